Background: an optimization exercise with open tools, aiming at small area. Do not read the settings as production practice. At most, simulation tests tie the RTL to the original design; equivalence was not proved. The runs stand in the order in which they began. Some may have run side by side, so a run need not build on the results above it, and the first need not be the original design. Some runs may be left out. An edit can pass the tests and still lose a function that they never use. The RTL of runs 1, 9 to 11, 18, 20, 22 and 23 was laid out without a check of its function. In runs 15 to 29 the design's own scripts or RTL, not TritonCTS, make the clock network. The clock port is modelled as an ideal driver, which makes a skipped or thinned clock tree look cheaper than it is; a real chip needs a root buffer or a tree.

===== design.v =====
module datapath(clk, rst, start_addr, end_addr, data_reg_ld_wire_in, i_sel, i_ld, i_clr, j_ld, j_clr, data_reg_ld, data_reg_clr, sel_def_max_min, min_ld, min_clr, max_ld, max_clr, max_diff_ld, max_diff_clr, i_lte_j, data_lt_min, data_lt_max, max_diff, start_addr_out);
input clk, rst;
input [7:0] start_addr, end_addr, data_reg_ld_wire_in;
input i_sel, i_ld, i_clr, j_ld, j_clr, data_reg_ld, data_reg_clr, sel_def_max_min, min_ld, min_clr, max_ld, max_clr, max_diff_ld, max_diff_clr;
output i_lte_j, data_lt_min, data_lt_max; 
output [7:0] max_diff;
output [7:0] start_addr_out;
wire [7:0] i_ld_wire_in, i_add_wire, i_wire_out;
wire [7:0] j_wire_out;
wire [7:0] data_reg_wire_out;
wire [7:0] min_mux_wire_out, max_mux_wire_out;
wire [7:0] min_wire_out, max_wire_out;
wire [7:0] sub_wire_out;
	Mux I_MUX(start_addr, i_add_wire, i_sel, i_ld_wire_in);
	Register I_REG(clk, rst, i_clr, i_ld, i_ld_wire_in, i_wire_out);
	Register START_REG(clk, rst, 0, 1, start_addr, start_addr_out);
	Register J_REG(clk, rst, j_clr, j_ld, end_addr, j_wire_out);
	Adder I_ADDER(i_wire_out, 8'b00000001, i_add_wire);
	Compare_LTE IJ_COMP(i_wire_out, j_wire_out, i_lte_j);
	Register DATA_REG(clk, rst, data_reg_clr, data_reg_ld, data_reg_ld_wire_in, data_reg_wire_out);
	Mux MIN_MUX(8'b11111111, data_reg_wire_out, sel_def_max_min, min_mux_wire_out);
	Mux MAX_MUX(8'b00000000, data_reg_wire_out, sel_def_max_min, max_mux_wire_out);
	Register MIN_REG(clk, rst, min_clr, min_ld, min_mux_wire_out, min_wire_out);
	Register MAX_REG(clk, rst, max_clr, max_ld, max_mux_wire_out, max_wire_out);
	Compare_LTE MIN_COMP(data_reg_wire_out, min_wire_out, data_lt_min);
	Compare_LTE MAX_COMP(max_wire_out, data_reg_wire_out, data_lt_max);
	Subtractor MAXMIN_SUB(max_wire_out, min_wire_out, sub_wire_out);
	Register MAX_DIFF_REG(clk, rst, max_diff_clr, max_diff_ld, sub_wire_out, max_diff); 
endmodule
module Mux(Input0, Input1, Sel, Data_out);
	parameter input_size = 8;
	input [input_size-1:0] Input0;
	input [input_size-1:0] Input1;
	input Sel;
	output reg [7:0] Data_out;
	always @ (Sel, Input0, Input1) begin
		if( Sel == 0) begin
			Data_out <= Input0;
		end
		else  begin
			Data_out <= Input1;
		end
	end
endmodule
module Register(clk, rst, clr, ld, I, Q);
	parameter reg_width = 8;
	input clk, rst, clr, ld;
	input [reg_width-1:0] I;
	output reg [reg_width-1:0] Q;
	always @ (posedge clk) begin
		if( rst == 1 ) begin
			Q <= 0;		
		end
		else begin
			if( clr == 1 ) begin
				Q <= 0;
			end
			else if( ld == 1 ) begin
				Q <= I;
			end
		end
	end   
endmodule
module Adder(A, B, Result);
	parameter adder_size = 8;
	input [adder_size-1:0] A;
	input [adder_size-1:0] B;
	output reg [adder_size-1:0] Result;
	always @ (A, B) begin
		Result <= A + B;
	end
endmodule
module Subtractor(A, B, Result);
	parameter sub_size = 8;
	input [sub_size-1:0] A;
	input [sub_size-1:0] B;
	output reg [sub_size-1:0] Result;
	always @ (A, B) begin	
		Result <= A - B;
	end
endmodule
module Compare_LTE(A, B, LTE);
	parameter adder_size = 8;
	input [adder_size - 1:0] A;
	input [adder_size-1:0] B;
	output reg LTE;
	always @ (A, B) begin
		if(A <= B) begin
			LTE <= 1;
		end
		else begin
			LTE <=0;
		end
	end
endmodule
module controller(clk, rst, start, i_lte_j, data_lt_min, data_lt_max, max_diff, start_addr_out, i_sel, i_ld, i_clr, j_ld, j_clr, data_reg_ld, data_reg_clr, sel_def_max_min, min_ld, min_clr, max_ld, max_clr, max_diff_ld, max_diff_clr, busy, data_reg_ld_wire_in, scl, sda, sda_oe_out, sda_in);
input clk, rst, start, i_lte_j, data_lt_min, data_lt_max;
input [7:0] max_diff;
input [7:0] start_addr_out;
output reg i_sel, i_ld, i_clr, j_ld, j_clr, data_reg_ld, data_reg_clr, sel_def_max_min, min_ld, min_clr, max_ld, max_clr, max_diff_ld, max_diff_clr, busy;
output reg [7:0] data_reg_ld_wire_in;
output scl, sda, sda_oe_out;
input sda_in;
parameter S_init = 0, 
	  S_wait_for_reg_load = 1, 
	  S_setup_signal_generate = 2, 
  	  S_start_signal_generate = 3, 
	  S_data_signal_generate0 = 4, 
	  S_data_signal_generate1 = 5,
	  S_send_write_bit0 = 6,
	  S_send_write_bit1 = 7,
	  S_release_sda_device_addr = 8,
	  S_wait_for_ack_device_addr0 = 9,
	  S_wait_for_ack_device_addr1 = 10,
	  S_dummy_device_addr = 11,
	  S_send_word_addr0 = 12,
	  S_send_word_addr1 = 13,
	  S_release_sda_word_addr = 14,
	  S_wait_for_ack_word_addr0 = 15,
	  S_wait_for_ack_word_addr1 = 16,
	  S_dummy_word_addr = 17,
	  S_start_signal_generate_read0 = 18,
	  S_start_signal_generate_read1 = 19,
	  S_device_addr_generate0 = 20,
	  S_device_addr_generate1 = 21,
	  S_send_read_bit0 = 22,
	  S_send_read_bit1 = 23,
	  S_release_sda_device_addr2 = 24,
	  S_wait_for_ack_device_addr2_0 = 25,
	  S_wait_for_ack_device_addr2_1 = 26,
	  S_dummy_device_addr1 = 27,
	  S_send_ack_mem = 28,
	  S_send_ack_mem1 = 29,
	  S_send_ack_mem2 = 30,
	  S_receive_data_from_mem = 31,
	  S_get_compare_ij_result = 32,
  	  S_wait_for_ltmin_ltmax_signal = 33,
	  S_get_ltmin_ltmax_signal = 34,
	  S_wait_for_min_max_update = 35,
	  S_incr_addr = 36,
	  S_ld_max_diff = 37,
	  S_wait_for_max_diff_update = 38,
	  S_send_stop_signal = 39,
	  S_send_stop_signal1 = 40,
	  S_send_stop_signal2 = 41,
	  S_send_stop_signal3 = 42,
	  S_send_stop_signal4 = 43,
	  S_send_stop_signal5 = 44,
	  S_update_reg_write = 45,
	  S_send_data_mem = 46,
	  S_stop = 47;
reg [5:0] State;
parameter [6:0]DEVICE_ID = 7'b1010001;
parameter WRITE_BIT = 1'b0;
parameter READ_BIT = 1'b1;
reg reg_load_ctr, reg_ctr_wait_for_ltmin_ltmax, reg_ctr_wait_for_min_max_update, reg_ctr_wait_for_max_diff_update;
reg [1:0] start_ctr_reg, data_ctr_reg0, data_ctr_reg1, data_rw_reg0, data_rw_reg1, release_ctr_device_reg, release_ctr_word_reg, deviceaddr_ack_ctr_reg, send_word_ctr_reg0, send_word_ctr_reg1, wordaddr_ack_ctr_reg, start_ctr_read_reg, data_ctr_reg2, data_ctr_reg3, data_rw_reg2, data_rw_reg3, release_ctr_device_reg2, deviceaddr_ack_ctr_reg2, dummy_ctr_device_addr_reg, dummy_ctr_word_addr_reg, dummy_ctr_device_addr1_reg;
reg [2:0] index1, index2;
reg [3:0] index_word_addr;
reg [4:0] read_data_ctr_reg;
reg sda_oe, scl_oe, sda_data; 
reg [2:0] read_value_ctr_reg;
reg [7:0] read_ctr_cont_reg, write_addr_reg;
reg flag_write_reg, flag_data_write_reg;
reg [2:0] setup_ctr_reg;
reg [7:0] tmp_addr_reg;
reg [7:0] MAX_DIFF;
reg FIRSTTIME;
assign sda = sda_data;
assign sda_oe_out = sda_oe;
assign scl = scl_oe ? 1'b1 : 1'b0;
	always @(posedge clk)
	begin
		if(rst == 1)
		begin
			State <= S_init;
			busy <= 1'b0;
			i_sel <= 1'b0; i_ld <= 1'b0;
			i_clr <= 1'b1; j_ld <= 1'b0; j_clr <= 1'b1;
			sel_def_max_min <= 1'b0; min_ld <= 1'b0; 
			min_clr <= 1'b1; max_clr <= 1'b1;
			max_diff_ld <= 1'b0; max_diff_clr <= 1'b1;
			data_reg_ld <= 1'b0; data_reg_clr <= 1'b1;
			reg_load_ctr <= 1;
			reg_ctr_wait_for_ltmin_ltmax <= 1;
			reg_ctr_wait_for_min_max_update <= 1;
			reg_ctr_wait_for_max_diff_update <= 1;
			scl_oe <= 1'b1;
			sda_oe <= 1'b1;
			sda_data <= 1'b1;
			setup_ctr_reg <= 3;
			start_ctr_reg <= 1;
			data_ctr_reg0 <= 1;
			data_ctr_reg1 <= 1;
			data_ctr_reg2 <= 1;
			data_ctr_reg3 <= 1;
			data_rw_reg0 <= 1;
			data_rw_reg1 <= 1;
			data_rw_reg2 <= 1;
			data_rw_reg3 <= 1;
			release_ctr_device_reg <= 1;
			release_ctr_device_reg2 <= 1;
			release_ctr_word_reg <= 1;
			deviceaddr_ack_ctr_reg <= 1;
			deviceaddr_ack_ctr_reg2 <= 1;
			wordaddr_ack_ctr_reg <= 1;
			send_word_ctr_reg0 <= 1;
			send_word_ctr_reg1 <= 1;
			start_ctr_read_reg <= 1;
			read_data_ctr_reg <= 17;
			dummy_ctr_device_addr_reg <= 1;
			dummy_ctr_word_addr_reg <= 1;
			dummy_ctr_device_addr1_reg <= 1;
			index1 <= 7;
			index2 <= 7;
			index_word_addr <= 8;
			read_value_ctr_reg <= 7;
			flag_write_reg <= 0;
			flag_data_write_reg <= 0;
			write_addr_reg <= 255;			
			FIRSTTIME <= 1'b1;
		end
		else
		begin
			case(State)
				S_init:
				begin
					busy <= 1'b0;
					i_ld <= 1'b1;
					i_clr <= 1'b0;
					j_ld <= 1'b1;
					j_clr <= 1'b0;
					i_sel <= 1'b0;
					sel_def_max_min <= 1'b0;
					min_clr <= 1'b0; max_clr <= 1'b0;
					min_ld <= 1'b1; max_ld <= 1'b1;
					scl_oe <= 1'b1;
					sda_oe <= 1'b1;
					sda_data <= 1'b1;
					if(start == 1'b1)
					begin
						State <= S_wait_for_reg_load;
						busy <= 1'b1;
					end
					else
					begin
						State <= S_init;
					end
				end
				S_wait_for_reg_load:
				begin
					if(reg_load_ctr != 0)
					begin
						tmp_addr_reg <= start_addr_out;
						reg_load_ctr <= reg_load_ctr - 1;
						State <= S_wait_for_reg_load;
						i_ld <= 1'b0; i_clr <= 1'b0;
						min_ld <= 1'b0; min_clr <= 1'b0;
						max_ld <= 1'b0; max_clr <= 1'b0;
					end
					else
					begin
						if(FIRSTTIME == 1'b1)
						begin
							State <= S_setup_signal_generate;
						end
						else
						begin
							State <= S_send_ack_mem;
						end	
					end
				end
				S_setup_signal_generate:
				begin
					if(setup_ctr_reg != 0)
					begin
						scl_oe <= 1'b1;
						sda_oe <= 1'b1;
						sda_data <= 1'b1;
						State <= S_setup_signal_generate;
						setup_ctr_reg <= setup_ctr_reg - 1;		
					end
					else
					begin
						State <= S_start_signal_generate;
					end
				end	
				S_start_signal_generate:
				begin
					if(start_ctr_reg != 0)
					begin
						scl_oe <= 1'b1;
						sda_oe <= 1'b1;
						sda_data <= 1'b0;
						State <= S_start_signal_generate;
						start_ctr_reg <= start_ctr_reg - 1;		
					end
					else
					begin
						State <= S_data_signal_generate0;
					end
				end
				S_data_signal_generate0:
				begin
					if(data_ctr_reg0 != 0)
					begin
						scl_oe <= 1'b0;
						sda_oe <= 1'b1;
						sda_data <= DEVICE_ID[index1-1];
						State <= S_data_signal_generate0;
						data_ctr_reg0 <= data_ctr_reg0 - 1;
					end
					else
					begin
						State <= S_data_signal_generate1;
					end
				end
				S_data_signal_generate1:
				begin
					if(data_ctr_reg1 != 0)
					begin
						scl_oe <= 1'b1;
						sda_oe <= 1'b1;
						sda_data <= DEVICE_ID[index1-1];
						data_ctr_reg1 <= data_ctr_reg1 - 1;
						index1 <= index1 - 1;	
					end
					else
					begin
						if(index1 == 0)
						begin
							State <= S_send_write_bit0;
						end
						else
						begin
							State <= S_data_signal_generate0;
							data_ctr_reg0 <= 1;
							data_ctr_reg1 <= 1;
						end
					end
				end
				S_send_write_bit0:
				begin
					if(data_rw_reg0 != 0)
					begin
						scl_oe <= 1'b0;
						sda_oe <= 1'b1;
						sda_data <= WRITE_BIT;
						data_rw_reg0 <= data_rw_reg0 - 1;
					end
					else
					begin
						State <= S_send_write_bit1;
					end
				end
				S_send_write_bit1:
				begin
					if(data_rw_reg1 != 0)
					begin
						scl_oe <= 1'b1;
						sda_oe <= 1'b1;
						sda_data <= WRITE_BIT;
						data_rw_reg1 <= data_rw_reg1 - 1;
					end
					else
					begin
						State <= S_release_sda_device_addr;
					end
				end
				S_release_sda_device_addr:
				begin
					if(release_ctr_device_reg != 0)
					begin
						scl_oe <= 1'b0;
						sda_oe <= 1'b0;
						release_ctr_device_reg <= release_ctr_device_reg - 1;
					end
					else
					begin
						State <= S_wait_for_ack_device_addr0;
					end	
				end
				S_wait_for_ack_device_addr0:
				begin
					State <= S_wait_for_ack_device_addr1;
				end
				S_wait_for_ack_device_addr1:
				begin
					scl_oe <= 1'b1;
					if(deviceaddr_ack_ctr_reg != 0)
					begin
						deviceaddr_ack_ctr_reg <= deviceaddr_ack_ctr_reg - 1;
					end
					else
					begin
						State <= S_dummy_device_addr;
					end
				end
				S_dummy_device_addr:
				begin
					if(dummy_ctr_device_addr_reg != 0)
					begin
						scl_oe <= 1'b0;
						State <= S_dummy_device_addr;
						dummy_ctr_device_addr_reg <= dummy_ctr_device_addr_reg - 1;
					end
					else
					begin
						State <= S_send_word_addr0;
					end
				end
				S_send_word_addr0:
				begin
					if(send_word_ctr_reg0 != 0)
					begin
						scl_oe <= 1'b0;
						sda_oe <= 1'b1;
						if( (flag_write_reg == 0) && (flag_data_write_reg == 0) )
						begin
							sda_data <= tmp_addr_reg[index_word_addr-1];
						end
						else if( (flag_write_reg == 1) && (flag_data_write_reg == 0) )
						begin
							sda_data <= write_addr_reg[index_word_addr-1];
						end
						else if( (flag_write_reg == 1) && (flag_data_write_reg == 1) )
						begin
							sda_data <= MAX_DIFF[index_word_addr-1];
						end
						State <= S_send_word_addr0;
						send_word_ctr_reg0 <= send_word_ctr_reg0 - 1;
					end
					else
					begin
						State <= S_send_word_addr1;
					end
				end	
				S_send_word_addr1:
				begin
					if(send_word_ctr_reg1 != 0)
					begin
						scl_oe <= 1'b1;
						sda_oe <= 1'b1;
						if( (flag_write_reg == 0) && (flag_data_write_reg == 0) )
						begin
							sda_data <= tmp_addr_reg[index_word_addr-1];
						end
						else if( (flag_write_reg == 1) && (flag_data_write_reg == 0) )
						begin
							sda_data <= write_addr_reg[index_word_addr-1];
						end
						else if( (flag_write_reg == 1) && (flag_data_write_reg == 1) )
						begin
							sda_data <= MAX_DIFF[index_word_addr-1];
						end
						State <= S_send_word_addr1;
						send_word_ctr_reg1 <= send_word_ctr_reg1 - 1;
						index_word_addr <= index_word_addr - 1;	
					end
					else
					begin
						if(index_word_addr == 0)
						begin
							State <= S_release_sda_word_addr;
						end
						else
						begin
							State <= S_send_word_addr0;
							send_word_ctr_reg0 <= 1;
							send_word_ctr_reg1 <= 1;
						end
					end
				end
				S_release_sda_word_addr:
				begin
					if(release_ctr_word_reg != 0)
					begin
						scl_oe <= 1'b0;
						sda_oe <= 1'b0;
						release_ctr_word_reg <= release_ctr_word_reg - 1;
					end
					else
					begin
						State <= S_wait_for_ack_word_addr0;
					end	
				end
				S_wait_for_ack_word_addr0:
				begin
					State <= S_wait_for_ack_word_addr1; 
				end
				S_wait_for_ack_word_addr1:
				begin
					scl_oe <= 1'b1;
					if(wordaddr_ack_ctr_reg != 0)
					begin
						wordaddr_ack_ctr_reg <= wordaddr_ack_ctr_reg - 1;
					end
					else
					begin
						State <= S_dummy_word_addr;
					end
				end
				S_dummy_word_addr:
				begin
					if(dummy_ctr_word_addr_reg != 0)
					begin
						scl_oe <= 1'b0;
						State <= S_dummy_word_addr;
						dummy_ctr_word_addr_reg <= dummy_ctr_word_addr_reg - 1;
					end
					else
					begin
						if( (flag_write_reg == 0) && (flag_data_write_reg == 0) )
						begin
							State <= S_start_signal_generate_read0;
						end
						else if( (flag_write_reg == 1) && (flag_data_write_reg == 0) )
						begin
							State <= S_send_data_mem;	
						end
						else if((flag_write_reg == 1) && (flag_data_write_reg == 1))
						begin
							State <= S_send_stop_signal;
						end
					end
				end	
				S_start_signal_generate_read0:
				begin
					scl_oe <= 1'b1;
					sda_oe <= 1'b1;
					sda_data <= 1'b1;
					State <= S_start_signal_generate_read1;
				end				
				S_start_signal_generate_read1:
				begin
					if(start_ctr_read_reg != 0)
					begin
						scl_oe <= 1'b1;
						sda_oe <= 1'b1;
						sda_data <= 1'b0;
						State <= S_start_signal_generate_read1;
						start_ctr_read_reg <= start_ctr_read_reg - 1;		
					end
					else
					begin
						State <= S_device_addr_generate0;
					end
				end
				S_device_addr_generate0:
				begin
					if(data_ctr_reg2 != 0)
					begin
						scl_oe <= 1'b0;
						sda_oe <= 1'b1;
						sda_data <= DEVICE_ID[index2-1];
						State <= S_device_addr_generate0;
						data_ctr_reg2 <= data_ctr_reg2 - 1;
					end
					else
					begin
						State <= S_device_addr_generate1;
					end
				end
				S_device_addr_generate1:
				begin
					if(data_ctr_reg3 != 0)
					begin
						scl_oe <= 1'b1;
						sda_oe <= 1'b1;
						sda_data <= DEVICE_ID[index2-1];
						data_ctr_reg3 <= data_ctr_reg3 - 1;
						index2 <= index2 - 1;	
					end
					else
					begin
						if(index2 == 0)
						begin
							State <= S_send_read_bit0;
						end
						else
						begin
							State <= S_device_addr_generate0;
							data_ctr_reg2 <= 1;
							data_ctr_reg3 <= 1;
						end
					end
				end
				S_send_read_bit0:
				begin
					if(data_rw_reg2 != 0)
					begin
						scl_oe <= 1'b0;
						sda_oe <= 1'b1;
						sda_data <= READ_BIT;
						data_rw_reg2 <= data_rw_reg2 - 1;
					end
					else
					begin
						State <= S_send_read_bit1;
					end
				end
				S_send_read_bit1:
				begin
					if(data_rw_reg3 != 0)
					begin
						scl_oe <= 1'b1;
						sda_oe <= 1'b1;
						sda_data <= READ_BIT;
						data_rw_reg3 <= data_rw_reg3 - 1;
					end
					else
					begin
						State <= S_release_sda_device_addr2;
					end
				end
				S_release_sda_device_addr2:
				begin
					if(release_ctr_device_reg2 != 0)
					begin
						scl_oe <= 1'b0;
						sda_oe <= 1'b0;
						release_ctr_device_reg2 <= release_ctr_device_reg2 - 1;
					end
					else
					begin
						State <= S_wait_for_ack_device_addr2_0;
					end	
				end
				S_wait_for_ack_device_addr2_0:
				begin
					State <= S_wait_for_ack_device_addr2_1;
				end
				S_wait_for_ack_device_addr2_1:
				begin
					scl_oe <= 1'b1;
					if(deviceaddr_ack_ctr_reg2 != 0)
					begin
						deviceaddr_ack_ctr_reg2 <= deviceaddr_ack_ctr_reg2 - 1;
					end
					else
					begin
						State <= S_dummy_device_addr1;
					end
				end	
				S_dummy_device_addr1:
				begin
					if(dummy_ctr_device_addr1_reg != 0)
					begin
						scl_oe <= 1'b1;
						State <= S_dummy_device_addr1;
						dummy_ctr_device_addr1_reg <= dummy_ctr_device_addr1_reg - 1;
					end
					else
					begin
						scl_oe <= 1'b0;
						State <= S_receive_data_from_mem;
					end
				end
				S_send_ack_mem:
				begin
					scl_oe <= 1'b1;
					sda_oe <= 1'b1;
					sda_data <= 1'b0;
					State <= S_send_ack_mem1;
				end	
				S_send_ack_mem1:
				begin
					scl_oe <= 1'b0;
					sda_oe <= 1'b1;
					read_data_ctr_reg <= 17;
					read_value_ctr_reg <= 7;
					read_ctr_cont_reg <= read_ctr_cont_reg - 1;
					State <= S_send_ack_mem2;
				end
				S_send_ack_mem2:
				begin
					sda_oe <= 1'b0;
					State <= S_receive_data_from_mem;
				end
				S_receive_data_from_mem:
				begin
					if(read_data_ctr_reg != 0)
					begin	
						read_data_ctr_reg <= read_data_ctr_reg - 1;
						if((read_data_ctr_reg != 17) && (read_data_ctr_reg%2 == 1))
						begin
							data_reg_ld_wire_in[read_value_ctr_reg] <= sda_in;
							read_value_ctr_reg <= read_value_ctr_reg - 1;
						end
					end
					else
					begin
						State <= S_get_compare_ij_result;
					end
				end			
				S_get_compare_ij_result:
				begin
					if(i_lte_j == 1'b1)
					begin
						data_reg_ld <= 1'b1; data_reg_clr <= 1'b0;
						State <= S_wait_for_ltmin_ltmax_signal;
					end
					else if(i_lte_j == 1'b0)
					begin
						scl_oe <= 1'b1;
						sda_oe <= 1'b1;
						sda_data <= 1'b1;
						State <= S_ld_max_diff;
						i_ld <= 1'b0; i_clr <= 1'b0;	
					end
				end
				S_wait_for_ltmin_ltmax_signal:
				begin
					if(reg_ctr_wait_for_ltmin_ltmax != 0)
					begin
						reg_ctr_wait_for_ltmin_ltmax = reg_ctr_wait_for_ltmin_ltmax - 1;	
						State <= S_wait_for_ltmin_ltmax_signal;
					end	
					else
					begin
						State <= S_get_ltmin_ltmax_signal;
					end
				end
				S_get_ltmin_ltmax_signal:
				begin
					data_reg_ld <= 1'b0; data_reg_clr <= 1'b0;
					if(data_lt_min == 1'b1)
					begin
						sel_def_max_min <= 1'b1;
						min_ld <= 1'b1; min_clr <= 1'b0;
					end
					else if(data_lt_min == 1'b0)
					begin
						sel_def_max_min <= 1'b1;
						min_ld <= 1'b0; min_clr <= 1'b0;
					end
					if(data_lt_max == 1'b1)
					begin
						sel_def_max_min <= 1'b1;
						max_ld <= 1'b1; max_clr <= 1'b0;
					end
					else if(data_lt_max == 1'b0)
					begin
						sel_def_max_min <= 1'b1;
						max_ld <= 1'b0; max_clr <= 1'b0;
					end
					State <= S_wait_for_min_max_update;
				end
				S_wait_for_min_max_update:
				begin
					if(reg_ctr_wait_for_min_max_update != 0)
					begin
						reg_ctr_wait_for_min_max_update = reg_ctr_wait_for_min_max_update - 1;
						State <= S_wait_for_min_max_update;
					end
					else
					begin
						min_ld <= 1'b0; max_ld <= 1'b0;
						State <= S_incr_addr;
					end
				end
				S_incr_addr:
				begin
					i_ld <= 1'b1; i_clr <= 1'b0;
					i_sel <= 1'b1;	
					State <= S_wait_for_reg_load;
					FIRSTTIME <= 1'b0;
					reg_load_ctr <= 1;
					reg_ctr_wait_for_ltmin_ltmax <= 1;
					reg_ctr_wait_for_min_max_update <= 1;
				end
				S_ld_max_diff:
				begin
					max_diff_ld <= 1'b1; max_diff_clr <= 1'b0;
					State <= S_wait_for_max_diff_update;
				end
				S_wait_for_max_diff_update:
				begin
					if(reg_ctr_wait_for_max_diff_update != 0)
					begin
						reg_ctr_wait_for_max_diff_update <= reg_ctr_wait_for_max_diff_update - 1;
						State <= S_wait_for_max_diff_update;
					end
					else
					begin
						State <= S_send_stop_signal;
					end
				end
				S_send_stop_signal:
				begin
					scl_oe <= 1'b1;
					sda_oe <= 1'b1;
					sda_data <= 1'b0;
					State <= S_send_stop_signal1;
				end
				S_send_stop_signal1:
				begin
					sda_oe <= 1'b1;
					sda_data <= 1'b1;
					State <= S_send_stop_signal2;
				end
				S_send_stop_signal2:
				begin
					scl_oe <= 1'b0;
					State <= S_send_stop_signal3;
				end
				S_send_stop_signal3:
				begin
					scl_oe <= 1'b1;
					State <= S_send_stop_signal4;
				end
				S_send_stop_signal4:
				begin
					scl_oe <= 1'b1;
					sda_oe <= 1'b1;
					sda_data <= 1'b0;
					State <= S_send_stop_signal5;	
				end
				S_send_stop_signal5:
				begin
					scl_oe <= 1'b1;
					sda_oe <= 1'b1;
					sda_data <= 1'b1;
					if(flag_data_write_reg == 0)
					begin
						State <= S_update_reg_write;
					end
					else if(flag_data_write_reg == 1) 
					begin
						busy <= 0;
						State <= S_stop;
					end
				end
				S_update_reg_write:
				begin
					start_ctr_reg <= 1;
					data_ctr_reg0 <= 1;
					data_ctr_reg1 <= 1;
					index1 <= 7;
					data_rw_reg0 <= 1;
					data_rw_reg1 <= 1;
					release_ctr_device_reg <= 1;
					deviceaddr_ack_ctr_reg <= 1;
					dummy_ctr_device_addr_reg <= 1;
					send_word_ctr_reg0 <= 1;
					send_word_ctr_reg1 <= 1;
					release_ctr_word_reg <= 1;
					wordaddr_ack_ctr_reg <= 1;
					dummy_ctr_word_addr_reg <= 1;
					index_word_addr <= 8;
					flag_write_reg <= 1;
					MAX_DIFF <= max_diff;
					State <= S_start_signal_generate;
				end
				S_send_data_mem:
				begin
					send_word_ctr_reg0 <= 1;
					send_word_ctr_reg1 <= 1;
					release_ctr_word_reg <= 1;
					wordaddr_ack_ctr_reg <= 1;
					dummy_ctr_word_addr_reg <= 1;
					index_word_addr <= 8;
					flag_data_write_reg <= 1;
					State <= S_send_word_addr0;
				end
				S_stop:
				begin
				end
			endcase	
		end
	end  
endmodule
module fsmd(clk, rst, start, start_addr, end_addr, busy, max_diff, scl, sda, sda_oe, sda_in);
	input clk, rst, start;
	input [7:0] start_addr, end_addr;
	output busy;
	output [7:0] max_diff;
	wire i_sel, i_ld, i_clr, i_lte_j, j_ld, j_clr, data_reg_ld, data_reg_clr, sel_def_max_min, min_ld, min_clr, max_ld, max_clr, data_lt_min, data_lt_max, max_diff_ld, max_diff_clr;
	wire [7:0] max_diff, data_reg_ld_wire_in, start_addr_out;
	output scl, sda, sda_oe;
	input sda_in;
	controller C1 (clk, rst, start, i_lte_j, data_lt_min, data_lt_max, max_diff, start_addr_out, i_sel, i_ld, i_clr, j_ld, j_clr, data_reg_ld, data_reg_clr, sel_def_max_min, min_ld, min_clr, max_ld, max_clr, max_diff_ld, max_diff_clr, busy, data_reg_ld_wire_in, scl, sda, sda_oe, sda_in);
	datapath D1 (clk, rst, start_addr, end_addr, data_reg_ld_wire_in, i_sel, i_ld, i_clr, j_ld, j_clr, data_reg_ld, data_reg_clr, sel_def_max_min, min_ld, min_clr, max_ld, max_clr, max_diff_ld, max_diff_clr, i_lte_j, data_lt_min, data_lt_max,  max_diff, start_addr_out);
endmodule
module Top_Circuit(clk, rst, start, start_addr, end_addr, max_diff, busy, scl, sda_out, sda_oe, sda_in);
input clk, rst, start;
input [7:0] start_addr, end_addr;
output reg [7:0] max_diff;
output reg busy;
output scl, sda_out, sda_oe;
input sda_in;
wire [7:0] wire_max_diff;
wire wire_busy;
	fsmd F1(clk, rst, start, start_addr, end_addr, wire_busy, wire_max_diff, scl, sda_out, sda_oe, sda_in);
	always @(posedge clk)
	begin
		max_diff <= wire_max_diff;
		busy <= wire_busy;
	end
endmodule

===== run.sh =====
#!/bin/bash
# synth_recipe.tcl (not shown) runs the flow's synth.tcl, then flattens the netlist and writes it again
# the make line also repeats each setting of config.mk as NAME=value (left out here)
make -C /OpenROAD-flow-scripts/flow DESIGN_CONFIG=/design/flow/config.mk WORK_HOME=/design/flow/orfs CLKGATE_MAP_FILE= SYNTH_SCRIPT=/design/flow/synth_recipe.tcl finish

===== config.mk =====
export PLATFORM = sky130hd
export DESIGN_NAME = Top_Circuit
export DESIGN_NICKNAME = Top_Circuit
export VERILOG_FILES = /design/flow/design.v
export SDC_FILE = /design/flow/constraint.sdc
export NUM_CORES = 4
export LEC_CHECK = 0
export CAP_MARGIN = 20
export CORE_MARGIN = 2
export CORE_UTILIZATION = 40
export PLACE_DENSITY = 0.6
export SLEW_MARGIN = 20

===== constraint.sdc =====
create_clock -name core_clock -period 5.0 [get_ports {clk}]
set_input_delay 1.0000 -clock core_clock [delete_from_list [all_inputs] [get_ports {clk}]]
set_output_delay 1.0000 -clock core_clock [all_outputs]
set_load 0.01 [all_outputs]

==> out/results.txt, run 1 <==
ys async rst share: 0%
CP max FO: 21
DP HPWL: 19.8 mm
Critical Path Max Stage Delay: 0.81 ns
hold_sp: F1.D1.MAX_DIFF_REG.Q[7]$_SDFFE_PP0P_
Worst path slowest cell: dfxtp_1
final setup fails: 0
post-synth cell types: 83
max_slew headroom: 25.8%
flops & latches, synth: 182
share of layout cells above drive strength 1: 6.93%
largest net degree at the start of global routing: 48
post-synth top area share: 31.6%
antenna violations before repair: 0
wire length per cell: 17.6 um
Setup Crit Path Kind: reg2reg
area leader, netlist: dfxtp_1
H-tree levels: 4
PortBufs: 31
Worst EP arrival: 3.73 ns
fmax: 295 MHz
Routed WL: 26.7 mm
Slew @ Worst Pin: 1.10 ns
RePlAce Congestion: 0.970
Final Cycle Share: 67.8%
worst slack at placement: 1.70 ns
TritonCTS Buffers: 17
Max Cap Violations: 0
status: complete, no violations
DRC viols: 0
gr usage total: 21.1%
CTS root buffer: clkbuf_16
site row count: 57
FF-to-FF Start: F1.C1.State[1]$_SDFFE_PP0P_
via/cell ratio: 5.57
CTS tree: yes
grt ovf: 0
final worst slack: 1.61 ns
Slew Limit Fails: 0
clock-pin slew on the worst setup and hold paths: 0.08 ns
Mapped Cells: 1187
FILL cells: 2403
Fin. Hold Viols: 0
average size of a mapped cell: 8.37 um^2
critical-path cell list: buf_4, or2b_1, nor4_1, or4b_1, a2111o_1, a2111oi_0, a221oi_1
Fin Clk Skew: 0.0144 ns
CP startpoint: F1.C1.State[1]$_SDFFE_PP0P_
synthesized cell area: 0.00994 mm^2
CP required: 5.33 ns
Post-CTS Resized: 0
die width: 162 um
yosys warns: 9
Hold Slack: 0.374 ns
ANT cells: 0
clk buf depth: 2
Final nets: 1269
worst min-delay path class: reg2reg
post-layout minimum cycle time: 3.39 ns
die area: 0.0261 mm^2
initial drt markers: 713
Boundary Pins: 32
Syn Nets: 1272
setup bufs post-CTS: 0
Post-synth EDFFs: 25
Die H: 162 um
setup TNS: 0 ns
crit end category: register
Vias: 8478
crit start category: register
Worst-Skew Late Latency: 0.44 ns
unrepaired setup endpoints after global routing: no
global-route wire length before repair: 43.9 mm
hold-fix buffers at CTS: 0
ANT nets after route: 0
CORE AREA: 0.0243 mm^2
ys flop type: dfxtp_1
ranking of synthesized cells by area: dfxtp_1 (32%), ha_1 (8.1%), edfxtp_1 (7.6%)
Area after DPL: 0.0105 mm^2
clock sinks: 182
Initial Utilization: 40.9%
Pre-antenna DRT Iters: 5
register area share after synthesis: 39.2%
cell area after layout: 0.0110 mm^2
vias in the first global route: 7976
Area growth syn-to-layout: 11.2%
-- final timing paths --
kind / end / cells after the start / slack [ns]
worst max-delay path: F1.C1.State[1]$_SDFFE_PP0P_ / 7 / 1.61
worst min-delay path: max_diff[7]$_DFF_P_ / 0 / 0.37
worst max register to register: F1.C1.State[1]$_SDFFE_PP0P_ / 7 / 1.61
worst min register to register: max_diff[7]$_DFF_P_ / 0 / 0.37
-- Yosys cell counts, types with 15 or more instances --
library cell,n
dfxtp_1,157
nor2_1,121
nand2_1,115
inv_1,89
a21oi_1,68
o21ai_0,65
ha_1,64
clkbuf_1,45
nor3_1,33
nand3_1,30
mux2i_1,27
nor2b_1,27
edfxtp_1,25
o22ai_1,22
xnor2_1,22
a211oi_1,21
nand2b_1,15
-- cell type report --
cell class,count,area [um^2],share of cell area [%]
multi-input cells,844,5390,48.8
clock inverters,15,154,1.39
inverters,91,342,3.09
flip-flops and latches,182,3890,35.2
clock buffers,17,425,3.85
repair buffers,48,433,3.92
well taps,324,405,3.67
-- cell usage in the layout (no fill, tap or decap), types with 25 or more instances in the layout --
cell,n
o21ai_0,65
edfxtp_1,25
ha_1,64
inv_1,89
clkdlybuf4s50_1,30
nor2b_1,27
dfxtp_1,157
nor3_1,33
nor2_1,121
mux2i_1,27
a21oi_1,68
nand2_1,115
nand3_1,30
-- metrics by stage --
| stage | cells | util, % |
|---|---|---|
| floorplan | 1187 | - |
| global placement | 1489 | 43.0 |
| detailed placement | 1489 | 43.0 |
| CTS | 1521 | 45.4 |
| global route | 1521 | 45.4 |
| finish | 1521 | 45.4 |
-- layer usage --
layer	global-route usage, %	vias to the layer above	wire length [um]
met2	32.0	302	11700
li1	-	4202	-
met4	6.37	0	550
met5	0	-	0
met3	3.18	43	1700
met1	30.9	3931	12800
-- cell families after synthesis --
family          count (synthesis)  synth area share (%)
fa+ha+maj                      65                  8.26
compound gates                281                  18.4
mux                            33                  3.51
simple gates                  436                  21.6
flops                         182                  39.2
buf+inv                       161                  6.52
xor+xnor                       29                  2.56
-- worst max-delay path, delay by kind of cell (launching register included) --
family	cells	cell delay (ns)
AND/OR/NAND/NOR	3	1.27
AO/OA/AOI/OAI	3	0.83
flip-flops	1	0.81
buffers and inverters	1	0.35
Power of run 1 is not shown: the default activity estimate is doubtful for this run.
==> run 2, diff against run 1 <==
==> design.v (replaced) <==
module Top_Circuit(clk, rst, start, start_addr, end_addr, max_diff, busy, scl, sda_out, sda_oe, sda_in);
input clk, rst, start;
input [7:0] start_addr, end_addr;
output [7:0] max_diff;
output reg busy;
output reg scl, sda_out, sda_oe;
input sda_in;
localparam IDLE = 3'd0, PRE = 3'd1, FRM = 3'd2, RX = 3'd3, FIN = 3'd4, STOP = 3'd5, DONE = 3'd6;
reg [2:0] ph;
reg [5:0] c;
reg [1:0] fr;
reg wp;
reg [7:0] sr, ia, mn, mx;
reg f2;
wire [7:0] diff = mx - mn;
assign max_diff = f2 ? diff : 8'd0;
wire lte = ia <= end_addr;
reg [7:0] byte_v;
always @* begin
	case (fr)
		2'd0: byte_v = 8'hA2;
		2'd1: byte_v = wp ? 8'hFF : {sr[7], 7'b0};
		2'd2: byte_v = 8'hA3;
		default: byte_v = diff;
	endcase
end
wire [2:0] bidx = ~c[4:2];
wire bitv = (fr == 2'd1 && !wp) ? sr[7] : byte_v[bidx];
reg busy_c, f1;
always @* begin
	scl = 1'b1; sda_oe = 1'b1; sda_out = 1'b1;
	busy_c = 1'b1; f1 = 1'b0;
	case (ph)
		IDLE: busy_c = 1'b0;
		PRE: sda_out = (c < 6'd7);
		FRM: begin
			f1 = wp;
			if (c < 6'd32) begin
				scl = c[1]; sda_out = bitv;
			end else begin
				sda_oe = 1'b0;
				scl = (c == 6'd35) || (c == 6'd36) || (fr == 2'd2 && c == 6'd37);
			end
		end
		RX: begin
			if (c == 6'd28) begin scl = 1'b1; sda_out = 1'b0; end
			else if (c == 6'd29) begin scl = 1'b0; sda_out = 1'b0; end
			else begin scl = 1'b0; sda_oe = 1'b0; end
		end
		FIN: begin
			f1 = (c >= 6'd21);
			case (c)
				6'd18: begin scl = 1'b0; sda_oe = 1'b0; end
				6'd23, 6'd27, 6'd30, 6'd31: sda_out = 1'b0;
				6'd25: scl = 1'b0;
				default: ;
			endcase
		end
		STOP: begin
			f1 = 1'b1;
			case (c)
				6'd0, 6'd4: sda_out = 1'b0;
				6'd2: scl = 1'b0;
				6'd5: busy_c = 1'b0;
				default: ;
			endcase
		end
		default: begin busy_c = 1'b0; f1 = 1'b1; end
	endcase
end
wire rx_shift = (ph == RX) && !c[0] && (c >= 6'd2) && (c <= 6'd16);
wire tx_shift = (ph == FRM) && (fr == 2'd1) && (c[1:0] == 2'b11);
always @(posedge clk) begin
	busy <= busy_c;
	f2 <= f1;
	if (ph == IDLE) sr <= start_addr;
	else if (rx_shift || tx_shift) sr <= {sr[6:0], sda_in};
	if (ph == PRE && c == 6'd0 && fr == 2'd0) ia <= start_addr;
	if (ph == IDLE) begin
		mn <= 8'hFF; mx <= 8'h00;
	end else if (ph == RX && c == 6'd17 && lte) begin
		ia <= ia + 8'd1;
		if (sr <= mn) mn <= sr;
		if (mx <= sr) mx <= sr;
	end
	if (rst) begin
		ph <= IDLE;
	end else begin
		c <= c + 6'd1;
		case (ph)
			IDLE: begin
				c <= 6'd0; fr <= 2'd0; wp <= 1'b0;
				if (start) ph <= PRE;
			end
			PRE: if (c == 6'd8) begin ph <= FRM; c <= 6'd0; end
			FRM: begin
				if (fr == 2'd2 && c == 6'd37) begin ph <= RX; c <= 6'd0; end
				else if (fr == 2'd1 && !wp && c == 6'd38) begin ph <= PRE; c <= 6'd6; fr <= 2'd2; end
				else if (fr == 2'd1 && wp && c == 6'd39) begin c <= 6'd0; fr <= 2'd3; end
				else if (fr == 2'd0 && c == 6'd38) begin c <= 6'd0; fr <= 2'd1; end
				else if (fr == 2'd3 && c == 6'd38) begin ph <= STOP; c <= 6'd0; end
			end
			RX: begin
				if (c == 6'd17 && !lte) ph <= FIN;
				if (c == 6'd29) c <= 6'd0;
			end
			FIN: if (c == 6'd31) begin ph <= FRM; c <= 6'd0; fr <= 2'd0; wp <= 1'b1; end
			STOP: if (c == 6'd5) ph <= DONE;
			default: ;
		endcase
	end
end
endmodule
==> out/results.txt, run 2 <==
clk buf depth: 2
setup bufs post-CTS: 0
Area growth syn-to-layout: 13.0%
Final Cycle Share: 81.2%
H-tree levels: 2
post-synthesis xor/xnor area fraction: 2.28%
CP max FO: 4
area leader, netlist: dfxtp_1
delay-heaviest family, CP: compound AO/OA/AOI/OAI gates
Post-Layout Cell Count: 616
site row count: 35
register area share after synthesis: 28.5%
mux cell area share after synthesis: 5.39%
Critical Path Max Stage Delay: 0.50 ns
crit end category: primary output
post-synth top area share: 15.1%
Post-CTS Resized: 0
R2R depth: 7
main combinational cell family by area after synthesis: simple AND/OR/NAND/NOR gates
Slew Limit Fails: 0
Boundary Pins: 32
Post-synth EDFFs: 17
Critical Path Stages: 10
unrepaired setup endpoints after global routing: no
dpl cells: 608
most common cell after layout, fill and taps aside: nand2_1
CORE AREA: 0.00928 mm^2
DRC viols: 0
worst min-delay path class: reg2reg
Pre-antenna DRT Iters: 5
die width: 102 um
Synth Area in Adders: 12.9%
CP Buf/Inv Count: 2
fmax: 246 MHz
grt ovf: 0
Fin. Hold Viols: 0
initial drt markers: 377
TritonCTS Buffers: 5
setup TNS: 0 ns
Worst-Skew Late Latency: 0.31 ns
crit start category: register
gr usage total: 19.4%
clock sinks: 46
Fin Clk Skew: 0.00474 ns
share of layout cells above drive strength 1: 4.93%
status: complete, no violations
DP HPWL: 7.43 mm
ANT cells: 0
Max Cap Violations: 0
ANT nets after route: 0
via/cell ratio: 5.63
CTS tree: yes
Mapped Cells: 468
Post-synth top cells: nand2_1 (66), ha_1 (38), inv_1 (37)
Worst EP arrival: 3.06 ns
Initial Utilization: 41.3%
final setup fails: 0
commonest cells after routing, fill and taps aside: nand2_1 (66), ha_1 (38), inv_1 (37)
ys flop type: dfxtp_1
critical-path cell list: ha_1, inv_1, fa_1, a21o_1, a21oi_1, xnor2_1, a211o_1, a2111oi_0, o31ai_1, clkdlybuf4s50_1
largest net degree at the start of global routing: 24
Routed WL: 9.80 mm
CTS root buffer: clkbuf_8
die area: 0.0104 mm^2
RePlAce Congestion: 0.897
max_slew headroom: 29.0%
global-route wire length before repair: 16.2 mm
simple-gate share of the synthesized area: 23.8%
clock-pin slew on the worst setup and hold paths: 0.09 ns
final core occ: 46.7%
Vias: 3470
antenna violations before repair: 0
Worst path slowest cell: clkdlybuf4s50_1
FILL cells: 921
Die H: 102 um
vias in the first global route: 3285
Slew @ Worst Pin: 1.06 ns
Cells on Worst Hold Path: 2
post-layout minimum cycle time: 4.06 ns
ranking of synthesized cells by area: dfxtp_1 (15%), edfxtp_1 (13%), ha_1 (12%)
ys async rst share: 0%
hold-fix buffers at CTS: 0
PortBufs: 31
Compound-Gate Fraction of Synth Area: 20.8%
top-count cell post-synth: nand2_1
synthesized cell area: 0.00383 mm^2
flops & latches, synth: 46
wire length per cell: 15.9 um
Syn Nets: 527
yosys warns: 1
average size of a mapped cell: 8.19 um^2
Setup Crit Path Kind: reg2out
Final nets: 545
post-synth cell types: 66
CP required: 4.00 ns
-- run 2: cell types whose count changed in the layout (fill, tap and decap cells not counted), moves of 26 or more --
cell     delta
inv_1      -52
dfxtp_1   -128
nand2_1    -49
nor2_1     -94
nor3_1     -28
ha_1       -26
o21ai_0    -48
a21oi_1    -41
-- run 2: stage by stage --
stage | worst slack (ns) | hold WS [ns] | cell area (um^2)
2_1_floorplan | 1.92 | 0.435 | 3830
3_3_place_gp | 1.20 | 0.446 | 4230
3_5_place_dp | 1.09 | 0.457 | 4230
4_1_cts | 0.933 | 0.475 | 4330
5_1_grt | 0.640 | 0.504 | 4330
6_report | 0.941 | 0.467 | 4330
-- run 2: worst paths after layout --
| check | endpoint | startpoint | slack [ns] |
|---|---|---|---|
| setup / recovery | sda_out | mn[0]$_SDFFE_PP1P_ | 0.94 |
| hold / removal | mx[0]$_SDFFE_PP0P_ | mx[0]$_SDFFE_PP0P_ | 0.47 |
| setup reg to reg | ia[6]$_DFF_P_ | ph[0]$_SDFFE_PP0P_ | 1.98 |
| hold reg to reg | mx[0]$_SDFFE_PP0P_ | mx[0]$_SDFFE_PP0P_ | 0.47 |
-- run 2: cell type report --
type / instances / area, um^2 / area share [%]
Multi-Input combinational cell: 362 / 2500 / 57.8
Sequential cell: 46 / 1090 / 25.2
Timing Repair Buffer: 33 / 325 / 7.51
Tap cell: 129 / 161 / 3.73
Inverter: 38 / 143 / 3.29
Clock buffer: 6 / 93.8 / 2.17
Clock inverter: 2 / 13.8 / 0.318
-- run 2: cells by family after synthesis --
family,count (synthesis)
muxes,20
buffers and inverters,60
xor gates and xnor gates,10
adders and majority gates,39
and+or+nand+nor,180
DFF,46
AOI/OAI and AO/OA,113
-- run 2: metal layers --
metal / up-vias / global-route usage (%) / routed length (um)
met5: - / 0 / 0
met4: 0 / 4.92 / 131
met3: 12 / 2.39 / 517
met2: 115 / 30.3 / 4270
met1: 1609 / 28.5 / 4880
li1: 1734 / - / -
-- run 2: tightest hold or removal path, cell delays in order, from the launching register on --
cell and delay [ns]:
dfxtp_1 0.32, nand2_1 0.05, mux2i_1 0.05
Power of run 2 is not shown: the default activity estimate is doubtful for this run.
==> run 3, diff against run 2 <==
==> design.v (replaced) <==
module Top_Circuit(clk, rst, start, start_addr, end_addr, max_diff, busy, scl, sda_out, sda_oe, sda_in);
input clk, rst, start;
input [7:0] start_addr, end_addr;
output [7:0] max_diff;
output reg busy;
output reg scl, sda_out, sda_oe;
input sda_in;
localparam IDLE = 3'd0, PRE = 3'd1, FRM = 3'd2, RX = 3'd3, FIN = 3'd4, STOP = 3'd5;
reg [2:0] ph;
reg [5:0] c;
reg [1:0] fr;
reg wp;
reg [7:0] sr, ia, mn, mx;
reg f2;
reg [7:0] diff, ia_inc;
reg [5:0] c_inc;
reg lte, sr_le_mn, mx_le_sr, cy;
integer k;
always @* begin
	cy = 1'b1;
	for (k = 0; k < 8; k = k + 1) begin
		diff[k] = mx[k] ^ ~mn[k] ^ cy;
		cy = (mx[k] & ~mn[k]) | (cy & (mx[k] ^ ~mn[k]));
	end
	cy = 1'b1;
	for (k = 0; k < 8; k = k + 1) begin
		ia_inc[k] = ia[k] ^ cy;
		cy = cy & ia[k];
	end
	cy = 1'b1;
	for (k = 0; k < 6; k = k + 1) begin
		c_inc[k] = c[k] ^ cy;
		cy = cy & c[k];
	end
	lte = 1'b1; sr_le_mn = 1'b1; mx_le_sr = 1'b1;
	for (k = 0; k < 8; k = k + 1) begin
		lte = (~ia[k] & end_addr[k]) | (~ia[k] & lte) | (end_addr[k] & lte);
		sr_le_mn = (~sr[k] & mn[k]) | (~sr[k] & sr_le_mn) | (mn[k] & sr_le_mn);
		mx_le_sr = (~mx[k] & sr[k]) | (~mx[k] & mx_le_sr) | (sr[k] & mx_le_sr);
	end
end
assign max_diff = f2 ? diff : 8'd0;
wire [2:0] kb = c[4:2];
reg bitv;
always @* begin
	case (fr)
		2'd1: bitv = wp | sr[7];
		2'd3: bitv = diff[~kb];
		default: bitv = (kb == 3'd0) || (kb == 3'd2) || (kb == 3'd6) || (kb == 3'd7 && fr[1]);
	endcase
end
reg busy_c;
always @* begin
	scl = 1'b1; sda_oe = 1'b1; sda_out = 1'b1;
	busy_c = 1'b1;
	case (ph)
		IDLE: busy_c = 1'b0;
		PRE: sda_out = (c < 6'd7);
		FRM: begin
			if (!c[5]) begin
				scl = c[1]; sda_out = bitv;
			end else begin
				sda_oe = 1'b0;
				scl = (c == 6'd35) || (c == 6'd36) || (fr == 2'd2 && c == 6'd37);
			end
		end
		RX: begin
			if (c == 6'd28) begin scl = 1'b1; sda_out = 1'b0; end
			else if (c == 6'd29) begin scl = 1'b0; sda_out = 1'b0; end
			else begin scl = 1'b0; sda_oe = 1'b0; end
		end
		FIN: if (c == 6'd18) begin scl = 1'b0; sda_oe = 1'b0; end
		STOP: begin
			case (c)
				6'd0, 6'd4: sda_out = 1'b0;
				6'd2: scl = 1'b0;
				6'd5: busy_c = (fr != 2'd3);
				default: ;
			endcase
		end
		default: ;
	endcase
end
wire rx_shift = (ph == RX) && !c[0] && (c >= 6'd2) && (c <= 6'd16);
wire tx_shift = (ph == FRM) && (fr == 2'd1) && (c[1:0] == 2'b11);
always @(posedge clk) begin
	busy <= busy_c;
	f2 <= wp;
	if (ph == IDLE) sr <= start_addr;
	else if (rx_shift || tx_shift) sr <= {sr[6:0], sda_in};
	if (ph == PRE && c == 6'd0) ia <= start_addr;
	if (ph == IDLE) begin
		mn <= 8'hFF; mx <= 8'h00;
	end else if (ph == RX && c == 6'd17 && lte) begin
		ia <= ia_inc;
		if (sr_le_mn) mn <= sr;
		if (mx_le_sr) mx <= sr;
	end
	if (rst) begin
		ph <= IDLE; wp <= 1'b0;
	end else begin
		c <= c_inc;
		case (ph)
			IDLE: begin
				c <= 6'd0; fr <= 2'd0; wp <= 1'b0;
				if (start) ph <= PRE;
			end
			PRE: if (c == 6'd8) begin ph <= FRM; c <= 6'd0; end
			FRM: if (c == 6'd38) begin
				case (fr)
					2'd0: begin c <= 6'd0; fr <= 2'd1; end
					2'd1: if (wp) begin c <= 6'd63; fr <= 2'd3; end
					      else begin ph <= PRE; c <= 6'd6; fr <= 2'd2; end
					2'd2: begin ph <= RX; c <= 6'd1; end
					default: begin ph <= STOP; c <= 6'd0; end
				endcase
			end
			RX: begin
				if (c == 6'd17 && !lte) ph <= FIN;
				if (c == 6'd29) c <= 6'd0;
			end
			FIN: begin
				if (c == 6'd20) wp <= 1'b1;
				if (c == 6'd22) begin ph <= STOP; c <= 6'd0; end
			end
			STOP: if (c == 6'd5) begin
				if (fr == 2'd3) c <= 6'd5;
				else begin ph <= PRE; c <= 6'd6; fr <= 2'd0; end
			end
			default: ;
		endcase
	end
end
endmodule
==> out/results.txt, run 3 <==
ranking of synthesized cells by area: dfxtp_1 (18%), edfxtp_1 (14%), ha_1 (7.7%)
status: failed layout checks
worst slack at placement: -0.537 ns
wire length per cell: 16.3 um
R2R Setup Slk: 2.42 ns
Hold Slack: 0.475 ns
unrepaired setup endpoints after global routing: yes
Worst EP arrival: 4.33 ns
ANT nets after route: 0
synthesized cell area: 0.00343 mm^2
final worst slack: -0.328 ns
FILL cells: 819
die width: 96.6 um
grt ovf: 0
vias in the first global route: 2858
RePlAce Congestion: 0.909
CTS root buffer: clkbuf_8
via/cell ratio: 5.61
Area after DPL: 0.00387 mm^2
clk buf depth: 2
Post-synth top cells: nand2_1 (50), inv_1 (35), dfxtp_1 (30)
Worst-Skew Late Latency: 0.31 ns
crit end category: primary output
R2R depth: 6
Setup Crit Path Kind: reg2out
main combinational cell family by area after synthesis: simple AND/OR/NAND/NOR gates
clock-pin slew on the worst setup and hold paths: 0.10 ns
setup bufs post-CTS: 0
ys async rst share: 0%
PortBufs: 31
Pre-antenna DRT Iters: 4
Initial Utilization: 41.5%
Die H: 96.6 um
Routed WL: 8.56 mm
DRC viols: 0
Area growth syn-to-layout: 16.0%
fmax: 188 MHz
FF-to-FF Start: ph[1]$_SDFFE_PP0P_
H-tree levels: 2
Synth Area in Adders: 12.1%
CORE AREA: 0.00826 mm^2
DP HPWL: 6.63 mm
Slew @ Worst Pin: 0.701 ns
post-synth cell types: 68
Boundary Pins: 32
post-layout minimum cycle time: 5.33 ns
Post-synth EDFFs: 16
area leader, netlist: dfxtp_1
worst min-delay path class: reg2reg
most common cell after layout, fill and taps aside: nand2_1
commonest cells after routing, fill and taps aside: nand2_1 (50), inv_1 (34), nor2_1 (29), clkdlybuf4s50_1 (29), dfxtp_1 (28)
yosys warns: 1
antenna violations before repair: 0
max_slew headroom: 53.2%
Fin. Hold Viols: 0
ANT cells: 0
cell area after layout: 0.00398 mm^2
dpl cells: 518
final setup fails: 1
share of layout cells above drive strength 1: 11.6%
Final nets: 467
TritonCTS Buffers: 5
Compound-Gate Fraction of Synth Area: 17.5%
FF-to-FF End: mn[1]$_SDFFE_PP1P_
Syn Nets: 435
CP startpoint: mx[0]$_SDFFE_PP0P_
ys flop type: dfxtp_1
simple-gate share of the synthesized area: 24.4%
site row count: 33
Final Cycle Share: 107%
Setup crit end: sda_out
SO Viols: setup timing
Max Cap Violations: 0
top-count cell post-synth: nand2_1
gr usage total: 19.5%
global-route wire length before repair: 14.0 mm
mux cell area share after synthesis: 7.77%
clock sinks: 46
CTS tree: yes
Mapped Cells: 388
register area share after synthesis: 31.5%
post-synthesis xor/xnor area fraction: 1.02%
largest net degree at the start of global routing: 21
Post-Layout Cell Count: 526
Fin Clk Skew: 0.0128 ns
die area: 0.00933 mm^2
CP max FO: 2
flops & latches, synth: 46
Vias: 2953
Slew Limit Fails: 0
CP required: 4.00 ns
average size of a mapped cell: 8.84 um^2
crit start category: register
post-synth top area share: 17.5%
initial drt markers: 151
Cells on Worst Hold Path: 2
run 3: critical path: stages (launching register included):
cell      delay (ns)
dfxtp_2         0.34
inv_1           0.05
ha_1            0.13
inv_1           0.05
fa_2            0.33
fa_2            0.34
fa_2            0.35
fa_2            0.35
inv_2           0.06
fa_1            0.15
inv_1           0.05
fa_2            0.34
xnor2_2         0.14
xnor2_1         0.15
mux4_2          0.45
o211ai_1        0.19
a32oi_1         0.12
a221o_1         0.28
buf_2           0.14
run 3: timing repair:
| item | 4_1_cts | 5_1_grt |
|---|---|---|
| setup endpoints to repair | 2 | 2 |
| pin swaps | 2 | 1 |
| hold buffers | 0 | 0 |
| gates resized for setup | 11 | 3 |
run 3: logic make-up (layout without fill, tap and decap cells):
logic type      Yosys count  after routing
simple gates            158            158
compound gates           78             78
xor+xnor                  4              4
buf+inv                  49             82
fa+ha+maj                30             30
flops                    46             46
mux                      23             23
run 3: layout make-up:
class	count	area (um^2)	area share, %
clock inverter	3	18.8	0.472
tap	105	131	3.30
timing repair buffer	39	368	9.25
clock buffer	5	68.8	1.73
multi-input combinational	293	2180	54.7
inverter	35	131	3.30
sequential	46	1080	27.2
run 3: metrics by stage:
stage	utilization (%)	TNS, ns
6_report	48.2	-0.328
5_1_grt	48.2	-0.474
4_1_cts	48.0	-0.331
3_5_place_dp	46.9	-0.537
3_3_place_gp	46.9	-0.465
2_1_floorplan	-	0
run 3: worst min-delay path by stage:
stage	startpoint	to	slack [ns]
after CTS	mx[5]$_SDFFE_PP0P_	mx[5]$_SDFFE_PP0P_	0.47
after floorplan	wp$_SDFFE_PP0P_	f2$_DFF_P_	0.40
after global routing	wp$_SDFFE_PP0P_	f2$_DFF_P_	0.48
final	mx[5]$_SDFFE_PP0P_	mx[5]$_SDFFE_PP0P_	0.48
after global placement	mx[5]$_SDFFE_PP0P_	mx[5]$_SDFFE_PP0P_	0.45
after detailed placement	mx[5]$_SDFFE_PP0P_	mx[5]$_SDFFE_PP0P_	0.46
run 3: per-layer routing:
layer,vias up,wire length (um),GRT usage (%)
met3,8,504,2.72
met5,-,0,0
met4,0,99,4.69
li1,1439,-,-
met2,102,4080,33.6
met1,1404,3880,25.9
Power of run 3 is not shown: the default activity estimate is doubtful for this run.
==> run 4, diff against run 3 <==
--- a/design.v
+++ b/design.v
@@ -11,10 +11,11 @@
 reg [1:0] fr;
 reg wp;
 reg [7:0] sr, ia, mn, mx;
-reg f2;
+reg dbit;
 reg [7:0] diff, ia_inc;
 reg [5:0] c_inc;
-reg lte, sr_le_mn, mx_le_sr, cy;
+reg lte, sr_le_y, cy;
+wire [7:0] y = c[1] ? mx : mn;
 integer k;
 always @* begin
 	cy = 1'b1;
@@ -32,20 +33,19 @@
 		c_inc[k] = c[k] ^ cy;
 		cy = cy & c[k];
 	end
-	lte = 1'b1; sr_le_mn = 1'b1; mx_le_sr = 1'b1;
+	lte = 1'b1; sr_le_y = ~c[1];
 	for (k = 0; k < 8; k = k + 1) begin
 		lte = (~ia[k] & end_addr[k]) | (~ia[k] & lte) | (end_addr[k] & lte);
-		sr_le_mn = (~sr[k] & mn[k]) | (~sr[k] & sr_le_mn) | (mn[k] & sr_le_mn);
-		mx_le_sr = (~mx[k] & sr[k]) | (~mx[k] & mx_le_sr) | (sr[k] & mx_le_sr);
+		sr_le_y = (~sr[k] & y[k]) | (~sr[k] & sr_le_y) | (y[k] & sr_le_y);
 	end
 end
-assign max_diff = f2 ? diff : 8'd0;
+assign max_diff = wp ? diff : 8'd0;
 wire [2:0] kb = c[4:2];
 reg bitv;
 always @* begin
 	case (fr)
 		2'd1: bitv = wp | sr[7];
-		2'd3: bitv = diff[~kb];
+		2'd3: bitv = dbit;
 		default: bitv = (kb == 3'd0) || (kb == 3'd2) || (kb == 3'd6) || (kb == 3'd7 && fr[1]);
 	endcase
 end
@@ -85,7 +85,9 @@
 wire tx_shift = (ph == FRM) && (fr == 2'd1) && (c[1:0] == 2'b11);
 always @(posedge clk) begin
 	busy <= busy_c;
-	f2 <= wp;
+	dbit <= diff[~c_inc[4:2]];
+	if (ph == IDLE) wp <= 1'b0;
+	else if (ph == FIN && c == 6'd21) wp <= 1'b1;
 	if (ph == IDLE) sr <= start_addr;
 	else if (rx_shift || tx_shift) sr <= {sr[6:0], sda_in};
 	if (ph == PRE && c == 6'd0) ia <= start_addr;
@@ -93,16 +95,15 @@
 		mn <= 8'hFF; mx <= 8'h00;
 	end else if (ph == RX && c == 6'd17 && lte) begin
 		ia <= ia_inc;
-		if (sr_le_mn) mn <= sr;
-		if (mx_le_sr) mx <= sr;
-	end
+		if (sr_le_y) mn <= sr;
+	end else if (ph == RX && c == 6'd18 && !sr_le_y) mx <= sr;
 	if (rst) begin
-		ph <= IDLE; wp <= 1'b0;
+		ph <= IDLE;
 	end else begin
 		c <= c_inc;
 		case (ph)
 			IDLE: begin
-				c <= 6'd0; fr <= 2'd0; wp <= 1'b0;
+				c <= 6'd0; fr <= 2'd0;
 				if (start) ph <= PRE;
 			end
 			PRE: if (c == 6'd8) begin ph <= FRM; c <= 6'd0; end
@@ -120,7 +121,6 @@
 				if (c == 6'd29) c <= 6'd0;
 			end
 			FIN: begin
-				if (c == 6'd20) wp <= 1'b1;
 				if (c == 6'd22) begin ph <= STOP; c <= 6'd0; end
 			end
 			STOP: if (c == 6'd5) begin
==> out/results.txt, run 4 <==
Mapped Cells: 387
post-synth top area share: 18.0%
ys async rst share: 0%
Setup Crit Path Kind: reg2out
status: complete, no violations
post-synth cell types: 61
ANT cells: 0
CTS tree: yes
max_slew headroom: 33.6%
FF-to-FF Start: mx[0]$_SDFFE_PP0P_
clk buf depth: 2
vias in the first global route: 2805
Area growth syn-to-layout: 13.6%
final setup fails: 0
Post-synth EDFFs: 16
clock-pin slew on the worst setup and hold paths: 0.09 ns
Boundary Pins: 32
CP required: 4.00 ns
H-tree levels: 2
Final nets: 456
Setup crit end: max_diff[7]
ys flop type: dfxtp_1
synthesized cell area: 0.00334 mm^2
Post-CTS Resized: 0
CP startpoint: mx[0]$_SDFFE_PP0P_
post-layout minimum cycle time: 4.71 ns
Post-synth top cells: a21oi_1 (33), dfxtp_1 (30), nand2_1 (29)
worst min-delay path class: reg2reg
crit end category: primary output
wire length per cell: 16.7 um
hold-fix buffers at CTS: 0
fmax: 212 MHz
antenna violations before repair: 0
Routed WL: 8.58 mm
Worst-Skew Late Latency: 0.31 ns
ranking of synthesized cells by area: dfxtp_1 (18%), edfxtp_1 (14%), ha_1 (7.9%)
largest net degree at the start of global routing: 28
CORE AREA: 0.00818 mm^2
Die H: 95.4 um
register area share after synthesis: 32.4%
Max Cap Violations: 0
Slew @ Worst Pin: 0.986 ns
ANT nets after route: 0
Vias: 2959
unrepaired setup endpoints after global routing: no
Fin. Hold Viols: 0
share of layout cells above drive strength 1: 6.83%
Slew Limit Fails: 0
via/cell ratio: 5.75
FILL cells: 810
top-count cell post-synth: a21oi_1
commonest cells after routing, fill and taps aside: a21oi_1 (33), clkdlybuf4s50_1 (31), dfxtp_1 (30)
gr usage total: 20.0%
average size of a mapped cell: 8.63 um^2
area leader, netlist: dfxtp_1
setup bufs post-CTS: 0
site row count: 33
crit start category: register
RePlAce Congestion: 0.903
flops & latches, synth: 46
R2R Setup Slk: 1.47 ns
DP HPWL: 6.39 mm
setup TNS: 0 ns
Syn Nets: 434
Initial Utilization: 40.9%
CP max FO: 2
Area after DPL: 0.00371 mm^2
grt ovf: 0
Final Cycle Share: 94.2%
DRC viols: 0
most common cell after layout, fill and taps aside: a21oi_1
cell area after layout: 0.00379 mm^2
yosys warns: 1
R2R depth: 14
Pre-antenna DRT Iters: 5
clock sinks: 46
die area: 0.00910 mm^2
CTS root buffer: clkbuf_8
FF-to-FF End: dbit$_DFF_P_
Worst EP arrival: 3.71 ns
global-route wire length before repair: 14.2 mm
Fin Clk Skew: 0.0102 ns
PortBufs: 31
initial drt markers: 112
TritonCTS Buffers: 5
die width: 95.4 um
## run 4: worst max-delay path, cell delays in order (launching register included)
cell             delay (ns)
dfxtp_1                0.32
inv_1                  0.07
ha_1                   0.16
fa_1                   0.16
inv_1                  0.05
fa_1                   0.37
fa_1                   0.39
fa_1                   0.39
fa_1                   0.37
inv_1                  0.07
fa_1                   0.17
xor2_1                 0.17
xnor2_1                0.09
nor2_1                 0.09
clkdlybuf4s50_1        0.54
## run 4: logic make-up after synthesis
family	after synthesis	share of synthesized area, %
xor gates and xnor gates	4	1.05
DFF	46	32.4
adders and majority gates	30	12.4
AOI/OAI and AO/OA	117	22.1
muxes	23	7.57
and+or+nand+nor	121	18.4
buffers and inverters	46	6.07
## run 4: cell type report
type / count / area [um^2] / share of cell area (%)
Tap cell: 105 / 131 / 3.46
Inverter: 28 / 105 / 2.77
Clock buffer: 6 / 72.6 / 1.91
Multi-Input combinational cell: 295 / 2060 / 54.4
Timing Repair Buffer: 33 / 325 / 8.58
Sequential cell: 46 / 1080 / 28.5
Clock inverter: 2 / 13.8 / 0.363
## run 4: how the worst min path moves through the flow
stage | from | endpoint | slack, ns | cells after the start
after floorplan | mx[0]$_SDFFE_PP0P_ | mx[0]$_SDFFE_PP0P_ | 0.45 | 2
after global placement | mx[0]$_SDFFE_PP0P_ | mx[0]$_SDFFE_PP0P_ | 0.47 | 2
after detailed placement | mx[0]$_SDFFE_PP0P_ | mx[0]$_SDFFE_PP0P_ | 0.47 | 2
after CTS | mx[0]$_SDFFE_PP0P_ | mx[0]$_SDFFE_PP0P_ | 0.48 | 2
after global routing | mx[0]$_SDFFE_PP0P_ | mx[0]$_SDFFE_PP0P_ | 0.49 | 2
final | mx[0]$_SDFFE_PP0P_ | mx[0]$_SDFFE_PP0P_ | 0.49 | 2
## run 4: stage by stage
step	hold WS (ns)	utilization (%)	cells	setup WS (ns)
final	0.491	46.4	515	0.288
after global routing	0.493	46.4	515	0.120
after CTS	0.482	46.4	515	0.275
after detailed placement	0.469	45.3	507	0.615
after global placement	0.467	45.3	507	0.619
after floorplan	0.450	-	387	1.18
## run 4: routing by layer
layer	share of wire, %	vias to the layer above	GRT usage (%)
met3	4.3	13	3.08
met2	49	83	34.4
met1	45	1409	26.0
met5	0	-	0
li1	-	1454	-
met4	1.8	0	5.95
Power of run 4 is not shown: the default activity estimate is doubtful for this run.
==> run 5, diff against run 4 <==
==> flow/run.sh (new file) <==
#!/bin/bash
# Standard ORFS layout, with the port buffers made from the smallest buffer cell.
set -euo pipefail
export BUFFER_PORTS_ARGS="-buffer_cell sky130_fd_sc_hd__buf_1"
bash standard.sh > standard_flow.log 2>&1
==> standard.sh (new file) <==
#!/bin/bash
# synth_recipe.tcl (not shown) runs the flow's synth.tcl, then flattens the netlist and writes it again
# the make line also repeats each setting of config.mk as NAME=value (left out here)
make -C /OpenROAD-flow-scripts/flow DESIGN_CONFIG=/design/flow/config.mk WORK_HOME=/design/flow/orfs CLKGATE_MAP_FILE= SYNTH_SCRIPT=/design/flow/synth_recipe.tcl "${@:-finish}"
removed: run.sh
==> out/results.txt, run 5 <==
FILL cells: 847
vias in the first global route: 2891
Routed WL: 8.53 mm
Post-synth EDFFs: 16
antenna violations before repair: 0
multi-input logic area: 0.00207 mm^2
die width: 95.4 um
top-count cell post-synth: a21oi_1
Area growth syn-to-layout: 7.94%
Die H: 95.4 um
DP HPWL: 6.32 mm
flops & latches, synth: 46
max_slew headroom: 33.5%
Pre-antenna DRT Iters: 5
post-synth cell types: 61
post-synth top area share: 18.0%
via/cell ratio: 5.84
worst min-delay path class: reg2reg
gr usage total: 20.1%
die area: 0.00910 mm^2
crit end category: primary output
final setup fails: 0
commonest cells after routing, fill and taps aside: a21oi_1 (33), buf_1 (31), dfxtp_1 (30)
Max Cap Violations: 0
area leader, netlist: dfxtp_1
Slew Limit Fails: 0
TritonCTS Buffers: 5
Setup Crit Path Kind: reg2out
Syn Nets: 434
CP max FO: 2
ys flop type: dfxtp_1
ranking of synthesized cells by area: dfxtp_1 (18%), edfxtp_1 (14%), ha_1 (7.9%)
Mapped Cells: 387
setup bufs post-CTS: 0
clock-pin slew on the worst setup and hold paths: 0.09 ns
synthesized cell area: 0.00334 mm^2
Initial Utilization: 40.9%
Worst EP arrival: 3.43 ns
Final Cycle Share: 88.7%
Slew @ Worst Pin: 0.986 ns
Worst-Skew Late Latency: 0.30 ns
Final nets: 456
setup TNS: 0 ns
PortBufs: 31
Vias: 3009
unrepaired setup endpoints after global routing: no
clock sinks: 46
ys async rst share: 0%
average size of a mapped cell: 8.63 um^2
fmax: 226 MHz
ANT cells: 0
largest net degree at the start of global routing: 28
share of layout cells above drive strength 1: 6.83%
Post-synth top cells: a21oi_1 (33), dfxtp_1 (30), nand2_1 (29)
CORE AREA: 0.00818 mm^2
H-tree levels: 2
initial drt markers: 149
wire length per cell: 16.6 um
sequential cell area: 0.00108 mm^2
Fin Clk Skew: 0.00787 ns
DRC viols: 0
CP required: 4.00 ns
grt ovf: 0
site row count: 33
yosys warns: 1
status: complete, no violations
RePlAce Congestion: 0.927
ANT nets after route: 0
crit start category: register
post-layout minimum cycle time: 4.43 ns
Boundary Pins: 32
global-route wire length before repair: 14.3 mm
most common cell after layout, fill and taps aside: a21oi_1
clk buf depth: 2
CTS root buffer: clkbuf_8
register area share after synthesis: 32.4%
CTS tree: yes
Fin. Hold Viols: 0
Post-CTS Resized: 0
hold-fix buffers at CTS: 0
[run 5: critical path, stage by stage, from the launching register on]
cell and delay [ns]:
dfxtp_1 0.32, inv_1 0.07, ha_1 0.17, fa_1 0.17, inv_1 0.05, fa_1 0.39
fa_1 0.40, fa_1 0.42, fa_1 0.37, inv_1 0.08, fa_1 0.18, xor2_1 0.17
xnor2_1 0.09, nor2_1 0.10, buf_1 0.15
[run 5: area by class of cell]
type / count / share of cell area, %
inverter: 28 / 2.91
tap: 105 / 3.64
multi-input combinational: 295 / 57.4
timing repair buffer: 33 / 3.64
clock inverter: 2 / 0.382
sequential: 46 / 30.0
clock buffer: 6 / 2.01
[run 5: logic make-up (layout without fill, tap and decap cells)]
kind of cell | after synthesis | in the layout | share of synthesized area [%]
buf+inv | 46 | 69 | 6.07
mux | 23 | 23 | 7.57
compound gates | 117 | 117 | 22.1
simple gates | 121 | 121 | 18.4
flops | 46 | 46 | 32.4
xor+xnor | 4 | 4 | 1.05
fa+ha+maj | 30 | 30 | 12.4
[run 5: final timing paths]
check	from	endpoint	slack [ns]	cells past startpoint
setup / recovery	mx[0]$_SDFFE_PP0P_	max_diff[7]	0.57	14
hold / removal	mx[0]$_SDFFE_PP0P_	mx[0]$_SDFFE_PP0P_	0.49	2
setup reg to reg	mx[0]$_SDFFE_PP0P_	dbit$_DFF_P_	1.40	14
hold reg to reg	mx[0]$_SDFFE_PP0P_	mx[0]$_SDFFE_PP0P_	0.49	2
[run 5: stage by stage]
| step | setup slack, ns | cell area (um^2) | util, % | std cells | hold WS, ns |
|---|---|---|---|---|---|
| floorplan | 1.18 | 3340 | - | 387 | 0.450 |
| CTS | 0.575 | 3610 | 44.1 | 515 | 0.486 |
| global route | 0.375 | 3610 | 44.1 | 515 | 0.522 |
| global placement | 0.985 | 3520 | 43.1 | 507 | 0.463 |
| detailed placement | 0.935 | 3520 | 43.1 | 507 | 0.470 |
| finish | 0.567 | 3610 | 44.1 | 515 | 0.489 |
[run 5: per-layer routing]
| layer | vias to the layer above | share of wire (%) | GRT usage (%) | routed length (um) |
|---|---|---|---|---|
| met1 | 1413 | 43 | 25.5 | 3650 |
| met3 | 17 | 5.9 | 3.16 | 503 |
| li1 | 1453 | - | - | - |
| met4 | 0 | 1.9 | 6.90 | 162 |
| met2 | 126 | 49 | 34.8 | 4210 |
| met5 | - | 0 | 0 | 0 |
Power of run 5 is not shown: the default activity estimate is doubtful for this run.
==> run 6, diff against run 5 <==
==> flow/run.sh (replaced) <==
#!/bin/bash
# The standard ORFS layout (standard.sh) with changes that only affect which cells are
# chosen: synthesis maps logic with an area-oriented abc script and leaves adders as plain
# gates for abc (no half/full adder cells), and port buffers use the smallest buffer cell.
set -euo pipefail
here=$PWD
export BUFFER_PORTS_ARGS="-buffer_cell sky130_fd_sc_hd__buf_1"
export ADDER_MAP_FILE=
export AREA_ABC_SCRIPT=$here/flow/area.abc
export FLOW_SYNTH_TCL=$here/synth_recipe.tcl
sed "s|SYNTH_SCRIPT=[^ ]*|SYNTH_SCRIPT=$here/flow/synth_area.tcl|" standard.sh > standard_area_synth.sh
bash standard_area_synth.sh synth > synth_flow.log 2>&1
bash standard.sh > standard_flow.log 2>&1
==> flow/area.abc (new file) <==
strash; ifraig; scorr; dc2; strash; dch -f; map -a; strash; dch -f; map -a; strash; dch -f; map -a; topo
==> flow/synth_area.tcl (new file) <==
# The standard synthesis (synth_recipe.tcl, sourced unchanged below) with one change:
# abc maps the logic with an area-oriented script (flow/area.abc) instead of ORFS's
# abc_speed/abc_area script. Registers are untouched by abc, so their names and cells stay
# those of the standard synthesis.
proc abc {args} {
  set i [lsearch -exact $args -script]
  if { $i >= 0 } { lset args [expr { $i + 1 }] $::env(AREA_ABC_SCRIPT) }
  yosys abc {*}$args
}
source $::env(FLOW_SYNTH_TCL)
--- a/config.mk
+++ b/config.mk
@@ -8,5 +8,8 @@
 export CAP_MARGIN = 20
 export CORE_MARGIN = 2
 export CORE_UTILIZATION = 40
+export CTS_BUF_LIST = sky130_fd_sc_hd__clkbuf_16
+export CTS_CLUSTER_DIAMETER = 200
+export CTS_CLUSTER_SIZE = 50
 export PLACE_DENSITY = 0.6
 export SLEW_MARGIN = 20
==> out/results.txt, run 6 <==
status: complete, no violations
Setup Crit Path Kind: reg2out
post-layout minimum cycle time: 3.54 ns
max_slew headroom: 36.9%
register area share after synthesis: 37.5%
grt ovf: 0
gr usage total: 21.2%
FILL cells: 723
H-tree levels: 2
Area growth syn-to-layout: 14.0%
clock sinks: 46
Boundary Pins: 32
DRC viols: 0
PortBufs: 31
Initial Utilization: 41.9%
synthesized cell area: 0.00288 mm^2
Post-synth EDFFs: 16
Final nets: 485
CTS tree: yes
Pre-antenna DRT Iters: 5
Die H: 88.9 um
setup bufs post-CTS: 0
Worst-Skew Late Latency: 0.29 ns
largest net degree at the start of global routing: 29
Worst EP arrival: 2.54 ns
ANT nets after route: 0
worst min-delay path class: reg2reg
post-synth top area share: 20.9%
Post-synth top cells: clkinv_1 (79), nor2_1 (77), o21ai_0 (51)
hold-fix buffers at CTS: 0
TritonCTS Buffers: 5
crit end category: primary output
vias in the first global route: 2662
cell area after layout: 0.00328 mm^2
crit start category: register
final setup fails: 0
clk buf depth: 2
CORE AREA: 0.00687 mm^2
antenna violations before repair: 0
Mapped Cells: 424
via/cell ratio: 5.26
ys async rst share: 0%
die width: 88.9 um
Fin. Hold Viols: 0
Slew @ Worst Pin: 0.941 ns
flops & latches, synth: 46
Routed WL: 7.75 mm
Final Cycle Share: 70.9%
post-synth cell types: 30
Vias: 2957
yosys warns: 1
Area after DPL: 0.00314 mm^2
unrepaired setup endpoints after global routing: no
CP required: 4.00 ns
average size of a mapped cell: 6.79 um^2
Slew Limit Fails: 0
top-count cell post-synth: clkinv_1
setup TNS: 0 ns
area leader, netlist: dfxtp_1
Post-CTS Resized: 0
fmax: 282 MHz
RePlAce Congestion: 1.03
global-route wire length before repair: 12.9 mm
ranking of synthesized cells by area: dfxtp_1 (21%), edfxtp_1 (17%), clkinv_1 (10%)
share of layout cells above drive strength 1: 2.58%
DP HPWL: 6.01 mm
wire length per cell: 13.8 um
Fin Clk Skew: 0.00492 ns
CP max FO: 3
CTS root buffer: clkbuf_16
site row count: 30
most common cell after layout, fill and taps aside: clkinv_1
initial drt markers: 341
commonest cells after routing, fill and taps aside: clkinv_1 (79), nor2_1 (77), o21ai_0 (51)
ANT cells: 0
die area: 0.00790 mm^2
clock-pin slew on the worst setup and hold paths: 0.06 ns
Max Cap Violations: 0
ys flop type: dfxtp_1
Syn Nets: 444
[run 6: final cells by class]
class	instances	area [um^2]	area share (%)
Clock buffer	5	125	3.81
Clock inverter	3	13.8	0.419
Inverter	79	297	9.03
Multi-Input combinational cell	299	1510	45.9
Sequential cell	46	1080	32.9
Tap cell	96	120	3.66
Timing Repair Buffer	34	139	4.23
[run 6: worst max-delay path, stage by stage (launching register included)]
cell	delay, ns
dfxtp_1	0.37
clkinv_1	0.09
maj3_1	0.38
a21oi_1	0.20
nand2_1	0.07
o21ai_0	0.13
clkinv_1	0.11
nor2_1	0.11
a21oi_1	0.07
a21oi_1	0.21
a21oi_1	0.11
xnor2_1	0.15
nor2_1	0.10
buf_1	0.16
[run 6: cell families after synthesis]
| kind of cell | synth area share [%] |
|---|---|
| compound gates | 26.5 |
| xor+xnor | 4.26 |
| fa+ha+maj | 0.695 |
| buf+inv | 10.3 |
| flops | 37.5 |
| mux | 0.348 |
| simple gates | 20.3 |
[run 6: path summary, 6_finish.rpt]
| kind | startpoint | endpoint | slack (ns) | depth (start not counted) |
|---|---|---|---|---|
| worst max-delay path | mx[1]$_SDFFE_PP0P_ | max_diff[7] | 1.46 | 13 |
| worst min-delay path | mn[2]$_SDFFE_PP1P_ | mn[2]$_SDFFE_PP1P_ | 0.51 | 2 |
| worst max register to register | c[1]$_DFFE_PN_ | mn[7]$_SDFFE_PP1P_ | 1.81 | 13 |
| worst min register to register | mn[2]$_SDFFE_PP1P_ | mn[2]$_SDFFE_PP1P_ | 0.51 | 2 |
[run 6: metrics by stage]
stage,hold slack [ns],cells,setup slack [ns],util (%)
after global routing,0.538,562,1.09,47.8
final,0.510,562,1.46,47.8
after floorplan,0.466,424,1.61,-
after global placement,0.484,554,1.56,45.8
after detailed placement,0.492,554,1.44,45.8
after CTS,0.509,562,1.43,47.8
[run 6: layer usage]
metal / share of wire, % / global-route usage [%] / routed length [um]
met1: 50 / 31.3 / 3900
met3: 6.2 / 4.20 / 481
met5: 0 / 0 / 0
met4: 1.3 / 6.89 / 97
met2: 42 / 30.9 / 3260
Power of run 6 is not shown: the default activity estimate is doubtful for this run.
==> run 7, diff against run 6 <==
--- a/config.mk
+++ b/config.mk
@@ -8,8 +8,8 @@
 export CAP_MARGIN = 20
 export CORE_MARGIN = 2
 export CORE_UTILIZATION = 40
-export CTS_BUF_LIST = sky130_fd_sc_hd__clkbuf_16
-export CTS_CLUSTER_DIAMETER = 200
-export CTS_CLUSTER_SIZE = 50
+export CTS_BUF_LIST = sky130_fd_sc_hd__clkbuf_8
+export CTS_CLUSTER_DIAMETER = 100
+export CTS_CLUSTER_SIZE = 30
 export PLACE_DENSITY = 0.6
 export SLEW_MARGIN = 20
==> out/results.txt, run 7 <==
antenna violations before repair: 0
flops & latches, synth: 46
FF-to-FF Start: c[1]$_DFFE_PN_
TritonCTS Buffers: 5
ys flop type: dfxtp_1
CP startpoint: mx[1]$_SDFFE_PP0P_
sequential cell area: 0.00108 mm^2
RePlAce Congestion: 1.03
critical-path cell list: clkinv_1, maj3_1, a21oi_1, nand2_1, o21ai_0, clkinv_1, nor2_1, a21oi_1, a21oi_1, a21oi_1, xnor2_1, nor2_1, buf_1
share of layout cells above drive strength 1: 2.58%
largest net degree at the start of global routing: 29
Critical Path Most Common Cell: a21oi_1
CTS tree: yes
worst min-delay path class: reg2reg
global-route wire length before repair: 12.9 mm
status: complete, no violations
unrepaired setup endpoints after global routing: no
die area: 0.00790 mm^2
ANT cells: 0
Critical Path Max Stage Delay: 0.38 ns
final setup fails: 0
H-tree levels: 2
CP required: 4.00 ns
Post-synth top cells: clkinv_1 (79), nor2_1 (77), o21ai_0 (51)
final worst slack: 1.43 ns
clock-pin slew on the worst setup and hold paths: 0.09 ns
wire length per cell: 13.8 um
crit start category: register
Worst EP arrival: 2.57 ns
Slew @ Worst Pin: 0.950 ns
CP max FO: 3
yosys warns: 1
Post-Layout Cell Count: 562
post-layout minimum cycle time: 3.57 ns
CP Buf/Inv Count: 3
site row count: 30
hold_sp: mn[2]$_SDFFE_PP1P_
initial drt markers: 359
via/cell ratio: 5.32
Worst path slowest cell: dfxtp_1
Vias: 2988
Final Cycle Share: 71.4%
CORE AREA: 0.00687 mm^2
die width: 88.9 um
delay-heaviest family, CP: compound AO/OA/AOI/OAI gates
clk buf depth: 2
FILL cells: 731
max_slew headroom: 36.3%
average size of a mapped cell: 6.79 um^2
gr usage total: 21.1%
Mapped Cells: 424
worst slack at placement: 1.44 ns
Setup Crit Path Kind: reg2out
dpl cells: 554
Pre-antenna DRT Iters: 5
Initial Utilization: 41.9%
Worst-Skew Late Latency: 0.30 ns
ranking of synthesized cells by area: dfxtp_1 (21%), edfxtp_1 (17%), clkinv_1 (10%)
area leader, netlist: dfxtp_1
Routed WL: 7.74 mm
Fin. Hold Viols: 0
ys async rst share: 0%
setup TNS: 0 ns
Final nets: 485
register area share after synthesis: 37.5%
PortBufs: 31
Die H: 88.9 um
Syn Nets: 444
grt ovf: 0
crit end category: primary output
Boundary Pins: 32
commonest cells after routing, fill and taps aside: clkinv_1 (79), nor2_1 (77), o21ai_0 (51)
multi-input logic area: 0.00151 mm^2
CTS root buffer: clkbuf_8
Area growth syn-to-layout: 12.0%
clock sinks: 46
Fin Clk Skew: 0.00960 ns
top-count cell post-synth: clkinv_1
post-synth cell types: 30
Slew Limit Fails: 0
vias in the first global route: 2651
DP HPWL: 6.01 mm
Post-CTS Resized: 0
synthesized cell area: 0.00288 mm^2
DRC viols: 0
Max Cap Violations: 0
hold-fix buffers at CTS: 0
fmax: 280 MHz
setup bufs post-CTS: 0
post-synth top area share: 20.9%
most common cell after layout, fill and taps aside: clkinv_1
Post-synth EDFFs: 16
ANT nets after route: 0
## run 7: changes by cell type in the layout (fill, tap and decap cells not counted)
cell / previous run / this run
clkbuf_8: 0 / 5
clkbuf_16: 5 / 0
## run 7: area by class of cell
class                   instances  area share (%)
inverters                      79            9.19
clock inverters                 3           0.427
repair buffers                 34            4.30
clock buffers                   5            2.13
multi-input cells             299            46.7
well taps                      96            3.72
flip-flops and latches         46            33.5
## run 7: metal layers
layer  GRT usage [%]  part of all wire [%]
met4            6.47                   1.7
met5               0                     0
met2            30.9                    42
met1            31.3                    50
met3            3.92                   6.2
## run 7: cell families (layout without fill, tap and decap cells)
family                   after synthesis  count (layout)  synth area share [%]
AND/OR/NAND/NOR                      147             147                  20.3
XOR/XNOR                              14              14                  4.26
buffers and inverters                 79             121                  10.3
flip-flops                            46              46                  37.5
adder cells (fa/ha/maj)                2               2                 0.695
multiplexers                           1               1                 0.348
AO/OA/AOI/OAI                        135             135                  26.5
## run 7: worst paths after layout
kind | end | slack (ns) | cells after the start
max | max_diff[7] | 1.43 | 13
min reg2reg | mn[2]$_SDFFE_PP1P_ | 0.51 | 2
min | mn[2]$_SDFFE_PP1P_ | 0.51 | 2
max reg2reg | mn[7]$_SDFFE_PP1P_ | 1.79 | 13
## run 7: metrics by stage
step                cell area (um^2)  hold slack [ns]  utilization [%]
finish                          3230            0.511             47.0
global route                    3230            0.543             47.0
CTS                             3230            0.513             47.0
detailed placement              3140            0.492             45.8
global placement                3140            0.484             45.8
floorplan                       2880            0.466                -
## run 7: worst reg2reg max path, stage by stage (launching register included)
cell      delay, ns
edfxtp_1       0.83
o21ai_0        0.24
nand2_1        0.09
o21ai_0        0.07
o22ai_1        0.16
o21ai_0        0.12
a221oi_1       0.27
o221ai_1       0.14
nand2_1        0.12
clkinv_1       0.07
nor2_1         0.39
clkinv_1       0.32
a21oi_1        0.19
o21ai_0        0.09
Power of run 7 is not shown: the default activity estimate is doubtful for this run.
==> run 8, diff against run 7 <==
--- a/config.mk
+++ b/config.mk
@@ -8,8 +8,5 @@
 export CAP_MARGIN = 20
 export CORE_MARGIN = 2
 export CORE_UTILIZATION = 40
-export CTS_BUF_LIST = sky130_fd_sc_hd__clkbuf_8
-export CTS_CLUSTER_DIAMETER = 100
-export CTS_CLUSTER_SIZE = 30
 export PLACE_DENSITY = 0.6
 export SLEW_MARGIN = 20
==> out/results.txt, run 8 <==
status: complete, no violations
clock sinks: 46
Worst EP arrival: 2.57 ns
crit start category: register
fmax: 280 MHz
CTS tree: yes
most common cell after layout, fill and taps aside: clkinv_1
final worst slack: 1.43 ns
RePlAce Congestion: 1.03
Slew @ Worst Pin: 0.956 ns
Worst Hold Endpoint: mn[4]$_SDFFE_PP1P_
largest net degree at the start of global routing: 29
clk buf depth: 2
CP required: 4.00 ns
Fin. Hold Viols: 0
final setup fails: 0
Worst path slowest cell: dfxtp_1
antenna violations before repair: 0
Critical Path Max Stage Delay: 0.38 ns
share of layout cells above drive strength 1: 2.58%
ys flop type: dfxtp_1
global-route wire length before repair: 12.9 mm
R2R Setup Slk: 1.82 ns
CORE AREA: 0.00687 mm^2
ys async rst share: 0%
setup bufs post-CTS: 0
gr busiest metal: met1
Setup Crit Path Kind: reg2out
register area share after synthesis: 37.5%
post-synth top area share: 20.9%
Critical Path Most Common Cell: a21oi_1
ANT cells: 0
max_slew headroom: 35.9%
Boundary Pins: 32
area leader, netlist: dfxtp_1
TritonCTS Buffers: 5
worst min-delay path class: reg2reg
vias in the first global route: 2651
Worst-Skew Late Latency: 0.30 ns
met2 usage: 30.9%
Final nets: 485
post-synth cell types: 30
via/cell ratio: 5.30
Pre-antenna DRT Iters: 5
met3 Track Usage GR: 3.92%
FILL cells: 731
average size of a mapped cell: 6.79 um^2
ANT nets after route: 0
top-count cell post-synth: clkinv_1
cell area after layout: 0.00323 mm^2
Post-CTS Resized: 0
FF-to-FF End: mn[7]$_SDFFE_PP1P_
commonest cells after routing, fill and taps aside: clkinv_1 (79), nor2_1 (77), o21ai_0 (51)
worst slack at placement: 1.44 ns
gr usage total: 21.1%
unrepaired setup endpoints after global routing: no
initial drt markers: 369
Final Cycle Share: 71.3%
met1 Usage GRT: 31.3%
DRC viols: 0
CTS root buffer: clkbuf_8
Post-synth EDFFs: 16
Cells on Worst Hold Path: 2
Vias: 2978
H-tree levels: 2
setup TNS: 0 ns
synthesized cell area: 0.00288 mm^2
grt ovf: 0
PortBufs: 31
R2R depth: 13
Fin Clk Skew: 0.00786 ns
Slew Limit Fails: 0
DP HPWL: 6.01 mm
wire length per cell: 13.7 um
Max Cap Violations: 0
Die H: 88.9 um
critical-path cell list: clkinv_1, maj3_1, a21oi_1, nand2_1, o21ai_0, clkinv_1, nor2_1, a21oi_1, a21oi_1, a21oi_1, xnor2_1, nor2_1, buf_1
clock-pin slew on the worst setup and hold paths: 0.09 ns
die area: 0.00790 mm^2
FF-to-FF Start: c[1]$_DFFE_PN_
hold-fix buffers at CTS: 0
hold_sp: sr[4]$_DFFE_PP_
site row count: 30
ranking of synthesized cells by area: dfxtp_1 (21%), edfxtp_1 (17%), clkinv_1 (10%)
flops & latches, synth: 46
Post-synth top cells: clkinv_1 (79), nor2_1 (77), o21ai_0 (51)
post-layout minimum cycle time: 3.57 ns
Area after DPL: 0.00314 mm^2
yosys warns: 1
Hold Slack: 0.511 ns
Routed WL: 7.71 mm
Area growth syn-to-layout: 12.0%
Mapped Cells: 424
crit end category: primary output
die width: 88.9 um
CP max FO: 3
Syn Nets: 444
Initial Utilization: 41.9%
[run 8: cell counts after synthesis]
Identical to the previous run, type by type.
[run 8: final cells by class]
cell class | count | area (um^2) | area share [%]
Multi-Input combinational cell | 299 | 1510 | 46.7
Sequential cell | 46 | 1080 | 33.5
Inverter | 79 | 297 | 9.19
Timing Repair Buffer | 34 | 139 | 4.30
Tap cell | 96 | 120 | 3.72
Clock buffer | 7 | 76.3 | 2.37
Clock inverter | 1 | 6.26 | 0.194
[run 8: kinds of logic (layout without fill, tap and decap cells)]
kind of cell	Yosys count	count (layout)	synth area share [%]
AO/OA/AOI/OAI	135	135	26.5
XOR/XNOR	14	14	4.26
adder cells (fa/ha/maj)	2	2	0.695
buffers and inverters	79	121	10.3
flip-flops	46	46	37.5
multiplexers	1	1	0.348
AND/OR/NAND/NOR	147	147	20.3
[run 8: how the worst max path moves through the flow]
stage                            start            endpoint  slack [ns]  cells past startpoint
floorplan                  end_addr[1]  mn[1]$_SDFFE_PP1P_        1.61                     16
global placement           end_addr[1]  mn[6]$_SDFFE_PP1P_        1.56                     18
detailed placement         end_addr[1]  mn[7]$_SDFFE_PP1P_        1.44                     18
CTS                 mx[0]$_SDFFE_PP0P_         max_diff[7]        1.40                     13
global route        mx[1]$_SDFFE_PP0P_         max_diff[7]        1.07                     13
finish              mx[1]$_SDFFE_PP0P_         max_diff[7]        1.43                     13
[run 8: metrics by stage]
| step | util, % | std cells |
|---|---|---|
| 3_5_place_dp | 45.8 | 554 |
| 2_1_floorplan | - | 424 |
| 6_report | 47.0 | 562 |
| 5_1_grt | 47.0 | 562 |
| 3_3_place_gp | 45.8 | 554 |
| 4_1_cts | 47.0 | 562 |
[run 8: routing by layer]
metal,routed length [um],vias up,part of all wire [%]
met5,0,-,0
met4,114,0,1.5
met3,506,17,6.6
met2,3220,107,42
met1,3870,1315,50
li1,-,1539,-
[run 8: critical path: cells and delay by family (launching register included)]
family,cells,cell delay (ns)
simple gates,3,0.27
buf+inv,3,0.36
compound gates,5,0.72
flops,1,0.38
xor+xnor,1,0.15
fa+ha+maj,1,0.38
Power of run 8 is not shown: the default activity estimate is doubtful for this run.
==> run 9, diff against run 8 <==
--- a/design.v
+++ b/design.v
@@ -11,7 +11,6 @@
 reg [1:0] fr;
 reg wp;
 reg [7:0] sr, ia, mn, mx;
-reg dbit;
 reg [7:0] diff, ia_inc;
 reg [5:0] c_inc;
 reg lte, sr_le_y, cy;
@@ -45,7 +44,7 @@
 always @* begin
 	case (fr)
 		2'd1: bitv = wp | sr[7];
-		2'd3: bitv = dbit;
+		2'd3: bitv = sr[7];
 		default: bitv = (kb == 3'd0) || (kb == 3'd2) || (kb == 3'd6) || (kb == 3'd7 && fr[1]);
 	endcase
 end
@@ -82,13 +81,13 @@
 	endcase
 end
 wire rx_shift = (ph == RX) && !c[0] && (c >= 6'd2) && (c <= 6'd16);
-wire tx_shift = (ph == FRM) && (fr == 2'd1) && (c[1:0] == 2'b11);
+wire tx_shift = (ph == FRM) && fr[0] && !c[5] && (c[1:0] == 2'b11);
 always @(posedge clk) begin
 	busy <= busy_c;
-	dbit <= diff[~c_inc[4:2]];
 	if (ph == IDLE) wp <= 1'b0;
 	else if (ph == FIN && c == 6'd21) wp <= 1'b1;
 	if (ph == IDLE) sr <= start_addr;
+	else if (ph == FRM && fr == 2'd1 && wp) sr <= diff;
 	else if (rx_shift || tx_shift) sr <= {sr[6:0], sda_in};
 	if (ph == PRE && c == 6'd0) ia <= start_addr;
 	if (ph == IDLE) begin
==> out/results.txt, run 9 <==
R2R Setup Slk: 1.94 ns
synthesized cell area: 0.00282 mm^2
Worst-Skew Late Latency: 0.30 ns
R2R depth: 11
Max Cap Violations: 0
Final Cycle Share: 76.6%
worst min-delay path class: reg2reg
grt ovf: 0
Post-CTS Resized: 0
clock-pin slew on the worst setup and hold paths: 0.09 ns
initial drt markers: 276
PortBufs: 31
via/cell ratio: 5.47
final setup fails: 0
fmax: 261 MHz
cell area after layout: 0.00320 mm^2
share of layout cells above drive strength 1: 3.31%
die area: 0.00773 mm^2
commonest cells after routing, fill and taps aside: clkinv_1 (75), nand2_1 (58), o21ai_0 (57)
ranking of synthesized cells by area: dfxtp_1 (21%), edfxtp_1 (17%), o21ai_0 (10%)
Post-synth EDFFs: 16
CP startpoint: mx[1]$_SDFFE_PP0P_
Post-synth top cells: clkinv_1 (75), nand2_1 (58), o21ai_0 (57)
max_slew headroom: 38.1%
vias in the first global route: 2669
Slew Limit Fails: 0
area leader, netlist: dfxtp_1
unrepaired setup endpoints after global routing: no
TritonCTS Buffers: 5
setup TNS: 0 ns
clock sinks: 45
register area share after synthesis: 37.7%
clk buf depth: 2
DP HPWL: 6.41 mm
crit end category: primary output
die width: 87.9 um
FF-to-FF Start: ph[0]$_SDFFE_PP0P_
post-synth top area share: 20.6%
gr usage total: 22.4%
DRC viols: 0
RePlAce Congestion: 0.952
Initial Utilization: 41.5%
hold-fix buffers at CTS: 0
site row count: 30
Die H: 87.9 um
Syn Nets: 430
Area growth syn-to-layout: 13.7%
post-synth cell types: 32
CTS tree: yes
CP required: 4.00 ns
ys flop type: dfxtp_1
Area after DPL: 0.00309 mm^2
average size of a mapped cell: 6.87 um^2
ys async rst share: 0%
yosys warns: 1
wire length per cell: 14.8 um
top-count cell post-synth: clkinv_1
ANT nets after route: 0
Hold Slack: 0.483 ns
CP max FO: 3
final core occ: 47.1%
Vias: 3002
FILL cells: 718
H-tree levels: 2
crit start category: register
Fin. Hold Viols: 0
Fin Clk Skew: 0.0132 ns
most common cell after layout, fill and taps aside: clkinv_1
CORE AREA: 0.00679 mm^2
Boundary Pins: 32
Worst EP arrival: 2.83 ns
Setup crit end: max_diff[6]
ANT cells: 0
setup bufs post-CTS: 0
Routed WL: 8.15 mm
Final nets: 472
Mapped Cells: 410
post-layout minimum cycle time: 3.83 ns
global-route wire length before repair: 13.3 mm
flops & latches, synth: 45
CTS root buffer: clkbuf_8
Slew @ Worst Pin: 0.926 ns
antenna violations before repair: 0
Setup Crit Path Kind: reg2out
status: complete, no violations
largest net degree at the start of global routing: 21
FF-to-FF End: ph[2]$_SDFFE_PP0P_
Pre-antenna DRT Iters: 5
==> run 9: stage by stage <==
| step | std cells | setup slack (ns) |
|---|---|---|
| 2_1_floorplan | 410 | 1.76 |
| 3_3_place_gp | 541 | 1.59 |
| 3_5_place_dp | 541 | 1.50 |
| 4_1_cts | 549 | 1.15 |
| 5_1_grt | 549 | 0.824 |
| 6_report | 549 | 1.17 |
==> run 9: layer usage <==
layer / global-route usage (%) / share of wire [%]
met1: 34.0 / 49
met2: 32.9 / 44
met3: 3.86 / 5.9
met4: 5.31 / 1.4
met5: 0 / 0
==> run 9: worst min-delay path by stage <==
stage               slack [ns]                from  cells after the start                  to
detailed placement        0.47  mx[0]$_SDFFE_PP0P_                      2  mx[0]$_SDFFE_PP0P_
finish                    0.48  mx[0]$_SDFFE_PP0P_                      2  mx[0]$_SDFFE_PP0P_
CTS                       0.48  mx[0]$_SDFFE_PP0P_                      2  mx[0]$_SDFFE_PP0P_
global placement          0.46  mx[7]$_SDFFE_PP0P_                      2  mx[7]$_SDFFE_PP0P_
floorplan                 0.45  mx[0]$_SDFFE_PP0P_                      2  mx[0]$_SDFFE_PP0P_
global route              0.52  mx[7]$_SDFFE_PP0P_                      2  mx[7]$_SDFFE_PP0P_
==> run 9: critical path: stages, from the launching register on <==
cell and delay [ns]:
dfxtp_1 0.35, clkinv_1 0.10, or2_2 0.29, nand2_1 0.09, o21ai_0 0.10, clkinv_1 0.06, nor2_1 0.04, a21oi_1 0.19
nor2_1 0.07, a21oi_1 0.21, nor2_1 0.06, a21oi_1 0.19, nor2_1 0.06, a21oi_1 0.20, xor2_1 0.18, clkinv_1 0.09
nor2_1 0.08, buf_1 0.16
==> run 9: final cells by class <==
cell class / count / area, um^2 / area share [%]
multi-input cells: 290 / 1480 / 46.3
inverters: 75 / 282 / 8.79
clock inverters: 2 / 38.8 / 1.21
well taps: 96 / 120 / 3.75
flip-flops and latches: 45 / 1060 / 33.1
clock buffers: 6 / 72.6 / 2.27
repair buffers: 35 / 146 / 4.57
==> run 9: cells by family after synthesis <==
family	synth area share [%]
multiplexers	0.355
AO/OA/AOI/OAI	29.2
flip-flops	37.7
AND/OR/NAND/NOR	19.9
adder cells (fa/ha/maj)	0.355
XOR/XNOR	2.49
buffers and inverters	9.99
Power of run 9 is not shown: the default activity estimate is doubtful for this run.
==> run 10, diff against run 9 <==
==> flow/area.abc (replaced) <==
strash; &get -n; &st; &synch2; &dch -f; &put; amap; topo
==> out/results.txt, run 10 <==
post-synth cell types: 35
vias in the first global route: 2588
initial drt markers: 381
die area: 0.00742 mm^2
share of layout cells above drive strength 1: 2.28%
post-layout minimum cycle time: 4.07 ns
Die H: 86.1 um
Fin Clk Skew: 0.0144 ns
Mapped Cells: 353
PortBufs: 31
Pre-antenna DRT Iters: 5
Syn Nets: 373
setup TNS: 0 ns
synthesized cell area: 0.00270 mm^2
Setup Crit Path Kind: reg2out
ys flop type: dfxtp_1
Boundary Pins: 32
flops & latches, synth: 45
global-route wire length before repair: 13.2 mm
Slew Limit Fails: 0
antenna violations before repair: 0
ANT nets after route: 0
Post-CTS Resized: 0
crit end category: primary output
post-synth top area share: 21.5%
Area growth syn-to-layout: 11.7%
TritonCTS Buffers: 5
clock-pin slew on the worst setup and hold paths: 0.10 ns
Worst Hold Endpoint: ia[7]$_DFF_P_
ys async rst share: 0%
gr usage total: 22.5%
ranking of synthesized cells by area: dfxtp_1 (22%), edfxtp_1 (18%), clkinv_1 (7.9%)
fmax: 246 MHz
most common cell after layout, fill and taps aside: clkinv_1
area leader, netlist: dfxtp_1
Post-synth EDFFs: 16
Max Cap Violations: 0
hold-fix buffers at CTS: 0
average size of a mapped cell: 7.65 um^2
FF-to-FF End: mx[2]$_SDFFE_PP0P_
top-count cell post-synth: clkinv_1
dpl cells: 463
CTS root buffer: clkbuf_8
Cells on Worst Hold Path: 1
CP required: 4.00 ns
CP max FO: 4
DRC viols: 0
ANT cells: 0
FF-to-FF Start: c[1]$_DFFE_PN_
max_slew headroom: 44.4%
multi-input logic area: 0.00142 mm^2
unrepaired setup endpoints after global routing: no
DP HPWL: 6.14 mm
Initial Utilization: 42.0%
Vias: 2853
via/cell ratio: 6.06
CORE AREA: 0.00642 mm^2
status: complete, no violations
worst min-delay path class: reg2reg
Fin. Hold Viols: 0
grt ovf: 0
crit start category: register
hold_sp: ia[7]$_DFF_P_
Final nets: 413
die width: 86.1 um
RePlAce Congestion: 0.964
sequential cell area: 0.00106 mm^2
Post-synth top cells: clkinv_1 (57), nor2_1 (56), nand2_1 (35)
Routed WL: 7.99 mm
yosys warns: 1
largest net degree at the start of global routing: 21
register area share after synthesis: 39.3%
Post-Layout Cell Count: 471
wire length per cell: 17.0 um
FILL cells: 648
setup bufs post-CTS: 0
R2R depth: 13
final core occ: 46.9%
R2R Setup Slk: 1.37 ns
Worst-Skew Late Latency: 0.31 ns
clk buf depth: 2
CTS tree: yes
Slew @ Worst Pin: 0.831 ns
site row count: 29
commonest cells after routing, fill and taps aside: clkinv_1 (57), nor2_1 (56), nand2_1 (35)
Final Cycle Share: 81.3%
Worst EP arrival: 3.07 ns
final setup fails: 0
H-tree levels: 2
clock sinks: 45
-- run 10: changes by cell type in the layout (fill, tap and decap cells not counted), sizes merged, moves of 6 or more --
cell	change
o221a	+10
nand3	-6
a21oi	-22
clkinv	-18
a22oi	-7
a211oi	+6
nand2	-23
o221ai	+11
o21ai	-30
-- run 10: how the worst max path moves through the flow --
stage                  startpoint            endpoint  slack, ns  cells after the start
3_3_place_gp          end_addr[1]       ia[7]$_DFF_P_       1.29                     14
4_1_cts        mn[0]$_SDFFE_PP1P_         max_diff[7]       0.93                     18
5_1_grt        mn[0]$_SDFFE_PP1P_         max_diff[7]       0.57                     18
6_report       mn[0]$_SDFFE_PP1P_         max_diff[7]       0.93                     18
3_5_place_dp          end_addr[1]       ia[7]$_DFF_P_       1.15                     14
2_1_floorplan      c[1]$_DFFE_PN_  mx[0]$_SDFFE_PP0P_       1.62                     12
-- run 10: critical path: stages, from the launching register on --
cell and delay (ns):
dfxtp_1 0.32, clkinv_1 0.10, nor2_1 0.25, nand2_1 0.09
o21ai_0 0.13, nand2_1 0.08, o21ai_0 0.13, nand2_1 0.09
o21ai_0 0.14, nand2_1 0.08, o21ai_0 0.13, o21ai_0 0.22
nor2_1 0.17, clkinv_1 0.07, a22oi_1 0.19, nor2_1 0.07
a21oi_1 0.28, nor2_1 0.07, buf_1 0.13
-- run 10: final cells by class --
type,count,share of cell area (%)
multi-input cells,251,47.2
flip-flops and latches,45,35.2
inverters,57,7.10
repair buffers,33,4.36
well taps,77,3.20
clock buffers,6,2.41
clock inverters,2,0.498
-- run 10: stage by stage --
step	hold WS (ns)	setup slack, ns	cell area, um^2
finish	0.500	0.933	3010
global route	0.527	0.572	3010
detailed placement	0.481	1.15	2930
CTS	0.496	0.932	3010
global placement	0.474	1.29	2930
floorplan	0.449	1.62	2700
-- run 10: cell families (layout without fill, tap and decap cells) --
logic type      count (synthesis)  in the layout  share of synthesized area [%]
compound gates                119            119                           31.2
buf+inv                        57             98                           7.93
flops                          45             45                           39.3
simple gates                  132            132                           21.6
-- run 10: metal layers --
layer	part of all wire (%)	track usage, %	vias up
li1	-	-	1403
met1	49	34.0	1307
met2	42	33.1	134
met3	7.2	2.98	9
met4	1.2	6.93	0
met5	0	0	-
Power of run 10 is not shown: the default activity estimate is doubtful for this run.
==> run 11, diff against run 10 <==
--- a/config.mk
+++ b/config.mk
@@ -8,5 +8,7 @@
 export CAP_MARGIN = 20
 export CORE_MARGIN = 2
 export CORE_UTILIZATION = 40
+export CTS_BUF_LIST = sky130_fd_sc_hd__clkbuf_4 sky130_fd_sc_hd__clkbuf_8
+export CTS_CLUSTER_SIZE = 12
 export PLACE_DENSITY = 0.6
 export SLEW_MARGIN = 20
==> out/results.txt, run 11 <==
synthesized cell area: 0.00270 mm^2
DP HPWL: 6.14 mm
R2R depth: 13
FF-to-FF Start: c[1]$_DFFE_PN_
largest net degree at the start of global routing: 21
Final Cycle Share: 81.3%
die area: 0.00742 mm^2
RePlAce Congestion: 0.964
Worst EP arrival: 3.07 ns
initial drt markers: 388
Worst Hold Endpoint: ia[7]$_DFF_P_
hold-fix buffers at CTS: 0
wire length per cell: 17.0 um
Max Cap Violations: 0
most common cell after layout, fill and taps aside: clkinv_1
Slew Limit Fails: 0
register area share after synthesis: 39.3%
commonest cells after routing, fill and taps aside: clkinv_1 (57), nor2_1 (56), nand2_1 (35)
Pre-antenna DRT Iters: 5
Boundary Pins: 32
status: complete, no violations
post-layout minimum cycle time: 4.07 ns
Fin. Hold Viols: 0
PortBufs: 31
final setup fails: 0
Setup Crit Path Kind: reg2out
DRC viols: 0
crit start category: register
clk buf depth: 2
ys async rst share: 0%
clock sinks: 45
fmax: 246 MHz
CORE AREA: 0.00642 mm^2
Critical Path Most Common Cell: o21ai_0
Post-synth EDFFs: 16
yosys warns: 1
global-route wire length before repair: 13.1 mm
die width: 86.1 um
Initial Utilization: 42.0%
Worst path slowest cell: dfxtp_1
area leader, netlist: dfxtp_1
Slew @ Worst Pin: 0.816 ns
setup TNS: 0 ns
top-count cell post-synth: clkinv_1
share of layout cells above drive strength 1: 2.54%
Syn Nets: 373
CP required: 4.00 ns
unrepaired setup endpoints after global routing: no
post-synth cell types: 35
worst min-delay path class: reg2reg
critical-path cell list: clkinv_1, nor2_1, nand2_1, o21ai_0, nand2_1, o21ai_0, nand2_1, o21ai_0, nand2_1, o21ai_0, o21ai_0, nor2_1, clkinv_1, a22oi_1, nor2_1, a21oi_1, nor2_1, buf_1
CTS tree: yes
grt ovf: 0
gr usage total: 22.5%
Final nets: 413
Mapped Cells: 353
Routed WL: 8.03 mm
average size of a mapped cell: 7.65 um^2
Fin Clk Skew: 0.0160 ns
Vias: 2864
ANT cells: 0
TritonCTS Buffers: 5
max_slew headroom: 45.4%
vias in the first global route: 2588
Post-CTS Resized: 0
Post-synth top cells: clkinv_1 (57), nor2_1 (56), nand2_1 (35)
setup bufs post-CTS: 0
Critical Path Max Stage Delay: 0.32 ns
CTS root buffer: clkbuf_8
post-synth top area share: 21.5%
ys flop type: dfxtp_1
Worst-Skew Late Latency: 0.31 ns
CP max FO: 4
Cells on Worst Hold Path: 1
ANT nets after route: 0
FF-to-FF End: mx[2]$_SDFFE_PP0P_
antenna violations before repair: 0
via/cell ratio: 6.08
R2R Setup Slk: 1.35 ns
hold_sp: ia[7]$_DFF_P_
crit end category: primary output
flops & latches, synth: 45
FILL cells: 646
ranking of synthesized cells by area: dfxtp_1 (22%), edfxtp_1 (18%), clkinv_1 (7.9%)
clock-pin slew on the worst setup and hold paths: 0.10 ns
Area growth syn-to-layout: 11.8%
site row count: 29
H-tree levels: 2
Die H: 86.1 um
-- run 11: worst max path at each step --
stage | startpoint | to | slack (ns) | cells past startpoint
floorplan | c[1]$_DFFE_PN_ | mx[0]$_SDFFE_PP0P_ | 1.62 | 12
global placement | end_addr[1] | ia[7]$_DFF_P_ | 1.29 | 14
detailed placement | end_addr[1] | ia[7]$_DFF_P_ | 1.15 | 14
CTS | mn[0]$_SDFFE_PP1P_ | max_diff[7] | 0.93 | 18
global route | mn[0]$_SDFFE_PP1P_ | max_diff[7] | 0.57 | 18
finish | mn[0]$_SDFFE_PP1P_ | max_diff[7] | 0.93 | 18
-- run 11: critical path, delay by kind of cell (launching register included) --
family / cells / cell delay (ns)
compound gates: 7 / 1.20
simple gates: 8 / 0.91
flops: 1 / 0.32
buf+inv: 3 / 0.31
-- run 11: area by class of cell --
cell class                      count  area [um^2]  area share, %
Clock buffer                        6         76.3           2.53
Clock inverter                      2         15.0          0.498
Inverter                           57          214           7.09
Sequential cell                    45         1060           35.2
Tap cell                           77         96.3           3.19
Multi-Input combinational cell    251         1420           47.2
Timing Repair Buffer               33          131           4.35
-- run 11: kinds of logic after synthesis --
kind of cell / share of synthesized area, %
simple gates: 21.6
compound gates: 31.2
flops: 39.3
buf+inv: 7.93
-- run 11: through the flow --
stage | util (%) | hold slack, ns | setup WS, ns | cell area [um^2] | std cells
CTS | 47.0 | 0.496 | 0.933 | 3020 | 471
global route | 47.0 | 0.527 | 0.570 | 3020 | 471
finish | 47.0 | 0.492 | 0.935 | 3020 | 471
global placement | 45.6 | 0.474 | 1.29 | 2930 | 463
floorplan | - | 0.449 | 1.62 | 2700 | 353
detailed placement | 45.6 | 0.481 | 1.15 | 2930 | 463
-- run 11: layer usage --
| metal | GRT usage [%] | share of wire [%] | up-vias |
|---|---|---|---|
| met5 | 0 | 0 | - |
| met4 | 6.93 | 1.3 | 0 |
| met3 | 2.98 | 7.6 | 11 |
| met2 | 33.1 | 42 | 146 |
| met1 | 34.0 | 49 | 1303 |
| li1 | - | - | 1404 |
Power of run 11 is not shown: the default activity estimate is doubtful for this run.
==> run 12, diff against run 11 <==
==> design.v (replaced) <==
module Top_Circuit(clk, rst, start, start_addr, end_addr, max_diff, busy, scl, sda_out, sda_oe, sda_in);
input clk, rst, start;
input [7:0] start_addr, end_addr;
output [7:0] max_diff;
output reg busy;
output reg scl, sda_out, sda_oe;
input sda_in;
localparam IDLE = 3'd0,   
           F0 = 3'd1,     
           F1 = 3'd2,     
           F23 = 3'd3,    
           RX = 3'd4,     
           STOP = 3'd5,   
           STOPF = 3'd6;  
reg [2:0] sg;
reg [5:0] c;
reg wp;                   
reg [7:0] sr, ia, mn, mx;
reg [7:0] diff, ia_inc;
reg [5:0] c_inc;
reg lte, sr_le_y, cy;
wire [7:0] y = c[1] ? mx : mn;
integer k;
always @* begin
	cy = 1'b1;
	for (k = 0; k < 8; k = k + 1) begin
		diff[k] = mx[k] ^ ~mn[k] ^ cy;
		cy = (mx[k] & ~mn[k]) | (cy & (mx[k] ^ ~mn[k]));
	end
	cy = 1'b1;
	for (k = 0; k < 8; k = k + 1) begin
		ia_inc[k] = ia[k] ^ cy;
		cy = cy & ia[k];
	end
	cy = 1'b1;
	for (k = 0; k < 6; k = k + 1) begin
		c_inc[k] = c[k] ^ cy;
		cy = cy & c[k];
	end
	lte = 1'b1; sr_le_y = ~c[1];
	for (k = 0; k < 8; k = k + 1) begin
		lte = (~ia[k] & end_addr[k]) | (~ia[k] & lte) | (end_addr[k] & lte);
		sr_le_y = (~sr[k] & y[k]) | (~sr[k] & sr_le_y) | (y[k] & sr_le_y);
	end
end
assign max_diff = wp ? diff : 8'd0;
wire [2:0] kb = c[4:2];
wire devbit = (kb == 3'd0) || (kb == 3'd2) || (kb == 3'd6) || (kb == 3'd7 && sg == F23);
reg busy_c;
always @* begin
	scl = 1'b1; sda_oe = 1'b1; sda_out = 1'b1;
	busy_c = 1'b1;
	case (sg)
		IDLE: busy_c = 1'b0;
		F0, F1, F23: begin
			if (!c[5]) begin
				scl = c[1];
				sda_out = (sg == F1) ? (wp | sr[7]) : (sg == F23 && wp) ? sr[7] : devbit;
			end else if (c[4]) begin
				sda_out = (c < 6'd62);
			end else begin
				sda_oe = 1'b0;
				scl = (c == 6'd35) || (c == 6'd36) || (sg == F23 && !wp && c == 6'd37);
			end
		end
		RX: begin
			if (c[5]) begin
				if (c == 6'd50) begin scl = 1'b0; sda_oe = 1'b0; end
			end else if (c == 6'd28) begin scl = 1'b1; sda_out = 1'b0; end
			else if (c == 6'd29) begin scl = 1'b0; sda_out = 1'b0; end
			else begin scl = 1'b0; sda_oe = 1'b0; end
		end
		default: begin
			case (c)
				6'd0, 6'd4: sda_out = 1'b0;
				6'd2: scl = 1'b0;
				6'd5: busy_c = (sg != STOPF);
				default: ;
			endcase
		end
	endcase
end
wire rx_shift = (sg == RX) && !c[5] && !c[0] && (c >= 6'd2) && (c <= 6'd16);
wire tx_shift = ((sg == F1 && !wp) || (sg == F23 && wp)) && !c[5] && (c[1:0] == 2'b11);
always @(posedge clk) begin
	busy <= busy_c;
	if (sg == IDLE) wp <= 1'b0;
	else if (sg == RX && c == 6'd53) wp <= 1'b1;
	if (sg == IDLE) sr <= start_addr;
	else if (sg == F1 && wp) sr <= diff;
	else if (rx_shift || tx_shift) sr <= {sr[6:0], sda_in};
	if (sg == F0 && c == 6'd55) ia <= start_addr;
	if (sg == IDLE) begin
		mn <= 8'hFF; mx <= 8'h00;
	end else if (sg == RX && c == 6'd17 && lte) begin
		ia <= ia_inc;
		if (sr_le_y) mn <= sr;
	end else if (sg == RX && c == 6'd18 && !sr_le_y) mx <= sr;
	if (rst) begin
		sg <= IDLE;
	end else begin
		c <= c_inc;
		case (sg)
			IDLE: begin
				c <= 6'd55;
				if (start) sg <= F0;
			end
			F0: if (c == 6'd38) begin sg <= F1; c <= 6'd0; end
			F1: if (!wp && c == 6'd38) begin sg <= F23; c <= 6'd61; end
			    else if (wp && c == 6'd39) begin sg <= F23; c <= 6'd0; end
			F23: if (c == 6'd38) begin
				if (wp) begin sg <= STOPF; c <= 6'd0; end
				else begin sg <= RX; c <= 6'd1; end
			end
			RX: begin
				if (c == 6'd17 && !lte) c <= 6'd50;
				if (c == 6'd29) c <= 6'd0;
				if (c == 6'd54) begin sg <= STOP; c <= 6'd0; end
			end
			STOP: if (c == 6'd5) begin sg <= F0; c <= 6'd61; end
			STOPF: if (c == 6'd5) c <= 6'd5;
			default: ;
		endcase
	end
end
endmodule
==> flow/area.abc (replaced) <==
strash; ifraig; scorr; dc2; dc2; dch -f; amap; strash; &get -n; &st; &synch2; &put; dch -f; amap; strash; dch -f; amap; topo
--- a/config.mk
+++ b/config.mk
@@ -8,7 +8,5 @@
 export CAP_MARGIN = 20
 export CORE_MARGIN = 2
 export CORE_UTILIZATION = 40
-export CTS_BUF_LIST = sky130_fd_sc_hd__clkbuf_4 sky130_fd_sc_hd__clkbuf_8
-export CTS_CLUSTER_SIZE = 12
 export PLACE_DENSITY = 0.6
 export SLEW_MARGIN = 20
==> out/results.txt, run 12 <==
antenna violations before repair: 0
Slew @ Worst Pin: 0.821 ns
Post-synth EDFFs: 14
status: complete, no violations
yosys warns: 1
vias in the first global route: 2668
Synth Area in Adders: 0%
ys flop type: dfxtp_1
Final Cycle Share: 79.3%
setup bufs post-CTS: 0
Setup Crit Path Kind: reg2reg
Boundary Pins: 32
PortBufs: 31
R2R Setup Slk: 1.04 ns
global-route wire length before repair: 13.3 mm
Vias: 2886
final setup fails: 0
FF-to-FF Start: c[1]$_DFFE_PN_
mux cell area share after synthesis: 0%
ANT nets after route: 0
CP max FO: 16
FF-to-FF End: mn[5]$_SDFFE_PP1P_
Fin Clk Skew: 0.00631 ns
grt ovf: 0
CP required: 5.22 ns
Mapped Cells: 373
Slew Limit Fails: 0
Syn Nets: 393
FILL cells: 693
Post-CTS Resized: 0
hold_sp: mx[0]$_SDFFE_PP0P_
site row count: 29
gr usage total: 22.9%
CP startpoint: c[1]$_DFFE_PN_
post-synth cell types: 34
worst min-delay path class: reg2reg
Area growth syn-to-layout: 12.1%
clock sinks: 43
fmax: 252 MHz
Die H: 85.4 um
Final nets: 433
Max Cap Violations: 0
post-synth top area share: 21.9%
simple-gate share of the synthesized area: 22.6%
most common cell after layout, fill and taps aside: nor2_1
RePlAce Congestion: 0.915
wire length per cell: 16.5 um
Fin. Hold Viols: 0
initial drt markers: 174
post-layout minimum cycle time: 3.96 ns
crit start category: register
average size of a mapped cell: 7.10 um^2
via/cell ratio: 5.88
hold-fix buffers at CTS: 0
CORE AREA: 0.00639 mm^2
TritonCTS Buffers: 5
die area: 0.00729 mm^2
CTS root buffer: clkbuf_8
Worst EP arrival: 4.18 ns
unrepaired setup endpoints after global routing: no
clk buf depth: 2
area leader, netlist: dfxtp_1
Hold Slack: 0.512 ns
Worst-Skew Late Latency: 0.31 ns
Post-synth top cells: nor2_1 (78), clkinv_1 (60), a21oi_1 (34)
H-tree levels: 2
post-synthesis xor/xnor area fraction: 0%
share of layout cells above drive strength 1: 2.42%
Pre-antenna DRT Iters: 5
Initial Utilization: 41.5%
commonest cells after routing, fill and taps aside: nor2_1 (78), clkinv_1 (60), a21oi_1 (34)
top-count cell post-synth: nor2_1
ys async rst share: 0%
register area share after synthesis: 37.8%
Setup crit end: mn[5]$_SDFFE_PP1P_
synthesized cell area: 0.00265 mm^2
die width: 85.4 um
R2R depth: 17
Compound-Gate Fraction of Synth Area: 31.1%
DP HPWL: 6.16 mm
max_slew headroom: 45.1%
Cells on Worst Hold Path: 2
clock-pin slew on the worst setup and hold paths: 0.09 ns
CTS tree: yes
largest net degree at the start of global routing: 18
ranking of synthesized cells by area: dfxtp_1 (22%), edfxtp_1 (16%), nor2_1 (11%)
main combinational cell family by area after synthesis: compound AO/OA/AOI/OAI gates
setup TNS: 0 ns
crit end category: register
flops & latches, synth: 43
DRC viols: 0
ANT cells: 0
Routed WL: 8.11 mm
## run 12: cell types whose count changed after synthesis, moves of 5 or more
cell	before	now
nor2_1	56	78
o221ai_1	14	7
a21oi_1	17	34
a221oi_1	4	10
o221a_1	10	0
nand2_1	35	27
o22ai_1	13	18
nand3_1	2	7
## run 12: cells by family (layout without fill, tap and decap cells)
logic type	Yosys count	count (layout)
DFF	43	43
buffers and inverters	60	101
and+or+nand+nor	143	143
AOI/OAI and AO/OA	127	127
## run 12: stage by stage
step	worst slack, ns	instance area, um^2	utilization, %	std cells
after floorplan	1.47	2650	-	373
after global placement	1.26	2880	45.0	483
after detailed placement	1.18	2880	45.0	483
after CTS	1.14	2970	46.5	491
after global routing	0.657	2970	46.5	491
final	1.04	2970	46.5	491
## run 12: layout make-up
cell class	count	area, um^2	area share [%]
multi-input combinational	270	1420	47.9
timing repair buffer	33	131	4.42
sequential	43	1000	33.7
clock buffer	5	68.8	2.32
clock inverter	3	25.0	0.842
tap	77	96.3	3.24
inverter	60	225	7.58
## run 12: per-layer routing
metal / part of all wire, % / GRT usage (%) / vias to the layer above
li1: - / - / 1440
met1: 46 / 31.9 / 1340
met2: 46 / 35.8 / 90
met3: 5.4 / 3.70 / 16
met4: 2.5 / 8.23 / 0
met5: 0 / 0 / -
## run 12: critical path, cell delays in order, from the launching register on
cell and delay [ns]:
edfxtp_1 0.69, clkinv_1 0.44, o22ai_1 0.31, nand2_1 0.09
o211ai_1 0.08, o21ai_0 0.10, o21ai_0 0.17, a222oi_1 0.08
nor2_1 0.09, a21oi_1 0.04, a211oi_1 0.22, nor2_1 0.07
o21a_1 0.10, a21oi_1 0.18, clkinv_1 0.14, nor4_1 0.61
clkinv_1 0.25, o221ai_1 0.22
## run 12: how the worst min path moves through the flow
stage,end,slack [ns]
final,mx[0]$_SDFFE_PP0P_,0.51
after global routing,mx[0]$_SDFFE_PP0P_,0.55
after CTS,mx[0]$_SDFFE_PP0P_,0.51
after detailed placement,mx[0]$_SDFFE_PP0P_,0.50
after global placement,mx[0]$_SDFFE_PP0P_,0.49
after floorplan,mx[0]$_SDFFE_PP0P_,0.46
Power of run 12 is not shown: the default activity estimate is doubtful for this run.
==> run 13, diff against run 12 <==
--- a/config.mk
+++ b/config.mk
@@ -7,6 +7,6 @@
 export LEC_CHECK = 0
 export CAP_MARGIN = 20
 export CORE_MARGIN = 2
-export CORE_UTILIZATION = 40
-export PLACE_DENSITY = 0.6
+export CORE_UTILIZATION = 65
+export PLACE_DENSITY = 0.8
 export SLEW_MARGIN = 20
==> out/results.txt, run 13 <==
global-route wire length before repair: 11.9 mm
worst min-delay path class: reg2reg
post-synthesis xor/xnor area fraction: 0%
Setup Crit Path Kind: reg2reg
Boundary Pins: 32
Post-synth EDFFs: 14
R2R depth: 17
largest net degree at the start of global routing: 18
most common cell after layout, fill and taps aside: nor2_1
die width: 67.8 um
final worst slack: 1.06 ns
die area: 0.00460 mm^2
wire length per cell: 16.9 um
area leader, netlist: dfxtp_1
ys flop type: dfxtp_1
Fin. Hold Viols: 0
average size of a mapped cell: 7.10 um^2
commonest cells after routing, fill and taps aside: nor2_1 (78), clkinv_1 (60), a21oi_1 (34)
CP max FO: 16
Worst-Skew Late Latency: 0.32 ns
ANT cells: 0
share of layout cells above drive strength 1: 2.42%
post-synth top area share: 21.9%
Hold Slack: 0.517 ns
initial drt markers: 673
main combinational cell family by area after synthesis: compound AO/OA/AOI/OAI gates
Initial Utilization: 66.7%
Syn Nets: 393
crit end category: register
PortBufs: 31
CP required: 5.22 ns
Final Cycle Share: 78.8%
ANT nets after route: 0
top-count cell post-synth: nor2_1
grt ovf: 0
Routed WL: 7.82 mm
clk buf depth: 2
crit start category: register
Post-CTS Resized: 0
register area share after synthesis: 37.8%
Compound-Gate Fraction of Synth Area: 31.1%
CORE AREA: 0.00397 mm^2
ranking of synthesized cells by area: dfxtp_1 (22%), edfxtp_1 (16%), nor2_1 (11%)
flops & latches, synth: 43
setup bufs post-CTS: 0
fmax: 254 MHz
synthesized cell area: 0.00265 mm^2
CTS tree: yes
hold-fix buffers at CTS: 0
Worst EP arrival: 4.16 ns
Slew Limit Fails: 0
ys async rst share: 0%
simple-gate share of the synthesized area: 22.6%
Final nets: 433
clock-pin slew on the worst setup and hold paths: 0.09 ns
gr usage total: 34.8%
Max Cap Violations: 0
Mapped Cells: 373
unrepaired setup endpoints after global routing: no
Area growth syn-to-layout: 11.6%
vias in the first global route: 2511
DP HPWL: 5.68 mm
Vias: 3059
TritonCTS Buffers: 5
H-tree levels: 2
DRC viols: 0
worst slack at placement: 1.24 ns
setup TNS: 0 ns
site row count: 23
post-layout minimum cycle time: 3.94 ns
post-synth cell types: 34
final setup fails: 0
yosys warns: 1
max_slew headroom: 46.3%
status: complete, no violations
Pre-antenna DRT Iters: 6
Fin Clk Skew: 0.0104 ns
via/cell ratio: 6.59
CTS root buffer: clkbuf_8
clock sinks: 43
Synth Area in Adders: 0%
RePlAce Congestion: 0.993
mux cell area share after synthesis: 0%
Cells on Worst Hold Path: 2
Die H: 67.8 um
Post-synth top cells: nor2_1 (78), clkinv_1 (60), a21oi_1 (34)
Slew @ Worst Pin: 0.800 ns
antenna violations before repair: 0
[run 13: changes by cell type in the layout (fill, tap and decap cells not counted), sizes merged]
cell and delta:
bufinv +1, clkinvlp -1
[run 13: path summary, 6_finish.rpt]
path | start | endpoint | slack (ns)
min | ia[3]$_DFF_P_ | ia[3]$_DFF_P_ | 0.52
max | c[1]$_DFFE_PN_ | mn[4]$_SDFFE_PP1P_ | 1.06
max reg2reg | c[1]$_DFFE_PN_ | mn[4]$_SDFFE_PP1P_ | 1.06
min reg2reg | ia[3]$_DFF_P_ | ia[3]$_DFF_P_ | 0.52
[run 13: per-layer routing]
| metal | global-route usage [%] | wire (um) | vias to the layer above |
|---|---|---|---|
| li1 | - | - | 1436 |
| met1 | 48.1 | 3340 | 1381 |
| met2 | 50.6 | 3340 | 200 |
| met3 | 11.2 | 847 | 42 |
| met4 | 13.5 | 296 | 0 |
| met5 | 0 | 0 | - |
[run 13: area by class of cell]
class,instances,area (um^2)
inverter,60,225
tap,50,62.6
timing repair buffer,33,131
multi-input combinational,270,1420
clock inverter,3,43.8
clock buffer,5,68.8
fill,329,1020
sequential,43,1000
[run 13: critical path, cell delays in order, from the launching register on]
cell,delay [ns]
edfxtp_1,0.67
clkinv_1,0.42
o22ai_1,0.30
nand2_1,0.08
o211ai_1,0.08
o21ai_0,0.10
o21ai_0,0.20
a222oi_1,0.10
nor2_1,0.10
a21oi_1,0.04
a211oi_1,0.21
nor2_1,0.07
o21a_1,0.10
a21oi_1,0.17
clkinv_1,0.13
nor4_1,0.60
clkinv_1,0.26
o221ai_1,0.22
[run 13: per-stage QoR]
| step | instances | util (%) | area [um^2] |
|---|---|---|---|
| final | 464 | 74.4 | 2960 |
| after global routing | 464 | 74.4 | 2960 |
| after CTS | 464 | 74.4 | 2960 |
| after detailed placement | 456 | 71.6 | 2840 |
| after global placement | 456 | 71.6 | 2840 |
| after floorplan | 373 | - | 2650 |
[run 13: logic make-up (layout without fill, tap and decap cells)]
group                  after synthesis  after routing
AOI/OAI and AO/OA                  127            127
buffers and inverters               60            101
DFF                                 43             43
and+or+nand+nor                    143            143
Power of run 13 is not shown: the default activity estimate is doubtful for this run.
==> run 14, diff against run 13 <==
==> flow/area.abc (replaced) <==
strash; dc2; dc2; dch -f; amap; strash; dc2; dch -f; amap; strash; dc2; dch -f; amap; topo
--- a/config.mk
+++ b/config.mk
@@ -7,6 +7,6 @@
 export LEC_CHECK = 0
 export CAP_MARGIN = 20
 export CORE_MARGIN = 2
-export CORE_UTILIZATION = 65
-export PLACE_DENSITY = 0.8
+export CORE_UTILIZATION = 40
+export PLACE_DENSITY = 0.6
 export SLEW_MARGIN = 20
==> out/results.txt, run 14 <==
ANT nets after route: 0
worst slack at placement: 1.61 ns
H-tree levels: 2
Post-CTS Resized: 0
yosys warns: 1
Fin Clk Skew: 0.00552 ns
average size of a mapped cell: 7.57 um^2
mux cell area share after synthesis: 0%
R2R depth: 13
register area share after synthesis: 38.7%
Post-synth EDFFs: 14
commonest cells after routing, fill and taps aside: nor2_1 (55), clkinv_1 (54), nand2_1 (35)
ys async rst share: 0%
Syn Nets: 362
hold-fix buffers at CTS: 0
FF-to-FF End: mn[7]$_SDFFE_PP1P_
Worst EP arrival: 2.76 ns
RePlAce Congestion: 0.953
post-synth cell types: 33
site row count: 29
vias in the first global route: 2570
die width: 84.4 um
PortBufs: 31
antenna violations before repair: 0
CP max FO: 3
Synth Area in Adders: 0%
worst min-delay path class: reg2reg
setup TNS: 0 ns
ANT cells: 0
FF-to-FF Start: c[1]$_DFFE_PN_
hold_sp: ia[0]$_DFF_P_
final setup fails: 0
via/cell ratio: 6.00
Post-synth top cells: nor2_1 (55), clkinv_1 (54), nand2_1 (35)
Worst-Skew Late Latency: 0.30 ns
synthesized cell area: 0.00259 mm^2
Worst path slowest cell: dfxtp_1
Mapped Cells: 342
most common cell after layout, fill and taps aside: nor2_1
post-synthesis xor/xnor area fraction: 0%
simple-gate share of the synthesized area: 17.4%
Initial Utilization: 41.0%
Setup Crit Path Kind: reg2out
clk buf depth: 2
Max Cap Violations: 0
ys flop type: dfxtp_1
status: complete, no violations
share of layout cells above drive strength 1: 3.12%
gr usage total: 21.3%
initial drt markers: 257
critical-path cell list: clkinv_1, a22oi_1, nand2_1, o21ai_0, nand2_1, o21ai_0, nand2_1, o21ai_0, nand2_1, o21ai_0, nand2_1, o21ai_0, nand2_1, o21ai_0, nor2_1, a21oi_1, nor2_1, buf_1
final worst slack: 1.24 ns
top-count cell post-synth: nor2_1
Area growth syn-to-layout: 13.2%
post-synth top area share: 22.4%
R2R Setup Slk: 1.65 ns
TritonCTS Buffers: 5
post-layout minimum cycle time: 3.76 ns
Boundary Pins: 32
flops & latches, synth: 43
area leader, netlist: dfxtp_1
cell area after layout: 0.00293 mm^2
crit end category: primary output
Worst Hold Endpoint: ia[0]$_DFF_P_
Area after DPL: 0.00283 mm^2
Slew @ Worst Pin: 1.05 ns
final core occ: 46.4%
setup bufs post-CTS: 0
Slew Limit Fails: 0
CP required: 4.00 ns
main combinational cell family by area after synthesis: compound AO/OA/AOI/OAI gates
Final Cycle Share: 75.1%
CP Buf/Inv Count: 2
CTS tree: yes
max_slew headroom: 29.2%
CORE AREA: 0.00631 mm^2
Compound-Gate Fraction of Synth Area: 36.1%
wire length per cell: 15.7 um
unrepaired setup endpoints after global routing: no
largest net degree at the start of global routing: 17
clock-pin slew on the worst setup and hold paths: 0.09 ns
Vias: 2771
Routed WL: 7.23 mm
Fin. Hold Viols: 0
Die H: 84.4 um
grt ovf: 0
Final nets: 404
clock sinks: 43
DP HPWL: 5.54 mm
crit start category: register
delay-heaviest family, CP: compound AO/OA/AOI/OAI gates
Pre-antenna DRT Iters: 6
FILL cells: 676
fmax: 266 MHz
Critical Path Max Stage Delay: 0.38 ns
CTS root buffer: clkbuf_8
die area: 0.00713 mm^2
DRC viols: 0
Cells on Worst Hold Path: 1
ranking of synthesized cells by area: dfxtp_1 (22%), edfxtp_1 (16%), nor2_1 (8.0%)
global-route wire length before repair: 12.4 mm
==> run 14: cell type report <==
type                            instances  area (um^2)  share of cell area [%]
Multi-Input combinational cell        245         1380                    47.3
Sequential cell                        43         1000                    34.2
Inverter                               54          203                    6.92
Timing Repair Buffer                   35          146                    5.00
Tap cell                               77         96.3                    3.29
Clock buffer                            6         82.6                    2.82
Clock inverter                          2         15.0                   0.513
==> run 14: stage by stage <==
| stage | hold slack (ns) | cells |
|---|---|---|
| finish | 0.497 | 462 |
| global route | 0.522 | 462 |
| CTS | 0.503 | 462 |
| detailed placement | 0.482 | 454 |
| global placement | 0.465 | 454 |
| floorplan | 0.443 | 342 |
==> run 14: worst max-delay path by stage <==
stage | start | endpoint | slack (ns) | cells after the start
final | mx[1]$_SDFFE_PP0P_ | max_diff[7] | 1.24 | 18
after global routing | mx[1]$_SDFFE_PP0P_ | max_diff[7] | 0.76 | 18
after CTS | mx[1]$_SDFFE_PP0P_ | max_diff[7] | 1.25 | 18
after detailed placement | mn[1]$_SDFFE_PP1P_ | max_diff[7] | 1.61 | 18
after global placement | mx[1]$_SDFFE_PP0P_ | max_diff[7] | 1.63 | 18
after floorplan | c[1]$_DFFE_PN_ | mx[7]$_SDFFE_PP0P_ | 1.68 | 12
==> run 14: kinds of logic (layout without fill, tap and decap cells) <==
| group | count (synthesis) | count (layout) |
|---|---|---|
| compound gates | 136 | 136 |
| buf+inv | 54 | 97 |
| flops | 43 | 43 |
| simple gates | 109 | 109 |
==> run 14: worst register-to-register path, stage by stage, from the launching register on <==
cell and delay [ns]:
edfxtp_1 0.64, clkinv_1 0.43, o22ai_1 0.28, nand2_1 0.09, o221ai_1 0.08, o221ai_1 0.14
a222oi_1 0.26, o21ai_0 0.14, o211ai_1 0.09, o21ai_0 0.14, nand2_1 0.34, clkinv_1 0.33
o22ai_1 0.22, nand2_1 0.07
==> run 14: layer usage <==
layer / share of wire, % / track usage (%) / vias up
met5: 0 / 0 / -
met4: 1.5 / 6.64 / 0
met3: 6.9 / 4.62 / 11
met2: 43 / 32.3 / 117
met1: 49 / 30.4 / 1264
li1: - / - / 1379
Power of run 14 is not shown: the default activity estimate is doubtful for this run.
==> run 15, diff against run 14 <==
==> flow/run.sh (replaced) <==
#!/bin/bash
# The standard ORFS layout (standard.sh) with changes that only affect which cells are
# chosen and how the clock is distributed:
#  - synthesis maps logic with an area-oriented abc script (flow/area.abc) and leaves adders
#    as plain gates for abc (no half/full adder cells); registers are untouched;
#  - port buffers use the smallest buffer cell;
#  - the clock port drives three leaf clock buffers, one per register cluster
#    (flow/manual_cts.tcl), instead of a root buffer and four leaves.
set -euo pipefail
here=$PWD
export BUFFER_PORTS_ARGS="-buffer_cell sky130_fd_sc_hd__buf_1"
export ADDER_MAP_FILE=
export AREA_ABC_SCRIPT=$here/flow/area.abc
export FLOW_SYNTH_TCL=$here/synth_recipe.tcl
export PRE_CTS_TCL=$here/flow/manual_cts.tcl
export MANUAL_CLK_K=3
export MANUAL_CLKBUF=sky130_fd_sc_hd__clkbuf_8
sed "s|SYNTH_SCRIPT=[^ ]*|SYNTH_SCRIPT=$here/flow/synth_area.tcl|" standard.sh > standard_area_synth.sh
bash standard_area_synth.sh synth > synth_flow.log 2>&1
bash standard.sh > standard_flow.log 2>&1
==> flow/manual_clk.tcl (new file) <==
set block [ord::get_db_block]
set clknet [[$block findBTerm clk] getNet]
set master [[ord::get_db] findMaster $::env(MANUAL_CLKBUF)]
set K $::env(MANUAL_CLK_K)
set its {}
foreach it [$clknet getITerms] {
  set bb [[$it getInst] getBBox]
  lappend its [list $it [expr {([$bb xMin] + [$bb xMax]) / 2.0}] [expr {([$bb yMin] + [$bb yMax]) / 2.0}]]
}
set its [lsort -real -index 1 $its]
set n [llength $its]
# initial centers: spread along x
set cs {}
for {set k 0} {$k < $K} {incr k} {
  set e [lindex $its [expr {int(($k + 0.5) * $n / $K)}]]
  lappend cs [list [lindex $e 1] [lindex $e 2]]
}
for {set iter 0} {$iter < 50} {incr iter} {
  set asg {}
  foreach e $its {
    set best 0; set bd 1e30
    for {set k 0} {$k < $K} {incr k} {
      set c [lindex $cs $k]
      set d [expr {abs([lindex $e 1] - [lindex $c 0]) + abs([lindex $e 2] - [lindex $c 1])}]
      if {$d < $bd} { set bd $d; set best $k }
    }
    lappend asg $best
  }
  set ncs {}
  for {set k 0} {$k < $K} {incr k} {
    set sx 0; set sy 0; set m 0
    foreach e $its a $asg { if {$a == $k} { set sx [expr {$sx + [lindex $e 1]}]; set sy [expr {$sy + [lindex $e 2]}]; incr m } }
    if {$m > 0} { lappend ncs [list [expr {$sx / $m}] [expr {$sy / $m}]] } else { lappend ncs [lindex $cs $k] }
  }
  set cs $ncs
}
for {set k 0} {$k < $K} {incr k} {
  set inst [odb::dbInst_create $block $master clkbuf_leaf_$k]
  set net [odb::dbNet_create $block clknet_leaf_$k]
  $net setSigType CLOCK
  [$inst findITerm A] connect $clknet
  [$inst findITerm X] connect $net
  set m 0
  foreach e $its a $asg { if {$a == $k} { set it [lindex $e 0]; $it disconnect; $it connect $net; incr m } }
  set c [lindex $cs $k]
  $inst setLocation [expr {int([lindex $c 0])}] [expr {int([lindex $c 1])}]
  $inst setPlacementStatus PLACED
  puts "clock leaf $k: $::env(MANUAL_CLKBUF) drives $m sinks"
}
==> flow/manual_cts.tcl (new file) <==
# PRE_CTS_TCL hook: the design has only a few dozen registers, so instead of TritonCTS's
# H-tree (a root buffer and four leaf buffers) the clock port drives a few leaf buffers
# directly, one per cluster of registers. The rest of ORFS's cts step (legalisation, timing
# repair) runs as usual.
source [file join [file dirname [info script]] manual_clk.tcl]
set_propagated_clock [all_clocks]
proc clock_tree_synthesis { args } {
  puts "clock tree: built by flow/manual_clk.tcl, TritonCTS not run"
}
==> out/results.txt, run 15 <==
flops & latches, synth: 43
ANT cells: 0
Post-synth top cells: nor2_1 (55), clkinv_1 (54), nand2_1 (35)
top-count cell post-synth: nor2_1
via/cell ratio: 5.98
Post-CTS Resized: 0
initial drt markers: 221
Routed WL: 7.22 mm
antenna violations before repair: 0
Area growth syn-to-layout: 11.0%
RePlAce Congestion: 0.953
setup TNS: 0 ns
Syn Nets: 362
synthesized cell area: 0.00259 mm^2
post-synth top area share: 22.4%
Fin. Hold Viols: 0
Setup Crit Path Kind: reg2out
wire length per cell: 15.8 um
Worst-Skew Late Latency: 0.16 ns
hold-fix buffers at CTS: 0
worst min-delay path class: reg2reg
main combinational cell family by area after synthesis: compound AO/OA/AOI/OAI gates
area leader, netlist: dfxtp_1
crit end category: primary output
post-layout minimum cycle time: 3.60 ns
setup bufs post-CTS: 0
gr usage total: 20.3%
DP HPWL: 5.54 mm
die width: 84.4 um
DRC viols: 0
critical-path cell list: clkinv_1, a22oi_1, nand2_1, o21ai_0, nand2_1, o21ai_0, nand2_1, o21ai_0, nand2_1, o21ai_0, nand2_1, o21ai_0, nand2_1, o21ai_0, nor2_1, a21oi_1, nor2_1, buf_1
most common cell after layout, fill and taps aside: nor2_1
Boundary Pins: 32
ys async rst share: 0%
Area after DPL: 0.00283 mm^2
CORE AREA: 0.00631 mm^2
register area share after synthesis: 38.7%
die area: 0.00713 mm^2
vias in the first global route: 2527
clock-pin slew on the worst setup and hold paths: 0.10 ns
unrepaired setup endpoints after global routing: no
ranking of synthesized cells by area: dfxtp_1 (22%), edfxtp_1 (16%), nor2_1 (8.0%)
Fin Clk Skew: 0.00723 ns
Pre-antenna DRT Iters: 5
global-route wire length before repair: 12.3 mm
CP required: 4.00 ns
largest net degree at the start of global routing: 17
Initial Utilization: 41.0%
Die H: 84.4 um
max_slew headroom: 25.9%
Synth Area in Adders: 0%
mux cell area share after synthesis: 0%
post-synthesis xor/xnor area fraction: 0%
grt ovf: 0
cell area after layout: 0.00287 mm^2
share of layout cells above drive strength 1: 1.84%
Final Cycle Share: 72.1%
average size of a mapped cell: 7.57 um^2
ANT nets after route: 0
Compound-Gate Fraction of Synth Area: 36.1%
Worst EP arrival: 2.60 ns
Slew @ Worst Pin: 1.10 ns
yosys warns: 1
status: complete, no violations
Hold Slack: 0.499 ns
Mapped Cells: 342
Critical Path Max Stage Delay: 0.38 ns
Final nets: 402
Slew Limit Fails: 0
site row count: 29
FILL cells: 680
crit start category: register
commonest cells after routing, fill and taps aside: nor2_1 (55), clkinv_1 (54), nand2_1 (35)
Worst path slowest cell: dfxtp_1
fmax: 277 MHz
CP max FO: 3
ys flop type: dfxtp_1
post-synth cell types: 33
final core occ: 45.5%
Vias: 2732
Max Cap Violations: 0
final setup fails: 0
simple-gate share of the synthesized area: 17.4%
PortBufs: 31
Post-synth EDFFs: 14
-- run 15: cell counts after synthesis --
No cell type changed its count.
-- run 15: area by class of cell --
type	count	area [um^2]	area share, %
inverter	54	203	7.06
buffer	3	41.3	1.44
multi-input combinational	245	1380	48.2
sequential	43	1000	34.9
timing repair buffer	35	146	5.10
tap	77	96.3	3.36
-- run 15: critical path, delay by kind of cell (launching register included) --
family          cells  cell delay, ns
flops               1            0.38
compound gates      8            1.13
buf+inv             2            0.25
simple gates        8            0.68
-- run 15: kinds of logic after synthesis --
family	count (synthesis)
compound gates	136
buf+inv	54
flops	43
simple gates	109
-- run 15: final timing paths --
| kind | startpoint | end | slack, ns | cells past startpoint |
|---|---|---|---|---|
| setup reg to reg | c[1]$_DFFE_PN_ | mn[7]$_SDFFE_PP1P_ | 1.66 | 13 |
| hold / removal | ia[0]$_DFF_P_ | ia[0]$_DFF_P_ | 0.50 | 1 |
| hold reg to reg | ia[0]$_DFF_P_ | ia[0]$_DFF_P_ | 0.50 | 1 |
| setup / recovery | mx[1]$_SDFFE_PP0P_ | max_diff[7] | 1.40 | 18 |
-- run 15: routing by layer --
| layer | track usage, % | routed length, um | up-vias |
|---|---|---|---|
| li1 | - | - | 1367 |
| met1 | 30.3 | 3510 | 1254 |
| met2 | 32.5 | 3120 | 104 |
| met3 | 2.75 | 520 | 7 |
| met4 | 2.02 | 64 | 0 |
| met5 | 0 | 0 | - |
-- run 15: stage by stage --
| stage | setup slack, ns | std cells |
|---|---|---|
| final | 1.40 | 457 |
| after global routing | 0.910 | 457 |
| after CTS | 1.40 | 457 |
| after detailed placement | 1.61 | 454 |
| after global placement | 1.63 | 454 |
| after floorplan | 1.68 | 342 |
Power of run 15 is not shown: the default activity estimate is doubtful for this run.
==> run 16, diff against run 15 <==
--- a/config.mk
+++ b/config.mk
@@ -8,5 +8,6 @@
 export CAP_MARGIN = 20
 export CORE_MARGIN = 2
 export CORE_UTILIZATION = 40
+export GPL_TIMING_DRIVEN = 0
 export PLACE_DENSITY = 0.6
 export SLEW_MARGIN = 20
==> out/results.txt, run 16 <==
R2R Setup Slk: 1.38 ns
final worst slack: 1.38 ns
Worst path slowest cell: nor4_2
Compound-Gate Fraction of Synth Area: 36.1%
CORE AREA: 0.00631 mm^2
via/cell ratio: 5.76
mux cell area share after synthesis: 0%
post-synthesis xor/xnor area fraction: 0%
post-synth top area share: 22.4%
PortBufs: 31
Final nets: 400
top-count cell post-synth: nor2_1
DRC viols: 0
cell area after layout: 0.00287 mm^2
R2R depth: 10
Pre-antenna DRT Iters: 4
clock-pin slew on the worst setup and hold paths: 0.09 ns
main combinational cell family by area after synthesis: compound AO/OA/AOI/OAI gates
Die H: 84.4 um
Syn Nets: 362
ranking of synthesized cells by area: dfxtp_1 (22%), edfxtp_1 (16%), nor2_1 (8.0%)
CP max FO: 14
Hold Slack: 0.483 ns
average size of a mapped cell: 7.57 um^2
Slew Limit Fails: 0
hold-fix buffers at CTS: 0
Routed WL: 6.91 mm
Fin Clk Skew: 0.0480 ns
unrepaired setup endpoints after global routing: no
commonest cells after routing, fill and taps aside: clkinv_1 (54), nor2_1 (54), nand2_1 (35)
worst slack at placement: 1.41 ns
vias in the first global route: 2357
register area share after synthesis: 38.7%
Post-synth EDFFs: 14
ys flop type: dfxtp_1
die area: 0.00713 mm^2
grt ovf: 0
RePlAce Congestion: 0.905
global-route wire length before repair: 11.7 mm
CP startpoint: c[1]$_DFFE_PN_
Post-CTS Resized: 0
Cells on Worst Hold Path: 1
ys async rst share: 0%
max_slew headroom: 44.2%
FF-to-FF End: ia[1]$_DFF_P_
synthesized cell area: 0.00259 mm^2
final setup fails: 0
crit end category: register
Synth Area in Adders: 0%
crit start category: register
CP required: 5.05 ns
Boundary Pins: 32
Setup Crit Path Kind: reg2reg
post-synth cell types: 33
gr usage total: 19.4%
setup TNS: 0 ns
ANT nets after route: 0
yosys warns: 1
Initial Utilization: 41.0%
setup bufs post-CTS: 0
critical-path cell list: clkinv_1, nor2_1, clkinv_1, nor2_1, nand2_1, nor4_2, clkinv_1, nor2_1, a21oi_1, o22a_1
Vias: 2619
share of layout cells above drive strength 1: 2.12%
ANT cells: 0
worst min-delay path class: reg2reg
Worst-Skew Late Latency: 0.18 ns
flops & latches, synth: 43
Worst EP arrival: 3.68 ns
fmax: 276 MHz
Mapped Cells: 342
hold_sp: ia[0]$_DFF_P_
Area growth syn-to-layout: 10.8%
post-layout minimum cycle time: 3.62 ns
antenna violations before repair: 0
area leader, netlist: dfxtp_1
Post-synth top cells: nor2_1 (55), clkinv_1 (54), nand2_1 (35)
Critical Path Max Stage Delay: 0.71 ns
status: complete, no violations
site row count: 29
Area after DPL: 0.00282 mm^2
Worst Hold Endpoint: ia[0]$_DFF_P_
FF-to-FF Start: c[1]$_DFFE_PN_
Max Cap Violations: 0
Final Cycle Share: 72.5%
largest net degree at the start of global routing: 21
DP HPWL: 5.43 mm
Fin. Hold Viols: 0
die width: 84.4 um
delay-heaviest family, CP: simple AND/OR/NAND/NOR gates
CP Buf/Inv Count: 3
simple-gate share of the synthesized area: 17.4%
initial drt markers: 176
wire length per cell: 15.2 um
Slew @ Worst Pin: 0.831 ns
[run 16: cell counts after synthesis]
No cell type changed its count.
[run 16: worst reg2reg max path: stages (launching register included)]
cell and delay, ns:
edfxtp_1 0.65, clkinv_1 0.46, nor2_1 0.26, clkinv_1 0.17
nor2_1 0.25, nand2_1 0.13, nor4_2 0.71, clkinv_1 0.48
nor2_1 0.21, a21oi_1 0.06, o22a_1 0.19
[run 16: worst max path at each step]
stage                              end  slack (ns)  cells past startpoint
floorplan           mx[7]$_SDFFE_PP0P_        1.68                     12
global placement    mx[0]$_SDFFE_PP0P_        0.39                     12
detailed placement       ia[1]$_DFF_P_        1.41                     10
CTS                        max_diff[7]        1.37                     18
global route               max_diff[7]        0.88                     18
finish                   ia[1]$_DFF_P_        1.38                     10
[run 16: metrics by stage]
step	util [%]	std cells
2_1_floorplan	-	342
3_3_place_gp	44.4	450
3_5_place_dp	44.7	452
4_1_cts	45.4	455
5_1_grt	45.4	455
6_report	45.4	455
[run 16: cell type report]
class	count	area [um^2]
Buffer	3	41.3
Fill cell	689	3450
Inverter	54	203
Multi-Input combinational cell	245	1400
Sequential cell	43	1000
Tap cell	77	96.3
Timing Repair Buffer	33	126
[run 16: cells by family after synthesis]
family	after synthesis
AO/OA/AOI/OAI	136
flip-flops	43
buffers and inverters	54
AND/OR/NAND/NOR	109
[run 16: per-layer routing]
metal / vias up / part of all wire [%] / track usage [%]
met5: - / 0 / 0
met4: 0 / 0.80 / 1.30
met3: 5 / 4.9 / 1.18
met2: 63 / 44 / 30.7
met1: 1188 / 50 / 30.4
li1: 1363 / - / -
Power of run 16 is not shown: the default activity estimate is doubtful for this run.
==> run 17, diff against run 16 <==
--- a/config.mk
+++ b/config.mk
@@ -5,9 +5,9 @@
 export SDC_FILE = /design/flow/constraint.sdc
 export NUM_CORES = 4
 export LEC_CHECK = 0
-export CAP_MARGIN = 20
+export CAP_MARGIN = 0
 export CORE_MARGIN = 2
 export CORE_UTILIZATION = 40
 export GPL_TIMING_DRIVEN = 0
 export PLACE_DENSITY = 0.6
-export SLEW_MARGIN = 20
+export SLEW_MARGIN = 0
==> out/results.txt, run 17 <==
status: complete, no violations
synthesized cell area: 0.00259 mm^2
most common cell after layout, fill and taps aside: nor2_1
Die H: 84.4 um
CP max FO: 14
CP Buf/Inv Count: 3
Fin. Hold Viols: 0
Worst-Skew Late Latency: 0.15 ns
fmax: 247 MHz
RePlAce Congestion: 0.905
CP required: 5.00 ns
Fin Clk Skew: 0.00152 ns
post-layout minimum cycle time: 4.05 ns
average size of a mapped cell: 7.57 um^2
via/cell ratio: 5.85
area leader, netlist: dfxtp_1
wire length per cell: 15.2 um
PortBufs: 31
ys async rst share: 0%
site row count: 29
worst min-delay path class: reg2reg
Syn Nets: 362
gr usage total: 19.8%
grt ovf: 0
post-synth top area share: 22.4%
yosys warns: 1
Slew @ Worst Pin: 1.26 ns
ranking of synthesized cells by area: dfxtp_1 (22%), edfxtp_1 (16%), nor2_1 (8.0%)
register area share after synthesis: 38.7%
global-route wire length before repair: 12.0 mm
Critical Path Max Stage Delay: 1.02 ns
setup bufs post-CTS: 0
flops & latches, synth: 43
Post-synth EDFFs: 14
setup TNS: 0 ns
delay-heaviest family, CP: simple AND/OR/NAND/NOR gates
crit start category: register
Post-CTS Resized: 0
Routed WL: 6.89 mm
Initial Utilization: 41.0%
Critical Path Most Common Cell: clkinv_1
ANT nets after route: 0
DP HPWL: 5.38 mm
crit end category: register
Worst EP arrival: 4.05 ns
DRC viols: 0
Post-synth top cells: nor2_1 (55), clkinv_1 (54), nand2_1 (35)
unrepaired setup endpoints after global routing: no
Area growth syn-to-layout: 10.1%
Worst path slowest cell: nor4_1
CORE AREA: 0.00631 mm^2
largest net degree at the start of global routing: 17
critical-path cell list: clkinv_1, nor2_1, clkinv_1, nor2_1, nand2_1, nor4_1, clkinv_1, a22oi_1, o22ai_1
final setup fails: 0
ANT cells: 0
final core occ: 45.1%
die area: 0.00713 mm^2
die width: 84.4 um
antenna violations before repair: 0
share of layout cells above drive strength 1: 1.06%
commonest cells after routing, fill and taps aside: nor2_1 (55), clkinv_1 (54), nand2_1 (35)
Setup Crit Path Kind: reg2reg
Vias: 2652
Final nets: 398
Slew Limit Fails: 0
initial drt markers: 202
FILL cells: 664
ys flop type: dfxtp_1
clock-pin slew on the worst setup and hold paths: 0.09 ns
post-synth cell types: 33
hold-fix buffers at CTS: 0
Pre-antenna DRT Iters: 5
Mapped Cells: 342
Final Cycle Share: 81.0%
max_slew headroom: 15.1%
Boundary Pins: 32
vias in the first global route: 2431
Max Cap Violations: 0
top-count cell post-synth: nor2_1
-- run 17: kinds of logic (layout without fill, tap and decap cells) --
kind of cell | count (synthesis) | after routing | share of synthesized area [%]
flip-flops | 43 | 43 | 38.7
AO/OA/AOI/OAI | 136 | 136 | 36.1
AND/OR/NAND/NOR | 109 | 109 | 17.4
buffers and inverters | 54 | 88 | 7.83
-- run 17: metal layers --
layer | GRT usage, % | share of wire, % | vias up
met4 | 1.73 | 0.97 | 0
met1 | 30.6 | 49 | 1212
li1 | - | - | 1364
met5 | 0 | 0 | -
met3 | 0.885 | 4.8 | 4
met2 | 32.0 | 45 | 72
-- run 17: through the flow --
stage	hold WS, ns	cells	setup WS, ns	area (um^2)
3_3_place_gp	0.455	450	0.390	2800
6_report	0.491	453	0.949	2850
2_1_floorplan	0.443	342	1.68	2590
5_1_grt	0.543	453	0.570	2850
3_5_place_dp	0.463	450	0.945	2810
4_1_cts	0.487	453	0.912	2850
-- run 17: path summary, 6_finish.rpt --
path	start	end	slack, ns	cells after the start
worst max-delay path	c[1]$_DFFE_PN_	ia[2]$_DFF_P_	0.95	9
worst min-delay path	ia[0]$_DFF_P_	ia[0]$_DFF_P_	0.49	1
worst max register to register	c[1]$_DFFE_PN_	ia[2]$_DFF_P_	0.95	9
worst min register to register	ia[0]$_DFF_P_	ia[0]$_DFF_P_	0.49	1
-- run 17: cell type report --
cell class / count / area (um^2) / share of cell area (%)
flip-flops and latches: 43 / 1000 / 35.1
multi-input cells: 245 / 1390 / 48.8
inverters: 54 / 203 / 7.12
plain buffers: 3 / 41.3 / 1.45
well taps: 77 / 96.3 / 3.38
repair buffers: 31 / 116 / 4.09
Power of run 17 is not shown: the default activity estimate is doubtful for this run.
==> run 18, diff against run 17 <==
--- a/design.v
+++ b/design.v
@@ -12,10 +12,20 @@
            RX = 3'd4,     
            STOP = 3'd5,   
            STOPF = 3'd6;  
-reg [2:0] sg;
-reg [5:0] c;
-reg wp;                   
-reg [7:0] sr, ia, mn, mx;
+reg [2:0] sg_n;
+wire [2:0] sg = ~sg_n;
+reg [5:0] c_n;
+wire [5:0] c = ~c_n;
+reg wp_n;
+wire wp = ~wp_n;                   
+reg [7:0] sr_n;
+wire [7:0] sr = ~sr_n;
+reg [7:0] mx_n;
+wire [7:0] mx = ~mx_n;
+reg [7:0] mn_n;
+wire [7:0] mn = ~mn_n;
+reg [7:0] ia_n;
+wire [7:0] ia = ~ia_n;
 reg [7:0] diff, ia_inc;
 reg [5:0] c_inc;
 reg lte, sr_le_y, cy;
@@ -84,41 +94,41 @@
 wire tx_shift = ((sg == F1 && !wp) || (sg == F23 && wp)) && !c[5] && (c[1:0] == 2'b11);
 always @(posedge clk) begin
 	busy <= busy_c;
-	if (sg == IDLE) wp <= 1'b0;
-	else if (sg == RX && c == 6'd53) wp <= 1'b1;
-	if (sg == IDLE) sr <= start_addr;
-	else if (sg == F1 && wp) sr <= diff;
-	else if (rx_shift || tx_shift) sr <= {sr[6:0], sda_in};
-	if (sg == F0 && c == 6'd55) ia <= start_addr;
+	if (sg == IDLE) wp_n <= ~(1'b0);
+	else if (sg == RX && c == 6'd53) wp_n <= ~(1'b1);
+	if (sg == IDLE) sr_n <= ~(start_addr);
+	else if (sg == F1 && wp) sr_n <= ~(diff);
+	else if (rx_shift || tx_shift) sr_n <= ~({sr[6:0], sda_in});
+	if (sg == F0 && c == 6'd55) ia_n <= ~(start_addr);
 	if (sg == IDLE) begin
-		mn <= 8'hFF; mx <= 8'h00;
+		mn_n <= ~(8'hFF); mx_n <= ~(8'h00);
 	end else if (sg == RX && c == 6'd17 && lte) begin
-		ia <= ia_inc;
-		if (sr_le_y) mn <= sr;
-	end else if (sg == RX && c == 6'd18 && !sr_le_y) mx <= sr;
+		ia_n <= ~(ia_inc);
+		if (sr_le_y) mn_n <= ~(sr);
+	end else if (sg == RX && c == 6'd18 && !sr_le_y) mx_n <= ~(sr);
 	if (rst) begin
-		sg <= IDLE;
+		sg_n <= ~(IDLE);
 	end else begin
-		c <= c_inc;
+		c_n <= ~(c_inc);
 		case (sg)
 			IDLE: begin
-				c <= 6'd55;
-				if (start) sg <= F0;
+				c_n <= ~(6'd55);
+				if (start) sg_n <= ~(F0);
 			end
-			F0: if (c == 6'd38) begin sg <= F1; c <= 6'd0; end
-			F1: if (!wp && c == 6'd38) begin sg <= F23; c <= 6'd61; end
-			    else if (wp && c == 6'd39) begin sg <= F23; c <= 6'd0; end
+			F0: if (c == 6'd38) begin sg_n <= ~(F1); c_n <= ~(6'd0); end
+			F1: if (!wp && c == 6'd38) begin sg_n <= ~(F23); c_n <= ~(6'd61); end
+			    else if (wp && c == 6'd39) begin sg_n <= ~(F23); c_n <= ~(6'd0); end
 			F23: if (c == 6'd38) begin
-				if (wp) begin sg <= STOPF; c <= 6'd0; end
-				else begin sg <= RX; c <= 6'd1; end
+				if (wp) begin sg_n <= ~(STOPF); c_n <= ~(6'd0); end
+				else begin sg_n <= ~(RX); c_n <= ~(6'd1); end
 			end
 			RX: begin
-				if (c == 6'd17 && !lte) c <= 6'd50;
-				if (c == 6'd29) c <= 6'd0;
-				if (c == 6'd54) begin sg <= STOP; c <= 6'd0; end
+				if (c == 6'd17 && !lte) c_n <= ~(6'd50);
+				if (c == 6'd29) c_n <= ~(6'd0);
+				if (c == 6'd54) begin sg_n <= ~(STOP); c_n <= ~(6'd0); end
 			end
-			STOP: if (c == 6'd5) begin sg <= F0; c <= 6'd61; end
-			STOPF: if (c == 6'd5) c <= 6'd5;
+			STOP: if (c == 6'd5) begin sg_n <= ~(F0); c_n <= ~(6'd61); end
+			STOPF: if (c == 6'd5) c_n <= ~(6'd5);
 			default: ;
 		endcase
 	end
--- a/flow/run.sh
+++ b/flow/run.sh
@@ -4,7 +4,7 @@
 #  - synthesis maps logic with an area-oriented abc script (flow/area.abc) and leaves adders
 #    as plain gates for abc (no half/full adder cells); registers are untouched;
 #  - port buffers use the smallest buffer cell;
-#  - the clock port drives three leaf clock buffers, one per register cluster
+#  - the clock port drives four leaf clock buffers, one per register cluster
 #    (flow/manual_cts.tcl), instead of a root buffer and four leaves.
 set -euo pipefail
 here=$PWD
@@ -13,7 +13,7 @@
 export AREA_ABC_SCRIPT=$here/flow/area.abc
 export FLOW_SYNTH_TCL=$here/synth_recipe.tcl
 export PRE_CTS_TCL=$here/flow/manual_cts.tcl
-export MANUAL_CLK_K=3
+export MANUAL_CLK_K=4
 export MANUAL_CLKBUF=sky130_fd_sc_hd__clkbuf_8
 sed "s|SYNTH_SCRIPT=[^ ]*|SYNTH_SCRIPT=$here/flow/synth_area.tcl|" standard.sh > standard_area_synth.sh
 bash standard_area_synth.sh synth > synth_flow.log 2>&1
==> flow/area.abc (replaced) <==
strash; ifraig; scorr; dc2; dc2; dch -f; amap; strash; &get -n; &st; &synch2; &put; dch -f; amap; strash; dch -f; amap; topo
==> out/results.txt, run 18 <==
Boundary Pins: 32
post-synth top area share: 22.1%
DRC viols: 0
Slew Limit Fails: 0
flops & latches, synth: 43
vias in the first global route: 2529
Pre-antenna DRT Iters: 5
status: complete, no violations
initial drt markers: 327
die width: 85.0 um
DR top layer: met4
wire length per cell: 15.7 um
Worst EP arrival: 4.39 ns
Setup Crit Path Kind: reg2reg
ranking of synthesized cells by area: dfxtp_1 (22%), edfxtp_1 (16%), nor2_1 (10%)
Fin. Hold Viols: 0
Post-synth top cells: nor2_1 (70), clkinv_1 (55), dfxtp_1 (29)
Post-CTS Resized: 0
Fin Clk Skew: 0.0398 ns
Slew @ Worst Pin: 1.28 ns
most common cell after layout, fill and taps aside: nor2_1
share of layout cells above drive strength 1: 1.30%
ANT cells: 0
Die H: 85.0 um
via/cell ratio: 6.03
site row count: 29
Detail Route met3 WL: 570 um
antenna violations before repair: 0
grt ovf: 0
Max Cap Violations: 0
Final Cycle Share: 86.8%
Area growth syn-to-layout: 10.4%
Initial Utilization: 41.3%
global-route wire length before repair: 12.2 mm
crit start category: register
commonest cells after routing, fill and taps aside: nor2_1 (70), clkinv_1 (55), buf_1 (31)
met2 WL post-DR: 3.17 mm
Final nets: 407
hold-fix buffers at CTS: 0
clock-pin slew on the worst setup and hold paths: 0.09 ns
R2R Setup Slk: 0.66 ns
DP HPWL: 5.41 mm
ANT nets after route: 0
worst min-delay path class: reg2reg
area leader, netlist: dfxtp_1
Syn Nets: 370
setup TNS: 0 ns
Post-synth EDFFs: 14
unrepaired setup endpoints after global routing: no
Worst-Skew Late Latency: 0.15 ns
ys flop type: dfxtp_1
ys async rst share: 0%
register area share after synthesis: 38.1%
post-synth cell types: 35
CORE AREA: 0.00635 mm^2
average size of a mapped cell: 7.50 um^2
top-count cell post-synth: nor2_1
largest net degree at the start of global routing: 19
fmax: 230 MHz
CP required: 5.05 ns
CP max FO: 11
yosys warns: 1
gr usage total: 19.9%
die area: 0.00722 mm^2
Met1 Routed Length: 3.44 mm
synthesized cell area: 0.00262 mm^2
max_slew headroom: 13.6%
final setup fails: 0
Routed WL: 7.23 mm
RePlAce Congestion: 0.944
crit end category: register
setup bufs post-CTS: 0
Vias: 2787
Mapped Cells: 350
PortBufs: 31
post-layout minimum cycle time: 4.34 ns
run 18: changes by cell type in the layout (fill, tap and decap cells not counted), moves of 7 or more:
cell	delta
nor2_1	+15
a22oi_1	-13
o21ai_0	-12
a21oi_1	+11
nand2_1	-10
nor3_1	+7
o22ai_1	-7
run 18: stage by stage:
step	hold slack [ns]	area [um^2]	worst slack [ns]	instances	utilization, %
finish	0.509	2900	0.660	462	45.6
CTS	0.514	2900	0.774	462	45.6
global route	0.550	2900	0.271	462	45.6
floorplan	0.462	2620	1.59	350	-
detailed placement	0.502	2840	0.805	458	44.8
global placement	0.486	2840	0.353	458	44.7
run 18: cell families after synthesis:
| kind of cell | Yosys count | share of synthesized area [%] |
|---|---|---|
| flops | 43 | 38.1 |
| simple gates | 129 | 21.1 |
| compound gates | 123 | 32.9 |
| buf+inv | 55 | 7.87 |
run 18: worst max-delay path, stage by stage, from the launching register on:
cell and delay (ns):
dfxtp_1 0.41, clkinv_1 0.26, nor2_1 0.64, nand2_1 0.45
a21o_1 0.31, nor4_1 0.98, clkinv_1 0.48, nand2_1 0.31
o21a_1 0.18, nor2_1 0.04, a311oi_1 0.18
run 18: cell type report:
| type | instances | area [um^2] |
|---|---|---|
| Fill cell | 654 | 3450 |
| Multi-Input combinational cell | 252 | 1420 |
| Sequential cell | 43 | 1000 |
| Inverter | 55 | 206 |
| Timing Repair Buffer | 31 | 116 |
| Tap cell | 77 | 96.3 |
| Buffer | 4 | 55.1 |
run 18: routing by layer:
metal / vias up / track usage (%)
met5: - / 0
met1: 1275 / 30.9
met2: 110 / 30.5
li1: 1397 / -
met3: 5 / 1.75
met4: 0 / 3.46
run 18: final timing paths:
path	to	from	cells past startpoint
worst min-delay path	mn_n[7]$_SDFFE_PP0P_	mn_n[7]$_SDFFE_PP0P_	2
worst max-delay path	ia_n[7]$_DFF_P_	sg_n[0]$_SDFFE_PP1P_	10
worst max register to register	ia_n[7]$_DFF_P_	sg_n[0]$_SDFFE_PP1P_	10
worst min register to register	mn_n[7]$_SDFFE_PP0P_	mn_n[7]$_SDFFE_PP0P_	2
Power of run 18 is not shown: the default activity estimate is doubtful for this run.
==> run 19, diff against run 18 <==
==> design.v: back to that of run 12 <==
==> flow/area.abc (replaced) <==
strash; dc2; dc2; dch -f; amap; strash; dc2; dch -f; amap; strash; dc2; dch -f; amap; topo
==> out/results.txt, run 19 <==
fmax: 249 MHz
Critical Path Max Stage Delay: 1.02 ns
global-route wire length before repair: 12.1 mm
Slew @ Worst Pin: 1.26 ns
Post-synth top cells: nor2_1 (55), clkinv_1 (54), nand2_1 (35)
cell area after layout: 0.00286 mm^2
RePlAce Congestion: 0.905
CP max FO: 14
Boundary Pins: 32
DRC viols: 0
Worst EP arrival: 4.00 ns
unrepaired setup endpoints after global routing: no
clock-pin slew on the worst setup and hold paths: 0.09 ns
via/cell ratio: 5.96
average size of a mapped cell: 7.57 um^2
status: complete, no violations
Critical Path Most Common Cell: clkinv_1
register area share after synthesis: 38.7%
worst min-delay path class: reg2reg
Pre-antenna DRT Iters: 5
Initial Utilization: 41.0%
critical-path cell list: clkinv_1, nor2_1, clkinv_1, nor2_1, nand2_1, nor4_1, clkinv_1, a22oi_1, o22ai_1
Max Cap Violations: 0
die area: 0.00713 mm^2
flops & latches, synth: 43
ys flop type: dfxtp_1
setup bufs post-CTS: 0
synthesized cell area: 0.00259 mm^2
largest net degree at the start of global routing: 17
ANT nets after route: 0
DP HPWL: 5.38 mm
final core occ: 45.3%
PortBufs: 31
CORE AREA: 0.00631 mm^2
commonest cells after routing, fill and taps aside: nor2_1 (55), clkinv_1 (54), nand2_1 (35)
post-synth cell types: 33
share of layout cells above drive strength 1: 1.33%
Die H: 84.4 um
final setup fails: 0
Post-Layout Cell Count: 454
Slew Limit Fails: 0
crit end category: register
Vias: 2705
vias in the first global route: 2434
ANT cells: 0
post-synth top area share: 22.4%
Post-synth EDFFs: 14
area leader, netlist: dfxtp_1
Area growth syn-to-layout: 10.6%
CP required: 4.98 ns
most common cell after layout, fill and taps aside: nor2_1
CP Buf/Inv Count: 3
Post-CTS Resized: 0
Syn Nets: 362
Worst path slowest cell: nor4_1
Area after DPL: 0.00281 mm^2
Routed WL: 7.00 mm
Worst-Skew Late Latency: 0.15 ns
Fin Clk Skew: 0.0320 ns
wire length per cell: 15.4 um
site row count: 29
antenna violations before repair: 0
gr usage total: 20.1%
dpl cells: 450
Final Cycle Share: 80.4%
Mapped Cells: 342
Final nets: 399
initial drt markers: 206
top-count cell post-synth: nor2_1
Setup Crit Path Kind: reg2reg
grt ovf: 0
setup TNS: 0 ns
delay-heaviest family, CP: simple AND/OR/NAND/NOR gates
yosys warns: 1
Fin. Hold Viols: 0
die width: 84.4 um
post-layout minimum cycle time: 4.02 ns
hold-fix buffers at CTS: 0
ys async rst share: 0%
ranking of synthesized cells by area: dfxtp_1 (22%), edfxtp_1 (16%), nor2_1 (8.0%)
max_slew headroom: 15.1%
crit start category: register
-- run 19: changes by cell type in the layout (fill, tap and decap cells not counted), moves of 4 or more --
cell      previous run  this run
nor2_1              70        55
a22oi_1              5        18
o21ai_0             22        34
a21oi_1             21        10
nand2_1             25        35
nor3_1              11         4
o22ai_1             15        22
a211oi_1             6         1
o221ai_1            15        10
a222oi_1             5         1
-- run 19: worst paths after layout --
path / start / cells after the start / endpoint / slack (ns)
max: c[1]$_DFFE_PN_ / 9 / ia[4]$_DFF_P_ / 0.98
min: ia[0]$_DFF_P_ / 1 / ia[0]$_DFF_P_ / 0.49
max reg2reg: c[1]$_DFFE_PN_ / 9 / ia[4]$_DFF_P_ / 0.98
min reg2reg: ia[0]$_DFF_P_ / 1 / ia[0]$_DFF_P_ / 0.49
-- run 19: metrics by stage --
step	setup slack (ns)	hold WS, ns
6_report	0.978	0.489
5_1_grt	0.619	0.543
4_1_cts	0.947	0.486
3_5_place_dp	0.945	0.463
3_3_place_gp	0.390	0.455
2_1_floorplan	1.68	0.443
-- run 19: kinds of logic after synthesis --
kind of cell / after synthesis / share of synthesized area, %
AOI/OAI and AO/OA: 136 / 36.1
buffers and inverters: 54 / 7.83
DFF: 43 / 38.7
and+or+nand+nor: 109 / 17.4
-- run 19: metal layers --
metal | vias up | share of wire (%) | track usage (%)
met2 | 102 | 45 | 31.7
met3 | 10 | 6.0 | 1.47
met1 | 1229 | 48 | 31.2
met5 | - | 0 | 0
li1 | 1364 | - | -
met4 | 0 | 1.1 | 2.02
-- run 19: cell type report --
class	instances	area (um^2)
fill	663	3450
multi-input combinational	245	1390
sequential	43	1000
inverter	54	203
timing repair buffer	31	116
tap	77	96.3
buffer	4	55.1
-- run 19: worst register-to-register path, stage by stage (launching register included) --
cell and delay [ns]:
edfxtp_1 0.65, clkinv_1 0.46, nor2_1 0.28, clkinv_1 0.16, nor2_1 0.23, nand2_1 0.11
nor4_1 1.02, clkinv_1 0.57, a22oi_1 0.31, o22ai_1 0.09
Power of run 19 is not shown: the default activity estimate is doubtful for this run.
==> run 20, diff against run 19 <==
--- a/design.v
+++ b/design.v
@@ -2,16 +2,17 @@
 input clk, rst, start;
 input [7:0] start_addr, end_addr;
 output [7:0] max_diff;
-output reg busy;
+output busy;
 output reg scl, sda_out, sda_oe;
 input sda_in;
 localparam IDLE = 3'd0,   
+           IDLEB = 3'd4,  
            F0 = 3'd1,     
            F1 = 3'd2,     
            F23 = 3'd3,    
-           RX = 3'd4,     
-           STOP = 3'd5,   
-           STOPF = 3'd6;  
+           RX = 3'd5,     
+           STOP = 3'd6,   
+           STOPF = 3'd7;  
 reg [2:0] sg;
 reg [5:0] c;
 reg wp;                   
@@ -47,11 +48,13 @@
 wire [2:0] kb = c[4:2];
 wire devbit = (kb == 3'd0) || (kb == 3'd2) || (kb == 3'd6) || (kb == 3'd7 && sg == F23);
 reg busy_c;
+wire idle = (sg[1:0] == 2'b00);
+assign busy = (sg == IDLEB) || !(idle || (sg == F0 && c == 6'd55) || (sg == STOPF && c == 6'd6));
 always @* begin
 	scl = 1'b1; sda_oe = 1'b1; sda_out = 1'b1;
 	busy_c = 1'b1;
 	case (sg)
-		IDLE: busy_c = 1'b0;
+		IDLE, IDLEB: busy_c = 1'b0;
 		F0, F1, F23: begin
 			if (!c[5]) begin
 				scl = c[1];
@@ -74,7 +77,7 @@
 			case (c)
 				6'd0, 6'd4: sda_out = 1'b0;
 				6'd2: scl = 1'b0;
-				6'd5: busy_c = (sg != STOPF);
+				6'd5, 6'd6: busy_c = (sg != STOPF);
 				default: ;
 			endcase
 		end
@@ -83,27 +86,26 @@
 wire rx_shift = (sg == RX) && !c[5] && !c[0] && (c >= 6'd2) && (c <= 6'd16);
 wire tx_shift = ((sg == F1 && !wp) || (sg == F23 && wp)) && !c[5] && (c[1:0] == 2'b11);
 always @(posedge clk) begin
-	busy <= busy_c;
-	if (sg == IDLE) wp <= 1'b0;
+	if (idle) wp <= 1'b0;
 	else if (sg == RX && c == 6'd53) wp <= 1'b1;
-	if (sg == IDLE) sr <= start_addr;
+	if (idle) sr <= start_addr;
 	else if (sg == F1 && wp) sr <= diff;
 	else if (rx_shift || tx_shift) sr <= {sr[6:0], sda_in};
 	if (sg == F0 && c == 6'd55) ia <= start_addr;
-	if (sg == IDLE) begin
+	if (idle) begin
 		mn <= 8'hFF; mx <= 8'h00;
 	end else if (sg == RX && c == 6'd17 && lte) begin
 		ia <= ia_inc;
 		if (sr_le_y) mn <= sr;
 	end else if (sg == RX && c == 6'd18 && !sr_le_y) mx <= sr;
 	if (rst) begin
-		sg <= IDLE;
+		sg <= busy_c ? IDLEB : IDLE;
 	end else begin
 		c <= c_inc;
 		case (sg)
-			IDLE: begin
+			IDLE, IDLEB: begin
 				c <= 6'd55;
-				if (start) sg <= F0;
+				sg <= start ? F0 : IDLE;
 			end
 			F0: if (c == 6'd38) begin sg <= F1; c <= 6'd0; end
 			F1: if (!wp && c == 6'd38) begin sg <= F23; c <= 6'd61; end
@@ -118,7 +120,7 @@
 				if (c == 6'd54) begin sg <= STOP; c <= 6'd0; end
 			end
 			STOP: if (c == 6'd5) begin sg <= F0; c <= 6'd61; end
-			STOPF: if (c == 6'd5) c <= 6'd5;
+			STOPF: if (c == 6'd6) c <= 6'd6;
 			default: ;
 		endcase
 	end
--- a/flow/run.sh
+++ b/flow/run.sh
@@ -4,7 +4,7 @@
 #  - synthesis maps logic with an area-oriented abc script (flow/area.abc) and leaves adders
 #    as plain gates for abc (no half/full adder cells); registers are untouched;
 #  - port buffers use the smallest buffer cell;
-#  - the clock port drives four leaf clock buffers, one per register cluster
+#  - the clock port drives three (four if needed for slew) leaf clock buffers, one per register cluster
 #    (flow/manual_cts.tcl), instead of a root buffer and four leaves.
 set -euo pipefail
 here=$PWD
@@ -13,7 +13,8 @@
 export AREA_ABC_SCRIPT=$here/flow/area.abc
 export FLOW_SYNTH_TCL=$here/synth_recipe.tcl
 export PRE_CTS_TCL=$here/flow/manual_cts.tcl
-export MANUAL_CLK_K=4
+export MANUAL_CLK_K=3
+export MANUAL_CLK_MAX_SLEW=0.105
 export MANUAL_CLKBUF=sky130_fd_sc_hd__clkbuf_8
 sed "s|SYNTH_SCRIPT=[^ ]*|SYNTH_SCRIPT=$here/flow/synth_area.tcl|" standard.sh > standard_area_synth.sh
 bash standard_area_synth.sh synth > synth_flow.log 2>&1
==> flow/area.abc (replaced) <==
strash; ifraig; scorr; dc2; dc2; dch -f; amap; strash; dc2; dch -f; amap; strash; dch -f; amap; topo
==> flow/manual_clk.tcl (replaced) <==
proc manual_clk_build { K } {
  set block [ord::get_db_block]
  set clknet [[$block findBTerm clk] getNet]
  set master [[ord::get_db] findMaster $::env(MANUAL_CLKBUF)]
  set its {}
  foreach it [$clknet getITerms] {
    set bb [[$it getInst] getBBox]
    lappend its [list $it [expr {([$bb xMin] + [$bb xMax]) / 2.0}] [expr {([$bb yMin] + [$bb yMax]) / 2.0}]]
  }
  set its [lsort -real -index 1 $its]
  set n [llength $its]
  set cs {}
  for {set k 0} {$k < $K} {incr k} {
    set e [lindex $its [expr {int(($k + 0.5) * $n / $K)}]]
    lappend cs [list [lindex $e 1] [lindex $e 2]]
  }
  for {set iter 0} {$iter < 50} {incr iter} {
    set asg {}
    foreach e $its {
      set best 0; set bd 1e30
      for {set k 0} {$k < $K} {incr k} {
        set c [lindex $cs $k]
        set d [expr {abs([lindex $e 1] - [lindex $c 0]) + abs([lindex $e 2] - [lindex $c 1])}]
        if {$d < $bd} { set bd $d; set best $k }
      }
      lappend asg $best
    }
    set ncs {}
    for {set k 0} {$k < $K} {incr k} {
      set sx 0; set sy 0; set m 0
      foreach e $its a $asg {
        if {$a == $k} { set sx [expr {$sx + [lindex $e 1]}]; set sy [expr {$sy + [lindex $e 2]}]; incr m }
      }
      if {$m > 0} { lappend ncs [list [expr {$sx / $m}] [expr {$sy / $m}]] } else { lappend ncs [lindex $cs $k] }
    }
    set cs $ncs
  }
  set made {}
  for {set k 0} {$k < $K} {incr k} {
    set inst [odb::dbInst_create $block $master clkbuf_leaf_$k]
    set net [odb::dbNet_create $block clknet_leaf_$k]
    $net setSigType CLOCK
    [$inst findITerm A] connect $clknet
    [$inst findITerm X] connect $net
    set m 0
    foreach e $its a $asg {
      if {$a == $k} { set it [lindex $e 0]; $it disconnect; $it connect $net; incr m }
    }
    set c [lindex $cs $k]
    $inst setLocation [expr {int([lindex $c 0])}] [expr {int([lindex $c 1])}]
    $inst setPlacementStatus PLACED
    lappend made [list $inst $net $m]
  }
  return $made
}

proc manual_clk_undo { made } {
  set block [ord::get_db_block]
  set clknet [[$block findBTerm clk] getNet]
  foreach e $made {
    lassign $e inst net m
    foreach it [$net getITerms] { if {[$it getInst] ne $inst} { $it disconnect; $it connect $clknet } }
    odb::dbInst_destroy $inst
    odb::dbNet_destroy $net
  }
}

proc manual_clk_worst_slew { } {
  estimate_parasitics -placement
  set worst 0
  foreach pin [get_pins -hierarchical */CLK] {
    set s [get_property $pin slew_max]
    if {$s > $worst} { set worst $s }
  }
  return $worst
}

set K $::env(MANUAL_CLK_K)
while 1 {
  set made [manual_clk_build $K]
  set_propagated_clock [all_clocks]
  set w [manual_clk_worst_slew]
  puts "manual clock tree: $K leaf buffers ($::env(MANUAL_CLKBUF)), sinks [lmap e $made {lindex $e 2}], estimated worst clock-pin slew $w ns"
  if {$w <= $::env(MANUAL_CLK_MAX_SLEW) || $K >= 4} { break }
  manual_clk_undo $made
  incr K
}
==> out/results.txt, run 20 <==
Slew @ Worst Pin: 1.25 ns
hold-fix buffers at CTS: 0
wire length per cell: 16.2 um
initial drt markers: 203
CORE AREA: 0.00639 mm^2
post-synth top area share: 19.2%
mux cell area share after synthesis: 0%
Post-CTS Resized: 0
post-layout minimum cycle time: 4.18 ns
Post-synth top cells: nor2_1 (77), clkinv_1 (63), o21ai_0 (39)
setup TNS: 0 ns
gr usage total: 21.3%
die width: 85.6 um
worst min-delay path class: reg2reg
max_slew headroom: 15.8%
Initial Utilization: 41.7%
Post-Layout Cell Count: 484
Critical Path Max Stage Delay: 0.68 ns
via/cell ratio: 5.98
die area: 0.00732 mm^2
CP max FO: 10
post-synthesis xor/xnor area fraction: 0%
Fin Clk Skew: 0.0262 ns
largest net degree at the start of global routing: 21
register area share after synthesis: 38.0%
final setup fails: 0
global-route wire length before repair: 13.0 mm
Pre-antenna DRT Iters: 5
Worst-Skew Late Latency: 0.15 ns
fmax: 239 MHz
antenna violations before repair: 0
ranking of synthesized cells by area: edfxtp_1 (19%), dfxtp_1 (19%), nor2_1 (11%)
Die H: 85.6 um
clock-pin slew on the worst setup and hold paths: 0.09 ns
setup bufs post-CTS: 0
dpl cells: 479
critical-path cell list: buf_1, or2_0, a222oi_1, o21ai_0, a31oi_1, nor3_1, a21oi_1, nor2_1, clkinv_1, nor2_1, clkinv_1, o221ai_1
Worst path slowest cell: nor2_1
Post-synth EDFFs: 17
Final Cycle Share: 83.6%
post-synth cell types: 30
area leader, netlist: edfxtp_1
commonest cells after routing, fill and taps aside: nor2_1 (77), clkinv_1 (63), o21ai_0 (39)
most common cell after layout, fill and taps aside: nor2_1
yosys warns: 1
grt ovf: 0
Routed WL: 7.86 mm
Max Cap Violations: 0
Vias: 2892
share of layout cells above drive strength 1: 1.23%
simple-gate share of the synthesized area: 20.1%
Setup Crit Path Kind: in2reg
Area growth syn-to-layout: 10.3%
unrepaired setup endpoints after global routing: no
top-count cell post-synth: nor2_1
CP Buf/Inv Count: 3
main combinational cell family by area after synthesis: compound AO/OA/AOI/OAI gates
RePlAce Congestion: 0.943
ANT cells: 0
DP HPWL: 5.88 mm
Slew Limit Fails: 0
site row count: 29
synthesized cell area: 0.00266 mm^2
PortBufs: 31
Worst EP arrival: 4.23 ns
Fin. Hold Viols: 0
crit end category: register
average size of a mapped cell: 7.17 um^2
Syn Nets: 391
delay-heaviest family, CP: simple AND/OR/NAND/NOR gates
ANT nets after route: 0
flops & latches, synth: 42
vias in the first global route: 2695
Boundary Pins: 32
Compound-Gate Fraction of Synth Area: 33.0%
status: complete, no violations
CP required: 5.05 ns
Synth Area in Adders: 0%
Final nets: 429
ys async rst share: 0%
crit start category: input port
Mapped Cells: 371
ys flop type: dfxtp_1
DRC viols: 0
run 20: routing by layer:
metal | vias to the layer above | wire length, um | track usage, %
met1 | 1318 | 3580 | 29.7
met3 | 20 | 486 | 1.92
li1 | 1437 | - | -
met2 | 117 | 3600 | 35.9
met5 | - | 0 | 0
met4 | 0 | 189 | 5.19
run 20: cell type report:
| type | count | area (um^2) |
|---|---|---|
| fill | 691 | 3450 |
| multi-input combinational | 266 | 1410 |
| sequential | 42 | 1010 |
| inverter | 63 | 236 |
| timing repair buffer | 32 | 124 |
| tap | 77 | 96.3 |
| buffer | 4 | 55.1 |
run 20: final timing paths:
| check | slack, ns | end | from | cells past startpoint |
|---|---|---|---|---|
| max | 0.82 | mn[2]$_SDFFE_PP1P_ | end_addr[1] | 12 |
| min | 0.49 | mx[3]$_SDFFE_PP0P_ | mx[3]$_SDFFE_PP0P_ | 2 |
| max reg2reg | 1.06 | mn[2]$_SDFFE_PP1P_ | sg[0]$_SDFFCE_PP0P_ | 10 |
| min reg2reg | 0.49 | mx[3]$_SDFFE_PP0P_ | mx[3]$_SDFFE_PP0P_ | 2 |
run 20: metrics by stage:
stage / utilization (%) / hold WS, ns / setup slack, ns / area [um^2]
after floorplan: - / 0.452 / 1.81 / 2660
after global placement: 45.0 / 0.475 / 0.668 / 2870
after detailed placement: 45.0 / 0.480 / 0.675 / 2870
after CTS: 45.8 / 0.495 / 0.554 / 2930
after global routing: 46.0 / 0.514 / 0.379 / 2940
final: 46.0 / 0.489 / 0.822 / 2940
run 20: logic make-up after synthesis:
family / Yosys count
flops: 42
compound gates: 136
buf+inv: 63
simple gates: 130
run 20: worst register-to-register path, stage by stage, from the launching register on:
cell and delay [ns]:
edfxtp_1 0.50, clkinv_1 0.18, nor2_1 0.21, clkinv_1 0.12, nor2_1 0.38, nand2_1 0.10, nor2_1 0.50, clkinv_1 0.47
nor2_1 0.69, clkinv_1 0.43, o221ai_1 0.25
Power of run 20 is not shown: the default activity estimate is doubtful for this run.
==> run 21, diff against run 20 <==
==> design.v: back to that of run 12 <==
==> flow/area.abc (replaced) <==
strash; dc2; dc2; dch -f; amap; strash; dc2; dch -f; amap; strash; dc2; dch -f; amap; topo
==> out/results.txt, run 21 <==
initial drt markers: 202
largest net degree at the start of global routing: 17
commonest cells after routing, fill and taps aside: nor2_1 (55), clkinv_1 (54), nand2_1 (35)
Cells on Worst Hold Path: 1
Final nets: 398
most common cell after layout, fill and taps aside: nor2_1
die width: 84.4 um
FF-to-FF Start: c[1]$_DFFE_PN_
dpl cells: 450
Initial Utilization: 41.0%
critical-path cell list: clkinv_1, nor2_1, clkinv_1, nor2_1, nand2_1, nor4_1, clkinv_1, a22oi_1, o22ai_1
Vias: 2652
Mapped Cells: 342
cell area after layout: 0.00285 mm^2
Setup Crit Path Kind: reg2reg
grt ovf: 0
vias in the first global route: 2431
site row count: 29
Worst EP arrival: 4.05 ns
Routed WL: 6.89 mm
Worst-Skew Late Latency: 0.15 ns
DP HPWL: 5.38 mm
Final Cycle Share: 81.0%
Area growth syn-to-layout: 10.1%
setup bufs post-CTS: 0
Boundary Pins: 32
max_slew headroom: 15.1%
DRC viols: 0
FF-to-FF End: ia[2]$_DFF_P_
average size of a mapped cell: 7.57 um^2
Worst Hold Endpoint: ia[0]$_DFF_P_
hold_sp: ia[0]$_DFF_P_
fmax: 247 MHz
CP Buf/Inv Count: 3
met1 Usage GRT: 30.6%
met2 usage: 32.0%
Pre-antenna DRT Iters: 5
crit start category: register
ys async rst share: 0%
Post-Layout Cell Count: 453
wire length per cell: 15.2 um
crit end category: register
clock-pin slew on the worst setup and hold paths: 0.09 ns
Fin Clk Skew: 0.00152 ns
unrepaired setup endpoints after global routing: no
hold-fix buffers at CTS: 0
Slew @ Worst Pin: 1.26 ns
Post-CTS Resized: 0
via/cell ratio: 5.85
final core occ: 45.1%
Post-synth EDFFs: 14
CORE AREA: 0.00631 mm^2
setup TNS: 0 ns
antenna violations before repair: 0
CP required: 5.00 ns
register area share after synthesis: 38.7%
ys flop type: dfxtp_1
Area after DPL: 0.00281 mm^2
global-route wire length before repair: 12.0 mm
yosys warns: 1
worst min-delay path class: reg2reg
gr busiest metal: met2
Post-synth top cells: nor2_1 (55), clkinv_1 (54), nand2_1 (35)
ANT nets after route: 0
post-synth top area share: 22.4%
post-layout minimum cycle time: 4.05 ns
area leader, netlist: dfxtp_1
ANT cells: 0
Fin. Hold Viols: 0
Die H: 84.4 um
R2R depth: 9
synthesized cell area: 0.00259 mm^2
Critical Path Most Common Cell: clkinv_1
delay-heaviest family, CP: simple AND/OR/NAND/NOR gates
gr usage total: 19.8%
Worst path slowest cell: nor4_1
top-count cell post-synth: nor2_1
Max Cap Violations: 0
Slew Limit Fails: 0
post-synth cell types: 33
RePlAce Congestion: 0.905
PortBufs: 31
Syn Nets: 362
flops & latches, synth: 43
status: complete, no violations
ranking of synthesized cells by area: dfxtp_1 (22%), edfxtp_1 (16%), nor2_1 (8.0%)
share of layout cells above drive strength 1: 1.06%
Critical Path Max Stage Delay: 1.02 ns
met3 Track Usage GR: 0.885%
final setup fails: 0
R2R Setup Slk: 0.95 ns
CP max FO: 14
die area: 0.00713 mm^2
run 21: worst max path at each step:
stage / from / end / cells after the start
global placement: c[1]$_DFFE_PN_ / mx[0]$_SDFFE_PP0P_ / 12
floorplan: c[1]$_DFFE_PN_ / mx[7]$_SDFFE_PP0P_ / 12
global route: c[1]$_DFFE_PN_ / mx[5]$_SDFFE_PP0P_ / 12
finish: c[1]$_DFFE_PN_ / ia[2]$_DFF_P_ / 9
CTS: c[1]$_DFFE_PN_ / ia[2]$_DFF_P_ / 9
detailed placement: c[1]$_DFFE_PN_ / ia[2]$_DFF_P_ / 9
run 21: layout make-up:
type | instances | area, um^2
Fill cell | 664 | 3470
Multi-Input combinational cell | 245 | 1390
Sequential cell | 43 | 1000
Inverter | 54 | 203
Timing Repair Buffer | 31 | 116
Tap cell | 77 | 96.3
Buffer | 3 | 41.3
run 21: routing by layer:
layer	up-vias	part of all wire, %
met5	-	0
met4	0	0.97
met2	72	45
li1	1364	-
met3	4	4.8
met1	1212	49
run 21: cells by family (layout without fill, tap and decap cells):
logic type | after synthesis | count (layout) | share of synthesized area [%]
compound gates | 136 | 136 | 36.1
simple gates | 109 | 109 | 17.4
buf+inv | 54 | 88 | 7.83
flops | 43 | 43 | 38.7
run 21: worst reg2reg max path: cells and delay by family, from the launching register on:
family,cells,cell delay [ns]
flops,1,0.66
buf+inv,3,1.17
compound gates,2,0.41
simple gates,4,1.65
run 21: per-stage QoR:
| step | setup WS, ns | hold WS, ns |
|---|---|---|
| after floorplan | 1.68 | 0.443 |
| after detailed placement | 0.945 | 0.463 |
| final | 0.949 | 0.491 |
| after global routing | 0.570 | 0.543 |
| after CTS | 0.912 | 0.487 |
| after global placement | 0.390 | 0.455 |
Power of run 21 is not shown: the default activity estimate is doubtful for this run.
==> run 22, diff against run 21 <==
--- a/design.v
+++ b/design.v
@@ -80,8 +80,8 @@
 		end
 	endcase
 end
-wire rx_shift = (sg == RX) && !c[5] && !c[0] && (c >= 6'd2) && (c <= 6'd16);
-wire tx_shift = ((sg == F1 && !wp) || (sg == F23 && wp)) && !c[5] && (c[1:0] == 2'b11);
+wire rx_shift = (sg == RX) && !c[0];
+wire tx_shift = (sg == F1 || sg == F23) && (c[1:0] == 2'b11);
 always @(posedge clk) begin
 	busy <= busy_c;
 	if (sg == IDLE) wp <= 1'b0;
==> flow/area.abc (replaced) <==
strash; ifraig; scorr; dc2; dc2; dch -f; amap; strash; &get -n; &st; &synch2; &put; dch -f; amap; strash; dch -f; amap; topo
==> out/results.txt, run 22 <==
yosys warns: 1
ANT cells: 0
post-synth top area share: 22.3%
Setup Crit Path Kind: reg2reg
Max Cap Violations: 0
CP required: 4.74 ns
post-layout minimum cycle time: 4.46 ns
fmax: 224 MHz
flops & latches, synth: 43
Pre-antenna DRT Iters: 5
global-route wire length before repair: 13.1 mm
site row count: 29
die width: 84.7 um
crit end category: register
setup TNS: 0 ns
commonest cells after routing, fill and taps aside: nor2_1 (86), clkinv_1 (58), a21oi_1 (34)
Final Cycle Share: 89.2%
status: complete, no violations
hold_sp: ia[7]$_DFF_P_
ys flop type: dfxtp_1
Area growth syn-to-layout: 10.5%
largest net degree at the start of global routing: 19
ranking of synthesized cells by area: dfxtp_1 (22%), edfxtp_1 (16%), nor2_1 (12%)
clock-pin slew on the worst setup and hold paths: 0.07 ns
grt ovf: 0
max_slew headroom: 15.9%
Fin. Hold Viols: 0
setup bufs post-CTS: 0
die area: 0.00718 mm^2
ANT nets after route: 0
via/cell ratio: 5.82
Initial Utilization: 41.3%
crit start category: register
R2R Setup Slk: 0.54 ns
share of layout cells above drive strength 1: 1.24%
Setup crit end: sr[4]$_DFFE_PP_
CP max FO: 18
wire length per cell: 16.1 um
synthesized cell area: 0.00261 mm^2
Fin Clk Skew: 0.0268 ns
Final nets: 424
most common cell after layout, fill and taps aside: nor2_1
initial drt markers: 174
Die H: 84.7 um
R2R depth: 7
Routed WL: 7.69 mm
antenna violations before repair: 0
gr usage total: 21.7%
Boundary Pins: 32
Vias: 2786
average size of a mapped cell: 7.10 um^2
area leader, netlist: dfxtp_1
DRC viols: 0
Mapped Cells: 367
FF-to-FF Start: sg[0]$_SDFFE_PP0P_
DP HPWL: 5.95 mm
Slew Limit Fails: 0
register area share after synthesis: 38.4%
Syn Nets: 387
top-count cell post-synth: nor2_1
RePlAce Congestion: 0.925
PortBufs: 31
Post-synth top cells: nor2_1 (86), clkinv_1 (58), a21oi_1 (34)
CP startpoint: sg[0]$_SDFFE_PP0P_
hold-fix buffers at CTS: 0
Post-synth EDFFs: 14
Worst EP arrival: 4.20 ns
Slew @ Worst Pin: 1.26 ns
vias in the first global route: 2700
unrepaired setup endpoints after global routing: no
FF-to-FF End: sr[4]$_DFFE_PP_
FILL cells: 682
post-synth cell types: 31
ys async rst share: 0%
Worst-Skew Late Latency: 0.15 ns
CORE AREA: 0.00631 mm^2
worst min-delay path class: reg2reg
Post-CTS Resized: 0
final setup fails: 0
==> run 22: kinds of logic (layout without fill, tap and decap cells) <==
kind of cell           after synthesis  in the layout  synth area share [%]
and+or+nand+nor                    148            148                  23.7
AOI/OAI and AO/OA                  118            118                  29.6
DFF                                 43             43                  38.4
buffers and inverters               58             93                  8.35
==> run 22: critical path: stages, from the launching register on <==
cell and delay (ns):
dfxtp_1 0.40, nor2_1 0.44, clkinv_1 0.29, nor2_1 1.00
clkinv_1 0.91, nand2_1 0.51, a21oi_1 0.07, o21ai_0 0.44
==> run 22: area by class of cell <==
class / count / area, um^2 / share of cell area (%)
Inverter: 58 / 218 / 7.56
Buffer: 4 / 55.1 / 1.91
Sequential cell: 43 / 1000 / 34.8
Tap cell: 77 / 96.3 / 3.34
Multi-Input combinational cell: 266 / 1390 / 48.4
Timing Repair Buffer: 31 / 116 / 4.04
==> run 22: through the flow <==
step                area, um^2  instances  setup slack [ns]  hold slack [ns]  util [%]
finish                    2880        479             0.541            0.481      45.6
global route              2880        479             0.192            0.511      45.6
floorplan                 2610        367              2.04            0.445         -
detailed placement        2820        475             0.602            0.466      44.6
CTS                       2870        479             0.530            0.480      45.5
global placement          2820        475             0.609            0.466      44.6
==> run 22: worst min-delay path by stage <==
stage               endpoint  slack, ns  depth (start not counted)
2_1_floorplan  ia[7]$_DFF_P_       0.44                          1
3_3_place_gp   ia[4]$_DFF_P_       0.47                          2
3_5_place_dp   ia[7]$_DFF_P_       0.47                          1
4_1_cts        ia[7]$_DFF_P_       0.48                          1
5_1_grt        ia[4]$_DFF_P_       0.51                          2
6_report       ia[7]$_DFF_P_       0.48                          1
==> run 22: metal layers <==
metal / vias to the layer above / wire [um] / track usage [%]
li1: 1408 / - / -
met1: 1285 / 3820 / 32.8
met2: 86 / 3340 / 34.3
met3: 7 / 451 / 1.97
met4: 0 / 79 / 3.61
met5: - / 0 / 0
Power of run 22 is not shown: the default activity estimate is doubtful for this run.
==> run 23, diff against run 22 <==
--- a/design.v
+++ b/design.v
@@ -6,12 +6,12 @@
 output reg scl, sda_out, sda_oe;
 input sda_in;
 localparam IDLE = 3'd0,   
-           F0 = 3'd1,     
-           F1 = 3'd2,     
-           F23 = 3'd3,    
-           RX = 3'd4,     
-           STOP = 3'd5,   
-           STOPF = 3'd6;  
+           F0 = 3'd5,     
+           F1 = 3'd6,     
+           F23 = 3'd7,    
+           RX = 3'd1,     
+           STOP = 3'd2,   
+           STOPF = 3'd3;  
 reg [2:0] sg;
 reg [5:0] c;
 reg wp;                   
@@ -60,23 +60,19 @@
 				sda_out = (c < 6'd62);
 			end else begin
 				sda_oe = 1'b0;
-				scl = (c == 6'd35) || (c == 6'd36) || (sg == F23 && !wp && c == 6'd37);
+				scl = (c[2:0] == 3'd3) || (c[2:0] == 3'd4) || (sg == F23 && !wp && c[2:0] == 3'd5);
 			end
 		end
 		RX: begin
 			if (c[5]) begin
-				if (c == 6'd50) begin scl = 1'b0; sda_oe = 1'b0; end
-			end else if (c == 6'd28) begin scl = 1'b1; sda_out = 1'b0; end
-			else if (c == 6'd29) begin scl = 1'b0; sda_out = 1'b0; end
+				if (!c[2] && !c[0]) begin scl = 1'b0; sda_oe = 1'b0; end
+			end else if (c[4:2] == 3'b111) begin scl = !c[0]; sda_out = 1'b0; end
 			else begin scl = 1'b0; sda_oe = 1'b0; end
 		end
 		default: begin
-			case (c)
-				6'd0, 6'd4: sda_out = 1'b0;
-				6'd2: scl = 1'b0;
-				6'd5: busy_c = (sg != STOPF);
-				default: ;
-			endcase
+			if (c[1:0] == 2'b00) sda_out = 1'b0;
+			if (c[1:0] == 2'b10) scl = 1'b0;
+			if (c[2] && c[0]) busy_c = (sg != STOPF);
 		end
 	endcase
 end
@@ -85,11 +81,11 @@
 always @(posedge clk) begin
 	busy <= busy_c;
 	if (sg == IDLE) wp <= 1'b0;
-	else if (sg == RX && c == 6'd53) wp <= 1'b1;
+	else if (sg == RX && c[5] && c[2] && c[0]) wp <= 1'b1;
 	if (sg == IDLE) sr <= start_addr;
 	else if (sg == F1 && wp) sr <= diff;
 	else if (rx_shift || tx_shift) sr <= {sr[6:0], sda_in};
-	if (sg == F0 && c == 6'd55) ia <= start_addr;
+	if (sg == F0 && c[5:3] == 3'b110) ia <= start_addr;
 	if (sg == IDLE) begin
 		mn <= 8'hFF; mx <= 8'h00;
 	end else if (sg == RX && c == 6'd17 && lte) begin
@@ -105,20 +101,20 @@
 				c <= 6'd55;
 				if (start) sg <= F0;
 			end
-			F0: if (c == 6'd38) begin sg <= F1; c <= 6'd0; end
-			F1: if (!wp && c == 6'd38) begin sg <= F23; c <= 6'd61; end
-			    else if (wp && c == 6'd39) begin sg <= F23; c <= 6'd0; end
-			F23: if (c == 6'd38) begin
+			F0: if (c[5:4] == 2'b10 && c[2:0] == 3'b110) begin sg <= F1; c <= 6'd0; end
+			F1: if (!wp && c[5:4] == 2'b10 && c[2:0] == 3'b110) begin sg <= F23; c <= 6'd61; end
+			    else if (wp && c[5:4] == 2'b10 && c[2:0] == 3'b111) begin sg <= F23; c <= 6'd0; end
+			F23: if (c[5:4] == 2'b10 && c[2:0] == 3'b110) begin
 				if (wp) begin sg <= STOPF; c <= 6'd0; end
 				else begin sg <= RX; c <= 6'd1; end
 			end
 			RX: begin
 				if (c == 6'd17 && !lte) c <= 6'd50;
-				if (c == 6'd29) c <= 6'd0;
-				if (c == 6'd54) begin sg <= STOP; c <= 6'd0; end
+				if (!c[5] && c[4:2] == 3'b111 && c[0]) c <= 6'd0;
+				if (c[5] && c[2] && c[1]) begin sg <= STOP; c <= 6'd0; end
 			end
-			STOP: if (c == 6'd5) begin sg <= F0; c <= 6'd61; end
-			STOPF: if (c == 6'd5) c <= 6'd5;
+			STOP: if (c[2] && c[0]) begin sg <= F0; c <= 6'd61; end
+			STOPF: if (c[2] && c[0]) c <= 6'd5;
 			default: ;
 		endcase
 	end
==> flow/area.abc (replaced) <==
strash; ifraig; scorr; dc2; dc2; dch -f; amap; strash; dc2; dch -f; amap; strash; dch -f; amap; topo
==> out/results.txt, run 23 <==
most common cell after layout, fill and taps aside: nor2_1
share of layout cells above drive strength 1: 1.57%
crit start category: input port
gr usage total: 19.7%
vias in the first global route: 2466
Fin Clk Skew: 0.0591 ns
grt ovf: 0
Fin. Hold Viols: 0
yosys warns: 1
Final nets: 404
final setup fails: 0
Setup Crit Path Kind: in2reg
synthesized cell area: 0.00253 mm^2
setup TNS: 0 ns
post-synth cell types: 26
Post-synth EDFFs: 14
largest net degree at the start of global routing: 20
wire length per cell: 15.9 um
status: complete, no violations
die area: 0.00697 mm^2
Mapped Cells: 346
DP HPWL: 5.41 mm
Pre-antenna DRT Iters: 5
CP required: 5.05 ns
ranking of synthesized cells by area: dfxtp_1 (23%), edfxtp_1 (17%), nor2_1 (9.5%)
Initial Utilization: 42.0%
average size of a mapped cell: 7.31 um^2
Max Cap Violations: 0
hold-fix buffers at CTS: 0
Syn Nets: 366
global-route wire length before repair: 11.7 mm
CP max FO: 15
register area share after synthesis: 39.6%
top-count cell post-synth: nor2_1
clock-pin slew on the worst setup and hold paths: 0.11 ns
Area growth syn-to-layout: 11.0%
post-synth top area share: 23.0%
antenna violations before repair: 0
Worst EP arrival: 4.17 ns
DRC viols: 0
CORE AREA: 0.00603 mm^2
Die H: 83.5 um
Post-CTS Resized: 0
post-layout minimum cycle time: 4.12 ns
Boundary Pins: 32
Worst-Skew Late Latency: 0.16 ns
crit end category: register
unrepaired setup endpoints after global routing: no
area leader, netlist: dfxtp_1
via/cell ratio: 6.06
setup bufs post-CTS: 0
initial drt markers: 184
fmax: 243 MHz
die width: 83.5 um
site row count: 28
flops & latches, synth: 43
RePlAce Congestion: 0.921
PortBufs: 31
Final Cycle Share: 82.4%
Routed WL: 7.25 mm
Post-synth top cells: nor2_1 (64), clkinv_1 (55), o21ai_0 (42)
ys flop type: dfxtp_1
Vias: 2769
Slew @ Worst Pin: 0.861 ns
Slew Limit Fails: 0
ys async rst share: 0%
ANT cells: 0
commonest cells after routing, fill and taps aside: nor2_1 (64), clkinv_1 (55), o21ai_0 (42)
max_slew headroom: 42.6%
ANT nets after route: 0
worst min-delay path class: reg2reg
-- run 23: layout make-up --
class	count	area, um^2
plain buffers	4	55.1
inverters	55	206
multi-input cells	248	1330
repair buffers	32	124
flip-flops and latches	43	1000
fillers	641	3220
well taps	75	93.8
-- run 23: critical path: stages --
cell	delay (ns)
buf_1	0.09
o22ai_1	0.08
a31oi_1	0.17
a221oi_1	0.07
nor2_1	0.11
a221oi_1	0.05
nor3_1	0.19
a21oi_1	0.09
nor3_2	0.58
clkinv_1	0.35
nor2_1	0.61
clkinv_1	0.45
o22ai_1	0.26
nand2_1	0.07
-- run 23: final timing paths --
| check | startpoint | endpoint | slack, ns | cells after the start |
|---|---|---|---|---|
| worst max-delay path | end_addr[1] | mn[0]$_SDFFE_PP1P_ | 0.88 | 14 |
| worst min-delay path | mx[0]$_SDFFE_PP0P_ | mx[0]$_SDFFE_PP0P_ | 0.49 | 2 |
| worst max register to register | sg[0]$_SDFFE_PP0P_ | mn[0]$_SDFFE_PP1P_ | 1.30 | 9 |
| worst min register to register | mx[0]$_SDFFE_PP0P_ | mx[0]$_SDFFE_PP0P_ | 0.49 | 2 |
-- run 23: routing by layer --
layer / global-route usage, % / vias to the layer above / routed length, um
li1: - / 1360 / -
met1: 28.5 / 1283 / 3440
met2: 32.1 / 113 / 3190
met3: 1.98 / 13 / 499
met4: 3.96 / 0 / 116
met5: 0 / - / 0
-- run 23: cell families (layout without fill, tap and decap cells) --
family	Yosys count	after routing	share of synthesized area [%]
AOI/OAI and AO/OA	135	135	33.5
DFF	43	43	39.6
and+or+nand+nor	113	113	18.7
buffers and inverters	55	91	8.16
-- run 23: through the flow --
| stage | utilization [%] | hold WS (ns) | setup WS, ns | instance area (um^2) | cells |
|---|---|---|---|---|---|
| after floorplan | - | 0.444 | 1.34 | 2530 | 346 |
| after global placement | 45.5 | 0.461 | 0.224 | 2740 | 452 |
| after detailed placement | 45.5 | 0.468 | 0.177 | 2740 | 452 |
| after CTS | 46.4 | 0.486 | 0.375 | 2790 | 456 |
| after global routing | 46.6 | 0.522 | 0.435 | 2810 | 457 |
| final | 46.6 | 0.490 | 0.880 | 2810 | 457 |
Power of run 23 is not shown: the default activity estimate is doubtful for this run.
==> run 24, diff against run 23 <==
--- a/design.v
+++ b/design.v
@@ -6,12 +6,12 @@
 output reg scl, sda_out, sda_oe;
 input sda_in;
 localparam IDLE = 3'd0,   
-           F0 = 3'd5,     
-           F1 = 3'd6,     
-           F23 = 3'd7,    
-           RX = 3'd1,     
-           STOP = 3'd2,   
-           STOPF = 3'd3;  
+           F0 = 3'd1,     
+           F1 = 3'd2,     
+           F23 = 3'd3,    
+           RX = 3'd4,     
+           STOP = 3'd5,   
+           STOPF = 3'd6;  
 reg [2:0] sg;
 reg [5:0] c;
 reg wp;                   
==> flow/area.abc (replaced) <==
strash; ifraig; scorr; dc2; dc2; dch -f; amap; strash; dc2; dch -f; map -a; strash; dch -f; amap; topo
==> out/results.txt, run 24 <==
status: complete, no violations
clock-pin slew on the worst setup and hold paths: 0.09 ns
FILL cells: 665
flops & latches, synth: 43
post-layout minimum cycle time: 4.27 ns
wire length per cell: 15.8 um
share of layout cells above drive strength 1: 1.35%
ys flop type: dfxtp_1
Vias: 2667
Mapped Cells: 336
ranking of synthesized cells by area: dfxtp_1 (23%), edfxtp_1 (17%), clkinv_1 (8.9%)
setup TNS: 0 ns
most common cell after layout, fill and taps aside: clkinv_1
Hold Slack: 0.493 ns
yosys warns: 1
max_slew headroom: 18.7%
Fin. Hold Viols: 0
RePlAce Congestion: 0.934
initial drt markers: 268
Syn Nets: 356
multi-input logic area: 0.00131 mm^2
FF-to-FF End: mx[2]$_SDFFE_PP0P_
PortBufs: 31
register area share after synthesis: 39.5%
Fin Clk Skew: 0.0280 ns
CP max FO: 16
R2R depth: 12
DRC viols: 0
post-synth top area share: 22.9%
Post-synth EDFFs: 14
fmax: 234 MHz
grt ovf: 0
crit end category: register
Final Cycle Share: 85.3%
Boundary Pins: 32
Post-CTS Resized: 0
antenna violations before repair: 0
Final nets: 393
crit start category: register
Area after DPL: 0.00275 mm^2
site row count: 29
largest net degree at the start of global routing: 23
die width: 83.6 um
R2R Setup Slk: 0.73 ns
hold_sp: mx[6]$_SDFFE_PP0P_
Cells on Worst Hold Path: 2
cell area after layout: 0.00281 mm^2
average size of a mapped cell: 7.55 um^2
Area growth syn-to-layout: 10.7%
Routed WL: 7.06 mm
Pre-antenna DRT Iters: 5
Worst-Skew Late Latency: 0.15 ns
CP required: 5.05 ns
DP HPWL: 5.36 mm
via/cell ratio: 5.95
commonest cells after routing, fill and taps aside: clkinv_1 (60), nor2_1 (52), o21ai_0 (32)
FF-to-FF Start: c[1]$_DFFE_PN_
ANT nets after route: 0
Slew @ Worst Pin: 1.21 ns
final setup fails: 0
top-count cell post-synth: clkinv_1
worst min-delay path class: reg2reg
post-synth cell types: 30
ANT cells: 0
Slew Limit Fails: 0
Worst Hold Endpoint: mx[6]$_SDFFE_PP0P_
synthesized cell area: 0.00254 mm^2
global-route wire length before repair: 12.0 mm
Initial Utilization: 40.6%
Post-synth top cells: clkinv_1 (60), nor2_1 (53), o21ai_0 (32)
gr usage total: 20.1%
ys async rst share: 0%
setup bufs post-CTS: 0
Setup Crit Path Kind: reg2reg
unrepaired setup endpoints after global routing: no
Die H: 83.6 um
hold-fix buffers at CTS: 0
Max Cap Violations: 0
CORE AREA: 0.00624 mm^2
vias in the first global route: 2402
Worst EP arrival: 4.32 ns
sequential cell area: 0.00100 mm^2
die area: 0.00699 mm^2
area leader, netlist: dfxtp_1
[run 24: cell count changes in the layout (fill, tap and decap cells not counted), sizes merged, moves of 4 or more]
| cell | before | now |
|---|---|---|
| o21ai | 42 | 32 |
| clkinv | 55 | 60 |
| a22oi | 12 | 4 |
| a21oi | 15 | 24 |
| a222oi | 2 | 10 |
| a221oi | 9 | 4 |
| nand3 | 2 | 6 |
| o22ai | 36 | 26 |
| nor2 | 64 | 53 |
[run 24: per-layer routing]
layer | GRT usage (%) | share of wire [%]
met5 | 0 | 0
met4 | 3.37 | 1.3
met1 | 32.3 | 51
met3 | 1.78 | 5.0
met2 | 29.7 | 43
[run 24: area by class of cell]
type / instances / share of cell area, %
Tap cell: 77 / 3.43
Timing Repair Buffer: 31 / 4.15
Buffer: 4 / 1.96
Inverter: 60 / 8.02
Multi-Input combinational cell: 233 / 46.8
Sequential cell: 43 / 35.7
[run 24: cell families after synthesis]
kind of cell / synth area share [%]
buffers and inverters: 8.88
AO/OA/AOI/OAI: 35.2
flip-flops: 39.5
AND/OR/NAND/NOR: 16.4
[run 24: worst max path at each step]
stage | slack [ns] | cells after the start | from | end
2_1_floorplan | 1.74 | 12 | end_addr[0] | mn[6]$_SDFFE_PP1P_
3_3_place_gp | 0.90 | 12 | c[1]$_DFFE_PN_ | mx[2]$_SDFFE_PP0P_
3_5_place_dp | 0.87 | 12 | c[1]$_DFFE_PN_ | mx[2]$_SDFFE_PP0P_
4_1_cts | 0.85 | 12 | c[1]$_DFFE_PN_ | mx[2]$_SDFFE_PP0P_
5_1_grt | 0.54 | 12 | c[1]$_DFFE_PN_ | mx[2]$_SDFFE_PP0P_
6_report | 0.73 | 12 | c[1]$_DFFE_PN_ | mx[2]$_SDFFE_PP0P_
[run 24: stage by stage]
| step | utilization, % | setup slack [ns] | std cells |
|---|---|---|---|
| after floorplan | - | 1.74 | 336 |
| after global placement | 44.0 | 0.901 | 444 |
| after detailed placement | 44.1 | 0.873 | 444 |
| after CTS | 45.0 | 0.848 | 448 |
| after global routing | 45.0 | 0.538 | 448 |
| final | 45.0 | 0.733 | 448 |
[run 24: critical path, stage by stage, from the launching register on]
cell	delay, ns
edfxtp_1	0.73
clkinv_1	0.45
o22ai_1	0.27
nand2_1	0.08
o211ai_1	0.09
o211ai_1	0.11
o221ai_1	0.08
a222oi_1	0.09
o21ai_0	0.16
o21ai_0	0.14
nor4_1	0.93
clkinv_1	0.61
a221oi_1	0.44
Power of run 24 is not shown: the default activity estimate is doubtful for this run.
==> run 25, diff against run 24 <==
--- a/design.v
+++ b/design.v
@@ -11,7 +11,8 @@
            F23 = 3'd3,    
            RX = 3'd4,     
            STOP = 3'd5,   
-           STOPF = 3'd6;  
+           STOPF = 3'd6,  
+           DONE = 3'd7;   
 reg [2:0] sg;
 reg [5:0] c;
 reg wp;                   
@@ -51,7 +52,7 @@
 	scl = 1'b1; sda_oe = 1'b1; sda_out = 1'b1;
 	busy_c = 1'b1;
 	case (sg)
-		IDLE: busy_c = 1'b0;
+		IDLE, DONE: busy_c = 1'b0;
 		F0, F1, F23: begin
 			if (!c[5]) begin
 				scl = c[1];
@@ -69,7 +70,7 @@
 			end else if (c[4:2] == 3'b111) begin scl = !c[0]; sda_out = 1'b0; end
 			else begin scl = 1'b0; sda_oe = 1'b0; end
 		end
-		default: begin
+		STOP, STOPF: begin
 			if (c[1:0] == 2'b00) sda_out = 1'b0;
 			if (c[1:0] == 2'b10) scl = 1'b0;
 			if (c[2] && c[0]) busy_c = (sg != STOPF);
@@ -92,29 +93,32 @@
 		ia <= ia_inc;
 		if (sr_le_y) mn <= sr;
 	end else if (sg == RX && c == 6'd18 && !sr_le_y) mx <= sr;
+	c <= c_inc;
+	case (sg)
+		IDLE: c <= 6'd55;
+		F0: if (c[5:4] == 2'b10 && c[2:0] == 3'b110) c <= 6'd0;
+		F1: if (!wp && c[5:4] == 2'b10 && c[2:0] == 3'b110) c <= 6'd61;
+		    else if (wp && c[5:4] == 2'b10 && c[2:0] == 3'b111) c <= 6'd0;
+		F23: if (c[5:4] == 2'b10 && c[2:0] == 3'b110) c <= wp ? 6'd0 : 6'd1;
+		RX: begin
+			if (c == 6'd17 && !lte) c <= 6'd50;
+			if (!c[5] && c[4:2] == 3'b111 && c[0]) c <= 6'd0;
+			if (c[5] && c[2] && c[1]) c <= 6'd0;
+		end
+		STOP: if (c[2] && c[0]) c <= 6'd61;
+		default: ;
+	endcase
 	if (rst) begin
 		sg <= IDLE;
 	end else begin
-		c <= c_inc;
 		case (sg)
-			IDLE: begin
-				c <= 6'd55;
-				if (start) sg <= F0;
-			end
-			F0: if (c[5:4] == 2'b10 && c[2:0] == 3'b110) begin sg <= F1; c <= 6'd0; end
-			F1: if (!wp && c[5:4] == 2'b10 && c[2:0] == 3'b110) begin sg <= F23; c <= 6'd61; end
-			    else if (wp && c[5:4] == 2'b10 && c[2:0] == 3'b111) begin sg <= F23; c <= 6'd0; end
-			F23: if (c[5:4] == 2'b10 && c[2:0] == 3'b110) begin
-				if (wp) begin sg <= STOPF; c <= 6'd0; end
-				else begin sg <= RX; c <= 6'd1; end
-			end
-			RX: begin
-				if (c == 6'd17 && !lte) c <= 6'd50;
-				if (!c[5] && c[4:2] == 3'b111 && c[0]) c <= 6'd0;
-				if (c[5] && c[2] && c[1]) begin sg <= STOP; c <= 6'd0; end
-			end
-			STOP: if (c[2] && c[0]) begin sg <= F0; c <= 6'd61; end
-			STOPF: if (c[2] && c[0]) c <= 6'd5;
+			IDLE: if (start) sg <= F0;
+			F0: if (c[5:4] == 2'b10 && c[2:0] == 3'b110) sg <= F1;
+			F1: if ((!wp && c[5:4] == 2'b10 && c[2:0] == 3'b110) || (wp && c[5:4] == 2'b10 && c[2:0] == 3'b111)) sg <= F23;
+			F23: if (c[5:4] == 2'b10 && c[2:0] == 3'b110) sg <= wp ? STOPF : RX;
+			RX: if (c[5] && c[2] && c[1]) sg <= STOP;
+			STOP: if (c[2] && c[0]) sg <= F0;
+			STOPF: if (c[2] && c[0]) sg <= DONE;
 			default: ;
 		endcase
 	end
==> flow/area.abc (replaced) <==
strash; ifraig; scorr; dc2; dc2; dch -f; amap; strash; dc2; dch -f; amap; strash; dch -f; amap; topo
==> out/results.txt, run 25 <==
worst min-delay path class: reg2reg
average size of a mapped cell: 7.25 um^2
crit end category: register
commonest cells after routing, fill and taps aside: nor2_1 (60), clkinv_1 (55), dfxtp_1 (35)
Die H: 83.2 um
initial drt markers: 161
ranking of synthesized cells by area: dfxtp_1 (28%), edfxtp_1 (9.6%), nor2_1 (9.1%)
Area growth syn-to-layout: 10.9%
clock-pin slew on the worst setup and hold paths: 0.07 ns
setup bufs post-CTS: 0
die width: 83.2 um
Max Cap Violations: 0
post-synth top area share: 27.9%
R2R Setup Slk: 0.78 ns
status: complete, no violations
CORE AREA: 0.00599 mm^2
area leader, netlist: dfxtp_1
antenna violations before repair: 0
DP HPWL: 5.19 mm
cell area after layout: 0.00278 mm^2
gr usage total: 19.6%
final core occ: 46.4%
R2R depth: 10
ys flop type: dfxtp_1
PortBufs: 31
fmax: 219 MHz
Mapped Cells: 346
via/cell ratio: 5.86
die area: 0.00692 mm^2
post-layout minimum cycle time: 4.57 ns
Vias: 2674
DRC viols: 0
flops & latches, synth: 43
most common cell after layout, fill and taps aside: nor2_1
site row count: 28
FF-to-FF End: mn[5]$_SDFFE_PP1P_
max_slew headroom: 33.5%
final setup fails: 0
register area share after synthesis: 37.5%
dpl cells: 452
Pre-antenna DRT Iters: 4
critical-path cell list: buf_1, nor2_1, o221ai_1, o211ai_1, o221ai_1, a31oi_1, nor3_1, a21oi_1, nor4_2, clkinv_1, nor2_1, clkinv_1, o22ai_1, nand2_1
CP startpoint: end_addr[1]
Slew Limit Fails: 0
final worst slack: 0.431 ns
Fin. Hold Viols: 0
yosys warns: 1
Post-Layout Cell Count: 456
unrepaired setup endpoints after global routing: no
hold-fix buffers at CTS: 0
Post-synth EDFFs: 8
grt ovf: 0
Post-synth top cells: nor2_1 (61), clkinv_1 (55), dfxtp_1 (35)
Initial Utilization: 41.9%
largest net degree at the start of global routing: 22
share of layout cells above drive strength 1: 1.57%
CP max FO: 9
Critical Path Max Stage Delay: 0.70 ns
top-count cell post-synth: nor2_1
RePlAce Congestion: 0.919
worst slack at placement: -0.221 ns
Fin Clk Skew: 0.00995 ns
global-route wire length before repair: 11.7 mm
Setup crit end: mn[5]$_SDFFE_PP1P_
Final Cycle Share: 91.4%
Worst EP arrival: 4.59 ns
ys async rst share: 0%
wire length per cell: 15.1 um
CP required: 5.02 ns
Slew @ Worst Pin: 0.997 ns
ANT cells: 0
Worst-Skew Late Latency: 0.14 ns
Syn Nets: 366
Setup Crit Path Kind: in2reg
Worst path slowest cell: nor4_2
vias in the first global route: 2431
Routed WL: 6.87 mm
Boundary Pins: 32
crit start category: input port
ANT nets after route: 0
post-synth cell types: 34
synthesized cell area: 0.00251 mm^2
Area after DPL: 0.00272 mm^2
FF-to-FF Start: c[4]$_DFF_P_
Final nets: 403
==> run 25: changes by cell type after synthesis, sizes merged, moves of 5 or more <==
cell | previous run | this run
a221oi | 4 | 9
o221ai | 5 | 17
a21oi | 24 | 16
clkinv | 60 | 55
dfxtp | 29 | 35
nor2 | 53 | 61
edfxtp | 14 | 8
o22ai | 26 | 18
nand2 | 22 | 33
a222oi | 10 | 1
a22oi | 4 | 12
==> run 25: final cells by class <==
type                            instances  area [um^2]
Buffer                                  4         55.1
Sequential cell                        43          941
Inverter                               55          206
Tap cell                               75         93.8
Fill cell                             622         3210
Timing Repair Buffer                   31          116
Multi-Input combinational cell        248         1370
==> run 25: how the worst min path moves through the flow <==
| stage | startpoint | endpoint | slack (ns) | cells past startpoint |
|---|---|---|---|---|
| floorplan | ia[0]$_DFF_P_ | ia[0]$_DFF_P_ | 0.46 | 1 |
| global placement | ia[0]$_DFF_P_ | ia[0]$_DFF_P_ | 0.47 | 1 |
| detailed placement | ia[0]$_DFF_P_ | ia[0]$_DFF_P_ | 0.48 | 1 |
| CTS | mx[0]$_SDFFE_PP0P_ | mx[0]$_SDFFE_PP0P_ | 0.50 | 2 |
| global route | mx[0]$_SDFFE_PP0P_ | mx[0]$_SDFFE_PP0P_ | 0.51 | 2 |
| finish | mx[0]$_SDFFE_PP0P_ | mx[0]$_SDFFE_PP0P_ | 0.50 | 2 |
==> run 25: worst max-delay path, delay by kind of cell <==
family | cells | cell delay [ns]
buf+inv | 3 | 1.11
compound gates | 6 | 0.79
simple gates | 5 | 1.70
==> run 25: per-layer routing <==
| layer | track usage (%) | vias to the layer above | part of all wire, % |
|---|---|---|---|
| li1 | - | 1353 | - |
| met1 | 28.4 | 1227 | 47 |
| met2 | 33.4 | 86 | 46 |
| met3 | 1.39 | 8 | 6.3 |
| met4 | 1.49 | 0 | 0.92 |
| met5 | 0 | - | 0 |
==> run 25: kinds of logic (layout without fill, tap and decap cells) <==
| group | Yosys count | count (layout) | synth area share [%] |
|---|---|---|---|
| AOI/OAI and AO/OA | 124 | 124 | 33.5 |
| and+or+nand+nor | 124 | 124 | 20.7 |
| buffers and inverters | 55 | 90 | 8.23 |
| DFF | 43 | 43 | 37.5 |
==> run 25: stage by stage <==
stage               setup TNS (ns)  hold slack (ns)
floorplan                        0            0.455
global placement             -1.34            0.474
detailed placement           -1.30            0.479
CTS                              0            0.495
global route                     0            0.509
finish                           0            0.496
==> run 25: timing repair <==
action,in CTS,in global routing
endpoints found under the setup margin,8,0
resized for setup,1,0
hold endpoints to repair,0,0
Power of run 25 is not shown: the default activity estimate is doubtful for this run.
==> run 26, diff against run 25 <==
==> flow/area.abc (replaced) <==
strash; ifraig; scorr; dc2; dc2; dch -f; amap; strash; &get -n; &st; &synch2; &put; dch -f; amap; strash; dch -f; amap; topo
==> out/results.txt, run 26 <==
Syn Nets: 356
Slew Limit Fails: 0
post-synth cell types: 32
Vias: 2657
global-route wire length before repair: 11.5 mm
Pre-antenna DRT Iters: 5
Initial Utilization: 41.5%
largest net degree at the start of global routing: 19
clock-pin slew on the worst setup and hold paths: 0.07 ns
setup TNS: 0 ns
die width: 82.4 um
PortBufs: 31
flops & latches, synth: 43
unrepaired setup endpoints after global routing: no
DP HPWL: 5.29 mm
die area: 0.00679 mm^2
gr usage total: 21.2%
average size of a mapped cell: 7.32 um^2
Max Cap Violations: 0
crit end category: primary output
R2R Setup Slk: 0.81 ns
Routed WL: 7.25 mm
FF-to-FF End: mx[6]$_SDFFE_PP0P_
crit start category: register
via/cell ratio: 5.94
DRC viols: 0
initial drt markers: 239
share of layout cells above drive strength 1: 1.88%
Final Cycle Share: 84.0%
hold-fix buffers at CTS: 0
worst min-delay path class: reg2reg
fmax: 238 MHz
most common cell after layout, fill and taps aside: nor2_1
RePlAce Congestion: 0.917
Area growth syn-to-layout: 11.3%
vias in the first global route: 2347
Setup crit end: sda_out
Final nets: 394
antenna violations before repair: 0
Worst-Skew Late Latency: 0.16 ns
CP startpoint: sg[1]$_SDFFE_PP0P_
ys async rst share: 0%
top-count cell post-synth: nor2_1
post-synth top area share: 28.5%
post-layout minimum cycle time: 4.20 ns
Worst EP arrival: 3.20 ns
ys flop type: dfxtp_1
CP required: 4.00 ns
final setup fails: 0
status: complete, no violations
ranking of synthesized cells by area: dfxtp_1 (28%), nor2_1 (10%), edfxtp_1 (9.8%)
register area share after synthesis: 38.3%
commonest cells after routing, fill and taps aside: nor2_1 (66), clkinv_1 (51), dfxtp_1 (35)
FF-to-FF Start: c[1]$_DFF_P_
ANT nets after route: 0
grt ovf: 0
setup bufs post-CTS: 0
ANT cells: 0
CP max FO: 10
synthesized cell area: 0.00246 mm^2
Post-synth top cells: nor2_1 (67), clkinv_1 (51), dfxtp_1 (35)
Fin. Hold Viols: 0
Boundary Pins: 32
Fin Clk Skew: 0.0234 ns
Setup Crit Path Kind: reg2out
Mapped Cells: 336
R2R depth: 11
Post-synth EDFFs: 8
wire length per cell: 16.2 um
yosys warns: 1
area leader, netlist: dfxtp_1
Slew @ Worst Pin: 0.815 ns
Die H: 82.4 um
site row count: 28
CORE AREA: 0.00592 mm^2
max_slew headroom: 45.2%
-- run 26: worst min-delay path by stage --
stage | startpoint | endpoint | slack, ns | cells after the start
global route | mx[7]$_SDFFE_PP0P_ | mx[7]$_SDFFE_PP0P_ | 0.50 | 2
detailed placement | mx[7]$_SDFFE_PP0P_ | mx[7]$_SDFFE_PP0P_ | 0.47 | 2
CTS | mx[7]$_SDFFE_PP0P_ | mx[7]$_SDFFE_PP0P_ | 0.48 | 2
floorplan | ia[7]$_DFF_P_ | ia[7]$_DFF_P_ | 0.44 | 1
finish | mx[7]$_SDFFE_PP0P_ | mx[7]$_SDFFE_PP0P_ | 0.47 | 2
global placement | mx[7]$_SDFFE_PP0P_ | mx[7]$_SDFFE_PP0P_ | 0.46 | 2
-- run 26: kinds of logic (layout without fill, tap and decap cells) --
kind of cell	count (synthesis)	after routing	share of synthesized area, %
flops	43	43	38.3
simple gates	122	122	20.4
buf+inv	51	87	7.79
xor+xnor	1	1	0.356
compound gates	119	119	33.2
-- run 26: layout make-up --
cell class	count	area, um^2
Buffer	3	41.3
Fill cell	608	3180
Inverter	51	191
Multi-Input combinational cell	242	1330
Sequential cell	43	941
Tap cell	75	93.8
Timing Repair Buffer	33	136
-- run 26: timing repair --
action	in CTS	in global routing
endpoints found under the setup margin	0	8
hold endpoints to repair	0	0
gates resized for setup	0	1
-- run 26: critical path: stages, from the launching register on --
cell and delay [ns]:
dfxtp_1 0.48, clkinv_1 0.25, nor2_1 0.27, clkinv_1 0.19
nor2_1 0.65, clkinv_1 0.21, o21ai_0 0.16, nor3_1 0.08
or3_1 0.38, a32o_1 0.27, buf_1 0.13
-- run 26: through the flow --
step           setup slack (ns)  hold slack, ns  area (um^2)  std cells  utilization [%]
5_1_grt                   0.471           0.499         2740        447             46.2
2_1_floorplan              1.62           0.445         2460        336                -
6_report                  0.798           0.474         2740        447             46.2
4_1_cts                   0.381           0.478         2730        446             46.1
3_3_place_gp              0.277           0.459         2670        442             45.1
3_5_place_dp              0.403           0.466         2690        443             45.4
-- run 26: per-layer routing --
metal / vias up / share of wire [%] / routed length [um] / global-route usage (%)
met5: - / 0 / 0 / 0
met4: 0 / 1.7 / 125 / 3.50
met3: 9 / 5.3 / 381 / 1.41
met2: 88 / 47 / 3440 / 36.9
met1: 1244 / 46 / 3310 / 29.1
li1: 1316 / - / - / -
Power of run 26 is not shown: the default activity estimate is doubtful for this run.
==> run 27, diff against run 26 <==
==> flow/area.abc (replaced) <==
strash; &get -n; &deepsyn -T 30; &put; dch -f; amap; strash; &get -n; &deepsyn -T 30; &put; dch -f; amap; topo
--- a/flow/manual_clk.tcl
+++ b/flow/manual_clk.tcl
@@ -15,15 +15,26 @@
     lappend cs [list [lindex $e 1] [lindex $e 2]]
   }
   for {set iter 0} {$iter < 50} {incr iter} {
-    set asg {}
+    # assign sinks to the nearest centre with room left (at most ceil(n/K) per cluster),
+    # closest pairs first, so the clusters stay balanced
+    set cap [expr {($n + $K - 1) / $K}]
+    set pairs {}
+    set i 0
     foreach e $its {
-      set best 0; set bd 1e30
       for {set k 0} {$k < $K} {incr k} {
         set c [lindex $cs $k]
-        set d [expr {abs([lindex $e 1] - [lindex $c 0]) + abs([lindex $e 2] - [lindex $c 1])}]
-        if {$d < $bd} { set bd $d; set best $k }
+        lappend pairs [list [expr {abs([lindex $e 1] - [lindex $c 0]) + abs([lindex $e 2] - [lindex $c 1])}] $i $k]
       }
-      lappend asg $best
+      incr i
+    }
+    set asg [lrepeat $n -1]
+    set cnt [lrepeat $K 0]
+    foreach p [lsort -real -index 0 $pairs] {
+      lassign $p d i k
+      if {[lindex $asg $i] < 0 && [lindex $cnt $k] < $cap} {
+        lset asg $i $k
+        lset cnt $k [expr {[lindex $cnt $k] + 1}]
+      }
     }
     set ncs {}
     for {set k 0} {$k < $K} {incr k} {
==> out/results.txt, run 27 <==
status: complete, no violations
Final nets: 376
Mapped Cells: 319
met3 Track Usage GR: 1.01%
site row count: 27
Fin. Hold Viols: 0
CP Buf/Inv Count: 3
R2R depth: 13
met2 usage: 30.3%
flops & latches, synth: 43
Post-CTS Resized: 0
Slew @ Worst Pin: 1.11 ns
Worst-Skew Late Latency: 0.14 ns
ys flop type: dfxtp_1
Setup Crit Path Kind: reg2out
crit start category: register
gr busiest metal: met2
CP required: 4.00 ns
Die H: 80.5 um
Pre-antenna DRT Iters: 4
average size of a mapped cell: 7.34 um^2
Post-synth EDFFs: 8
Max Cap Violations: 0
Area growth syn-to-layout: 11.2%
DP HPWL: 4.67 mm
commonest cells after routing, fill and taps aside: nor2_1 (55), clkinv_1 (46), nand2_1 (35), dfxtp_1 (35), buf_1 (31)
top-count cell post-synth: nor2_1
Cells on Worst Hold Path: 2
ANT cells: 0
hold_sp: wp$_SDFFE_PP0P_
die width: 80.5 um
Fin Clk Skew: 0.00754 ns
Worst path slowest cell: nor2_1
dpl cells: 422
Slew Limit Fails: 0
wire length per cell: 14.5 um
RePlAce Congestion: 0.911
antenna violations before repair: 0
Boundary Pins: 32
FILL cells: 579
max_slew headroom: 25.2%
unrepaired setup endpoints after global routing: no
Critical Path Max Stage Delay: 0.84 ns
FF-to-FF End: mx[3]$_SDFFE_PP0P_
gr usage total: 19.2%
post-synth top area share: 29.9%
post-synth cell types: 30
post-layout minimum cycle time: 4.41 ns
ranking of synthesized cells by area: dfxtp_1 (30%), edfxtp_1 (10%), nor2_1 (8.8%)
global-route wire length before repair: 10.2 mm
most common cell after layout, fill and taps aside: nor2_1
CP max FO: 15
yosys warns: 1
Worst EP arrival: 3.41 ns
Post-synth top cells: nor2_1 (55), clkinv_1 (46), dfxtp_1 (35), nand2_1 (35), o21ai_0 (28)
R2R Setup Slk: 1.02 ns
Worst Hold Endpoint: sg[1]$_SDFFE_PP0P_
ANT nets after route: 0
delay-heaviest family, CP: simple AND/OR/NAND/NOR gates
setup bufs post-CTS: 0
hold-fix buffers at CTS: 0
grt ovf: 0
clock-pin slew on the worst setup and hold paths: 0.07 ns
critical-path cell list: nor2_1, clkinv_1, nor2_1, clkinv_1, o21ai_0, a311o_1, a31oi_1, o22ai_1, buf_1
ys async rst share: 0%
FF-to-FF Start: c[1]$_DFF_P_
synthesized cell area: 0.00234 mm^2
via/cell ratio: 5.74
initial drt markers: 230
Syn Nets: 339
fmax: 227 MHz
Initial Utilization: 42.0%
CORE AREA: 0.00557 mm^2
met1 Usage GRT: 29.4%
Final Cycle Share: 88.1%
register area share after synthesis: 40.2%
setup TNS: 0 ns
area leader, netlist: dfxtp_1
Routed WL: 6.19 mm
crit end category: primary output
Vias: 2446
share of layout cells above drive strength 1: 1.13%
die area: 0.00648 mm^2
final setup fails: 0
worst min-delay path class: reg2reg
PortBufs: 31
Post-Layout Cell Count: 426
vias in the first global route: 2127
largest net degree at the start of global routing: 16
DRC viols: 0
-- run 27: cell types whose count changed in the layout (fill, tap and decap cells not counted), moves of 3 or more --
cell and delta:
o22ai_1 +9, clkinv_1 -5, a211oi_1 -6, nand2_1 +6, o221ai_1 -9, a22oi_1 -11, a221oi_1 +3, o21ai_0 +6
nand4_1 -3, o22a_1 +9, nor2_1 -11
-- run 27: worst max path at each step --
| stage | endpoint | slack [ns] | start | cells past startpoint |
|---|---|---|---|---|
| after floorplan | scl | 1.82 | sg[1]$_SDFFE_PP0P_ | 8 |
| after global placement | scl | 0.80 | sg[1]$_SDFFE_PP0P_ | 9 |
| after detailed placement | scl | 0.83 | sg[1]$_SDFFE_PP0P_ | 9 |
| after CTS | scl | 0.63 | sg[1]$_SDFFE_PP0P_ | 9 |
| after global routing | scl | 0.31 | sg[1]$_SDFFE_PP0P_ | 9 |
| final | scl | 0.59 | sg[1]$_SDFFE_PP0P_ | 9 |
-- run 27: per-layer routing --
metal | vias to the layer above | share of wire, %
met2 | 77 | 43
li1 | 1245 | -
met1 | 1119 | 51
met4 | 0 | 0.82
met3 | 5 | 5.2
met5 | - | 0
-- run 27: final cells by class --
cell class                      instances  area, um^2  share of cell area, %
Buffer                                  4        55.1                   2.11
Inverter                               46         173                   6.63
Multi-Input combinational cell        230        1230                   47.2
Sequential cell                        43         941                   36.1
Tap cell                               72        90.1                   3.46
Timing Repair Buffer                   31         116                   4.47
-- run 27: logic make-up after synthesis --
family / after synthesis / share of synthesized area, %
buffers and inverters: 46 / 7.37
and+or+nand+nor: 115 / 20.2
AOI/OAI and AO/OA: 115 / 32.2
DFF: 43 / 40.2
-- run 27: metrics by stage --
stage | util [%] | hold WS (ns) | instance area [um^2] | setup WS (ns)
after floorplan | - | 0.479 | 2340 | 1.82
after detailed placement | 45.7 | 0.497 | 2550 | 0.828
after CTS | 46.7 | 0.511 | 2600 | 0.629
after global placement | 45.7 | 0.495 | 2550 | 0.804
after global routing | 46.7 | 0.533 | 2600 | 0.310
final | 46.7 | 0.504 | 2600 | 0.594
-- run 27: worst reg2reg max path: stages, from the launching register on --
cell	delay, ns
dfxtp_1	0.64
clkinv_1	0.51
o22ai_1	0.31
o221ai_1	0.14
a31oi_1	0.19
a21oi_1	0.06
nor2_1	0.09
a221oi_1	0.05
nor2_1	0.12
a21oi_1	0.07
nor4_1	0.84
clkinv_1	0.47
nand2_1	0.29
o22ai_1	0.11
Power of run 27 is not shown: the default activity estimate is doubtful for this run.
==> run 28, diff against run 27 <==
--- a/design.v
+++ b/design.v
@@ -89,9 +89,9 @@
 	if (sg == F0 && c[5:3] == 3'b110) ia <= start_addr;
 	if (sg == IDLE) begin
 		mn <= 8'hFF; mx <= 8'h00;
-	end else if (sg == RX && c == 6'd17 && lte) begin
+	end else if (sg == RX && c == 6'd17) begin
 		ia <= ia_inc;
-		if (sr_le_y) mn <= sr;
+		if (lte && sr_le_y) mn <= sr;
 	end else if (sg == RX && c == 6'd18 && !sr_le_y) mx <= sr;
 	c <= c_inc;
 	case (sg)
==> flow/area.abc (replaced) <==
strash; dc2; dc2; dch -f; amap; strash; &get -n; &deepsyn -T 30; &put; dch -f; amap; strash; dc2; dch -f; amap; topo
==> out/results.txt, run 28 <==
CORE AREA: 0.00582 mm^2
Slew @ Worst Pin: 0.790 ns
Pre-antenna DRT Iters: 4
crit start category: register
setup bufs post-CTS: 0
FF-to-FF End: mn[0]$_SDFFE_PP1P_
gr busiest metal: met2
Mapped Cells: 321
Syn Nets: 341
Critical Path Max Stage Delay: 0.72 ns
die area: 0.00655 mm^2
R2R Setup Slk: 1.48 ns
Worst EP arrival: 2.84 ns
Boundary Pins: 32
setup TNS: 0 ns
site row count: 28
Initial Utilization: 40.7%
FF-to-FF Start: c[1]$_DFF_P_
global-route wire length before repair: 10.5 mm
share of layout cells above drive strength 1: 0.845%
ANT cells: 0
final setup fails: 0
critical-path cell list: clkinv_1, nor2_1, nand4_1, or2_0, o21a_1, o21ai_0, nor3_1, o21a_1, buf_1
crit end category: primary output
wire length per cell: 14.6 um
grt ovf: 0
R2R depth: 13
ys async rst share: 0%
commonest cells after routing, fill and taps aside: nor2_1 (62), clkinv_1 (52), nand2_1 (39)
max_slew headroom: 47.1%
average size of a mapped cell: 7.38 um^2
post-synth cell types: 34
Post-synth EDFFs: 8
CP required: 4.00 ns
Final nets: 377
Setup crit end: scl
yosys warns: 1
Post-CTS Resized: 0
Final Cycle Share: 76.9%
area leader, netlist: dfxtp_1
Die H: 81.0 um
Vias: 2370
CP startpoint: c[1]$_DFF_P_
ranking of synthesized cells by area: dfxtp_1 (30%), edfxtp_1 (10%), nor2_1 (9.8%)
CP Buf/Inv Count: 2
synthesized cell area: 0.00237 mm^2
initial drt markers: 122
delay-heaviest family, CP: simple AND/OR/NAND/NOR gates
Setup Crit Path Kind: reg2out
post-layout minimum cycle time: 3.84 ns
clock-pin slew on the worst setup and hold paths: 0.10 ns
fmax: 260 MHz
DP HPWL: 4.80 mm
CP max FO: 14
worst min-delay path class: reg2reg
gr usage total: 19.8%
PortBufs: 31
largest net degree at the start of global routing: 16
met2 usage: 33.2%
flops & latches, synth: 43
Fin. Hold Viols: 0
die width: 81.0 um
top-count cell post-synth: nor2_1
Worst path slowest cell: dfxtp_1
Routed WL: 6.27 mm
met3 Track Usage GR: 1.00%
RePlAce Congestion: 0.932
Fin Clk Skew: 0.0112 ns
status: complete, no violations
post-synth top area share: 29.6%
vias in the first global route: 2179
DRC viols: 0
via/cell ratio: 5.51
hold-fix buffers at CTS: 0
Critical Path Most Common Cell: o21a_1
most common cell after layout, fill and taps aside: nor2_1
Post-synth top cells: nor2_1 (62), clkinv_1 (52), nand2_1 (39)
Max Cap Violations: 0
met1 Usage GRT: 29.1%
unrepaired setup endpoints after global routing: no
ys flop type: dfxtp_1
Worst-Skew Late Latency: 0.16 ns
Slew Limit Fails: 0
register area share after synthesis: 39.7%
ANT nets after route: 0
antenna violations before repair: 0
Area growth syn-to-layout: 10.6%
Critical Path Stages: 9
[run 28: cell count changes after synthesis, moves of 3 or more]
| cell | previous run | this run |
|---|---|---|
| clkinv_1 | 46 | 52 |
| o21ai_0 | 28 | 13 |
| a22oi_1 | 1 | 6 |
| a21oi_1 | 20 | 13 |
| a211oi_1 | 1 | 4 |
| nor2_1 | 55 | 62 |
| o21a_1 | 2 | 9 |
| nand2_1 | 35 | 39 |
| a221oi_1 | 11 | 5 |
| nor3_1 | 12 | 5 |
[run 28: worst min-delay path by stage]
stage                   from       endpoint  slack [ns]  cells after the start
4_1_cts        ia[4]$_DFF_P_  ia[4]$_DFF_P_        0.48                      2
5_1_grt        ia[5]$_DFF_P_  ia[5]$_DFF_P_        0.49                      2
3_5_place_dp   ia[4]$_DFF_P_  ia[4]$_DFF_P_        0.47                      2
2_1_floorplan  ia[1]$_DFF_P_  ia[1]$_DFF_P_        0.45                      2
6_report       ia[4]$_DFF_P_  ia[4]$_DFF_P_        0.48                      2
3_3_place_gp   ia[5]$_DFF_P_  ia[5]$_DFF_P_        0.46                      2
[run 28: layer usage]
metal  vias up  wire length [um]
met2        57              2860
met3         8               321
met4         0               106
li1       1240                 -
met5         -                 0
met1      1065              2980
[run 28: per-stage QoR]
step | worst slack [ns] | cell area (um^2) | hold slack, ns | utilization [%] | std cells
after floorplan | 2.13 | 2370 | 0.446 | - | 321
after global placement | 1.43 | 2580 | 0.458 | 44.3 | 427
after detailed placement | 1.43 | 2580 | 0.466 | 44.3 | 427
after CTS | 1.22 | 2620 | 0.481 | 45.1 | 430
after global routing | 0.948 | 2620 | 0.495 | 45.1 | 430
final | 1.16 | 2620 | 0.485 | 45.1 | 430
[run 28: final cells by class]
type | instances | area (um^2)
multi-input combinational | 226 | 1230
sequential | 43 | 941
inverter | 52 | 195
fill | 624 | 3200
timing repair buffer | 31 | 116
buffer | 3 | 41.3
tap | 75 | 93.8
[run 28: logic make-up after synthesis]
logic type,after synthesis,share of synthesized area (%)
simple gates,118,20.1
compound gates,108,31.9
flops,43,39.7
buf+inv,52,8.24
[run 28: worst min-delay path, cell delays in order (launching register included)]
cell	delay (ns)
dfxtp_1	0.33
nand2_1	0.05
a31oi_1	0.06
Power of run 28 is not shown: the default activity estimate is doubtful for this run.
==> run 29, diff against run 28 <==
==> flow/area.abc (replaced) <==
strash; dc2; dc2; dch -f; amap; strash; &get -n; &deepsyn -J 100 -T 300; &put; dch -f; amap; strash; dc2; dch -f; amap; topo
==> out/results.txt, run 29 <==
yosys warns: 1
share of layout cells above drive strength 1: 0.855%
ANT cells: 0
ys async rst share: 0%
CP Buf/Inv Count: 2
Worst EP arrival: 4.22 ns
Setup Crit Path Kind: reg2reg
R2R depth: 15
antenna violations before repair: 0
most common cell after layout, fill and taps aside: nor2_1
FILL cells: 608
sequential cell area: 941 um^2
flops & latches, synth: 43
setup bufs post-CTS: 0
vias in the first global route: 2058
via/cell ratio: 5.67
critical-path cell list: clkinv_1, nor2_1, a221oi_1, a21oi_1, o21ai_0, a222oi_1, a211oi_1, nor2_1, a21oi_1, nor2_1, a21oi_1, nor4_1, clkinv_1, nand2_1, o22ai_1
average size of a mapped cell: 7.37 um^2
die width: 80.4 um
post-synth top area share: 30.0%
final setup fails: 0
RePlAce Congestion: 0.871
Critical Path Max Stage Delay: 0.79 ns
initial drt markers: 156
DRC viols: 0
crit start category: register
mux cell area share after synthesis: 0%
Initial Utilization: 41.9%
CP max FO: 13
Die H: 80.4 um
PortBufs: 31
post-synthesis xor/xnor area fraction: 0%
Compound-Gate Fraction of Synth Area: 32.7%
Post-synth top cells: nor2_1 (55), clkinv_1 (52), dfxtp_1 (35), nand2_1 (35), a21oi_1 (23)
crit end category: register
setup TNS: 0 ns
wire length per cell: 14.5 um
Max Cap Violations: 0
Syn Nets: 337
fmax: 239 MHz
Synth Area in Adders: 0%
status: complete, no violations
Vias: 2397
Final Cycle Share: 83.6%
Cells on Worst Hold Path: 2
ys flop type: dfxtp_1
largest net degree at the start of global routing: 16
cell area after layout: 0.00258 mm^2
gr usage total: 19.3%
simple-gate share of the synthesized area: 18.7%
Post-synth EDFFs: 8
main combinational cell family by area after synthesis: compound AO/OA/AOI/OAI gates
clock-pin slew on the worst setup and hold paths: 0.10 ns
Final nets: 373
Slew Limit Fails: 0
delay-heaviest family, CP: simple AND/OR/NAND/NOR gates
grt ovf: 0
synthesized cell area: 0.00234 mm^2
die area: 0.00647 mm^2
Fin Clk Skew: 0.00737 ns
ANT nets after route: 0
Post-CTS Resized: 0
site row count: 27
multi-input logic area: 0.00120 mm^2
top-count cell post-synth: nor2_1
post-layout minimum cycle time: 4.18 ns
unrepaired setup endpoints after global routing: no
Post-Layout Cell Count: 423
final core occ: 46.4%
Boundary Pins: 32
dpl cells: 420
commonest cells after routing, fill and taps aside: nor2_1 (55), clkinv_1 (52), nand2_1 (35), dfxtp_1 (35), buf_1 (31)
Area after DPL: 0.00254 mm^2
DP HPWL: 4.66 mm
Area growth syn-to-layout: 10.6%
Worst path slowest cell: nor4_1
area leader, netlist: dfxtp_1
Fin. Hold Viols: 0
Worst-Skew Late Latency: 0.16 ns
worst min-delay path class: reg2reg
max_slew headroom: 33.4%
Mapped Cells: 317
hold-fix buffers at CTS: 0
Slew @ Worst Pin: 0.996 ns
ranking of synthesized cells by area: dfxtp_1 (30%), edfxtp_1 (10%), nor2_1 (8.8%)
CORE AREA: 0.00557 mm^2
global-route wire length before repair: 10.1 mm
Routed WL: 6.12 mm
CP required: 5.04 ns
post-synth cell types: 29
register area share after synthesis: 40.3%
Critical Path Stages: 15
Pre-antenna DRT Iters: 5
run 29: cell types whose count changed after synthesis, sizes merged, moves of 5 or more:
cell / change
a21oi: +10
a222oi: +10
nor2: -7
o21a: -7
o21ai: +7
o221ai: -5
run 29: cell families after synthesis:
family | Yosys count
AND/OR/NAND/NOR | 108
flip-flops | 43
AO/OA/AOI/OAI | 114
buffers and inverters | 52
run 29: final cells by class:
class | instances | area share [%]
multi-input cells | 222 | 46.4
flip-flops and latches | 43 | 36.4
inverters | 52 | 7.55
repair buffers | 31 | 4.50
well taps | 72 | 3.49
plain buffers | 3 | 1.60
run 29: worst paths after layout:
check	from	end	slack, ns
setup / recovery	c[1]$_DFF_P_	mx[2]$_SDFFE_PP0P_	0.82
setup reg to reg	c[1]$_DFF_P_	mx[2]$_SDFFE_PP0P_	0.82
hold / removal	ia[0]$_DFF_P_	ia[0]$_DFF_P_	0.48
hold reg to reg	ia[0]$_DFF_P_	ia[0]$_DFF_P_	0.48
run 29: worst reg2reg max path, cell delays in order, from the launching register on:
cell      delay [ns]
dfxtp_1         0.68
clkinv_1        0.54
nor2_1          0.21
a221oi_1        0.07
a21oi_1         0.11
o21ai_0         0.09
a222oi_1        0.25
a211oi_1        0.09
nor2_1          0.11
a21oi_1         0.05
nor2_1          0.10
a21oi_1         0.07
nor4_1          0.79
clkinv_1        0.44
nand2_1         0.36
o22ai_1         0.13
run 29: metrics by stage:
step / worst slack, ns / hold WS [ns]
after global routing: 0.479 / 0.511
after global placement: 0.828 / 0.458
after floorplan: 1.96 / 0.450
final: 0.819 / 0.482
after CTS: 0.908 / 0.487
after detailed placement: 0.933 / 0.472
run 29: layer usage:
| layer | track usage [%] | up-vias | routed length, um |
|---|---|---|---|
| li1 | - | 1228 | - |
| met4 | 1.19 | 0 | 43 |
| met5 | 0 | - | 0 |
| met1 | 29.2 | 1105 | 3020 |
| met3 | 1.24 | 4 | 353 |
| met2 | 31.7 | 60 | 2700 |
Power of run 29 is not shown: the default activity estimate is doubtful for this run.

-- what the ideal ports hide --
The flow's constraints put no driver on any port. The routed layouts listed below were extracted and timed again, unchanged, in two steps.
Step 1: set_driving_cell puts a clkbuf_16 on clk and a buf_2 on each other input, an assumption about the parent block.
Step 2 moves the port delays by t, midway between the first and last clock arrival at a register: inputs arrive t later, outputs are due t later. That takes back most of the time a late clock gives input paths.
Slacks: ideal / step 1 / step 2; pairs: ideal / step 1.
run | t, ns | setup slack, ns | hold slack, ns | slew at the worst register clock pin (ns) | worst slew at a driven data input, ns
run 1 | 0.479 | 1.608 / 1.608 / 1.608 | 0.374 / 0.374 / 0.374 | 0.08 / 0.08 | 0.04
run 2 | 0.337 | 0.941 / 0.911 / 1.091 | 0.467 / 0.467 / 0.467 | 0.09 / 0.09 | 0.03
run 3 | 0.336 | -0.328 / -0.359 / -0.023 | 0.475 / 0.475 / 0.475 | 0.10 / 0.10 | 0.03
run 4 | 0.331 | 0.288 / 0.258 / 0.589 | 0.491 / 0.491 / 0.491 | 0.10 / 0.10 | 0.03
run 5 | 0.331 | 0.567 / 0.537 / 0.868 | 0.489 / 0.489 / 0.489 | 0.09 / 0.09 | 0.03
run 6 | 0.319 | 1.455 / 1.422 / 1.476 | 0.510 / 0.510 / 0.510 | 0.06 / 0.06 | 0.03
run 7 | 0.326 | 1.432 / 1.402 / 1.482 | 0.511 / 0.511 / 0.511 | 0.09 / 0.09 | 0.03
run 8 | 0.327 | 1.433 / 1.403 / 1.487 | 0.511 / 0.511 / 0.511 | 0.09 / 0.09 | 0.03
run 9 | 0.323 | 1.171 / 1.145 / 1.467 | 0.483 / 0.483 / 0.483 | 0.09 / 0.09 | 0.03
run 10 | 0.330 | 0.933 / 0.903 / 1.123 | 0.500 / 0.500 / 0.500 | 0.10 / 0.10 | 0.03
run 11 | 0.331 | 0.935 / 0.904 / 1.151 | 0.492 / 0.492 / 0.492 | 0.10 / 0.10 | 0.03
run 12 | 0.333 | 1.036 / 1.036 / 1.036 | 0.512 / 0.512 / 0.512 | 0.09 / 0.09 | 0.03
run 13 | 0.337 | 1.060 / 1.060 / 1.060 | 0.517 / 0.517 / 0.517 | 0.09 / 0.09 | 0.03
run 14 | 0.325 | 1.245 / 1.216 / 1.541 | 0.497 / 0.497 / 0.497 | 0.09 / 0.09 | 0.03
run 15 | 0.205 | 1.395 / 1.342 / 1.547 | 0.499 / 0.499 / 0.499 | 0.10 / 0.10 | 0.03
run 16 | 0.202 | 1.376 / 1.333 / 1.376 | 0.483 / 0.483 / 0.483 | 0.12 / 0.12 | 0.03
run 17 | 0.201 | 0.949 / 0.950 / 0.950 | 0.491 / 0.491 / 0.491 | 0.09 / 0.09 | 0.03
run 18 | 0.191 | 0.660 / 0.660 / 0.660 | 0.509 / 0.509 / 0.509 | 0.10 / 0.10 | 0.03
run 19 | 0.201 | 0.978 / 0.978 / 0.978 | 0.489 / 0.489 / 0.489 | 0.09 / 0.09 | 0.03
run 20 | 0.199 | 0.822 / 0.859 / 0.660 | 0.489 / 0.489 / 0.489 | 0.09 / 0.09 | 0.04
run 21 | 0.201 | 0.949 / 0.950 / 0.950 | 0.491 / 0.491 / 0.491 | 0.09 / 0.09 | 0.03
run 22 | 0.191 | 0.541 / 0.541 / 0.541 | 0.481 / 0.481 / 0.481 | 0.09 / 0.09 | 0.04
run 23 | 0.197 | 0.880 / 0.919 / 0.722 | 0.490 / 0.490 / 0.490 | 0.11 / 0.11 | 0.04
run 24 | 0.195 | 0.733 / 0.733 / 0.733 | 0.493 / 0.493 / 0.493 | 0.09 / 0.09 | 0.03
run 25 | 0.199 | 0.431 / 0.470 / 0.271 | 0.496 / 0.496 / 0.496 | 0.08 / 0.08 | 0.03
run 26 | 0.202 | 0.798 / 0.744 / 0.810 | 0.474 / 0.474 / 0.474 | 0.10 / 0.10 | 0.03
run 27 | 0.189 | 0.594 / 0.541 / 0.729 | 0.504 / 0.504 / 0.504 | 0.08 / 0.08 | 0.04
run 28 | 0.202 | 1.156 / 1.107 / 1.308 | 0.485 / 0.485 / 0.485 | 0.10 / 0.10 | 0.04
run 29 | 0.199 | 0.819 / 0.819 / 0.819 | 0.482 / 0.482 / 0.482 | 0.10 / 0.10 | 0.03
For run 20, which loses most, drivers alone change the setup slack by +0.037 ns; drivers and shift together by -0.162 ns.
